From an optimization exercise on the open Yosys and OpenROAD flow, aimed at small area; shortcuts taken in it are not production practice. At most, simulation tests tie the RTL to the original design; equivalence was not proved. The runs stand in the order in which they began. Some may have run side by side, so a run need not build on the results above it, and the first need not be the original design. Not every run is shown, and edits may drop behaviour that the tests do not exercise. The RTL of runs 1, 5, 6, 15, 16, 18, 22 and 23 was laid out without a check of its function. No activity file was given, so power comes from the tool's default toggle rates.

`flow/run.sh`:
```
#!/bin/bash
# synth_recipe.tcl (not shown) runs the flow's synth.tcl, then flattens the netlist and writes it again
# the make line also repeats each setting of config.mk as NAME=value (left out here)
make -C /OpenROAD-flow-scripts/flow DESIGN_CONFIG=/design/flow/config.mk WORK_HOME=/design/flow/orfs CLKGATE_MAP_FILE= SYNTH_SCRIPT=/design/flow/synth_recipe.tcl finish
```
`flow/design.v`:
```
module key_deb
(
	input clk,
	input rst,
	input [3:0] key_in,
	output reg [3:0] key_out
);
reg [11:0] cnt;
reg clk100;
reg [3:0] key0,key1,key2;
wire tick = (cnt==2_500);
wire smp = tick & ~clk100;	 
always@(posedge clk)
begin
	if(rst)
	begin
		cnt <= 0;
		clk100 <= 0;
	end
	else if(tick)
	begin
		cnt <= 0;
		clk100 <= ~clk100;
	end
	else
		cnt <= cnt+1;
end
always@(posedge clk)
begin
	if(rst)
	begin
		key_out <= 4'hf;
		key0 <= 4'hf;
		key1 <= 4'hf;
		key2 <= 4'hf;
	end
	else if(smp)
	begin
		key_out <= key_in|key0|key1|key2;
		key2 <= key1;
		key1 <= key0;
		key0 <= key_in;
	end
end
endmodule
module cnt(clk,rst,key,dat0,dat1,dat2,dat3,dat4,dat5,dig_cnt,start,send_rate,rec_rate,txstate);
input clk,rst;
input [3:0]key;
output reg [3:0]dat0,dat1,dat2,dat3,dat4,dat5;
output reg [2:0] dig_cnt;
output reg start,send_rate,rec_rate,txstate;
reg [3:0] key_o;
reg [3:0] key_p;
wire [3:0] fall = key_p & ~key_o;	 
always@(posedge clk)
begin
	if(rst)
	begin
		key_o <= 4'hf;
		key_p <= 4'hf;
	end
	else
	begin
		key_o <= key;
		key_p <= key_o;
	end
end
always@(posedge clk)
begin
	if(rst)
		start <= 0;
	else if((dig_cnt==6)&&~key_o[1])
		start <= 1;
	else
		start <= 0;
end
always@(posedge clk)
begin
	if(rst)
		dig_cnt <= 0;
	else if(fall[0])
	begin
		if(dig_cnt==3'd6)
			dig_cnt <= 0;
		else
			dig_cnt <= dig_cnt + 1;
	end
end
always@(posedge clk)
begin
	if(rst)
	begin
		dat0 <= 0;
		dat1 <= 0;
		dat2 <= 0;
		dat3 <= 0;
		dat4 <= 0;
		dat5 <= 0;
	end
	else if(fall[1] && (dig_cnt!=6))
	begin
		case(dig_cnt)
			3'd0:dat0 <= dat0 + 3'd1;
			3'd1:dat1 <= dat1 + 3'd1;
			3'd2:dat2 <= dat2 + 3'd1;
			3'd3:dat3 <= dat3 + 3'd1;
			3'd4:dat4 <= dat4 + 3'd1;
			3'd5:dat5 <= dat5 + 3'd1;
			default:
				;
		endcase
	end
end
always@(posedge clk)
begin
	if(rst)
		txstate <= 0;
	else if(fall[2])
		txstate <= ~txstate;
end
always@(posedge clk)
begin
	if(rst)
	begin
		send_rate <= 0;
		rec_rate <= 0;
	end
	else if(fall[3])
	begin
		case(txstate)
			1'b0:send_rate <= ~send_rate;
			1'b1:rec_rate <= ~rec_rate;
		endcase
	end
end
endmodule
module disp(clk50M,rst,dat0,dat1,dat2,dat3,dat4,dat5,rec_dat24,txstate,dig,seg,dig_cnt);
input clk50M,rst,txstate;
input [3:0]dat0,dat1,dat2,dat3,dat4,dat5;
input [23:0]rec_dat24;
output reg [5:0]dig;
output reg [0:7]seg;
parameter N = 250,WIDTH = 8;
reg clk2k;
reg [WIDTH-1:0]cnt;
output reg [2:0]dig_cnt;
reg [3:0]bin_data;
wire tick = (cnt == N-1);
always@(posedge clk50M)
begin
	if(rst)
	begin
		cnt <= 0;
		clk2k <= 0;
	end
	else if(tick)
	begin
		cnt <= 0;
		clk2k <= ~clk2k;
	end
	else
		cnt <= cnt +1;
end
always@(posedge clk50M)	 
begin
	if(rst)
		dig_cnt <= 0;
	else if(tick & ~clk2k)
	begin
		if(dig_cnt==3'b101)
			dig_cnt <= 0;
		else
			dig_cnt <= dig_cnt + 1;
	end
end
always@(*)
begin
	case(dig_cnt)	 
		3'd0:dig = 6'b011111;
		3'd1:dig = 6'b101111;
		3'd2:dig = 6'b110111;
		3'd3:dig = 6'b111011;
		3'd4:dig = 6'b111101;
		3'd5:dig = 6'b111110;
		default:dig = 6'b000000;
	endcase
	if(~txstate)
	begin
		case(dig_cnt)	 
			3'd0:bin_data = dat0;
			3'd1:bin_data = dat1;
			3'd2:bin_data = dat2;
			3'd3:bin_data = dat3;
			3'd4:bin_data = dat4;
			3'd5:bin_data = dat5;
			default:bin_data = 4'h4;
		endcase
	end
	else
	begin
		case(dig_cnt)
			3'd0:bin_data = rec_dat24[3:0];
			3'd1:bin_data = rec_dat24[7:4];
			3'd2:bin_data = rec_dat24[11:8];
			3'd3:bin_data = rec_dat24[15:12];
			3'd4:bin_data = rec_dat24[19:16];
			3'd5:bin_data = rec_dat24[23:20];
		default:bin_data = 4'h4;
		endcase
	end
	case(bin_data)	 
		4'h0:seg = {8'b0000_0011};	 
		4'h1:seg = {8'b1001_1111};	 
		4'h2:seg = {8'b0010_0101};	 
		4'h3:seg = {8'b0000_1101};	 
		4'h4:seg = {8'b1001_1001};	 
		4'h5:seg = {8'b0100_1001};	 
		4'h6:seg = {8'b0100_0001};	 
		4'h7:seg = {8'b0001_1111};	 
		4'h8:seg = {8'b0000_0001};	 
		4'h9:seg = {8'b0000_1001};	 
		4'ha:seg = {8'b0001_0001};	 
		4'hb:seg = {8'b1100_0001};	 
		4'hc:seg = {8'b0110_0011};	 
		4'hd:seg = {8'b1000_0101};	 
		4'he:seg = {8'b0110_0001};	 
		4'hf:seg = {8'b0111_0001};	 
		default:seg = 8'b1111_1111;
	endcase
end
endmodule
module flikerer
(
	input clk,
	input rst,
	input [7:0]seg_in,
	input [2:0]disp_out,
	input [2:0]cnt_out,
	input txstate,
	output reg [7:0]seg
);
reg [17:0] cnt;
reg clk1;
always@(posedge clk)
begin
	if(rst)
	begin
		cnt <= 0;
		clk1 <= 0;
	end
	else if(cnt == 250_000)
	begin
		cnt <= 0;
		clk1 <= ~clk1;
	end
	else
		cnt <= cnt +1;
end
always@(posedge clk)
begin
	if(rst)
		seg <= 8'hff;
	else if(clk1)
	begin
		if((disp_out==cnt_out)&&~txstate)
			seg <= 8'hff;
		else
			seg <= seg_in;
	end
	else
		seg <= seg_in;
end
endmodule
module send(TxA,TxB,busy,start,clk,rst,send_rate_sel,dat24);	 
input [23:0] dat24;
reg [23:0] buffer24;
input start,clk,rst,send_rate_sel;
output reg TxA,TxB;
output busy;
reg [8:0] cnt_h;
reg [6:0] cnt_l;
reg clk_h,clk_l,clk_buff,buzy;
parameter Idle=0,BeginTx=1,SendBit=2,SendZero=3,SendNull=4;
reg [2:0] state;
reg [4:0] count;
wire clk_sel = send_rate_sel ? clk_h : clk_l;
wire step = clk_sel & ~clk_buff;	 
assign busy = buzy;
always@(posedge clk)	 
begin
	if(rst)
	begin
		cnt_h <= 0;
		cnt_l <= 0;
		clk_h <= 0;
		clk_l <= 0;
	end
	else if(cnt_h==250)
	begin
		cnt_h <= 0;
		clk_h <= ~clk_h;
		if(cnt_l==100)
		begin
			cnt_l <= 0;
			clk_l <= ~clk_l;
		end
		else
			cnt_l <= cnt_l+1;
	end
	else
		cnt_h <= cnt_h+1;
end
always@(posedge clk)	 
begin
	if(rst)
	begin
		state <= Idle;
		count <= 0;
		buffer24 <= 0;
		buzy <= 0;
		TxA <= 0;
		TxB <= 0;
	end
	else if(step)
	begin
		case(state)
			Idle:
			begin
				if(start==0)
					state <= Idle;
				else
					state <= BeginTx;
				buzy <= 0;
				TxA <= 0;
				TxB <= 0;
			end
			BeginTx:
			begin
				count <= 0;
				buffer24 <= dat24;
				buzy <= 1;
				TxA <= 0;
				TxB <= 0;
				state <= SendBit;
			end
			SendBit:
			begin
				count <= count+1;
				TxA <= buffer24[0];
				TxB <= ~buffer24[0];
				state <= SendZero;
			end
			SendZero:
			begin
				if(count==24)
				begin
					count <= 1;
					state <= SendNull;
				end
				else
					state <= SendBit;
				buffer24 <= buffer24>>1;
				TxA <= 0;
				TxB <= 0;
			end
			SendNull:
			begin
				if(count==6)
					state <= Idle;
				else
				begin
					count <= count+1;
					state <= SendNull;
				end
			end
			default:
				state <= Idle;
		endcase
	end
end
always@(posedge clk)	 
begin
	if(rst)
		clk_buff <= 0;
	else
		clk_buff <= clk_sel;
end
endmodule
module rec(RxA,RxB,clk,rst,rec_rate_sel,dat24);
output reg [23:0] dat24;
reg [23:0] buffer24;
input clk,rst,rec_rate_sel;
input RxA,RxB;
reg [8:0] cnt_h;
reg [6:0] cnt_l;
reg clk_h,clk_l,clk_buff;
parameter Idle=0,BeginRx=1,RecBit=2,RecZero=3,RecNull=4;
reg [2:0] state;
reg [4:0] count;
wire clk_sel = rec_rate_sel ? clk_h : clk_l;
wire step = ~clk_sel & clk_buff;	 
always@(posedge clk)	 
begin
	if(rst)
	begin
		cnt_h <= 0;
		cnt_l <= 0;
		clk_h <= 0;
		clk_l <= 0;
	end
	else if(cnt_h==250)
	begin
		cnt_h <= 0;
		clk_h <= ~clk_h;
		if(cnt_l==100)
		begin
			cnt_l <= 0;
			clk_l <= ~clk_l;
		end
		else
			cnt_l <= cnt_l+1;
	end
	else
		cnt_h <= cnt_h+1;
end
always@(posedge clk)	 
begin
	if(rst)
		clk_buff <= 0;
	else
		clk_buff <= clk_sel;
end
always@(posedge clk)	 
begin
	if(rst)
	begin
		state <= Idle;
		count <= 0;
		buffer24 <= 0;
		dat24 <= 0;
	end
	else if(step)
	begin
		case(state)
			Idle:
			begin
				if((RxA||RxB)==0)
					state <= Idle;
				else
				begin
					count <= 1;
					buffer24[23] <= (RxA)&&(~RxB);
					state <= RecZero;
				end
			end
			RecBit:
			begin
				count <= count+1;
				buffer24[23] <= (RxA)&&(~RxB);
				state <= RecZero;
			end
			RecZero:
			begin
				if(count==24)
				begin
					count <= 1;
					state <= RecNull;
				end
				else
				begin
					buffer24 <= buffer24>>1;
					state <= RecBit;
				end
			end
			RecNull:
			begin
				if(count==6)
				begin
					dat24 <= buffer24;
					state <= Idle;
				end
				else
				begin
					count <= count+1;
					state <= RecNull;
				end
			end
			default:
				state <= Idle;
		endcase
	end
end
endmodule
module led(clk,rst,txstate,send_rate,rec_rate,start,led);
input clk,rst,txstate,send_rate,rec_rate,start;
output reg [3:0]led;
always@(posedge clk)
begin
	if(rst)
		led <= 4'b0000;
	else
	begin
		if(txstate)
			led[0] <= 1;
		else
			led[0] <= 0;
		if(start)
			led[1] <= 1;
		else
			led[1] <= 0;
		if(send_rate)
			led[2] <= 1;
		else
			led[2] <= 0;
		if(rec_rate)
			led[3] <= 1;
		else
			led[3] <= 0;
	end
end
endmodule
module commu
(
	input clk,
	input rst,
	input [3:0]key,
	input RxA,
	input RxB,
	output [5:0]dig,
	output [0:7]seg,
	output TxA,
	output TxB,
	output busy,
	output [3:0] led
);
wire start,send_rate,rec_rate,txstate;
wire [23:0] dat_rec24;
wire [3:0] key_out;
key_deb key_deb_inst
(
	.clk(clk),
	.rst(rst),
	.key_in(key),
	.key_out(key_out)
);
wire [3:0] dat0,dat1,dat2,dat3,dat4,dat5;
wire [2:0]cnt_out;
cnt cnt_inst
(
	.clk(clk),
	.rst(rst),
	.key(key_out[3:0]),
	.dat0(dat0),
	.dat1(dat1),
	.dat2(dat2),
	.dat3(dat3),
	.dat4(dat4),
	.dat5(dat5),
	.dig_cnt(cnt_out),
	.start(start),
	.send_rate(send_rate),
	.rec_rate(rec_rate),
	.txstate(txstate)
);
wire [2:0]disp_cnt;
wire [0:7]seg_in;
disp disp_inst
(
	.clk50M(clk),
	.rst(rst),
	.dat0(dat0),
	.dat1(dat1),
	.dat2(dat2),
	.dat3(dat3),
	.dat4(dat4),
	.dat5(dat5),
	.rec_dat24(dat_rec24),
	.txstate(txstate),
	.dig(dig),
	.seg(seg_in),
	.dig_cnt(disp_cnt)
);
flikerer flikerer_inst
(
	.clk(clk),
	.rst(rst),
	.seg_in(seg_in),
	.disp_out(disp_cnt),
	.cnt_out(cnt_out),
	.txstate(txstate),
	.seg(seg)
);
wire [23:0] dat24 = {dat5,dat4,dat3,dat2,dat1,dat0};
send send_inst
(
	.dat24(dat24),
	.TxA(TxA),
	.TxB(TxB),
	.busy(busy),
	.start(start),
	.clk(clk),
	.rst(rst),
	.send_rate_sel(send_rate)
);
led led_inst
(
	.clk(clk),
	.rst(rst),
	.txstate(txstate),
	.send_rate(send_rate),
	.rec_rate(rec_rate),
	.start(TxA),
	.led(led)
);
rec rec_inst
(
	.dat24(dat_rec24),
	.clk(clk),
	.rst(rst),
	.RxA(RxA),
	.RxB(RxB),
	.rec_rate_sel(rec_rate)
);
endmodule
```
`flow/constraint.sdc`:
```
create_clock -name core_clock -period 10.0 [get_ports {clk}]
set_input_delay 2.0000 -clock core_clock [delete_from_list [all_inputs] [get_ports {clk}]]
set_output_delay 2.0000 -clock core_clock [all_outputs]
set_load 0.01 [all_outputs]
```
`flow/config.mk`:
```
export PLATFORM = sky130hd
export DESIGN_NAME = commu
export DESIGN_NICKNAME = commu
export VERILOG_FILES = /design/flow/design.v
export SDC_FILE = /design/flow/constraint.sdc
export NUM_CORES = 4
export LEC_CHECK = 0
export CAP_MARGIN = 20
export CORE_MARGIN = 2
export CORE_UTILIZATION = 40
export PLACE_DENSITY = 0.6
export SLEW_MARGIN = 20
```
==> notes.md, run 1 <==
R2R setup slack=6.75 ns; total wire length=20400 microns; area leader, netlist=dfxtp_1; Peak Freq=209 MHz; Leak=4.56 nW; nets=1227; CP Max Fanout=22; Finish-stage setup viols=0; switching power=0.000419 W; Via density=5.04; setup TNS=0 ns; RSZ-0062 raised after global routing=no; post-route ant nets=0; area share of the leading cell type in the synthesized netlist=44.9%; # Post-CTS Setup Buffers=0; Area Overhead vs Synth=13.0%; Pre-antenna DRT Iters=15; I/O Pins=29; Buf/Inv on CP=1; synthesized net count=1230; Sw Share=20.9%; Flop pwr share=48.1%; Synth area leaders=dfxtp_1 (45%), nor2_1 (7.2%), mux2i_1 (6.6%); Port Buffers=27; warning count from the yosys run=7; Clk pwr share=49.9%; Comb pwr share=2.0%; Core Footprint=26100 sq um; Total Routing Usage GR=14.4%; Slew Viols, Final=0; initial antenna violation count=0; Worst Setup End Kind=output pin; WHS Path Cells=1; ys flop type=dfxtp_1; Hold EP=cnt_inst.key_o[1]$_SDFF_PP1_; Netlist cell types=76; Row Count=59; Async SR Flop Fraction=0%; Die Footprint=28000 sq um; crit path cell chain=and2_1, ha_1, o21bai_1, clkdlybuf4s50_1; CTS Sinks=239; synthesis-stage register bit count=239; worst-margin pin slew=0.807 ns; # Max-Cap Violations=0; min-delay src=key_deb_inst.key_out[1]$_SDFFE_PP1P_; most frequent cells in the layout=dfxtp_1 (239), nor2_1 (203), nand2_1 (106); post-cts sizing count=0; Die H=167 microns; CTS tree=done; DPL Wire Length=13300 microns; number of global-route vias before repair=7150; number of cells on the critical path=4; cells after synthesis=1188; Reg-to-Reg End=flikerer_inst.seg[4]$_SDFF_PP1_; status=no timing/DRC/antenna violations; Period Utilization, post-route=47.9%; Relative slew margins=46.2%; clock buffer depth=3; EDFF count, synth=0; gr ovfl total=0; Slowest cell on crit path=dfxtp_1; Worst-Skew Late Latency=0.53 ns; Multi-input gate area=5440 sq um; critical path class=reg2out; CP arrival=2.79 ns; share of layout cells above drive strength 1=7.38%; final hold viol count=0; maximum vdd ir drop=0.0902 mV; CP delay by family, top=flip-flops; Mapped Avg Cell Area=8.97 sq um; internal power=0.00159 W; Worst R2R Start=disp_inst.dig_cnt[1]$_SDFFE_PP0P_; Antenna Diode Count=0; gpl congestion=0.761; Power Density=167 nW/um^2; register area share after synthesis=44.9%; critical path required time=8.00 ns; Die X=167 microns; Syn Std Cell Area=10700 sq um; crit path time final=4.79 ns; R2R depth=11; CTS H-tree lvls=1; first-pass GRT wire length=34800 microns; Filler cells=2555; slowest stage delay, CP=0.80 ns; total chip power=0.00201 W; Post-route DRC=0; Hold WC Path Type=reg2reg; vias=7763; startpoint types=flip-flop; clock slew at reported path FFs=0.06 ns; most common cell after layout, fill and taps aside=dfxtp_1; cts hold-fix bufs=0; clk_skew=0.0137 ns; initial DRC count=378; largest net degree at the start of global routing=84; register area=4780 sq um; Initial Util=40.8%; Root Driver=clkbuf_16; TritonCTS Buffers=27; wire length per cell=13.2 microns
through the flow:
stage                     utilization (%)  std cells  hold WS [ns]  instance area (sq um)  worst slack (ns)
after floorplan                         -       1188         0.408                  10700              6.19
after global placement               42.5       1490         0.425                  11100              5.66
after detailed placement             42.5       1490         0.420                  11100              5.64
after CTS                            46.0       1540         0.437                  12000              5.17
after global routing                 46.1       1541         0.444                  12000              5.05
final                                46.1       1541         0.434                  12000              5.21
Yosys cell counts (all sizes together) (21+ instances only):
cell type / instances
a211oi: 26
a21oi: 54
buf: 26
clkbuf: 42
dfxtp: 239
ha: 34
inv: 34
mux2i: 70
nand2: 108
nand3: 25
nand4: 21
nor2: 204
o21ai: 23
xnor2: 47
xor2: 48
worst reg2reg max path: stages (launching register included):
cell	delay, ns
dfxtp_1	0.54
and2_1	0.31
ha_1	0.36
a21o_1	0.25
a311oi_1	0.27
o21ai_0	0.16
nand2_2	0.23
inv_1	0.09
ha_1	0.23
nor3b_1	0.15
a2111oi_0	0.37
a31oi_1	0.12
area by class of cell:
| cell class | instances | share of cell area, % |
|---|---|---|
| Clock buffer | 41 | 6.79 |
| Clock inverter | 9 | 0.914 |
| Inverter | 34 | 1.06 |
| Multi-Input combinational cell | 847 | 45.2 |
| Sequential cell | 239 | 39.7 |
| Tap cell | 335 | 3.48 |
| Timing Repair Buffer | 36 | 2.85 |
routing by layer:
metal  routed length [microns]  global-route usage (%)  part of all wire, %
met3                       703                    2.39                  3.5
met1                     10100                    19.7                   50
met5                         0                       0                    0
met2                      9340                    24.1                   46
met4                       229                    2.95                  1.1
sequential cells by signal (all words and copies together), names as in the netlist, 5 cells and up:
register	flops
flikerer_inst.cnt	18
send_inst.cnt_l	7
rec_inst.cnt_h	9
send_inst.count	5
send_inst.cnt_h	9
disp_inst.cnt	8
send_inst.buffer24	24
key_deb_inst.cnt	12
rec_inst.cnt_l	7
rec_inst.count	5
rec_inst.buffer24	24
rec_inst.dat24	24
flikerer_inst.seg	7
power groups by stage:
stage                     registers [W]   logic, W  clock network (W)
after global routing           0.000967  0.0000447            0.00108
after global placement         0.000987  0.0000397                  0
after detailed placement       0.000987  0.0000400                  0
after floorplan                0.000986  0.0000287                  0
final                          0.000966  0.0000393            0.00100
after CTS                      0.000966  0.0000401            0.00104
kinds of logic after synthesis:
kind of cell / synth area share (%)
AOI/OAI and AO/OA: 10.3
xor gates and xnor gates: 7.81
adders and majority gates: 3.99
buffers and inverters: 4.21
DFF: 44.9
muxes: 7.21
other: 0.0352
and+or+nand+nor: 21.6
worst max path at each step:
stage                                                  from                              to
after floorplan           disp_inst.dig_cnt[0]$_SDFFE_PP0P_                          dig[1]
after global placement                                  rst  key_deb_inst.cnt[8]$_SDFF_PP0_
after detailed placement                                rst  key_deb_inst.cnt[4]$_SDFF_PP0_
after CTS                 disp_inst.dig_cnt[1]$_SDFFE_PP0P_                          dig[1]
after global routing      disp_inst.dig_cnt[1]$_SDFFE_PP0P_                          dig[1]
final                     disp_inst.dig_cnt[1]$_SDFFE_PP0P_                          dig[1]
==> inputs of run 2 (changes only) <==
==> flow/design.v (replaced) <==
module commu
(
	input clk,
	input rst,
	input [3:0]key,
	input RxA,
	input RxB,
	output [5:0]dig,
	output [0:7]seg,
	output TxA,
	output TxB,
	output busy,
	output [3:0] led
);
reg [12:0] kq;
wire kq_j = ((kq & 13'h1eee) == 13'h18c4);
wire smp = ((kq & 13'h1fef) == 13'h1cc7);
wire ph1 = ((kq & 13'h1fd7) == 13'h651);
wire ph2 = ((kq & 13'h1f37) == 13'h1315);
wire ph3 = kq_j;
wire kq_fb = (^(kq & 13'h100d)) ^ 1'b0 ^ kq_j;
always @(posedge clk)
	if (rst) kq <= 13'h10d3;
	else kq <= {~kq[11:0], kq_fb};
reg [2:0] r0, r1, r2, r3;
always @(posedge clk)
	if (rst) begin r0 <= 0; r1 <= 0; r2 <= 0; r3 <= 0; end
	else if (smp) begin
		r0 <= key[0] ? 3'd0 : (r0 == 3'd5 ? 3'd5 : r0 + 1'b1);
		r2 <= key[2] ? 3'd0 : (r2 == 3'd5 ? 3'd5 : r2 + 1'b1);
		r3 <= key[3] ? 3'd0 : (r3 == 3'd5 ? 3'd5 : r3 + 1'b1);
		r1 <= key[1] ? ((r1 == 3'd4 || r1 == 3'd5) ? 3'd6 : 3'd0)
		             : (r1 == 3'd6 ? 3'd1 : (r1 == 3'd5 ? 3'd5 : r1 + 1'b1));
	end
wire f0 = ph2 & (r0 == 3'd4);
wire f1 = ph2 & (r1 == 3'd4);
wire f2 = ph2 & (r2 == 3'd4);
wire f3 = ph2 & (r3 == 3'd4);
wire k1o = ph1 ? ~(r1 == 3'd5 || r1 == 3'd6) : ~(r1 == 3'd4 || r1 == 3'd5);
reg [2:0] cur;
reg [3:0] dat0, dat1, dat2, dat3, dat4, dat5;
reg start, txstate, send_rate, rec_rate;
always @(posedge clk) begin
	if (rst) begin
		cur <= 0; start <= 0; txstate <= 0; send_rate <= 0; rec_rate <= 0;
		dat0 <= 0; dat1 <= 0; dat2 <= 0; dat3 <= 0; dat4 <= 0; dat5 <= 0;
	end else begin
		start <= (cur == 3'd6) & ~k1o;
		if (f0) cur <= (cur == 3'd6) ? 3'd0 : cur + 1'b1;
		if (f1) case (cur)
			3'd0: dat0 <= dat0 + 1'b1;
			3'd1: dat1 <= dat1 + 1'b1;
			3'd2: dat2 <= dat2 + 1'b1;
			3'd3: dat3 <= dat3 + 1'b1;
			3'd4: dat4 <= dat4 + 1'b1;
			3'd5: dat5 <= dat5 + 1'b1;
			default: ;
		endcase
		if (f2) txstate <= ~txstate;
		if (f3 & ~txstate) send_rate <= ~send_rate;
		if (f3 & txstate) rec_rate <= ~rec_rate;
	end
end
reg [8:0] dq;
wire dq_j = ((dq & 9'hff) == 9'h62);
wire dstep = dq_j;
wire dq_fb = (^(dq & 9'h110)) ^ 1'b1 ^ dq_j;
always @(posedge clk)
	if (rst) dq <= 9'hf1;
	else dq <= {~dq[7:0], dq_fb};
reg [2:0] dsel;
always @(posedge clk)
	if (rst) dsel <= 0;
	else if (dstep) dsel <= (dsel == 3'd5) ? 3'd0 : dsel + 1'b1;
assign dig = (dsel == 3'd0) ? 6'b011111 :
             (dsel == 3'd1) ? 6'b101111 :
             (dsel == 3'd2) ? 6'b110111 :
             (dsel == 3'd3) ? 6'b111011 :
             (dsel == 3'd4) ? 6'b111101 :
             (dsel == 3'd5) ? 6'b111110 : 6'b000000;
reg [17:0] bq;
wire bq_j = ((bq & 18'h3ffff) == 18'h3fa63);
wire btick = bq_j;
wire bq_fb = (^(bq & 18'h20400)) ^ 1'b0 ^ bq_j;
always @(posedge clk)
	if (rst) bq <= 18'hb38;
	else bq <= {~bq[16:0], bq_fb};
reg blink;
always @(posedge clk)
	if (rst) blink <= 0;
	else if (btick) blink <= ~blink;
reg [23:0] rdat;
reg rvalid;
reg [3:0] nib;
reg blank;
reg [3:0] dnib, rnib;
always @(*) begin
	case (dsel)
		3'd0: dnib = dat0;
		3'd1: dnib = dat1;
		3'd2: dnib = dat2;
		3'd3: dnib = dat3;
		3'd4: dnib = dat4;
		default: dnib = dat5;
	endcase
	case (dsel)
		3'd0: rnib = rdat[3:0];
		3'd1: rnib = rdat[7:4];
		3'd2: rnib = rdat[11:8];
		3'd3: rnib = rdat[15:12];
		3'd4: rnib = rdat[19:16];
		default: rnib = rdat[23:20];
	endcase
end
always @(posedge clk) begin
	blank <= rst | (blink & (dsel == cur) & ~txstate);
	nib <= txstate ? (rnib & {4{rvalid}}) : dnib;
end
reg [0:7] code;
always @(*)
	case (nib)
		4'h0: code = 8'b0000_0011;
		4'h1: code = 8'b1001_1111;
		4'h2: code = 8'b0010_0101;
		4'h3: code = 8'b0000_1101;
		4'h4: code = 8'b1001_1001;
		4'h5: code = 8'b0100_1001;
		4'h6: code = 8'b0100_0001;
		4'h7: code = 8'b0001_1111;
		4'h8: code = 8'b0000_0001;
		4'h9: code = 8'b0000_1001;
		4'ha: code = 8'b0001_0001;
		4'hb: code = 8'b1100_0001;
		4'hc: code = 8'b0110_0011;
		4'hd: code = 8'b1000_0101;
		4'he: code = 8'b0110_0001;
		default: code = 8'b0111_0001;
	endcase
assign seg = blank ? 8'hff : code;
reg [7:0] hq;
wire hq_j = ((hq & 8'h7f) == 8'h6e);
wire htick = hq_j;
wire hq_fb = (^(hq & 8'hb8)) ^ 1'b0 ^ hq_j;
always @(posedge clk)
	if (rst) hq <= 8'h23;
	else hq <= {~hq[6:0], hq_fb};
reg [6:0] lq;
wire lq_j = ((lq & 7'h1f) == 7'ha);
wire ltick = lq_j;
wire lq_fb = (^(lq & 7'h44)) ^ 1'b1 ^ lq_j;
always @(posedge clk)
	if (rst) lq <= 7'h6b;
	else if (htick) lq <= {~lq[5:0], lq_fb};
reg clk_h, clk_l;
always @(posedge clk)
	if (rst) begin clk_h <= 0; clk_l <= 0; end
	else if (htick) begin
		clk_h <= ~clk_h;
		if (ltick) clk_l <= ~clk_l;
	end
localparam S_IDLE0 = 3'd0, S_IDLE1 = 3'd1, S_BEGIN = 3'd2, S_BIT = 3'd3, S_ZERO = 3'd4, S_NULL = 3'd5;
reg [2:0] sst;
reg [4:0] scnt;
reg [23:0] sbuf;
reg sbuf_clk;
wire ssel = send_rate ? clk_h : clk_l;
wire sstep = ssel & ~sbuf_clk;
always @(posedge clk) begin
	if (rst) sbuf_clk <= 0; else sbuf_clk <= ssel;
	if (rst) sst <= S_IDLE0;
	else if (sstep) case (sst)
		S_IDLE0, S_IDLE1: sst <= start ? S_BEGIN : S_IDLE0;
		S_BEGIN: sst <= S_BIT;
		S_BIT: sst <= S_ZERO;
		S_ZERO: sst <= (scnt == 5'd24) ? S_NULL : S_BIT;
		S_NULL: if (scnt == 5'd6) sst <= S_IDLE1;
		default: sst <= S_IDLE0;
	endcase
	if (sstep) case (sst)
		S_BEGIN: begin scnt <= 0; sbuf <= {dat5, dat4, dat3, dat2, dat1, dat0}; end
		S_BIT: scnt <= scnt + 1'b1;
		S_ZERO: begin if (scnt == 5'd24) scnt <= 1; sbuf[22:0] <= sbuf[23:1]; end
		S_NULL: scnt <= scnt + 1'b1;
		default: ;
	endcase
end
assign TxA = (sst == S_ZERO) & sbuf[0];
assign TxB = (sst == S_ZERO) & ~sbuf[0];
assign busy = (sst == S_IDLE1) | (sst == S_BIT) | (sst == S_ZERO) | (sst == S_NULL);
localparam R_IDLE = 2'd0, R_BIT = 2'd1, R_ZERO = 2'd2, R_NULL = 2'd3;
reg [1:0] rst_q;
reg [4:0] rcnt;
reg [23:0] rbuf;
reg rbuf_clk;
wire rsel = rec_rate ? clk_h : clk_l;
wire rstep = ~rsel & rbuf_clk;
wire rbit = RxA & ~RxB;
always @(posedge clk) begin
	if (rst) rbuf_clk <= 0; else rbuf_clk <= rsel;
	if (rst) begin rst_q <= R_IDLE; rvalid <= 0; end
	else if (rstep) case (rst_q)
		R_IDLE: if (RxA | RxB) rst_q <= R_ZERO;
		R_BIT: rst_q <= R_ZERO;
		R_ZERO: rst_q <= (rcnt == 5'd24) ? R_NULL : R_BIT;
		default: if (rcnt == 5'd6) begin rst_q <= R_IDLE; rvalid <= 1; end
	endcase
	if (rstep) case (rst_q)
		R_IDLE: if (RxA | RxB) begin rcnt <= 1; rbuf <= {rbit, rbuf[23:1]}; end
		R_BIT: begin rcnt <= rcnt + 1'b1; rbuf <= {rbit, rbuf[23:1]}; end
		R_ZERO: if (rcnt == 5'd24) rcnt <= 1;
		default: if (rcnt == 5'd6) rdat <= rbuf; else rcnt <= rcnt + 1'b1;
	endcase
end
reg led1;
always @(posedge clk) led1 <= ~rst & TxA;
wire tx_chg = ph3 & (r2 == 3'd4);
wire rt_chg = ph3 & (r3 == 3'd4);
wire tx_old = txstate ^ tx_chg;
assign led[0] = tx_old;
assign led[1] = led1;
assign led[2] = send_rate ^ (rt_chg & ~tx_old);
assign led[3] = rec_rate ^ (rt_chg & tx_old);
endmodule
==> notes.md, run 2 <==
status=no timing/DRC/antenna violations; most frequent cells in the layout=dfxtp_1 (121), nor2_1 (109), edfxtp_1 (82); initial DRC count=288; cells after synthesis=768; CTS H-tree lvls=1; I/O Pins=29; WHS Path Cells=1; Hold WC Path Type=reg2reg; warning count from the yosys run=1; EDFF count, synth=82; Async SR Flop Fraction=0%; hold_ws=0.391 ns; final hold viol count=0; maximum vdd ir drop=0.0964 mV; Leak=3.43 nW; initial antenna violation count=0; TritonCTS Buffers=22; Synth area leaders=edfxtp_1 (29%), dfxtp_1 (28%), nor2_1 (4.9%); crit path time final=5.04 ns; area leader, netlist=edfxtp_1; critical path required time=8.00 ns; synthesis-stage register bit count=203; # Max-Cap Violations=0; Clk pwr share=46.3%; fraction of synthesized area in multiplexers=5.83%; number of global-route vias before repair=4902; Flop pwr share=51.3%; # Post-CTS Setup Buffers=0; DPL Wire Length=10500 microns; CP arrival=3.04 ns; Root Driver=clkbuf_16; share of layout cells above drive strength 1=11.7%; critical path class=reg2out; Row Count=53; register area share after synthesis=56.7%; Die H=151 microns; Mapped Avg Cell Area=11.2 sq um; Antenna Diode Count=0; Syn Std Cell Area=8610 sq um; Total Routing Usage GR=14.0%; simple-gate share of the synthesized area=18.4%; ys flop type=dfxtp_1; Port Buffers=27; main combinational cell family by area after synthesis=simple AND/OR/NAND/NOR gates; post-cts sizing count=0; switching power=0.000367 W; Core Footprint=21100 sq um; internal power=0.00135 W; CP Max Fanout=19; largest net degree at the start of global routing=81; post-synthesis compound-gate area fraction=7.82%; most common cell in the netlist=dfxtp_1; area share of the leading cell type in the synthesized netlist=28.6%; Area Overhead vs Synth=14.1%; setup TNS=0 ns; Design Area, Final=9830 sq um; Pre-antenna DRT Iters=6; Post-synth top cells=dfxtp_1 (121), nor2_1 (112), edfxtp_1 (82), nand2_1 (31), a21oi_1 (30); Slew Viols, Final=0; Sw Share=21.4%; post-route ant nets=0; post-synthesis adder-cell area fraction=3.47%; Power Density=175 nW/um^2; Peak Freq=198 MHz; RSZ-0062 raised after global routing=no; Comb pwr share=2.4%; most common cell after layout, fill and taps aside=dfxtp_1; Finish-stage setup viols=0; Netlist cell types=69; Relative slew margins=40.4%; Die X=151 microns; gpl congestion=0.824; XOR/XNOR Fraction of Synth Area=4.68%; R2R depth=10; vias=5388; Period Utilization, post-route=50.4%; wire length per cell=14.6 microns; Worst-Skew Late Latency=0.51 ns; CTS tree=done; synthesized net count=799; Die Footprint=22700 sq um; Post-route DRC=0; gr ovfl total=0; clock buffer depth=3; CTS Sinks=203; top flop regs=rbuf (24), rdat (24), sbuf (24); Via density=5.00; Worst Setup End Kind=output pin; worst-margin pin slew=0.893 ns; clk_skew=0.0269 ns; total wire length=15700 microns; startpoint types=flip-flop; cts hold-fix bufs=0; nets=817; first-pass GRT wire length=25600 microns; placed cell area=9100 sq um; clock slew at reported path FFs=0.06 ns; Initial Util=40.8%
## run 2: changes by cell type in the layout (fill, tap and decap cells not counted), sizes merged, moves of 25 or more
cell	change
dfxtp	-118
edfxtp	+82
mux2i	-48
nand2	-77
nor2	-91
xor2	-25
## run 2: logic make-up (layout without fill, tap and decap cells)
kind of cell	after synthesis	after routing
other cells	1	1
simple gates	285	285
flops	203	203
mux	47	47
buf+inv	60	94
compound gates	102	102
fa+ha+maj	24	24
xor+xnor	46	46
## run 2: critical path: stages (launching register included)
cell and delay (ns):
dfxtp_1 0.74, inv_1 0.25, nor2_1 0.16, ha_1 0.54, nor2b_4 0.15, inv_4 0.13
clkdlybuf4s50_1 0.55
## run 2: final timing paths
check                                          start               end  slack (ns)
worst max-delay path            dsel[0]$_SDFFE_PP0P_            dig[0]        4.96
worst min-delay path                hq[0]$_SDFF_PP1_  hq[1]$_SDFF_PP1_        0.39
worst max register to register  dsel[0]$_SDFFE_PP0P_   code[0]$_DFF_P_        6.26
worst min register to register      hq[0]$_SDFF_PP1_  hq[1]$_SDFF_PP1_        0.39
## run 2: per-layer routing
metal / share of wire [%] / track usage, % / up-vias / wire length (microns)
met3: 3.2 / 2.18 / 23 / 506
met2: 44 / 21.0 / 76 / 6910
met1: 51 / 20.4 / 2538 / 7960
met5: 0 / 0 / - / 0
met4: 2.3 / 5.28 / 0 / 354
li1: - / - / 2751 / -
## run 2: metrics by stage
stage	cells	worst slack, ns	utilization (%)	power (W)
after detailed placement	1037	5.50	43.1	0.000940
after global routing	1077	4.76	46.6	0.00178
after floorplan	768	6.32	-	0.000926
final	1077	4.96	46.6	0.00172
after global placement	1036	5.58	43.1	0.000940
after CTS	1077	4.95	46.5	0.00174
## run 2: power groups by stage
stage	Combinational (W)	Sequential, W	Clock, W
final	0.0000404	0.000881	0.000796
after detailed placement	0.0000407	0.000899	0
after global routing	0.0000453	0.000883	0.000851
after CTS	0.0000409	0.000881	0.000819
after global placement	0.0000405	0.000899	0
after floorplan	0.0000297	0.000896	0
## run 2: final cells by class
class | instances | area, sq um
clock buffers | 24 | 558
clock inverters | 16 | 155
fillers | 1984 | 11300
inverters | 22 | 85.1
multi-input cells | 505 | 3490
flip-flops and latches | 203 | 4880
well taps | 275 | 344
repair buffers | 32 | 313
==> inputs of run 3 (changes only) <==
--- a/flow/config.mk
+++ b/flow/config.mk
@@ -9,4 +9,7 @@
 export CORE_MARGIN = 2
 export CORE_UTILIZATION = 40
+export CTS_BUF_LIST = sky130_fd_sc_hd__clkbuf_4
+export CTS_CLUSTER_DIAMETER = 40
+export CTS_CLUSTER_SIZE = 10
 export PLACE_DENSITY = 0.6
 export SLEW_MARGIN = 20
==> notes.md, run 3 <==
Flop pwr share=59.4%; top flop regs=rbuf (24), rdat (24), sbuf (24); critical path class=reg2out; Async SR Flop Fraction=0%; area share of the leading cell type in the synthesized netlist=28.6%; Slew Viols, Final=0; # Post-CTS Setup Buffers=0; clk_skew=0.0311 ns; startpoint types=flip-flop; Via density=4.98; Pre-antenna DRT Iters=5; total wire length=15600 microns; routed wl met3=573 microns; internal power=0.00115 W; Mapped Avg Cell Area=11.2 sq um; vias=5442; crit path time final=5.21 ns; gpl congestion=0.824; register area share after synthesis=56.7%; CP arrival=3.21 ns; # Max-Cap Violations=0; most common cell in the netlist=dfxtp_1; Finish-stage setup viols=0; Relative slew margins=39.6%; Area Overhead vs Synth=11.2%; Die H=151 microns; number of global-route vias before repair=4964; TritonCTS Buffers=31; clock buffer depth=3; CTS H-tree lvls=1; initial DRC count=310; Syn Std Cell Area=8610 sq um; Synth area leaders=edfxtp_1 (29%), dfxtp_1 (28%), nor2_1 (4.9%); Port Buffers=27; Die Footprint=22700 sq um; Post-synth top cells=dfxtp_1 (121), nor2_1 (112), edfxtp_1 (82), nand2_1 (31), a21oi_1 (30); Netlist cell types=69; setup TNS=0 ns; Leak=3.34 nW; cells after synthesis=768; RSZ-0062 raised after global routing=no; maximum vdd ir drop=0.0644 mV; WL met1=7820 microns; synthesis-stage register bit count=203; synthesized net count=799; CTS tree=done; wire length per cell=14.3 microns; DPL Wire Length=10500 microns; EDFF count, synth=82; final hold viol count=0; gr ovfl total=0; share of layout cells above drive strength 1=13.5%; Core Footprint=21100 sq um; CTS Sinks=203; switching power=0.000333 W; Peak Freq=192 MHz; Period Utilization, post-route=52.1%; Die X=151 microns; area leader, netlist=edfxtp_1; status=no timing/DRC/antenna violations; CP Launch Point=dsel[0]$_SDFFE_PP0P_; Row Count=53; ys flop type=dfxtp_1; initial antenna violation count=1; CP Max Fanout=19; post-route ant nets=0; warning count from the yosys run=1; top routing layer in use=met4; largest net degree at the start of global routing=81; Clk pwr share=37.9%; min-delay src=dq[7]$_SDFF_PP1_; WHS Path Cells=1; Total Routing Usage GR=13.9%; Sw Share=22.5%; critical path required time=8.00 ns; Root Driver=clkbuf_4; Worst R2R Start=dsel[0]$_SDFFE_PP0P_; R2R depth=10; nets=826; first-pass GRT wire length=25500 microns; cts hold-fix bufs=0; WL met2=6870 microns; Worst Setup End Kind=output pin; most common cell after layout, fill and taps aside=dfxtp_1; Comb pwr share=2.7%; post-cts sizing count=0; most frequent cells in the layout=dfxtp_1 (121), nor2_1 (109), edfxtp_1 (82); Hold WC Path Type=reg2reg; clock slew at reported path FFs=0.10 ns; Power Density=155 nW/um^2; Post-route DRC=0; worst-margin pin slew=0.905 ns; I/O Pins=29; Initial Util=40.8%; Worst-Skew Late Latency=0.67 ns; hold_ws=0.393 ns
run 3: cell counts after synthesis:
No cell type changed its count.
run 3: logic make-up after synthesis:
logic type | synth area share, %
fa+ha+maj | 3.47
mux | 5.83
simple gates | 18.4
other cells | 0.0436
buf+inv | 3.01
compound gates | 7.82
flops | 56.7
xor+xnor | 4.68
run 3: path summary, 6_finish.rpt:
path	endpoint	slack, ns
worst max register to register	code[0]$_DFF_P_	6.24
worst min-delay path	dq[8]$_SDFF_PP0_	0.39
worst max-delay path	dig[0]	4.79
worst min register to register	dq[8]$_SDFF_PP0_	0.39
run 3: critical path, cell delays in order (launching register included):
cell             delay, ns
dfxtp_1               0.77
inv_1                 0.26
nor2_1                0.16
ha_1                  0.53
nor2b_4               0.15
inv_4                 0.12
clkdlybuf4s50_1       0.55
run 3: cell type report:
cell class | count | area (sq um)
multi-input combinational | 505 | 3490
inverter | 22 | 85.1
clock buffer | 36 | 270
sequential | 203 | 4880
clock inverter | 18 | 185
tap | 275 | 344
timing repair buffer | 32 | 313
antenna | 1 | 2.50
fill | 2007 | 11500
run 3: routing by layer:
| metal | track usage (%) | vias up |
|---|---|---|
| met2 | 20.8 | 84 |
| met5 | 0 | - |
| met4 | 4.86 | 0 |
| met1 | 20.3 | 2552 |
| met3 | 2.42 | 23 |
| li1 | - | 2783 |
run 3: through the flow:
stage	util, %	std cells	cell area, sq um	setup WS, ns	total power, W
4_1_cts	45.3	1091	9550	4.76	0.00151
3_5_place_dp	43.1	1037	9100	5.50	0.000940
3_3_place_gp	43.1	1036	9080	5.58	0.000940
5_1_grt	45.4	1092	9570	4.57	0.00155
2_1_floorplan	-	768	8610	6.32	0.000926
6_report	45.4	1092	9570	4.79	0.00148
run 3: power by group through the flow:
stage / logic [W] / clock network [W] / registers (W)
2_1_floorplan: 0.0000297 / 0 / 0.000896
3_3_place_gp: 0.0000405 / 0 / 0.000899
3_5_place_dp: 0.0000407 / 0 / 0.000899
4_1_cts: 0.0000409 / 0.000588 / 0.000881
5_1_grt: 0.0000453 / 0.000621 / 0.000883
6_report: 0.0000404 / 0.000562 / 0.000880
==> inputs of run 4 (changes only) <==
--- a/flow/config.mk
+++ b/flow/config.mk
@@ -9,7 +9,7 @@
 export CORE_MARGIN = 2
 export CORE_UTILIZATION = 40
-export CTS_BUF_LIST = sky130_fd_sc_hd__clkbuf_4
-export CTS_CLUSTER_DIAMETER = 40
-export CTS_CLUSTER_SIZE = 10
+export CTS_BUF_LIST = sky130_fd_sc_hd__clkbuf_8
+export CTS_CLUSTER_DIAMETER = 60
+export CTS_CLUSTER_SIZE = 16
 export PLACE_DENSITY = 0.6
 export SLEW_MARGIN = 20
==> notes.md, run 4 <==
Leak=3.32 nW; Power Density=152 nW/um^2; Syn Std Cell Area=8610 sq um; crit path time final=5.07 ns; Pre-antenna DRT Iters=5; Synth area leaders=edfxtp_1 (29%), dfxtp_1 (28%), nor2_1 (4.9%); Hold WC Path Type=reg2reg; simple-gate share of the synthesized area=18.4%; CP arrival=3.07 ns; CTS Sinks=203; initial antenna violation count=0; GR Util met2=20.8%; Via density=5.03; EDFF count, synth=82; Relative slew margins=39.6%; clock buffer depth=3; Port Buffers=27; Initial Util=40.8%; maximum vdd ir drop=0.0689 mV; met1 usage=20.7%; post-cts sizing count=0; placed cell area=9100 sq um; gpl congestion=0.824; warning count from the yosys run=1; Core Footprint=21100 sq um; min-delay src=hq[4]$_SDFF_PP0_; register area share after synthesis=56.7%; fraction of synthesized area in multiplexers=5.83%; R2R depth=10; wire length per cell=14.6 microns; Die Footprint=22700 sq um; Row Count=53; startpoint types=flip-flop; most frequent cells in the layout=dfxtp_1 (121), nor2_1 (109), edfxtp_1 (82); # Max-Cap Violations=0; DPL Wire Length=10500 microns; CTS H-tree lvls=1; Peak Freq=197 MHz; number of global-route vias before repair=4856; TritonCTS Buffers=18; largest net degree at the start of global routing=81; Netlist cell types=69; Worst Setup End Kind=output pin; first-pass GRT wire length=25500 microns; Hold EP=hq[5]$_SDFF_PP1_; Mapped Avg Cell Area=11.2 sq um; total wire length=15600 microns; cells after synthesis=768; post-route ant nets=0; Buf/Inv on CP=3; Post-route DRC=0; Die X=151 microns; area leader, netlist=edfxtp_1; Reg-to-Reg End=code[0]$_DFF_P_; synthesis-stage register bit count=203; met3 Usage GRT=2.21%; ys flop type=dfxtp_1; main combinational cell family by area after synthesis=simple AND/OR/NAND/NOR gates; setup TNS=0 ns; CP Max Fanout=19; critical path class=reg2out; status=no timing/DRC/antenna violations; Worst-Skew Late Latency=0.52 ns; Total Routing Usage GR=13.9%; RSZ-0062 raised after global routing=no; Worst R2R Start=dsel[0]$_SDFFE_PP0P_; Slew Viols, Final=0; cts hold-fix bufs=0; clk_skew=0.0242 ns; Async SR Flop Fraction=0%; clock slew at reported path FFs=0.11 ns; Area Overhead vs Synth=10.4%; # Post-CTS Setup Buffers=0; Design Area, Final=9510 sq um; Period Utilization, post-route=50.7%; gr ovfl total=0; slowest stage delay, CP=0.76 ns; worst-margin pin slew=0.905 ns; vias=5380; nets=813; Top Usage Layer GRT=met2; Finish-stage setup viols=0; synthesized net count=799; WHS Path Cells=1; post-synthesis compound-gate area fraction=7.82%; most common cell in the netlist=dfxtp_1; Post-synth top cells=dfxtp_1 (121), nor2_1 (112), edfxtp_1 (82), nand2_1 (31), a21oi_1 (30); Slowest cell on crit path=dfxtp_1; final hold viol count=0; initial DRC count=339; R2R setup slack=6.24 ns; share of layout cells above drive strength 1=10.7%; XOR/XNOR Fraction of Synth Area=4.68%; CTS tree=done; crit path cell chain=inv_1, nor2_1, ha_1, nor2b_4, inv_4, clkdlybuf4s50_1; post-synthesis adder-cell area fraction=3.47%; most common cell after layout, fill and taps aside=dfxtp_1; Die H=151 microns; area share of the leading cell type in the synthesized netlist=28.6%; I/O Pins=29; critical path required time=8.00 ns; Antenna Diode Count=0; top flop regs=rbuf (24), rdat (24), sbuf (24); CP delay by family, top=buffers and inverters; Root Driver=clkbuf_8
run 4: cell families (layout without fill, tap and decap cells):
| logic type | after synthesis | in the layout |
|---|---|---|
| buffers and inverters | 60 | 86 |
| DFF | 203 | 203 |
| AOI/OAI and AO/OA | 102 | 102 |
| muxes | 47 | 47 |
| adders and majority gates | 24 | 24 |
| xor gates and xnor gates | 46 | 46 |
| other | 1 | 1 |
| and+or+nand+nor | 285 | 285 |
run 4: worst reg2reg max path, stage by stage (launching register included):
cell	delay, ns
dfxtp_1	0.76
inv_1	0.26
nor2_1	0.16
ha_1	0.53
nor2b_4	0.15
a2111oi_0	0.50
o22a_1	0.38
inv_1	0.12
ha_1	0.27
or3_1	0.39
o211a_1	0.12
run 4: cell type report:
class | count | area, sq um
clock buffers | 20 | 275
repair buffers | 32 | 313
fillers | 2003 | 11600
clock inverters | 12 | 118
flip-flops and latches | 203 | 4880
multi-input cells | 505 | 3490
inverters | 22 | 85.1
well taps | 275 | 344
run 4: how the worst max path moves through the flow:
stage,startpoint,to,slack [ns],depth (start not counted)
after floorplan,dsel[1]$_SDFFE_PP0P_,dig[5],6.32,7
after global placement,dsel[0]$_SDFFE_PP0P_,dig[0],5.58,6
after detailed placement,dsel[0]$_SDFFE_PP0P_,dig[0],5.50,6
after CTS,dsel[0]$_SDFFE_PP0P_,dig[0],4.91,6
after global routing,dsel[0]$_SDFFE_PP0P_,dig[0],4.72,6
final,dsel[0]$_SDFFE_PP0P_,dig[0],4.93,6
run 4: metrics by stage:
step	util (%)	hold WS (ns)	std cells	setup WS [ns]	total power (W)
after floorplan	-	0.366	768	6.32	0.000926
after global placement	43.1	0.372	1036	5.58	0.000940
after detailed placement	43.1	0.380	1037	5.50	0.000940
after CTS	45.0	0.386	1069	4.91	0.00147
after global routing	45.1	0.393	1069	4.72	0.00151
final	45.1	0.383	1069	4.93	0.00144
run 4: layer usage:
metal  part of all wire, %  wire [microns]  vias to the layer above
li1                      -               -                     2730
met1                    51            7920                     2559
met2                    44            6800                       67
met3                   3.3             519                       24
met4                   2.1             321                        0
met5                     0               0                        -
run 4: power breakdown:
group	switching [W]	internal (W)	leakage [nW]	total [W]
combinational	0.0000204	0.0000200	1.36	0.0000404
sequential	0.0000113	0.000869	1.73	0.000880
clock	0.000282	0.000242	0.225	0.000524
total	0.000313	0.00113	3.32	0.00144
==> inputs of run 5 (changes only) <==
--- a/flow/design.v
+++ b/flow/design.v
@@ -15,12 +15,11 @@
 reg [12:0] kq;
 wire kq_j = ((kq & 13'h1eee) == 13'h18c4);
-wire smp = ((kq & 13'h1fef) == 13'h1cc7);
-wire ph1 = ((kq & 13'h1fd7) == 13'h651);
-wire ph2 = ((kq & 13'h1f37) == 13'h1315);
-wire ph3 = kq_j;
+wire smp = kq_j;
 wire kq_fb = (^(kq & 13'h100d)) ^ 1'b0 ^ kq_j;
 always @(posedge clk)
-	if (rst) kq <= 13'h10d3;
+	if (rst) kq <= 13'h1962;
 	else kq <= {~kq[11:0], kq_fb};
+reg ph1, ph2, ph3;
+always @(posedge clk) begin ph1 <= smp; ph2 <= ph1; ph3 <= ph2; end
 reg [2:0] r0, r1, r2, r3;
 always @(posedge clk)
@@ -173,5 +172,5 @@
 		S_BEGIN: sst <= S_BIT;
 		S_BIT: sst <= S_ZERO;
-		S_ZERO: sst <= (scnt == 5'd24) ? S_NULL : S_BIT;
+		S_ZERO: sst <= (scnt == 5'd23) ? S_NULL : S_BIT;
 		S_NULL: if (scnt == 5'd6) sst <= S_IDLE1;
 		default: sst <= S_IDLE0;
@@ -179,12 +178,12 @@
 	if (sstep) case (sst)
 		S_BEGIN: begin scnt <= 0; sbuf <= {dat5, dat4, dat3, dat2, dat1, dat0}; end
-		S_BIT: scnt <= scnt + 1'b1;
-		S_ZERO: begin if (scnt == 5'd24) scnt <= 1; sbuf[22:0] <= sbuf[23:1]; end
+		S_ZERO: scnt <= (scnt == 5'd23) ? 5'd1 : scnt + 1'b1;
 		S_NULL: scnt <= scnt + 1'b1;
 		default: ;
 	endcase
 end
-assign TxA = (sst == S_ZERO) & sbuf[0];
-assign TxB = (sst == S_ZERO) & ~sbuf[0];
+wire sbit = sbuf[scnt];
+assign TxA = (sst == S_ZERO) & sbit;
+assign TxB = (sst == S_ZERO) & ~sbit;
 assign busy = (sst == S_IDLE1) | (sst == S_BIT) | (sst == S_ZERO) | (sst == S_NULL);
 localparam R_IDLE = 2'd0, R_BIT = 2'd1, R_ZERO = 2'd2, R_NULL = 2'd3;
--- a/flow/config.mk
+++ b/flow/config.mk
@@ -8,8 +8,8 @@
 export CAP_MARGIN = 20
 export CORE_MARGIN = 2
-export CORE_UTILIZATION = 40
+export CORE_UTILIZATION = 65
 export CTS_BUF_LIST = sky130_fd_sc_hd__clkbuf_8
-export CTS_CLUSTER_DIAMETER = 60
-export CTS_CLUSTER_SIZE = 16
-export PLACE_DENSITY = 0.6
+export CTS_CLUSTER_DIAMETER = 50
+export CTS_CLUSTER_SIZE = 20
+export PLACE_DENSITY = 0.8
 export SLEW_MARGIN = 20
==> notes.md, run 5 <==
status=no timing/DRC/antenna violations; total wire length=14700 microns; clock slew at reported path FFs=0.11 ns; area share of the leading cell type in the synthesized netlist=29.5%; Die H=118 microns; Slowest cell on crit path=dfxtp_1; Power Density=155 nW/um^2; Via density=5.71; CP Max Fanout=28; Row Count=41; Period Utilization, post-route=52.3%; number of global-route vias before repair=4969; cts hold-fix bufs=0; Antenna Diode Count=0; vias=5256; Mapped Avg Cell Area=11.4 sq um; register area share after synthesis=58.9%; most frequent cells in the layout=dfxtp_1 (124), nor2_1 (104), edfxtp_1 (82); I/O Pins=29; Total Routing Usage GR=20.9%; R2R depth=10; Hold EP=ph2$_DFF_P_; final hold viol count=0; crit path cell chain=and2_1, ha_1, nor2b_1, o21ai_0, clkdlybuf4s50_1; clk_skew=0.0221 ns; initial DRC count=407; CTS H-tree lvls=1; Relative slew margins=30.1%; initial antenna violation count=0; Port Buffers=27; DPL Wire Length=10200 microns; critical path required time=8.00 ns; Syn Std Cell Area=8400 sq um; nets=768; CP arrival=3.23 ns; synthesized net count=762; synthesis-stage register bit count=206; R2R setup slack=6.04 ns; fin util=71.7%; Peak Freq=191 MHz; placed cell area=8690 sq um; TritonCTS Buffers=17; top flop regs=rbuf (24), rdat (24), sbuf (24); Worst-Skew Late Latency=0.50 ns; WHS Path Cells=0; gpl congestion=0.904; wire length per cell=15.9 microns; share of layout cells above drive strength 1=8.14%; most common cell in the netlist=dfxtp_1; Root Driver=clkbuf_8; Initial Util=66.6%; warning count from the yosys run=1; Pre-antenna DRT Iters=5; Async SR Flop Fraction=0%; Reg-to-Reg End=code[0]$_DFF_P_; most common cell after layout, fill and taps aside=dfxtp_1; Setup WS post-layout=4.77 ns; CTS tree=done; maximum vdd ir drop=0.184 mV; # Max-Cap Violations=0; worst-margin pin slew=1.05 ns; Die Footprint=13900 sq um; Worst R2R Start=dsel[2]$_SDFFE_PP0P_; startpoint types=flip-flop; critical path class=reg2out; cells after synthesis=734; # Post-CTS Setup Buffers=0; ys flop type=dfxtp_1; Filler cells=895; Synth area leaders=dfxtp_1 (30%), edfxtp_1 (29%), nor2_1 (4.7%); Layout Cells excl Fill=921; Worst Setup End Kind=output pin; area leader, netlist=dfxtp_1; slowest stage delay, CP=0.98 ns; clock buffer depth=3; Multi-input gate area=3170 sq um; crit path time final=5.23 ns; EDFF count, synth=82; Die X=118 microns; Slew Viols, Final=0; largest net degree at the start of global routing=115; Netlist cell types=71; Post-route DRC=0; post-route ant nets=0; Core Footprint=12600 sq um; Post-synth top cells=dfxtp_1 (124), nor2_1 (106), edfxtp_1 (82), a21oi_1 (35), nand2b_1 (31); Finish-stage setup viols=0; register area=4940 sq um; Area Overhead vs Synth=7.64%; gr ovfl total=0; Leak=3.19 nW; CTS Sinks=206; RSZ-0062 raised after global routing=no; first-pass GRT wire length=24000 microns; Design Area, Final=9040 sq um; placed cell count=893; pre-CTS WS=5.43 ns; setup TNS=0 ns; min-delay src=ph1$_DFF_P_; post-cts sizing count=0; Hold WC Path Type=reg2reg
==> run 5: changes by cell type in the layout (fill, tap and decap cells not counted), sizes merged, moves of 6 or more <==
cell,change
nand2,-9
a22o,-6
mux2,-19
nor2,-7
mux4,+7
nand3b,-8
nor4,-6
o21ai,-7
==> run 5: worst max path at each step <==
stage	from	to	slack, ns	cells after the start
4_1_cts	dsel[1]$_SDFFE_PP0P_	dig[4]	4.84	5
5_1_grt	dsel[1]$_SDFFE_PP0P_	dig[4]	4.61	5
6_report	dsel[1]$_SDFFE_PP0P_	dig[4]	4.77	5
3_5_place_dp	dsel[1]$_SDFFE_PP0P_	dig[4]	5.43	5
2_1_floorplan	scnt[0]$_DFFE_PP_	TxB	6.08	6
3_3_place_gp	dsel[1]$_SDFFE_PP0P_	dig[4]	5.48	5
==> run 5: through the flow <==
stage                     power (W)  hold slack (ns)
after detailed placement   0.000946            0.360
final                       0.00140            0.380
after global routing        0.00144            0.388
after floorplan            0.000934            0.332
after global placement     0.000943            0.340
after CTS                   0.00141            0.378
==> run 5: report_power, final <==
part | switching (W) | total [W] | internal, W
clock network | 0.000286 | 0.000471 | 0.000185
logic | 0.0000189 | 0.0000374 | 0.0000185
registers | 0.00000933 | 0.000890 | 0.000880
total | 0.000314 | 0.00140 | 0.00108
==> run 5: critical path, delay by kind of cell, from the launching register on <==
kind / cells / cell delay [ns]
flops: 1 / 0.98
simple gates: 2 / 0.35
fa+ha+maj: 1 / 0.45
buf+inv: 1 / 0.62
compound gates: 1 / 0.32
==> run 5: per-layer routing <==
| metal | routed length, microns | share of wire, % | up-vias | global-route usage [%] |
|---|---|---|---|---|
| met5 | 0 | 0 | - | 0 |
| met4 | 328 | 2.2 | 0 | 5.65 |
| met3 | 636 | 4.3 | 26 | 3.49 |
| met2 | 7050 | 48 | 137 | 35.0 |
| met1 | 6660 | 45 | 2491 | 28.6 |
| li1 | - | - | 2602 | - |
==> run 5: final cells by class <==
| type | count | share of cell area (%) |
|---|---|---|
| flip-flops and latches | 206 | 54.7 |
| clock buffers | 18 | 2.74 |
| multi-input cells | 464 | 35.1 |
| repair buffers | 27 | 2.96 |
| well taps | 172 | 2.38 |
| inverters | 24 | 1.13 |
| clock inverters | 10 | 1.05 |
==> run 5: kinds of logic after synthesis <==
kind of cell    Yosys count  synth area share [%]
simple gates            251                  15.5
flops                   206                  58.9
compound gates          111                  8.86
buf+inv                  64                  3.59
xor+xnor                 45                  4.69
mux                      35                  5.30
fa+ha+maj                21                  3.11
other cells               1                0.0446
==> inputs of run 6 (changes only) <==
--- a/flow/config.mk
+++ b/flow/config.mk
@@ -8,8 +8,8 @@
 export CAP_MARGIN = 20
 export CORE_MARGIN = 2
-export CORE_UTILIZATION = 65
+export CORE_UTILIZATION = 40
 export CTS_BUF_LIST = sky130_fd_sc_hd__clkbuf_8
-export CTS_CLUSTER_DIAMETER = 50
-export CTS_CLUSTER_SIZE = 20
-export PLACE_DENSITY = 0.8
+export CTS_CLUSTER_DIAMETER = 60
+export CTS_CLUSTER_SIZE = 16
+export PLACE_DENSITY = 0.6
 export SLEW_MARGIN = 20
==> notes.md, run 6 <==
initial DRC count=383; status=no timing/DRC/antenna violations; top flop regs=rbuf (24), rdat (24), sbuf (24); largest net degree at the start of global routing=115; CTS Sinks=206; maximum vdd ir drop=0.0933 mV; ys flop type=dfxtp_1; post-route ant nets=0; TritonCTS Buffers=17; synthesized net count=762; Port Buffers=27; RSZ-0062 raised after global routing=no; final hold viol count=0; Worst Setup End Kind=output pin; Antenna Diode Count=0; Leak=3.19 nW; Root Driver=clkbuf_8; synthesis-stage register bit count=206; initial antenna violation count=0; most frequent cells in the layout=dfxtp_1 (124), nor2_1 (104), edfxtp_1 (82); Most Frequent Cell on Critical Path=mux4_2; most common cell in the netlist=dfxtp_1; total chip power=0.00136 W; area share of the leading cell type in the synthesized netlist=29.5%; CP Launch Point=scnt[0]$_DFFE_PP_; Via density=5.15; clock slew at reported path FFs=0.10 ns; Syn Std Cell Area=8400 sq um; startpoint types=flip-flop; Relative slew margins=33.7%; CP arrival=3.10 ns; vias=5277; Worst-Skew Late Latency=0.51 ns; Mapped Avg Cell Area=11.4 sq um; Filler cells=1944; Die Footprint=22200 sq um; Slew Viols, Final=0; Area Overhead vs Synth=8.70%; warning count from the yosys run=1; DPL Wire Length=10500 microns; Row Count=53; crit path cell chain=mux4_2, mux4_2, inv_1, o22ai_1, nor3_1, clkdlybuf4s50_1; Finish-stage setup viols=0; worst-margin pin slew=0.993 ns; Worst R2R Start=dsel[2]$_SDFFE_PP0P_; area leader, netlist=dfxtp_1; CP delay by family, top=multiplexers; Core Footprint=20800 sq um; cts hold-fix bufs=0; Power Density=149 nW/um^2; nets=768; # Post-CTS Setup Buffers=0; Synth area leaders=dfxtp_1 (30%), edfxtp_1 (29%), nor2_1 (4.7%); cells after synthesis=734; Netlist cell types=71; crit path time final=5.10 ns; setup TNS=0 ns; most common cell after layout, fill and taps aside=dfxtp_1; Hold WC Path Type=reg2reg; total wire length=15300 microns; Die H=149 microns; gpl congestion=0.800; CP Max Fanout=10; critical path required time=8.00 ns; register area share after synthesis=58.9%; post-cts sizing count=0; slowest stage delay, CP=0.67 ns; Die X=149 microns; # Max-Cap Violations=0; Peak Freq=196 MHz; Async SR Flop Fraction=0%; CTS H-tree lvls=1; number of global-route vias before repair=5104; Buf/Inv on CP=2; wire length per cell=14.9 microns; register area=4940 sq um; gr ovfl total=0; Multi-input gate area=3170 sq um; share of layout cells above drive strength 1=7.48%; Post-route DRC=0; CTS tree=done; Post-synth top cells=dfxtp_1 (124), nor2_1 (106), edfxtp_1 (82), a21oi_1 (35), nand2b_1 (31); Total Routing Usage GR=13.9%; critical path class=reg2out; clock buffer depth=3; Initial Util=40.3%; first-pass GRT wire length=25100 microns; EDFF count, synth=82; clk_skew=0.0219 ns; min-delay src=ph1$_DFF_P_; Pre-antenna DRT Iters=5; Slowest cell on crit path=edfxtp_1; I/O Pins=29; Period Utilization, post-route=51.0%
run 6: cell counts after synthesis:
No cell type changed its count.
run 6: worst paths after layout:
check                                       end  slack (ns)  cells past startpoint
worst min register to register      ph2$_DFF_P_        0.37                      0
worst max-delay path                        TxB        4.90                      6
worst max register to register  code[0]$_DFF_P_        6.18                     10
worst min-delay path                ph2$_DFF_P_        0.37                      0
run 6: final cells by class:
class	count	share of cell area [%]
clock buffers	18	2.71
clock inverters	10	0.562
inverters	24	1.12
multi-input cells	464	34.7
flip-flops and latches	206	54.1
well taps	275	3.77
repair buffers	27	2.97
run 6: worst register-to-register path: stages, from the launching register on:
cell and delay [ns]:
dfxtp_1 0.86, inv_1 0.26, ha_1 0.45, nor2b_4 0.34
clkinv_8 0.11, o211a_1 0.23, a22oi_1 0.55, inv_1 0.15
ha_1 0.28, or3_1 0.37, o221a_1 0.12
run 6: where the power goes:
group          leakage, nW  internal, W  total (W)  switching [W]
clock                0.177     0.000171   0.000438       0.000267
combinational         1.25    0.0000185  0.0000371      0.0000186
sequential            1.75     0.000880   0.000889     0.00000892
total                 3.19      0.00107    0.00136       0.000295
run 6: logic make-up (layout without fill, tap and decap cells):
group | after synthesis | count (layout) | synth area share (%)
and+or+nand+nor | 251 | 251 | 15.5
DFF | 206 | 206 | 58.9
AOI/OAI and AO/OA | 111 | 111 | 8.86
buffers and inverters | 64 | 79 | 3.59
xor gates and xnor gates | 45 | 45 | 4.69
muxes | 35 | 35 | 5.30
adders and majority gates | 21 | 21 | 3.11
other | 1 | 1 | 0.0446
run 6: through the flow:
step / std cells / cell area [sq um] / hold WS (ns) / utilization (%) / setup WS [ns]
2_1_floorplan: 734 / 8400 / 0.332 / - / 6.08
3_3_place_gp: 996 / 8820 / 0.342 / 42.4 / 5.47
3_5_place_dp: 996 / 8820 / 0.351 / 42.4 / 5.44
4_1_cts: 1024 / 9120 / 0.366 / 43.8 / 4.85
5_1_grt: 1024 / 9130 / 0.378 / 43.9 / 4.67
6_report: 1024 / 9130 / 0.366 / 43.9 / 4.90
run 6: layer usage:
layer	vias to the layer above	track usage [%]	wire length (microns)
met5	-	0	0
met4	0	4.67	376
met3	27	2.02	406
met2	72	23.5	7440
met1	2582	18.3	7050
li1	2596	-	-
==> inputs of run 7 (changes only) <==
--- a/flow/design.v
+++ b/flow/design.v
@@ -26,24 +26,27 @@
 	if (rst) begin r0 <= 0; r1 <= 0; r2 <= 0; r3 <= 0; end
 	else if (smp) begin
-		r0 <= key[0] ? 3'd0 : (r0 == 3'd5 ? 3'd5 : r0 + 1'b1);
-		r2 <= key[2] ? 3'd0 : (r2 == 3'd5 ? 3'd5 : r2 + 1'b1);
-		r3 <= key[3] ? 3'd0 : (r3 == 3'd5 ? 3'd5 : r3 + 1'b1);
-		r1 <= key[1] ? ((r1 == 3'd4 || r1 == 3'd5) ? 3'd6 : 3'd0)
-		             : (r1 == 3'd6 ? 3'd1 : (r1 == 3'd5 ? 3'd5 : r1 + 1'b1));
+		r0 <= key[0] ? 3'b000 : {r0[2] | r0[1], r0[0], ~r0[2]};
+		r2 <= key[2] ? 3'b000 : {r2[2] | r2[1], r2[0], ~r2[2]};
+		r3 <= key[3] ? 3'b000 : {r3[2] | r3[1], r3[0], ~r3[2]};
+		r1 <= key[1] ? {1'b0, r1[2] & ~r1[0], 1'b0} : {r1[2] | (r1[1] & r1[0]), r1[0], ~r1[2]};
 	end
-wire f0 = ph2 & (r0 == 3'd4);
-wire f1 = ph2 & (r1 == 3'd4);
-wire f2 = ph2 & (r2 == 3'd4);
-wire f3 = ph2 & (r3 == 3'd4);
-wire k1o = ph1 ? ~(r1 == 3'd5 || r1 == 3'd6) : ~(r1 == 3'd4 || r1 == 3'd5);
+wire r0_4 = r0[1] & ~r0[0];
+wire r1_4 = r1[2] & r1[1] & ~r1[0];
+wire r2_4 = r2[1] & ~r2[0];
+wire r3_4 = r3[1] & ~r3[0];
+wire f0 = ph2 & r0_4;
+wire f1 = ph2 & r1_4;
+wire f2 = ph2 & r2_4;
+wire f3 = ph2 & r3_4;
+wire k1o = ph1 ? ~(~r1[0] & (r1[2] ^ r1[1])) : ~(r1[2] & ~r1[0]);
 reg [2:0] cur;
 reg [3:0] dat0, dat1, dat2, dat3, dat4, dat5;
 reg start, txstate, send_rate, rec_rate;
 always @(posedge clk) begin
+	start <= (cur == 3'd6) & ~k1o;	 
 	if (rst) begin
-		cur <= 0; start <= 0; txstate <= 0; send_rate <= 0; rec_rate <= 0;
+		cur <= 0; txstate <= 0; send_rate <= 0; rec_rate <= 0;
 		dat0 <= 0; dat1 <= 0; dat2 <= 0; dat3 <= 0; dat4 <= 0; dat5 <= 0;
 	end else begin
-		start <= (cur == 3'd6) & ~k1o;
 		if (f0) cur <= (cur == 3'd6) ? 3'd0 : cur + 1'b1;
 		if (f1) case (cur)
@@ -166,5 +169,5 @@
 wire sstep = ssel & ~sbuf_clk;
 always @(posedge clk) begin
-	if (rst) sbuf_clk <= 0; else sbuf_clk <= ssel;
+	sbuf_clk <= ssel;	 
 	if (rst) sst <= S_IDLE0;
 	else if (sstep) case (sst)
@@ -213,6 +216,6 @@
 reg led1;
 always @(posedge clk) led1 <= ~rst & TxA;
-wire tx_chg = ph3 & (r2 == 3'd4);
-wire rt_chg = ph3 & (r3 == 3'd4);
+wire tx_chg = ph3 & r2_4;
+wire rt_chg = ph3 & r3_4;
 wire tx_old = txstate ^ tx_chg;
 assign led[0] = tx_old;
==> notes.md, run 7 <==
Root Driver=clkbuf_8; post-cts sizing count=0; Relative slew margins=41.1%; number of cells on the critical path=6; Hold WC Path Type=reg2reg; Synth area leaders=dfxtp_1 (30%), edfxtp_1 (30%), nor2_1 (4.9%); TritonCTS Buffers=19; Area Overhead vs Synth=10.3%; EDFF count, synth=82; Port Buffers=27; area share of the leading cell type in the synthesized netlist=30.1%; total wire length=14500 microns; slowest stage delay, CP=0.67 ns; startpoint types=flip-flop; Top Usage Layer GRT=met2; Mapped Avg Cell Area=11.4 sq um; cells after synthesis=725; Row Count=52; Buf/Inv on CP=2; synthesized net count=754; Most Frequent Cell on Critical Path=mux4_2; share of layout cells above drive strength 1=8.03%; warning count from the yosys run=1; area leader, netlist=dfxtp_1; Worst Setup End Kind=output pin; Slowest cell on crit path=edfxtp_1; Leak=3.22 nW; Post-route DRC=0; clk_skew=0.0200 ns; I/O Pins=29; # Max-Cap Violations=0; Slew Viols, Final=0; clock buffer depth=3; clock slew at reported path FFs=0.10 ns; Initial Util=40.7%; Via density=5.06; # Post-CTS Setup Buffers=0; CP Launch Point=scnt[0]$_DFFE_PP_; vias=5151; post-synthesis adder-cell area fraction=3.32%; setup TNS=0 ns; Antenna Diode Count=0; CTS H-tree lvls=1; Die H=148 microns; DPL Wire Length=9930 microns; largest net degree at the start of global routing=113; XOR/XNOR Fraction of Synth Area=4.46%; post-route ant nets=0; gr ovfl total=0; critical path required time=8.00 ns; R2R depth=10; Syn Std Cell Area=8240 sq um; Die Footprint=21800 sq um; RSZ-0062 raised after global routing=no; Post-synth top cells=dfxtp_1 (124), nor2_1 (107), edfxtp_1 (82), nand2_1 (38), a21oi_1 (36); fraction of synthesized area in multiplexers=4.74%; simple-gate share of the synthesized area=15.8%; R2R setup slack=6.23 ns; Worst-Skew Late Latency=0.51 ns; initial antenna violation count=0; GR Util met2=22.5%; final hold viol count=0; ys flop type=dfxtp_1; critical path class=reg2out; CP Max Fanout=10; first-pass GRT wire length=24600 microns; Period Utilization, post-route=51.4%; initial DRC count=323; Core Footprint=20200 sq um; met1 usage=18.3%; Worst Setup EP=TxB; Pre-antenna DRT Iters=5; main combinational cell family by area after synthesis=simple AND/OR/NAND/NOR gates; most common cell in the netlist=dfxtp_1; most frequent cells in the layout=dfxtp_1 (124), nor2_1 (106), edfxtp_1 (82); crit path time final=5.14 ns; Netlist cell types=72; crit path cell chain=mux4_2, mux4_2, inv_1, o22ai_1, nor3_1, clkdlybuf4s50_1; nets=766; top flop regs=rbuf (24), rdat (24), sbuf (24); Async SR Flop Fraction=0%; worst-margin pin slew=0.882 ns; met3 Usage GRT=2.59%; Power Density=159 nW/um^2; Peak Freq=195 MHz; CP delay by family, top=multiplexers; CP arrival=3.14 ns; most common cell after layout, fill and taps aside=dfxtp_1; Total Routing Usage GR=13.6%; Die X=148 microns; synthesis-stage register bit count=206; gpl congestion=0.767; wire length per cell=14.3 microns; register area share after synthesis=60.0%; number of global-route vias before repair=5073; maximum vdd ir drop=0.0659 mV; cts hold-fix bufs=0; status=no timing/DRC/antenna violations; CTS tree=done; Worst R2R Start=dsel[0]$_SDFFE_PP0P_; Finish-stage setup viols=0; CTS Sinks=206; total chip power=0.00145 W; Reg-to-Reg End=code[0]$_DFF_P_; post-synthesis compound-gate area fraction=8.15%
==> run 7: final cells by class <==
type / count / area (sq um)
Inverter: 24 / 95.1
Clock inverter: 12 / 129
Multi-Input combinational cell: 457 / 3030
Fill cell: 1856 / 11100
Tap cell: 270 / 338
Timing Repair Buffer: 29 / 295
Sequential cell: 206 / 4940
Clock buffer: 19 / 262
==> run 7: power by group <==
part	switching (W)	total (W)	internal, W
registers	0.00000865	0.000889	0.000880
logic	0.0000173	0.0000359	0.0000186
clock network	0.000284	0.000524	0.000240
total	0.000310	0.00145	0.00114
==> run 7: per-stage QoR <==
| stage | hold WS (ns) | util (%) | cell area (sq um) | setup slack (ns) | instances |
|---|---|---|---|---|---|
| 6_report | 0.376 | 44.9 | 9090 | 4.86 | 1017 |
| 5_1_grt | 0.390 | 44.9 | 9090 | 4.68 | 1017 |
| 4_1_cts | 0.378 | 44.8 | 9060 | 4.83 | 1016 |
| 3_5_place_dp | 0.360 | 42.9 | 8670 | 5.39 | 985 |
| 3_3_place_gp | 0.357 | 42.9 | 8670 | 5.47 | 985 |
| 2_1_floorplan | 0.351 | - | 8240 | 6.08 | 725 |
==> run 7: how the worst min path moves through the flow <==
stage                startpoint           to  slack [ns]  cells after the start
floorplan           ph1$_DFF_P_  ph2$_DFF_P_        0.35                      0
global placement    ph1$_DFF_P_  ph2$_DFF_P_        0.36                      0
detailed placement  ph1$_DFF_P_  ph2$_DFF_P_        0.36                      0
CTS                 ph1$_DFF_P_  ph2$_DFF_P_        0.38                      0
global route        ph1$_DFF_P_  ph2$_DFF_P_        0.39                      0
finish              ph1$_DFF_P_  ph2$_DFF_P_        0.38                      0
==> run 7: routing by layer <==
layer  part of all wire [%]  routed length (microns)
met1                     47                     6910
met2                     47                     6800
met3                    3.7                      543
met4                    2.0                      293
met5                      0                        0
==> run 7: cell families after synthesis <==
logic type	Yosys count
simple gates	263
flops	206
compound gates	99
buf+inv	62
xor+xnor	42
mux	30
fa+ha+maj	22
other cells	1
==> inputs of run 8 (changes only) <==
==> flow/flow/run.sh (new file) <==
#!/bin/bash
# Standard ORFS layout with smaller port buffers and a clock tree without dummy loads.
set -euo pipefail
export BUFFER_PORTS_ARGS="-buffer_cell sky130_fd_sc_hd__buf_1"
export CTS_ARGS="-sink_clustering_enable -repair_clock_nets -sink_clustering_size 16 -sink_clustering_max_diameter 60 -buf_list sky130_fd_sc_hd__clkbuf_8 -dont_use_dummy_load"
bash standard.sh > standard_flow.log 2>&1
==> flow/standard.sh (new file) <==
#!/bin/bash
# synth_recipe.tcl (not shown) runs the flow's synth.tcl, then flattens the netlist and writes it again
# the make line also repeats each setting of config.mk as NAME=value (left out here)
make -C /OpenROAD-flow-scripts/flow DESIGN_CONFIG=/design/flow/config.mk WORK_HOME=/design/flow/orfs CLKGATE_MAP_FILE= SYNTH_SCRIPT=/design/flow/synth_recipe.tcl "${@:-finish}"
removed: flow/run.sh
==> notes.md, run 8 <==
Design Area, Final=8780 sq um; share of layout cells above drive strength 1=7.08%; CTS tree=done; gpl congestion=0.772; Die Footprint=21800 sq um; CP Max Fanout=10; Core Footprint=20200 sq um; number of cells on the critical path=6; register area share after synthesis=60.0%; top flop regs=rbuf (24), rdat (24), sbuf (24); Netlist cell types=72; status=no timing/DRC/antenna violations; post-cts sizing count=0; Die H=148 microns; Worst R2R Start=dsel[1]$_SDFFE_PP0P_; Relative slew margins=30.0%; critical path class=reg2out; clk_skew=0.0373 ns; initial antenna violation count=0; Root Driver=clkbuf_8; Peak Freq=215 MHz; synthesized net count=754; Worst-Skew Late Latency=0.50 ns; I/O Pins=29; Post-route DRC=0; # Max-Cap Violations=0; Synth area leaders=dfxtp_1 (30%), edfxtp_1 (30%), nor2_1 (4.9%); synthesis-stage register bit count=206; Setup WS post-layout=5.34 ns; ys flop type=dfxtp_1; slowest stage delay, CP=0.65 ns; number of global-route vias before repair=4907; Via density=5.06; Reg-to-Reg End=code[0]$_DFF_P_; Async SR Flop Fraction=0%; R2R depth=10; Syn Std Cell Area=8240 sq um; most common cell after layout, fill and taps aside=dfxtp_1; most common cell in the netlist=dfxtp_1; # Post-CTS Setup Buffers=0; total wire length=14400 microns; Initial Util=40.7%; cts hold-fix bufs=0; clock slew at reported path FFs=0.09 ns; Hold WC Path Type=reg2reg; critical path required time=8.00 ns; DPL Wire Length=9890 microns; worst-margin pin slew=1.05 ns; CTS H-tree lvls=1; first-pass GRT wire length=23800 microns; Power Density=152 nW/um^2; largest net degree at the start of global routing=113; Post-synth top cells=dfxtp_1 (124), nor2_1 (107), edfxtp_1 (82), nand2_1 (38), a21oi_1 (36); cells after synthesis=725; Mapped Avg Cell Area=11.4 sq um; maximum vdd ir drop=0.0703 mV; area leader, netlist=dfxtp_1; Filler cells=1843; Area Overhead vs Synth=6.48%; RSZ-0062 raised after global routing=no; warning count from the yosys run=1; clock buffer depth=3; pre-CTS WS=5.83 ns; Total Routing Usage GR=13.2%; crit path cell chain=mux4_2, mux4_2, inv_1, o22ai_1, nor3_1, buf_1; Row Count=52; vias=5083; Die X=148 microns; Finish-stage setup viols=0; wire length per cell=14.3 microns; CP Launch Point=scnt[0]$_DFFE_PP_; final hold viol count=0; Port Buffers=27; TritonCTS Buffers=19; Period Utilization, post-route=46.6%; Slowest cell on crit path=edfxtp_1; Buf/Inv on CP=2; R2R setup slack=6.25 ns; setup TNS=0 ns; Slew Viols, Final=0; register area=4940 sq um; nets=765; gr ovfl total=0; Antenna Diode Count=0; placed cell area=8510 sq um; startpoint types=flip-flop; WHS Path Cells=0; Worst Setup End Kind=output pin; Worst Setup EP=TxB; Leak=3.06 nW; CP arrival=2.66 ns; post-route ant nets=0; Most Frequent Cell on Critical Path=mux4_2; CTS Sinks=206; CP delay by family, top=multiplexers; most frequent cells in the layout=dfxtp_1 (124), nor2_1 (106), edfxtp_1 (82); initial DRC count=284; EDFF count, synth=82; Multi-input gate area=3030 sq um; area share of the leading cell type in the synthesized netlist=30.1%; crit path time final=4.66 ns; Pre-antenna DRT Iters=4
-- run 8: cell type report --
type                    count  share of cell area (%)
flip-flops and latches    206                    56.3
multi-input cells         457                    34.5
well taps                 270                    3.85
clock buffers              19                    2.98
repair buffers             28                    1.28
inverters                  24                    1.08
-- run 8: how the worst min path moves through the flow --
| stage | slack (ns) | to | startpoint |
|---|---|---|---|
| after floorplan | 0.35 | ph2$_DFF_P_ | ph1$_DFF_P_ |
| after global placement | 0.36 | ph2$_DFF_P_ | ph1$_DFF_P_ |
| after detailed placement | 0.36 | ph2$_DFF_P_ | ph1$_DFF_P_ |
| after CTS | 0.38 | ph2$_DFF_P_ | ph1$_DFF_P_ |
| after global routing | 0.39 | ph2$_DFF_P_ | ph1$_DFF_P_ |
| final | 0.37 | ph2$_DFF_P_ | ph1$_DFF_P_ |
-- run 8: worst reg2reg max path, stage by stage, from the launching register on --
cell and delay (ns):
dfxtp_1 0.90, inv_2 0.16, nor2_1 0.14, ha_1 0.47, nor2b_4 0.15, a2111oi_0 0.50, o32a_1 0.42, inv_1 0.12
ha_1 0.27, and3_1 0.19, a311o_1 0.32
-- run 8: metal layers --
| metal | vias to the layer above | share of wire (%) | global-route usage [%] |
|---|---|---|---|
| li1 | 2550 | - | - |
| met1 | 2434 | 46 | 17.1 |
| met2 | 73 | 48 | 22.7 |
| met3 | 26 | 3.2 | 2.04 |
| met4 | 0 | 2.2 | 4.38 |
| met5 | - | 0 | 0 |
-- run 8: report_power, final --
part	internal, W	switching (W)	leakage, nW
Combinational	0.0000148	0.0000174	1.17
Clock	0.000170	0.000247	0.137
Sequential	0.000880	0.00000857	1.75
Total	0.00107	0.000273	3.06
-- run 8: stage by stage --
stage / std cells / hold WS [ns] / power [W] / util (%)
after floorplan: 725 / 0.351 / 0.000932 / -
after global placement: 985 / 0.357 / 0.000939 / 42.1
after detailed placement: 985 / 0.359 / 0.000941 / 42.1
after CTS: 1004 / 0.375 / 0.00136 / 43.4
after global routing: 1004 / 0.386 / 0.00139 / 43.4
final: 1004 / 0.372 / 0.00134 / 43.4
-- run 8: logic make-up (layout without fill, tap and decap cells) --
family | count (synthesis) | count (layout) | share of synthesized area, %
xor+xnor | 42 | 42 | 4.46
flops | 206 | 206 | 60.0
simple gates | 263 | 263 | 15.8
buf+inv | 62 | 71 | 3.46
mux | 30 | 30 | 4.74
compound gates | 99 | 99 | 8.15
other cells | 1 | 1 | 0.0455
fa+ha+maj | 22 | 22 | 3.32
==> inputs of run 9 (changes only) <==
--- a/flow/design.v
+++ b/flow/design.v
@@ -43,4 +43,7 @@
 reg [3:0] dat0, dat1, dat2, dat3, dat4, dat5;
 reg start, txstate, send_rate, rec_rate;
+function [3:0] inc_mask(input en, input [3:0] d);
+	inc_mask = {en & d[2] & d[1] & d[0], en & d[1] & d[0], en & d[0], en};
+endfunction
 always @(posedge clk) begin
 	start <= (cur == 3'd6) & ~k1o;	 
@@ -50,13 +53,10 @@
 	end else begin
 		if (f0) cur <= (cur == 3'd6) ? 3'd0 : cur + 1'b1;
-		if (f1) case (cur)
-			3'd0: dat0 <= dat0 + 1'b1;
-			3'd1: dat1 <= dat1 + 1'b1;
-			3'd2: dat2 <= dat2 + 1'b1;
-			3'd3: dat3 <= dat3 + 1'b1;
-			3'd4: dat4 <= dat4 + 1'b1;
-			3'd5: dat5 <= dat5 + 1'b1;
-			default: ;
-		endcase
+		dat0 <= dat0 ^ inc_mask(f1 & (cur == 3'd0), dat0);
+		dat1 <= dat1 ^ inc_mask(f1 & (cur == 3'd1), dat1);
+		dat2 <= dat2 ^ inc_mask(f1 & (cur == 3'd2), dat2);
+		dat3 <= dat3 ^ inc_mask(f1 & (cur == 3'd3), dat3);
+		dat4 <= dat4 ^ inc_mask(f1 & (cur == 3'd4), dat4);
+		dat5 <= dat5 ^ inc_mask(f1 & (cur == 3'd5), dat5);
 		if (f2) txstate <= ~txstate;
 		if (f3 & ~txstate) send_rate <= ~send_rate;
@@ -75,10 +75,12 @@
 	if (rst) dsel <= 0;
 	else if (dstep) dsel <= (dsel == 3'd5) ? 3'd0 : dsel + 1'b1;
-assign dig = (dsel == 3'd0) ? 6'b011111 :
-             (dsel == 3'd1) ? 6'b101111 :
-             (dsel == 3'd2) ? 6'b110111 :
-             (dsel == 3'd3) ? 6'b111011 :
-             (dsel == 3'd4) ? 6'b111101 :
-             (dsel == 3'd5) ? 6'b111110 : 6'b000000;
+wire [5:0] don;
+assign don[0] = ~dsel[2] & ~dsel[1] & ~dsel[0];
+assign don[1] = ~dsel[2] & ~dsel[1] & dsel[0];
+assign don[2] = dsel[1] & ~dsel[0];
+assign don[3] = dsel[1] & dsel[0];
+assign don[4] = dsel[2] & ~dsel[0];
+assign don[5] = dsel[2] & dsel[0];
+assign dig = ~{don[0], don[1], don[2], don[3], don[4], don[5]};
 reg [17:0] bq;
 wire bq_j = ((bq & 18'h3ffff) == 18'h3fa63);
@@ -96,48 +98,32 @@
 reg [3:0] nib;
 reg blank;
-reg [3:0] dnib, rnib;
-always @(*) begin
-	case (dsel)
-		3'd0: dnib = dat0;
-		3'd1: dnib = dat1;
-		3'd2: dnib = dat2;
-		3'd3: dnib = dat3;
-		3'd4: dnib = dat4;
-		default: dnib = dat5;
-	endcase
-	case (dsel)
-		3'd0: rnib = rdat[3:0];
-		3'd1: rnib = rdat[7:4];
-		3'd2: rnib = rdat[11:8];
-		3'd3: rnib = rdat[15:12];
-		3'd4: rnib = rdat[19:16];
-		default: rnib = rdat[23:20];
-	endcase
-end
+wire [5:0] sd = don & {6{~txstate}};
+wire [5:0] sr = don & {6{txstate & rvalid}};
+wire [3:0] dnib = ({4{sd[0]}} & dat0) | ({4{sd[1]}} & dat1) | ({4{sd[2]}} & dat2) |
+                  ({4{sd[3]}} & dat3) | ({4{sd[4]}} & dat4) | ({4{sd[5]}} & dat5);
+wire [3:0] rnib = ({4{sr[0]}} & rdat[3:0]) | ({4{sr[1]}} & rdat[7:4]) | ({4{sr[2]}} & rdat[11:8]) |
+                  ({4{sr[3]}} & rdat[15:12]) | ({4{sr[4]}} & rdat[19:16]) | ({4{sr[5]}} & rdat[23:20]);
 always @(posedge clk) begin
 	blank <= rst | (blink & (dsel == cur) & ~txstate);
-	nib <= txstate ? (rnib & {4{rvalid}}) : dnib;
-end
-reg [0:7] code;
-always @(*)
-	case (nib)
-		4'h0: code = 8'b0000_0011;
-		4'h1: code = 8'b1001_1111;
-		4'h2: code = 8'b0010_0101;
-		4'h3: code = 8'b0000_1101;
-		4'h4: code = 8'b1001_1001;
-		4'h5: code = 8'b0100_1001;
-		4'h6: code = 8'b0100_0001;
-		4'h7: code = 8'b0001_1111;
-		4'h8: code = 8'b0000_0001;
-		4'h9: code = 8'b0000_1001;
-		4'ha: code = 8'b0001_0001;
-		4'hb: code = 8'b1100_0001;
-		4'hc: code = 8'b0110_0011;
-		4'hd: code = 8'b1000_0101;
-		4'he: code = 8'b0110_0001;
-		default: code = 8'b0111_0001;
-	endcase
-assign seg = blank ? 8'hff : code;
+	nib <= dnib | rnib;
+end
+wire [0:7] code;
+localparam [15:0] SEG0 = 16'h2812;
+localparam [15:0] SEG1 = 16'hd860;
+localparam [15:0] SEG2 = 16'hd004;
+localparam [15:0] SEG3 = 16'h8492;
+localparam [15:0] SEG4 = 16'h02ba;
+localparam [15:0] SEG5 = 16'h208e;
+localparam [15:0] SEG6 = 16'h1083;
+localparam [15:0] SEG7 = 16'hffff;
+assign code[0] = blank | SEG0[nib];
+assign code[1] = blank | SEG1[nib];
+assign code[2] = blank | SEG2[nib];
+assign code[3] = blank | SEG3[nib];
+assign code[4] = blank | SEG4[nib];
+assign code[5] = blank | SEG5[nib];
+assign code[6] = blank | SEG6[nib];
+assign code[7] = 1'b1;
+assign seg = code;
 reg [7:0] hq;
 wire hq_j = ((hq & 8'h7f) == 8'h6e);
--- a/flow/config.mk
+++ b/flow/config.mk
@@ -9,7 +9,4 @@
 export CORE_MARGIN = 2
 export CORE_UTILIZATION = 40
-export CTS_BUF_LIST = sky130_fd_sc_hd__clkbuf_8
-export CTS_CLUSTER_DIAMETER = 60
-export CTS_CLUSTER_SIZE = 16
 export PLACE_DENSITY = 0.6
 export SLEW_MARGIN = 20
==> notes.md, run 9 <==
initial antenna violation count=0; TritonCTS Buffers=16; gr ovfl total=0; synthesis-stage register bit count=203; # Max-Cap Violations=0; setup TNS=0 ns; critical path class=reg2out; CTS H-tree lvls=1; Most Frequent Cell on Critical Path=a2111oi_0; area leader, netlist=edfxtp_1; area share of the leading cell type in the synthesized netlist=30.4%; Leak=3.00 nW; Sw Share=20.5%; top flop regs=rbuf (24), rdat (24), sbuf (24); Slowest cell on crit path=edfxtp_1; initial DRC count=296; maximum vdd ir drop=0.0592 mV; Port Buffers=27; Synth area leaders=edfxtp_1 (30%), dfxtp_1 (30%), nor2_1 (5.1%); wire length per cell=14.3 microns; largest net degree at the start of global routing=113; switching power=0.000264 W; Mapped Avg Cell Area=11.4 sq um; register area=4880 sq um; Flop pwr share=67.9%; Async SR Flop Fraction=0%; R2R setup slack=7.63 ns; Worst Setup End Kind=output pin; Antenna Diode Count=0; CP Max Fanout=14; worst-margin pin slew=1.07 ns; Die H=146 microns; clock buffer depth=3; critical path required time=8.00 ns; Setup WS post-layout=5.21 ns; Hold EP=ph2$_DFF_P_; post-route ant nets=0; min-delay src=ph1$_DFF_P_; internal power=0.00103 W; synthesized net count=740; most common cell after layout, fill and taps aside=dfxtp_1; share of layout cells above drive strength 1=6.09%; Root Driver=clkbuf_8; first-pass GRT wire length=23700 microns; crit path time final=4.79 ns; post-synthesis adder-cell area fraction=3.09%; Initial Util=40.4%; gpl congestion=0.812; Die Footprint=21400 sq um; Finish-stage setup viols=0; Slew Viols, Final=0; I/O Pins=29; Worst R2R Start=rec_rate$_SDFFE_PP0P_; Reg-to-Reg End=rbuf[1]$_DFFE_PP_; ys flop type=dfxtp_1; status=no timing/DRC/antenna violations; CTS Sinks=203; Relative slew margins=28.9%; Worst-Skew Late Latency=0.50 ns; number of global-route vias before repair=4868; most frequent cells in the layout=dfxtp_1 (121), nor2_1 (108), edfxtp_1 (82); main combinational cell family by area after synthesis=simple AND/OR/NAND/NOR gates; Core Footprint=20000 sq um; WHS Path Cells=0; CTS tree=done; fraction of synthesized area in multiplexers=4.00%; Filler cells=1924; Post-synth top cells=dfxtp_1 (121), nor2_1 (109), edfxtp_1 (82), nand2_1 (43), a21oi_1 (29); Post-route DRC=0; Netlist cell types=61; slowest stage delay, CP=0.69 ns; register area share after synthesis=60.3%; Design Area, Final=8620 sq um; startpoint types=flip-flop; Power Density=150 nW/um^2; EDFF count, synth=82; Comb pwr share=2.3%; post-cts sizing count=0; vias=5002; most common cell in the netlist=dfxtp_1; Total Routing Usage GR=13.3%; cts hold-fix bufs=0; final hold viol count=0; placed cell area=8400 sq um; Area Overhead vs Synth=6.41%; Syn Std Cell Area=8100 sq um; simple-gate share of the synthesized area=16.9%; clock slew at reported path FFs=0.10 ns; hold_ws=0.375 ns; Pre-antenna DRT Iters=4; Row Count=52; Die X=146 microns; total wire length=14200 microns; Period Utilization, post-route=47.9%; Hold WC Path Type=reg2reg; pre-CTS WS=5.74 ns; clk_skew=0.0329 ns; CP arrival=2.79 ns; nets=752; warning count from the yosys run=1; crit path cell chain=and2b_2, a2111oi_0, a2111oi_0, a221oi_2, nor3b_2, buf_1; Clk pwr share=29.8%; post-synthesis compound-gate area fraction=7.92%; cells after synthesis=712; XOR/XNOR Fraction of Synth Area=4.54%; Via density=5.04; R2R depth=4; DPL Wire Length=9770 microns; Multi-input gate area=2970 sq um; Peak Freq=209 MHz; # Post-CTS Setup Buffers=0; RSZ-0062 raised after global routing=no
## run 9: changes by cell type after synthesis, moves of 5 or more
| cell | delta |
|---|---|
| nor2b_1 | +10 |
| a21oi_1 | -7 |
| mux2i_1 | -7 |
| a221oi_1 | +6 |
| mux4_2 | -6 |
| nor3_1 | -6 |
| mux2_2 | +5 |
| nand2_1 | +5 |
| nand4_1 | -5 |
| or2_2 | -5 |
| xnor2_1 | +5 |
| xor2_1 | -5 |
## run 9: layer usage
layer	vias up	wire (microns)	share of wire [%]	GRT usage [%]
met2	80	6970	49	23.5
li1	2493	-	-	-
met1	2408	6400	45	16.8
met5	-	0	0	0
met4	0	266	1.9	3.93
met3	21	557	3.9	2.19
## run 9: logic make-up (layout without fill, tap and decap cells)
| logic type | Yosys count | in the layout |
|---|---|---|
| other cells | 1 | 1 |
| flops | 203 | 203 |
| fa+ha+maj | 20 | 20 |
| buf+inv | 57 | 67 |
| simple gates | 269 | 269 |
| xor+xnor | 42 | 42 |
| compound gates | 96 | 96 |
| mux | 24 | 24 |
## run 9: power by group through the flow
stage | Combinational (W) | Clock [W] | Sequential (W)
3_5_place_dp | 0.0000298 | 0 | 0.000895
4_1_cts | 0.0000301 | 0.000401 | 0.000876
6_report | 0.0000294 | 0.000384 | 0.000876
5_1_grt | 0.0000335 | 0.000433 | 0.000878
3_3_place_gp | 0.0000288 | 0 | 0.000894
2_1_floorplan | 0.0000239 | 0 | 0.000893
## run 9: per-stage QoR
step           total power, W  instances  util (%)
4_1_cts               0.00131        992      43.0
5_1_grt               0.00134        992      43.0
2_1_floorplan        0.000917        712         -
3_5_place_dp         0.000925        976      41.9
3_3_place_gp         0.000923        976      41.9
6_report              0.00129        992      43.0
## run 9: worst max-delay path: cells and delay by family, from the launching register on
kind,cells,cell delay [ns]
buffers and inverters,1,0.17
DFF,1,0.69
and+or+nand+nor,2,0.50
AOI/OAI and AO/OA,3,0.93
## run 9: worst max-delay path by stage
stage	startpoint	endpoint	slack, ns	cells after the start
2_1_floorplan	scnt[0]$_DFFE_PP_	TxB	6.24	6
3_3_place_gp	scnt[0]$_DFFE_PP_	TxB	5.82	6
3_5_place_dp	scnt[0]$_DFFE_PP_	TxB	5.74	6
4_1_cts	scnt[0]$_DFFE_PP_	TxB	5.17	6
5_1_grt	scnt[0]$_DFFE_PP_	TxB	4.87	6
6_report	scnt[0]$_DFFE_PP_	TxB	5.21	6
## run 9: final cells by class
| type | instances | area share, % |
|---|---|---|
| flip-flops and latches | 203 | 56.7 |
| multi-input cells | 452 | 34.4 |
| well taps | 270 | 3.92 |
| clock buffers | 16 | 2.55 |
| repair buffers | 31 | 1.57 |
| inverters | 20 | 0.871 |
==> inputs of run 10 (changes only) <==
==> flow/flow/run.sh (replaced) <==
#!/bin/bash
# Standard ORFS layout with smaller port buffers and a clock tree without dummy loads.
set -euo pipefail
export BUFFER_PORTS_ARGS="-buffer_cell sky130_fd_sc_hd__buf_1"
export CTS_ARGS="-sink_clustering_enable -repair_clock_nets -sink_clustering_size 10 -sink_clustering_max_diameter 40 -buf_list sky130_fd_sc_hd__clkbuf_4 -dont_use_dummy_load"
bash standard.sh > standard_flow.log 2>&1
==> notes.md, run 10 <==
warning count from the yosys run=1; WL met1=6410 microns; Filler cells=1943; Netlist cell types=61; Die H=146 microns; I/O Pins=29; Post-synth top cells=dfxtp_1 (121), nor2_1 (109), edfxtp_1 (82), nand2_1 (43), a21oi_1 (29); post-cts sizing count=0; area share of the leading cell type in the synthesized netlist=30.4%; # Post-CTS Setup Buffers=0; startpoint types=flip-flop; Period Utilization, post-route=49.2%; Peak Freq=203 MHz; CP arrival=2.92 ns; post-route ant nets=0; Core Footprint=20000 sq um; Die Footprint=21400 sq um; R2R depth=4; ys flop type=dfxtp_1; Power Density=148 nW/um^2; Pre-antenna DRT Iters=6; critical path required time=8.00 ns; RSZ-0062 raised after global routing=no; first-pass GRT wire length=24100 microns; number of global-route vias before repair=5011; status=no timing/DRC/antenna violations; synthesis-stage register bit count=203; Hold EP=bq[14]$_SDFF_PP0_; slowest stage delay, CP=0.69 ns; final hold viol count=0; critical path class=reg2out; CTS tree=done; CP Launch Point=scnt[0]$_DFFE_PP_; Slowest cell on crit path=edfxtp_1; vias=5077; initial antenna violation count=1; most common cell in the netlist=dfxtp_1; Root Driver=clkbuf_4; initial DRC count=297; cells after synthesis=712; wire length per cell=14.3 microns; TritonCTS Buffers=28; Most Frequent Cell on Critical Path=a2111oi_0; WL met2=7020 microns; synthesized net count=740; routed wl met3=564 microns; Finish-stage setup viols=0; crit path time final=4.92 ns; top routing layer in use=met4; most frequent cells in the layout=dfxtp_1 (121), nor2_1 (108), edfxtp_1 (82); min-delay src=bq[13]$_SDFF_PP0_; Area Overhead vs Synth=6.32%; Synth area leaders=edfxtp_1 (30%), dfxtp_1 (30%), nor2_1 (5.1%); DPL Wire Length=9770 microns; Worst Setup End Kind=output pin; Reg-to-Reg End=rbuf[18]$_DFFE_PP_; clock slew at reported path FFs=0.10 ns; Relative slew margins=28.5%; register area share after synthesis=60.3%; CP Max Fanout=14; Worst R2R Start=rec_rate$_SDFFE_PP0P_; R2R setup slack=7.61 ns; Total Routing Usage GR=13.5%; Async SR Flop Fraction=0%; area leader, netlist=edfxtp_1; clock buffer depth=3; Hold WC Path Type=reg2reg; total wire length=14300 microns; gr ovfl total=0; Via density=5.05; Buf/Inv on CP=1; EDFF count, synth=82; Mapped Avg Cell Area=11.4 sq um; share of layout cells above drive strength 1=7.63%; Syn Std Cell Area=8100 sq um; hold_ws=0.348 ns; worst-margin pin slew=1.07 ns; cts hold-fix bufs=0; Worst-Skew Late Latency=0.62 ns; Leak=3.02 nW; Port Buffers=27; WHS Path Cells=1; Row Count=52; Slew Viols, Final=0; # Max-Cap Violations=0; Die X=146 microns; largest net degree at the start of global routing=113; CTS H-tree lvls=1; CTS Sinks=203; nets=764; Post-route DRC=0; Initial Util=40.4%; setup TNS=0 ns; maximum vdd ir drop=0.0594 mV; gpl congestion=0.812; total chip power=0.00128 W; CP delay by family, top=compound AO/OA/AOI/OAI gates; most common cell after layout, fill and taps aside=dfxtp_1; clk_skew=0.0554 ns; crit path cell chain=and2b_2, a2111oi_0, a2111oi_0, a221oi_2, nor3b_2, buf_1; top flop regs=rbuf (24), rdat (24), sbuf (24)
[run 10: per-stage QoR]
stage	setup slack [ns]	util (%)	cell area, sq um	std cells
2_1_floorplan	6.24	-	8100	712
3_3_place_gp	5.82	41.9	8400	976
3_5_place_dp	5.74	41.9	8400	976
4_1_cts	5.00	43.0	8610	1004
5_1_grt	4.70	43.0	8610	1005
6_report	5.08	43.0	8610	1005
[run 10: cells by family (layout without fill, tap and decap cells)]
family / count (synthesis) / count (layout) / synth area share [%]
flip-flops: 203 / 203 / 60.3
buffers and inverters: 57 / 79 / 3.17
multiplexers: 24 / 24 / 4.00
XOR/XNOR: 42 / 42 / 4.54
other: 1 / 2 / 0.0463
adder cells (fa/ha/maj): 20 / 20 / 3.09
AND/OR/NAND/NOR: 269 / 269 / 16.9
AO/OA/AOI/OAI: 96 / 96 / 7.92
[run 10: area by class of cell]
type	count	area, sq um	share of cell area, %
well taps	270	338	3.92
clock buffers	28	210	2.44
inverters	20	75.1	0.872
flip-flops and latches	203	4880	56.7
multi-input cells	452	2970	34.4
diodes	1	2.50	0.0291
repair buffers	31	135	1.57
[run 10: where the power goes]
part | switching [W] | internal (W)
clock network | 0.000242 | 0.000128
registers | 0.00000828 | 0.000868
logic | 0.0000166 | 0.0000128
[run 10: how the worst max path moves through the flow]
stage | end | slack, ns | depth (start not counted)
5_1_grt | TxB | 4.70 | 6
3_3_place_gp | TxB | 5.82 | 6
2_1_floorplan | TxB | 6.24 | 6
3_5_place_dp | TxB | 5.74 | 6
6_report | TxB | 5.08 | 6
4_1_cts | TxB | 5.00 | 6
[run 10: metal layers]
metal / up-vias / track usage [%]
li1: 2534 / -
met1: 2415 / 16.6
met2: 95 / 23.9
met3: 33 / 2.38
met4: 0 / 4.90
met5: - / 0
==> inputs of run 11 (changes only) <==
--- a/flow/design.v
+++ b/flow/design.v
@@ -147,36 +147,23 @@
 		if (ltick) clk_l <= ~clk_l;
 	end
-localparam S_IDLE0 = 3'd0, S_IDLE1 = 3'd1, S_BEGIN = 3'd2, S_BIT = 3'd3, S_ZERO = 3'd4, S_NULL = 3'd5;
-reg [2:0] sst;
-reg [4:0] scnt;
+reg [5:0] sk;
 reg [23:0] sbuf;
 reg sbuf_clk;
 wire ssel = send_rate ? clk_h : clk_l;
 wire sstep = ssel & ~sbuf_clk;
+wire s_idle = sk[5] & sk[4] & ~sk[3] & sk[2] & sk[1];	 
+wire s_load = sk[5] & sk[4] & sk[3];			 
 always @(posedge clk) begin
 	sbuf_clk <= ssel;	 
-	if (rst) sst <= S_IDLE0;
-	else if (sstep) case (sst)
-		S_IDLE0, S_IDLE1: sst <= start ? S_BEGIN : S_IDLE0;
-		S_BEGIN: sst <= S_BIT;
-		S_BIT: sst <= S_ZERO;
-		S_ZERO: sst <= (scnt == 5'd23) ? S_NULL : S_BIT;
-		S_NULL: if (scnt == 5'd6) sst <= S_IDLE1;
-		default: sst <= S_IDLE0;
-	endcase
-	if (sstep) case (sst)
-		S_BEGIN: begin scnt <= 0; sbuf <= {dat5, dat4, dat3, dat2, dat1, dat0}; end
-		S_ZERO: scnt <= (scnt == 5'd23) ? 5'd1 : scnt + 1'b1;
-		S_NULL: scnt <= scnt + 1'b1;
-		default: ;
-	endcase
+	if (rst) sk <= 6'd55;
+	else if (sstep) sk <= s_idle ? (start ? 6'd63 : 6'd55) : sk + 1'b1;
+	if (sstep & s_load) sbuf <= {dat5, dat4, dat3, dat2, dat1, dat0};
 end
-wire sbit = sbuf[scnt];
-assign TxA = (sst == S_ZERO) & sbit;
-assign TxB = (sst == S_ZERO) & ~sbit;
-assign busy = (sst == S_IDLE1) | (sst == S_BIT) | (sst == S_ZERO) | (sst == S_NULL);
-localparam R_IDLE = 2'd0, R_BIT = 2'd1, R_ZERO = 2'd2, R_NULL = 2'd3;
-reg [1:0] rst_q;
-reg [4:0] rcnt;
+wire s_sym = sk[0] & ~(sk[5] & sk[4]);			 
+wire sbit = sbuf[sk[5:1]];
+assign TxA = s_sym & sbit;
+assign TxB = s_sym & ~sbit;
+assign busy = ~(sk[5] & sk[4] & sk[2] & sk[1] & sk[0]);	 
+reg [5:0] rk;
 reg [23:0] rbuf;
 reg rbuf_clk;
@@ -184,19 +171,17 @@
 wire rstep = ~rsel & rbuf_clk;
 wire rbit = RxA & ~RxB;
+wire r_idle = rk[5] & rk[4] & rk[2] & rk[0];		 
+wire r_copy = rk[5] & rk[4] & rk[2] & ~rk[0];		 
+wire r_bit = rk[0] & ~(rk[5] & (rk[4] | (rk[3] & rk[2] & rk[1])));	 
 always @(posedge clk) begin
 	if (rst) rbuf_clk <= 0; else rbuf_clk <= rsel;
-	if (rst) begin rst_q <= R_IDLE; rvalid <= 0; end
-	else if (rstep) case (rst_q)
-		R_IDLE: if (RxA | RxB) rst_q <= R_ZERO;
-		R_BIT: rst_q <= R_ZERO;
-		R_ZERO: rst_q <= (rcnt == 5'd24) ? R_NULL : R_BIT;
-		default: if (rcnt == 5'd6) begin rst_q <= R_IDLE; rvalid <= 1; end
-	endcase
-	if (rstep) case (rst_q)
-		R_IDLE: if (RxA | RxB) begin rcnt <= 1; rbuf <= {rbit, rbuf[23:1]}; end
-		R_BIT: begin rcnt <= rcnt + 1'b1; rbuf <= {rbit, rbuf[23:1]}; end
-		R_ZERO: if (rcnt == 5'd24) rcnt <= 1;
-		default: if (rcnt == 5'd6) rdat <= rbuf; else rcnt <= rcnt + 1'b1;
-	endcase
+	if (rst) begin rk <= 6'd53; rvalid <= 0; end
+	else if (rstep) begin
+		if (r_idle) begin if (RxA | RxB) rk <= 6'd0; end
+		else rk <= r_copy ? 6'd53 : rk + 1'b1;
+		if (r_copy) rvalid <= 1;
+	end
+	if (rstep & (r_bit | (r_idle & (RxA | RxB)))) rbuf <= {rbit, rbuf[23:1]};
+	if (rstep & r_copy) rdat <= rbuf;
 end
 reg led1;
==> flow/flow/run.sh (replaced) <==
#!/bin/bash
# Standard ORFS layout with smaller port buffers and a clock tree without dummy loads.
set -euo pipefail
export BUFFER_PORTS_ARGS="-buffer_cell sky130_fd_sc_hd__buf_1"
export CTS_ARGS="-sink_clustering_enable -repair_clock_nets -sink_clustering_size 12 -sink_clustering_max_diameter 50 -buf_list sky130_fd_sc_hd__clkbuf_8 -dont_use_dummy_load"
bash standard.sh > standard_flow.log 2>&1
==> notes.md, run 11 <==
Antenna Diode Count=0; Die H=144 microns; Initial Util=40.5%; first-pass GRT wire length=23600 microns; initial DRC count=247; final hold viol count=0; ys flop type=dfxtp_1; Pre-antenna DRT Iters=4; met3 Usage GRT=3.40%; Synth area leaders=dfxtp_1 (33%), edfxtp_1 (28%), nor2_1 (4.4%); TritonCTS Buffers=17; Post-route DRC=0; Netlist cell types=61; Period Utilization, post-route=46.9%; Peak Freq=213 MHz; post-synthesis compound-gate area fraction=8.52%; Relative slew margins=46.9%; warning count from the yosys run=1; top flop regs=rbuf (24), rdat (24), sbuf (24); Core Footprint=19300 sq um; gpl congestion=0.852; critical path required time=8.00 ns; largest net degree at the start of global routing=81; XOR/XNOR Fraction of Synth Area=4.37%; internal power=0.00101 W; vias=4939; CTS Sinks=200; gr ovfl total=0; DPL Wire Length=9800 microns; share of layout cells above drive strength 1=5.21%; register area share after synthesis=60.4%; met1 usage=18.5%; main combinational cell family by area after synthesis=simple AND/OR/NAND/NOR gates; Worst Setup End Kind=output pin; fraction of synthesized area in multiplexers=4.53%; Slowest cell on crit path=dfxtp_1; most common cell in the netlist=dfxtp_1; Worst-Skew Late Latency=0.48 ns; initial antenna violation count=0; # Post-CTS Setup Buffers=0; switching power=0.000260 W; status=no timing/DRC/antenna violations; Post-synth top cells=dfxtp_1 (128), nor2_1 (91), edfxtp_1 (72), nand2_1 (52), a21oi_1 (26); Filler cells=1766; total wire length=14200 microns; Power Density=152 nW/um^2; cts hold-fix bufs=0; Async SR Flop Fraction=0%; slowest stage delay, CP=0.72 ns; post-cts sizing count=0; clock slew at reported path FFs=0.11 ns; Die X=144 microns; synthesized net count=726; clk_skew=0.0381 ns; area leader, netlist=dfxtp_1; CTS tree=done; Most Frequent Cell on Critical Path=nor2b_1; Row Count=51; nets=737; clock buffer depth=2; startpoint types=flip-flop; CP arrival=2.69 ns; most common cell after layout, fill and taps aside=dfxtp_1; crit path cell chain=nor2b_1, a2111oi_0, a311oi_1, o311ai_1, nor2b_1, buf_1; crit path time final=4.69 ns; Area Overhead vs Synth=6.99%; Slew Viols, Final=0; Leak=2.88 nW; maximum vdd ir drop=0.0771 mV; wire length per cell=14.6 microns; critical path class=reg2out; Total Routing Usage GR=14.7%; post-route ant nets=0; Finish-stage setup viols=0; Die Footprint=20700 sq um; fin util=43.3%; number of global-route vias before repair=4741; Syn Std Cell Area=7830 sq um; post-synthesis adder-cell area fraction=2.72%; I/O Pins=29; Via density=5.07; worst-margin pin slew=0.797 ns; area share of the leading cell type in the synthesized netlist=32.7%; setup TNS=0 ns; GR Util met2=24.2%; Root Driver=clkbuf_8; Top Usage Layer GRT=met2; RSZ-0062 raised after global routing=no; Port Buffers=27; # Max-Cap Violations=0; simple-gate share of the synthesized area=16.7%; Flop pwr share=67.4%; most frequent cells in the layout=dfxtp_1 (128), nor2_1 (90), edfxtp_1 (72); Clk pwr share=30.2%; Mapped Avg Cell Area=11.2 sq um; EDFF count, synth=72; CTS H-tree lvls=4; cells after synthesis=701; Comb pwr share=2.4%; Hold WC Path Type=reg2reg; synthesis-stage register bit count=200; Sw Share=20.4%; CP Max Fanout=16
-- run 11: cells by family after synthesis --
kind of cell               count (synthesis)
and+or+nand+nor                          261
adders and majority gates                 17
buffers and inverters                     52
AOI/OAI and AO/OA                         99
other                                      1
muxes                                     32
DFF                                      200
xor gates and xnor gates                  39
-- run 11: final cells by class --
class / instances / area, sq um / share of cell area, %
flip-flops and latches: 200 / 4720 / 56.4
multi-input cells: 449 / 2900 / 34.7
clock buffers: 17 / 234 / 2.79
inverters: 14 / 52.6 / 0.628
repair buffers: 30 / 128 / 1.52
well taps: 265 / 332 / 3.96
-- run 11: routing by layer --
metal / part of all wire, % / vias up
li1: - / 2480
met1: 46 / 2359
met2: 49 / 75
met3: 2.5 / 25
met4: 2.2 / 0
met5: 0 / -
-- run 11: through the flow --
step | hold slack, ns | setup slack, ns | power [W] | cells | instance area [sq um]
2_1_floorplan | 0.351 | 6.34 | 0.000900 | 701 | 7830
3_3_place_gp | 0.362 | 6.06 | 0.000906 | 958 | 8130
3_5_place_dp | 0.361 | 5.81 | 0.000909 | 958 | 8130
4_1_cts | 0.367 | 5.29 | 0.00129 | 975 | 8370
5_1_grt | 0.379 | 5.12 | 0.00133 | 975 | 8370
6_report | 0.367 | 5.31 | 0.00127 | 975 | 8370
-- run 11: power groups by stage --
stage                     Combinational (W)  Clock [W]  Sequential (W)
after floorplan                   0.0000248          0        0.000875
after global placement            0.0000298          0        0.000877
after detailed placement          0.0000316          0        0.000878
after CTS                         0.0000315   0.000398        0.000859
after global routing              0.0000352   0.000431        0.000861
final                             0.0000310   0.000385        0.000859
-- run 11: worst paths after layout --
path / start / endpoint / slack [ns] / cells past startpoint
worst min-delay path: kq[10]$_SDFF_PP0_ / kq[11]$_SDFF_PP1_ / 0.37 / 1
worst max-delay path: sk[3]$_SDFFE_PP0P_ / TxB / 5.31 / 6
worst max register to register: kq[7]$_SDFF_PP0_ / r0[2]$_SDFFE_PP0P_ / 7.79 / 5
worst min register to register: kq[10]$_SDFF_PP0_ / kq[11]$_SDFF_PP1_ / 0.37 / 1
-- run 11: worst max-delay path: cells and delay by family, from the launching register on --
family | cells | cell delay (ns)
compound gates | 3 | 1.07
flops | 1 | 0.72
simple gates | 2 | 0.28
buf+inv | 1 | 0.16
==> inputs of run 12 (changes only) <==
==> flow/flow/run.sh (replaced) <==
#!/bin/bash
# Standard ORFS layout with smaller port buffers and a clock tree without dummy loads.
set -euo pipefail
export BUFFER_PORTS_ARGS="-buffer_cell sky130_fd_sc_hd__buf_1"
export CTS_ARGS="-sink_clustering_enable -repair_clock_nets -sink_clustering_size 30 -sink_clustering_max_diameter 80 -buf_list sky130_fd_sc_hd__clkbuf_16 -dont_use_dummy_load"
bash standard.sh > standard_flow.log 2>&1
==> notes.md, run 12 <==
vias=4944; Period Utilization, post-route=46.4%; Worst Setup EP=TxB; share of layout cells above drive strength 1=5.21%; Die X=144 microns; maximum vdd ir drop=0.106 mV; Port Buffers=27; startpoint types=flip-flop; cts hold-fix bufs=0; Synth area leaders=dfxtp_1 (33%), edfxtp_1 (28%), nor2_1 (4.4%); EDFF count, synth=72; Antenna Diode Count=0; worst-margin pin slew=0.797 ns; Area Overhead vs Synth=9.43%; Peak Freq=215 MHz; CTS tree=done; hold_ws=0.371 ns; Mapped Avg Cell Area=11.2 sq um; setup TNS=0 ns; Hold WC Path Type=reg2reg; Worst Setup End Kind=output pin; post-cts sizing count=0; CP Max Fanout=16; initial DRC count=274; most common cell in the netlist=dfxtp_1; Die H=144 microns; Finish-stage setup viols=0; Post-synth top cells=dfxtp_1 (128), nor2_1 (91), edfxtp_1 (72), nand2_1 (52), a21oi_1 (26); Total Routing Usage GR=14.7%; Syn Std Cell Area=7830 sq um; ys flop type=dfxtp_1; DPL Wire Length=9800 microns; Relative slew margins=46.9%; number of global-route vias before repair=4762; synthesis-stage register bit count=200; Via density=5.07; final hold viol count=0; CP arrival=2.64 ns; post-route ant nets=0; most frequent cells in the layout=dfxtp_1 (128), nor2_1 (90), edfxtp_1 (72); register area share after synthesis=60.4%; top routing layer in use=met4; Netlist cell types=61; Reg-to-Reg End=sbuf[1]$_DFFE_PP_; CP Launch Point=sk[3]$_SDFFE_PP0P_; Async SR Flop Fraction=0%; gr ovfl total=0; Row Count=51; warning count from the yosys run=1; synthesized net count=726; most common cell after layout, fill and taps aside=dfxtp_1; nets=737; top flop regs=rbuf (24), rdat (24), sbuf (24); WL met2=7050 microns; WL met1=6430 microns; total wire length=14200 microns; Post-route DRC=0; crit path time final=4.64 ns; CTS Sinks=200; clk_skew=0.0224 ns; initial antenna violation count=0; Leak=2.97 nW; R2R setup slack=7.80 ns; # Max-Cap Violations=0; Initial Util=40.5%; first-pass GRT wire length=23600 microns; Slew Viols, Final=0; R2R depth=4; Worst R2R Start=send_rate$_SDFFE_PP0P_; Pre-antenna DRT Iters=6; area share of the leading cell type in the synthesized netlist=32.7%; Power Density=168 nW/um^2; Die Footprint=20700 sq um; area leader, netlist=dfxtp_1; Worst-Skew Late Latency=0.43 ns; Core Footprint=19300 sq um; # Post-CTS Setup Buffers=0; gpl congestion=0.852; RSZ-0062 raised after global routing=no; clock buffer depth=2; critical path required time=8.00 ns; critical path class=reg2out; largest net degree at the start of global routing=81; wire length per cell=14.5 microns; routed wl met3=363 microns; CTS H-tree lvls=4; I/O Pins=29; cells after synthesis=701; Root Driver=clkbuf_16; status=no timing/DRC/antenna violations; TritonCTS Buffers=17; clock slew at reported path FFs=0.06 ns
run 12: cell types whose count changed in the layout (fill, tap and decap cells not counted):
cell	change
clkbuf_16	+17
clkbuf_8	-17
run 12: logic make-up after synthesis:
family | share of synthesized area [%]
DFF | 60.4
buffers and inverters | 2.72
other | 0.0479
xor gates and xnor gates | 4.37
and+or+nand+nor | 16.7
muxes | 4.53
AOI/OAI and AO/OA | 8.52
adders and majority gates | 2.72
run 12: metrics by stage:
step                      cells  utilization, %  power (W)  setup WS (ns)  area [sq um]
final                       975            44.3    0.00144           5.36          8560
after floorplan             701               -   0.000900           6.34          7830
after detailed placement    958            42.1   0.000909           5.81          8130
after global placement      958            42.1   0.000906           6.06          8130
after CTS                   975            44.3    0.00145           5.34          8560
after global routing        975            44.3    0.00149           5.17          8560
run 12: cell type report:
class	count	area, sq um
fill	1740	10800
sequential	200	4720
multi-input combinational	449	2900
clock buffer	17	425
tap	265	332
timing repair buffer	30	128
inverter	14	52.6
run 12: worst min-delay path by stage:
stage | slack, ns | cells past startpoint | to | from
finish | 0.37 | 0 | ph2$_DFF_P_ | ph1$_DFF_P_
global route | 0.38 | 0 | ph2$_DFF_P_ | ph1$_DFF_P_
CTS | 0.38 | 0 | ph2$_DFF_P_ | ph1$_DFF_P_
detailed placement | 0.36 | 0 | ph2$_DFF_P_ | ph1$_DFF_P_
global placement | 0.36 | 0 | ph2$_DFF_P_ | ph1$_DFF_P_
floorplan | 0.35 | 0 | ph2$_DFF_P_ | ph1$_DFF_P_
run 12: worst max-delay path, stage by stage (launching register included):
cell	delay (ns)
dfxtp_1	0.71
nor2b_1	0.10
a2111oi_0	0.60
a311oi_1	0.10
o311ai_1	0.37
nor2b_1	0.18
buf_1	0.16
run 12: where the power goes:
| group | switching [W] | total, W | internal (W) |
|---|---|---|---|
| Clock | 0.000252 | 0.000547 | 0.000296 |
| Sequential | 0.00000866 | 0.000860 | 0.000851 |
| Combinational | 0.0000176 | 0.0000312 | 0.0000136 |
| Total | 0.000278 | 0.00144 | 0.00116 |
run 12: routing by layer:
layer | up-vias | GRT usage, %
met5 | - | 0
met4 | 0 | 6.50
met2 | 72 | 24.3
li1 | 2487 | -
met3 | 26 | 3.43
met1 | 2359 | 18.3
==> inputs of run 13 (changes only) <==
==> flow/flow/run.sh (replaced) <==
#!/bin/bash
# Standard ORFS layout with smaller port buffers and a clock tree without dummy loads.
set -euo pipefail
export BUFFER_PORTS_ARGS="-buffer_cell sky130_fd_sc_hd__buf_1"
export CTS_ARGS="-sink_clustering_enable -repair_clock_nets -sink_clustering_size 16 -sink_clustering_max_diameter 60 -buf_list sky130_fd_sc_hd__clkbuf_8 -dont_use_dummy_load"
bash standard.sh > standard_flow.log 2>&1
==> notes.md, run 13 <==
most common cell after layout, fill and taps aside=dfxtp_1; Power Density=152 nW/um^2; Worst Setup End Kind=output pin; largest net degree at the start of global routing=81; Hold EP=kq[11]$_SDFF_PP1_; Design Area, Final=8370 sq um; fin util=43.3%; Finish-stage setup viols=0; Layout Cells excl Fill=975; crit path cell chain=nor2b_1, a2111oi_0, a311oi_1, o311ai_1, nor2b_1, buf_1; Leak=2.88 nW; slowest stage delay, CP=0.72 ns; most common cell in the netlist=dfxtp_1; post-cts sizing count=0; register area share after synthesis=60.4%; Multi-input gate area=2900 sq um; CTS H-tree lvls=4; Antenna Diode Count=0; crit path time final=4.69 ns; cells after synthesis=701; area leader, netlist=dfxtp_1; total wire length=14200 microns; status=no timing/DRC/antenna violations; Worst R2R Start=kq[7]$_SDFF_PP0_; Netlist cell types=61; I/O Pins=29; Core Footprint=19300 sq um; # Post-CTS Setup Buffers=0; EDFF count, synth=72; warning count from the yosys run=1; Reg-to-Reg End=r0[2]$_SDFFE_PP0P_; most frequent cells in the layout=dfxtp_1 (128), nor2_1 (90), edfxtp_1 (72); critical path class=reg2out; gr ovfl total=0; # Max-Cap Violations=0; RSZ-0062 raised after global routing=no; nets=737; Die Footprint=20700 sq um; Die H=144 microns; register area=4720 sq um; placed cell count=958; Slowest cell on crit path=dfxtp_1; Mapped Avg Cell Area=11.2 sq um; R2R depth=5; Worst-Skew Late Latency=0.48 ns; Filler cells=1766; vias=4939; clk_skew=0.0381 ns; post-route ant nets=0; Total Routing Usage GR=14.7%; Relative slew margins=46.9%; Slew Viols, Final=0; CTS tree=done; critical path required time=8.00 ns; Hold WC Path Type=reg2reg; CTS Sinks=200; area share of the leading cell type in the synthesized netlist=32.7%; placed cell area=8130 sq um; worst-margin pin slew=0.797 ns; DPL Wire Length=9800 microns; Most Frequent Cell on Critical Path=nor2b_1; maximum vdd ir drop=0.0771 mV; cts hold-fix bufs=0; Die X=144 microns; startpoint types=flip-flop; hold_ws=0.367 ns; synthesis-stage register bit count=200; Initial Util=40.5%; Port Buffers=27; Async SR Flop Fraction=0%; setup TNS=0 ns; Post-synth top cells=dfxtp_1 (128), nor2_1 (91), edfxtp_1 (72), nand2_1 (52), a21oi_1 (26); Synth area leaders=dfxtp_1 (33%), edfxtp_1 (28%), nor2_1 (4.4%); top flop regs=rbuf (24), rdat (24), sbuf (24); Via density=5.07; Post-route DRC=0; final hold viol count=0; gpl congestion=0.852; Pre-antenna DRT Iters=4; Area Overhead vs Synth=6.99%; initial DRC count=247; Peak Freq=213 MHz; clock buffer depth=2; CP Max Fanout=16; TritonCTS Buffers=17; ys flop type=dfxtp_1; Syn Std Cell Area=7830 sq um; share of layout cells above drive strength 1=5.21%; Root Driver=clkbuf_8; min-delay src=kq[10]$_SDFF_PP0_; synthesized net count=726; wire length per cell=14.6 microns; WHS Path Cells=1; initial antenna violation count=0; Period Utilization, post-route=46.9%; Row Count=51; R2R setup slack=7.79 ns; CP arrival=2.69 ns; number of global-route vias before repair=4741; clock slew at reported path FFs=0.11 ns; first-pass GRT wire length=23600 microns
==> run 13: kinds of logic after synthesis <==
group / synth area share, %
compound gates: 8.52
xor+xnor: 4.37
fa+ha+maj: 2.72
buf+inv: 2.72
flops: 60.4
mux: 4.53
other cells: 0.0479
simple gates: 16.7
==> run 13: how the worst max path moves through the flow <==
stage,start,to,slack [ns],depth (start not counted)
global route,sk[3]$_SDFFE_PP0P_,TxB,5.12,6
CTS,sk[3]$_SDFFE_PP0P_,TxB,5.29,6
detailed placement,sk[3]$_SDFFE_PP0P_,TxB,5.81,6
floorplan,sk[1]$_SDFFE_PP1P_,TxB,6.34,6
global placement,sk[3]$_SDFFE_PP0P_,TxB,6.06,6
finish,sk[3]$_SDFFE_PP0P_,TxB,5.31,6
==> run 13: routing by layer <==
layer | share of wire, % | vias up | track usage (%)
met3 | 2.5 | 25 | 3.40
met5 | 0 | - | 0
met2 | 49 | 75 | 24.2
met1 | 46 | 2359 | 18.5
li1 | - | 2480 | -
met4 | 2.2 | 0 | 6.24
==> run 13: final cells by class <==
cell class,count,share of cell area [%]
timing repair buffer,30,1.52
sequential,200,56.4
inverter,14,0.628
multi-input combinational,449,34.7
tap,265,3.96
clock buffer,17,2.79
==> run 13: stage by stage <==
stage | power, W | setup WS [ns]
final | 0.00127 | 5.31
after global routing | 0.00133 | 5.12
after CTS | 0.00129 | 5.29
after detailed placement | 0.000909 | 5.81
after global placement | 0.000906 | 6.06
after floorplan | 0.000900 | 6.34
==> run 13: critical path: cells and delay by family, from the launching register on <==
kind / cells / cell delay (ns)
buffers and inverters: 1 / 0.16
DFF: 1 / 0.72
and+or+nand+nor: 2 / 0.28
AOI/OAI and AO/OA: 3 / 1.07
==> run 13: power breakdown <==
| part | internal, W | switching (W) | total [W] |
|---|---|---|---|
| logic | 0.0000136 | 0.0000174 | 0.0000310 |
| registers | 0.000850 | 0.00000869 | 0.000859 |
| clock network | 0.000151 | 0.000234 | 0.000385 |
==> inputs of run 14 (changes only) <==
==> flow/flow/run.sh (replaced) <==
#!/bin/bash
# Standard ORFS layout with smaller port buffers and a clock tree without dummy loads.
set -euo pipefail
export BUFFER_PORTS_ARGS="-buffer_cell sky130_fd_sc_hd__buf_1"
export CTS_ARGS="-sink_clustering_enable -repair_clock_nets -sink_clustering_size 16 -sink_clustering_max_diameter 60 -buf_list {sky130_fd_sc_hd__clkbuf_4 sky130_fd_sc_hd__clkbuf_8} -dont_use_dummy_load"
bash standard.sh > standard_flow.log 2>&1
==> notes.md, run 14 <==
Sw Share=20.4%; synthesized net count=726; critical path required time=8.00 ns; initial DRC count=247; Relative slew margins=46.9%; total wire length=14200 microns; Hold EP=kq[11]$_SDFF_PP1_; Worst R2R Start=kq[7]$_SDFF_PP0_; post-cts sizing count=0; internal power=0.00101 W; # Max-Cap Violations=0; RSZ-0062 raised after global routing=no; Slew Viols, Final=0; CTS H-tree lvls=4; initial antenna violation count=0; worst-margin pin slew=0.797 ns; Async SR Flop Fraction=0%; Initial Util=40.5%; cts hold-fix bufs=0; pre-CTS WS=5.81 ns; Die X=144 microns; Port Buffers=27; I/O Pins=29; Die Footprint=20700 sq um; Peak Freq=213 MHz; share of layout cells above drive strength 1=5.21%; clock buffer depth=2; number of global-route vias before repair=4741; crit path time final=4.69 ns; most frequent cells in the layout=dfxtp_1 (128), nor2_1 (90), edfxtp_1 (72); top flop regs=rbuf (24), rdat (24), sbuf (24); Flop pwr share=67.4%; CTS Sinks=200; Finish-stage setup viols=0; Leak=2.88 nW; Antenna Diode Count=0; synthesis-stage register bit count=200; clk_skew=0.0381 ns; nets=737; most common cell after layout, fill and taps aside=dfxtp_1; post-route ant nets=0; wire length per cell=14.6 microns; Row Count=51; Mapped Avg Cell Area=11.2 sq um; maximum vdd ir drop=0.0771 mV; Power Density=152 nW/um^2; Via density=5.07; DPL Wire Length=9800 microns; R2R setup slack=7.79 ns; min-delay src=kq[10]$_SDFF_PP0_; Period Utilization, post-route=46.9%; Die H=144 microns; R2R depth=5; Reg-to-Reg End=r0[2]$_SDFFE_PP0P_; TritonCTS Buffers=17; area share of the leading cell type in the synthesized netlist=32.7%; Setup WS post-layout=5.31 ns; CP Launch Point=sk[3]$_SDFFE_PP0P_; total chip power=0.00127 W; WHS Path Cells=1; Synth area leaders=dfxtp_1 (33%), edfxtp_1 (28%), nor2_1 (4.4%); status=no timing/DRC/antenna violations; switching power=0.000260 W; critical path class=reg2out; CP Max Fanout=16; CTS tree=done; Post-synth top cells=dfxtp_1 (128), nor2_1 (91), edfxtp_1 (72), nand2_1 (52), a21oi_1 (26); Root Driver=clkbuf_8; ys flop type=dfxtp_1; Area Overhead vs Synth=6.99%; first-pass GRT wire length=23600 microns; Core Footprint=19300 sq um; Hold WC Path Type=reg2reg; setup TNS=0 ns; final hold viol count=0; gr ovfl total=0; EDFF count, synth=72; Post-route DRC=0; CP arrival=2.69 ns; gpl congestion=0.852; Pre-antenna DRT Iters=4; Clk pwr share=30.2%; startpoint types=flip-flop; cells after synthesis=701; Worst-Skew Late Latency=0.48 ns; area leader, netlist=dfxtp_1; register area share after synthesis=60.4%; warning count from the yosys run=1; Filler cells=1766; Netlist cell types=61; most common cell in the netlist=dfxtp_1; clock slew at reported path FFs=0.11 ns; largest net degree at the start of global routing=81; vias=4939; Syn Std Cell Area=7830 sq um; Comb pwr share=2.4%; Worst Setup End Kind=output pin; Total Routing Usage GR=14.7%; # Post-CTS Setup Buffers=0
-- run 14: cell counts in the layout (fill, tap and decap cells not counted) --
No cell type changed its count.
-- run 14: per-layer routing --
metal,wire length (microns),track usage (%),up-vias
li1,-,-,2480
met1,6590,18.5,2359
met2,6970,24.2,75
met3,353,3.40,25
met4,316,6.24,0
met5,0,0,-
-- run 14: cell families (layout without fill, tap and decap cells) --
kind of cell | count (synthesis) | in the layout | synth area share, %
buf+inv | 52 | 61 | 2.72
other cells | 1 | 1 | 0.0479
flops | 200 | 200 | 60.4
fa+ha+maj | 17 | 17 | 2.72
xor+xnor | 39 | 39 | 4.37
simple gates | 261 | 261 | 16.7
mux | 32 | 32 | 4.53
compound gates | 99 | 99 | 8.52
-- run 14: per-stage QoR --
| stage | hold WS (ns) | instance area [sq um] | utilization (%) | instances |
|---|---|---|---|---|
| 5_1_grt | 0.379 | 8370 | 43.3 | 975 |
| 4_1_cts | 0.367 | 8370 | 43.3 | 975 |
| 6_report | 0.367 | 8370 | 43.3 | 975 |
| 3_5_place_dp | 0.361 | 8130 | 42.1 | 958 |
| 2_1_floorplan | 0.351 | 7830 | - | 701 |
| 3_3_place_gp | 0.362 | 8130 | 42.1 | 958 |
-- run 14: final cells by class --
cell class | count | area [sq um] | area share (%)
multi-input combinational | 449 | 2900 | 34.7
clock buffer | 17 | 234 | 2.79
inverter | 14 | 52.6 | 0.628
sequential | 200 | 4720 | 56.4
timing repair buffer | 30 | 128 | 1.52
tap | 265 | 332 | 3.96
-- run 14: critical path, cell delays in order, from the launching register on --
cell       delay, ns
dfxtp_1         0.72
nor2b_1         0.10
a2111oi_0       0.60
a311oi_1        0.10
o311ai_1        0.37
nor2b_1         0.18
buf_1           0.16
-- run 14: power by group through the flow --
stage                      logic, W  registers [W]  clock network [W]
after floorplan           0.0000248       0.000875                  0
after global placement    0.0000298       0.000877                  0
after detailed placement  0.0000316       0.000878                  0
after CTS                 0.0000315       0.000859           0.000398
after global routing      0.0000352       0.000861           0.000431
final                     0.0000310       0.000859           0.000385
-- run 14: worst max path at each step --
stage / to / depth (start not counted)
floorplan: TxB / 6
global placement: TxB / 6
detailed placement: TxB / 6
CTS: TxB / 6
global route: TxB / 6
finish: TxB / 6
==> inputs of run 15 (changes only) <==
--- a/flow/design.v
+++ b/flow/design.v
@@ -14,9 +14,9 @@
 );
 reg [12:0] kq;
-wire kq_j = ((kq & 13'h1eee) == 13'h18c4);
+wire kq_j = ((kq & 13'hfee) == 13'h9ae);
 wire smp = kq_j;
-wire kq_fb = (^(kq & 13'h100d)) ^ 1'b0 ^ kq_j;
+wire kq_fb = (^(kq & 13'h1001)) ^ 1'b1 ^ kq_j;
 always @(posedge clk)
-	if (rst) kq <= 13'h1962;
+	if (rst) kq <= 13'hdfd;
 	else kq <= {~kq[11:0], kq_fb};
 reg ph1, ph2, ph3;
==> flow/flow/run.sh (replaced) <==
#!/bin/bash
# Standard ORFS layout with smaller port buffers and a clock tree without dummy loads.
set -euo pipefail
export BUFFER_PORTS_ARGS="-buffer_cell sky130_fd_sc_hd__buf_1"
export CTS_ARGS="-sink_clustering_enable -repair_clock_nets -sink_clustering_size 16 -sink_clustering_max_diameter 60 -buf_list sky130_fd_sc_hd__clkbuf_8 -dont_use_dummy_load"
bash standard.sh > standard_flow.log 2>&1
==> notes.md, run 15 <==
status=no timing/DRC/antenna violations; Core Footprint=19500 sq um; most frequent cells in the layout=dfxtp_1 (128), nor2_1 (94), edfxtp_1 (72); Die X=145 microns; pre-CTS WS=6.06 ns; Slowest cell on crit path=dfxtp_1; Pre-antenna DRT Iters=5; CTS Sinks=200; Period Utilization, post-route=44.3%; largest net degree at the start of global routing=77; number of global-route vias before repair=4999; Row Count=51; post-route ant nets=0; total wire length=14600 microns; Syn Std Cell Area=7920 sq um; post-cts sizing count=0; maximum vdd ir drop=0.0745 mV; DPL Wire Length=10000 microns; setup TNS=0 ns; synthesis-stage register bit count=200; Hold WC Path Type=reg2reg; Area Overhead vs Synth=6.87%; TritonCTS Buffers=17; ys flop type=dfxtp_1; clock buffer depth=2; CP delay by family, top=flip-flops; gr ovfl total=0; # Max-Cap Violations=0; Design Area, Final=8460 sq um; top flop regs=rbuf (24), rdat (24), sbuf (24); I/O Pins=29; clock slew at reported path FFs=0.09 ns; Post-synth top cells=dfxtp_1 (128), nor2_1 (94), edfxtp_1 (72), nand2_1 (46), nand2b_1 (32); area leader, netlist=dfxtp_1; CTS H-tree lvls=4; clk_skew=0.0382 ns; Mapped Avg Cell Area=11.2 sq um; nets=743; Netlist cell types=62; CP Max Fanout=16; vias=5012; most common cell in the netlist=dfxtp_1; wire length per cell=14.8 microns; Buf/Inv on CP=1; Die H=145 microns; most common cell after layout, fill and taps aside=dfxtp_1; Leak=2.93 nW; Finish-stage setup viols=0; initial antenna violation count=0; initial DRC count=337; CTS tree=done; Synth area leaders=dfxtp_1 (32%), edfxtp_1 (27%), nor2_1 (4.5%); register area share after synthesis=59.7%; cells after synthesis=707; Worst R2R Start=send_rate$_SDFFE_PP0P_; worst-margin pin slew=1.04 ns; Relative slew margins=31.0%; Port Buffers=27; share of layout cells above drive strength 1=6.01%; Via density=5.11; critical path required time=8.00 ns; synthesized net count=732; CP Launch Point=sk[3]$_SDFFE_PP0P_; Antenna Diode Count=0; first-pass GRT wire length=24500 microns; Post-route DRC=0; area share of the leading cell type in the synthesized netlist=32.4%; Root Driver=clkbuf_8; slowest stage delay, CP=0.68 ns; final hold viol count=0; placed cell area=8220 sq um; startpoint types=flip-flop; Async SR Flop Fraction=0%; RSZ-0062 raised after global routing=no; Power Density=150 nW/um^2; gpl congestion=0.932; Worst Setup End Kind=output pin; min-delay src=ph1$_DFF_P_; Peak Freq=226 MHz; cts hold-fix bufs=0; Die Footprint=20900 sq um; warning count from the yosys run=1; Initial Util=40.7%; Setup WS post-layout=5.57 ns; crit path time final=4.43 ns; Total Routing Usage GR=15.0%; CP arrival=2.43 ns; EDFF count, synth=72; crit path cell chain=mux2_2, o221ai_1, nor2_1, or3_1, buf_1; Worst-Skew Late Latency=0.46 ns; # Post-CTS Setup Buffers=0; critical path class=reg2out; Slew Viols, Final=0
==> run 15: cell type report <==
cell class / instances / area [sq um]
Clock buffer: 17 / 234
Fill cell: 1814 / 11000
Inverter: 16 / 60.1
Multi-Input combinational cell: 452 / 2980
Sequential cell: 200 / 4720
Tap cell: 265 / 332
Timing Repair Buffer: 31 / 135
==> run 15: cell families (layout without fill, tap and decap cells) <==
logic type,count (synthesis),in the layout,share of synthesized area (%)
buffers and inverters,55,64,2.91
adder cells (fa/ha/maj),17,17,2.69
other,1,1,0.0474
AND/OR/NAND/NOR,260,260,16.7
multiplexers,34,34,4.79
XOR/XNOR,39,39,4.31
flip-flops,200,200,59.7
AO/OA/AOI/OAI,101,101,8.91
==> run 15: worst reg2reg max path: cells and delay by family (launching register included) <==
family	cells	cell delay [ns]
and+or+nand+nor	2	1.38
DFF	1	0.40
muxes	1	0.18
==> run 15: final timing paths <==
kind / endpoint / depth (start not counted) / slack (ns)
worst max-delay path: TxA / 5 / 5.57
worst min-delay path: ph2$_DFF_P_ / 0 / 0.38
worst max register to register: sbuf[15]$_DFFE_PP_ / 3 / 7.62
worst min register to register: ph2$_DFF_P_ / 0 / 0.38
==> run 15: stage by stage <==
step	std cells	hold slack, ns	power, W	utilization (%)
floorplan	707	0.351	0.000894	-
global placement	963	0.359	0.000900	42.2
detailed placement	963	0.362	0.000903	42.2
CTS	980	0.375	0.00128	43.4
global route	981	0.384	0.00132	43.5
finish	981	0.377	0.00127	43.5
==> run 15: report_power, final <==
group / switching [W] / internal [W] / total [W]
registers: 0.00000774 / 0.000849 / 0.000857
clock network: 0.000232 / 0.000151 / 0.000383
logic: 0.0000159 / 0.0000108 / 0.0000267
total: 0.000256 / 0.00101 / 0.00127
==> run 15: routing by layer <==
metal	part of all wire [%]	wire, microns	track usage (%)
met1	47	6810	19.0
met2	48	6980	24.9
met3	2.9	427	3.42
met4	2.4	348	6.03
met5	0	0	0
==> inputs of run 16 (changes only) <==
--- a/flow/design.v
+++ b/flow/design.v
@@ -14,9 +14,9 @@
 );
 reg [12:0] kq;
-wire kq_j = ((kq & 13'hfee) == 13'h9ae);
+wire kq_j = ((kq & 13'h1eee) == 13'h18c4);
 wire smp = kq_j;
-wire kq_fb = (^(kq & 13'h1001)) ^ 1'b1 ^ kq_j;
+wire kq_fb = (^(kq & 13'h100d)) ^ 1'b0 ^ kq_j;
 always @(posedge clk)
-	if (rst) kq <= 13'hdfd;
+	if (rst) kq <= 13'h1962;
 	else kq <= {~kq[11:0], kq_fb};
 reg ph1, ph2, ph3;
@@ -171,13 +171,13 @@
 wire rstep = ~rsel & rbuf_clk;
 wire rbit = RxA & ~RxB;
-wire r_idle = rk[5] & rk[4] & rk[2] & rk[0];		 
-wire r_copy = rk[5] & rk[4] & rk[2] & ~rk[0];		 
-wire r_bit = rk[0] & ~(rk[5] & (rk[4] | (rk[3] & rk[2] & rk[1])));	 
+wire r_wait = rk[5] & rk[4];				 
+wire r_idle = r_wait & rk[2] & rk[1];			 
+wire r_copy = r_wait & rk[2] & rk[0];			 
+wire r_bit = ~rk[0] & ~r_wait;				 
 always @(posedge clk) begin
 	if (rst) rbuf_clk <= 0; else rbuf_clk <= rsel;
-	if (rst) begin rk <= 6'd53; rvalid <= 0; end
+	if (rst) begin rk <= 6'd54; rvalid <= 0; end
 	else if (rstep) begin
-		if (r_idle) begin if (RxA | RxB) rk <= 6'd0; end
-		else rk <= r_copy ? 6'd53 : rk + 1'b1;
+		if (~r_idle | RxA | RxB) rk <= r_idle ? 6'd1 : rk + 1'b1;
 		if (r_copy) rvalid <= 1;
 	end
==> notes.md, run 16 <==
Leak=2.94 nW; post-route ant nets=0; Port Buffers=27; clock slew at reported path FFs=0.10 ns; Mapped Avg Cell Area=11.2 sq um; wire length per cell=14.6 microns; initial antenna violation count=0; Antenna Diode Count=0; nets=734; area leader, netlist=dfxtp_1; Total Routing Usage GR=14.6%; cts hold-fix bufs=0; Netlist cell types=68; gpl congestion=0.832; most common cell in the netlist=dfxtp_1; CTS tree=done; Core Footprint=19300 sq um; gr ovfl total=0; Die H=144 microns; # Post-CTS Setup Buffers=0; total wire length=14200 microns; Peak Freq=223 MHz; TritonCTS Buffers=17; post-synthesis adder-cell area fraction=2.72%; Synth area leaders=dfxtp_1 (33%), edfxtp_1 (28%), nor2_1 (4.3%); area share of the leading cell type in the synthesized netlist=32.8%; clk_skew=0.0318 ns; routed wl met3=443 microns; EDFF count, synth=72; Finish-stage setup viols=0; Via density=5.10; most common cell after layout, fill and taps aside=dfxtp_1; Relative slew margins=37.3%; WL met2=7060 microns; Multi-input gate area=2860 sq um; CTS H-tree lvls=4; simple-gate share of the synthesized area=16.0%; CP arrival=2.49 ns; first-pass GRT wire length=23500 microns; Worst Setup End Kind=output pin; Syn Std Cell Area=7810 sq um; main combinational cell family by area after synthesis=simple AND/OR/NAND/NOR gates; pre-CTS WS=5.85 ns; RSZ-0062 raised after global routing=no; XOR/XNOR Fraction of Synth Area=4.71%; Post-synth top cells=dfxtp_1 (128), nor2_1 (90), edfxtp_1 (72), nand2_1 (70), xnor2_1 (26); DPL Wire Length=9990 microns; post-cts sizing count=0; fraction of synthesized area in multiplexers=3.81%; critical path class=reg2out; crit path time final=4.49 ns; worst-margin pin slew=0.941 ns; initial DRC count=379; CTS Sinks=200; Filler cells=1781; Async SR Flop Fraction=0%; clock buffer depth=2; ys flop type=dfxtp_1; Die Footprint=20700 sq um; maximum vdd ir drop=0.0737 mV; status=no timing/DRC/antenna violations; synthesis-stage register bit count=200; Setup WS post-layout=5.51 ns; Area Overhead vs Synth=6.82%; top routing layer in use=met4; share of layout cells above drive strength 1=6.36%; Hold WC Path Type=reg2reg; vias=4957; CP Max Fanout=16; register area=4720 sq um; WL met1=6510 microns; most frequent cells in the layout=dfxtp_1 (128), nor2_1 (88), edfxtp_1 (72); largest net degree at the start of global routing=91; Initial Util=40.4%; top flop regs=rbuf (24), rdat (24), sbuf (24); Root Driver=clkbuf_8; setup TNS=0 ns; Worst-Skew Late Latency=0.46 ns; critical path required time=8.00 ns; startpoint types=flip-flop; synthesized net count=720; total chip power=0.00127 W; Pre-antenna DRT Iters=5; fin util=43.2%; R2R setup slack=7.67 ns; I/O Pins=29; Post-route DRC=0; Row Count=51; Die X=144 microns; post-synthesis compound-gate area fraction=9.16%; # Max-Cap Violations=0; hold_ws=0.376 ns; warning count from the yosys run=1; Slew Viols, Final=0; final hold viol count=0; cells after synthesis=695; Period Utilization, post-route=44.9%; register area share after synthesis=60.5%; Power Density=152 nW/um^2; number of global-route vias before repair=4797
==> run 16: cell types whose count changed in the layout (fill, tap and decap cells not counted), moves of 6 or more <==
cell and change:
mux2i_1 -7, nand2_1 +24, o211ai_1 +8, a211o_1 -6, nor2_1 -6, nand2b_1 -26
==> run 16: metal layers <==
layer	global-route usage (%)	vias to the layer above
met2	24.3	82
met1	18.3	2389
li1	-	2469
met5	0	-
met3	3.67	17
met4	5.11	0
==> run 16: worst paths after layout <==
check / startpoint / end / depth (start not counted)
worst max-delay path: sk[3]$_SDFFE_PP0P_ / TxB / 6
worst min-delay path: kq[4]$_SDFF_PP0_ / kq[5]$_SDFF_PP1_ / 1
worst max register to register: rec_rate$_SDFFE_PP0P_ / rbuf[12]$_DFFE_PP_ / 4
worst min register to register: kq[4]$_SDFF_PP0_ / kq[5]$_SDFF_PP1_ / 1
==> run 16: cell type report <==
cell class,count,area share (%)
sequential,200,56.6
multi-input combinational,443,34.3
tap,265,3.97
clock buffer,17,2.80
timing repair buffer,31,1.59
inverter,16,0.720
==> run 16: worst max-delay path, cell delays in order (launching register included) <==
cell	delay (ns)
dfxtp_1	0.71
nor2b_1	0.10
a2111oi_1	0.48
a311oi_1	0.12
o311ai_2	0.30
nor2b_1	0.18
buf_1	0.15
==> run 16: kinds of logic (layout without fill, tap and decap cells) <==
family | after synthesis | after routing
AOI/OAI and AO/OA | 101 | 101
and+or+nand+nor | 256 | 256
muxes | 26 | 26
xor gates and xnor gates | 42 | 42
other | 1 | 1
DFF | 200 | 200
adders and majority gates | 17 | 17
buffers and inverters | 52 | 64
==> run 16: report_power, final <==
group          internal (W)  switching, W   total, W
Clock              0.000151      0.000229   0.000380
Sequential         0.000850    0.00000847   0.000859
Combinational     0.0000117     0.0000180  0.0000297
Total               0.00101      0.000255    0.00127
==> run 16: through the flow <==
stage	cell area, sq um	instances
2_1_floorplan	7810	695
3_3_place_gp	8110	955
3_5_place_dp	8110	955
4_1_cts	8340	972
5_1_grt	8350	972
6_report	8350	972
==> inputs of run 17 (changes only) <==
--- a/flow/design.v
+++ b/flow/design.v
@@ -157,5 +157,5 @@
 	sbuf_clk <= ssel;	 
 	if (rst) sk <= 6'd55;
-	else if (sstep) sk <= s_idle ? (start ? 6'd63 : 6'd55) : sk + 1'b1;
+	else if (sstep & ~(s_idle & sk[0] & ~start)) sk <= (s_idle & start) ? 6'd63 : sk + 1'b1;	 
 	if (sstep & s_load) sbuf <= {dat5, dat4, dat3, dat2, dat1, dat0};
 end
==> notes.md, run 17 <==
status=no timing/DRC/antenna violations; critical path required time=8.00 ns; DPL Wire Length=9730 microns; Worst Setup End Kind=output pin; CP Max Fanout=12; total chip power=0.00127 W; share of layout cells above drive strength 1=5.19%; Antenna Diode Count=0; I/O Pins=29; CTS H-tree lvls=4; synthesized net count=709; Total Routing Usage GR=14.8%; Power Density=153 nW/um^2; Relative slew margins=31.8%; Syn Std Cell Area=7760 sq um; startpoint types=flip-flop; Pre-antenna DRT Iters=4; Area Overhead vs Synth=6.84%; clock slew at reported path FFs=0.10 ns; most common cell after layout, fill and taps aside=dfxtp_1; initial DRC count=305; clk_skew=0.0294 ns; TritonCTS Buffers=17; cells after synthesis=684; Setup WS post-layout=5.51 ns; maximum vdd ir drop=0.0766 mV; Port Buffers=27; Die H=143 microns; warning count from the yosys run=1; most frequent cells in the layout=dfxtp_1 (128), nor2_1 (88), edfxtp_1 (72); Post-route DRC=0; final hold viol count=0; Die X=143 microns; # Max-Cap Violations=0; most common cell in the netlist=dfxtp_1; ys flop type=dfxtp_1; Leak=2.99 nW; initial antenna violation count=0; area share of the leading cell type in the synthesized netlist=33.0%; fin util=43.9%; nets=721; Peak Freq=223 MHz; Root Driver=clkbuf_8; vias=4857; cts hold-fix bufs=0; Hold WC Path Type=reg2reg; EDFF count, synth=72; gpl congestion=0.780; Via density=5.09; Die Footprint=20500 sq um; Async SR Flop Fraction=0%; CP arrival=2.49 ns; synthesis-stage register bit count=200; post-route ant nets=0; Netlist cell types=65; Core Footprint=18900 sq um; setup TNS=0 ns; number of global-route vias before repair=4816; Finish-stage setup viols=0; crit path time final=4.49 ns; Row Count=50; gr ovfl total=0; Initial Util=41.1%; total wire length=14100 microns; Worst-Skew Late Latency=0.46 ns; Post-synth top cells=dfxtp_1 (128), nor2_1 (89), edfxtp_1 (72), nand2_1 (58); post-cts sizing count=0; wire length per cell=14.8 microns; # Post-CTS Setup Buffers=0; clock buffer depth=2; largest net degree at the start of global routing=96; Synth area leaders=dfxtp_1 (33%), edfxtp_1 (28%), nor2_1 (4.3%); critical path class=reg2out; CTS tree=done; first-pass GRT wire length=23500 microns; top flop regs=rbuf (24), rdat (24), sbuf (24); register area share after synthesis=60.9%; CTS Sinks=200; area leader, netlist=dfxtp_1; RSZ-0062 raised after global routing=no; pre-CTS WS=6.00 ns; Slew Viols, Final=0; worst-margin pin slew=1.02 ns; Period Utilization, post-route=44.9%; Mapped Avg Cell Area=11.3 sq um
run 17: changes by cell type in the layout (fill, tap and decap cells not counted), moves of 3 or more:
cell      before  now
mux2i_1       14   21
a22oi_1        9    5
or3_1          5    2
nand2b_1       6   10
a21oi_1       24   20
nand2_1       70   58
a31oi_1        2    5
mux2_2        10    7
nor3_1         9   14
nor2b_1       16   12
run 17: layout make-up:
class	instances	area (sq um)
Multi-Input combinational cell	430	2820
Tap cell	260	325
Inverter	17	63.8
Clock buffer	17	234
Fill cell	1797	10600
Sequential cell	200	4720
Timing Repair Buffer	30	125
run 17: stage by stage:
step | cell area, sq um | hold WS (ns) | cells
4_1_cts | 8290 | 0.374 | 954
5_1_grt | 8290 | 0.377 | 954
6_report | 8290 | 0.372 | 954
2_1_floorplan | 7760 | 0.343 | 684
3_5_place_dp | 8060 | 0.351 | 937
3_3_place_gp | 8050 | 0.347 | 937
run 17: routing by layer:
layer | wire length, microns | vias to the layer above | part of all wire [%] | global-route usage [%]
li1 | - | 2418 | - | -
met1 | 6500 | 2361 | 46 | 18.2
met2 | 6940 | 60 | 49 | 24.7
met3 | 515 | 18 | 3.6 | 4.49
met4 | 201 | 0 | 1.4 | 5.21
met5 | 0 | - | 0 | 0
run 17: final timing paths:
check,depth (start not counted),slack [ns],end,from
setup / recovery,6,5.51,TxB,sk[1]$_SDFFE_PP1P_
hold / removal,1,0.37,kq[6]$_SDFF_PP1_,kq[5]$_SDFF_PP1_
setup reg to reg,3,7.72,sbuf[11]$_DFFE_PP_,send_rate$_SDFFE_PP0P_
hold reg to reg,1,0.37,kq[6]$_SDFF_PP1_,kq[5]$_SDFF_PP1_
run 17: logic make-up (layout without fill, tap and decap cells):
group	Yosys count	in the layout	synth area share [%]
DFF	200	200	60.9
xor gates and xnor gates	44	44	4.97
other	1	1	0.0483
AOI/OAI and AO/OA	89	89	8.05
adders and majority gates	17	17	2.74
muxes	31	31	4.60
buffers and inverters	54	64	2.98
and+or+nand+nor	248	248	15.7
run 17: worst max-delay path, stage by stage (launching register included):
cell     delay [ns]
dfxtp_1        0.63
mux2i_1        0.15
mux4_2         0.48
nor3b_1        0.16
a221o_1        0.31
and3_1         0.19
buf_1          0.12
run 17: report_power, final:
part	total (W)	switching [W]	leakage, nW	internal [W]
sequential	0.000859	0.00000860	1.71	0.000851
combinational	0.0000316	0.0000181	1.16	0.0000135
clock	0.000380	0.000230	0.122	0.000151
total	0.00127	0.000257	2.99	0.00101
==> inputs of run 18 (changes only) <==
--- a/flow/design.v
+++ b/flow/design.v
@@ -39,13 +39,12 @@
 wire f2 = ph2 & r2_4;
 wire f3 = ph2 & r3_4;
-wire k1o = ph1 ? ~(~r1[0] & (r1[2] ^ r1[1])) : ~(r1[2] & ~r1[0]);
+wire k1o_p = (ph1 | ph2) ? ~(~r1[0] & (r1[2] ^ r1[1])) : ~(r1[2] & ~r1[0]);
 reg [2:0] cur;
 reg [3:0] dat0, dat1, dat2, dat3, dat4, dat5;
-reg start, txstate, send_rate, rec_rate;
+reg txstate, send_rate, rec_rate;
 function [3:0] inc_mask(input en, input [3:0] d);
 	inc_mask = {en & d[2] & d[1] & d[0], en & d[1] & d[0], en & d[0], en};
 endfunction
 always @(posedge clk) begin
-	start <= (cur == 3'd6) & ~k1o;	 
 	if (rst) begin
 		cur <= 0; txstate <= 0; send_rate <= 0; rec_rate <= 0;
@@ -64,4 +63,6 @@
 	end
 end
+wire cur6_p = (ph3 & r0_4) ? (cur == 3'd0) : (cur == 3'd6);
+wire start = cur6_p & ~k1o_p;
 reg [8:0] dq;
 wire dq_j = ((dq & 9'hff) == 9'h62);
==> notes.md, run 18 <==
EDFF count, synth=72; Clk pwr share=30.1%; synthesis-stage register bit count=199; Hold EP=kq[5]$_SDFF_PP1_; wire length per cell=14.7 microns; clock slew at reported path FFs=0.08 ns; maximum vdd ir drop=0.0964 mV; total wire length=14400 microns; TritonCTS Buffers=17; initial DRC count=318; Finish-stage setup viols=0; Slowest cell on crit path=dfxtp_1; Peak Freq=225 MHz; Sw Share=20.3%; gpl congestion=0.804; Period Utilization, post-route=44.5%; DPL Wire Length=9700 microns; pre-CTS WS=5.89 ns; area leader, netlist=dfxtp_1; critical path required time=8.00 ns; Row Count=51; most common cell in the netlist=dfxtp_1; XOR/XNOR Fraction of Synth Area=4.61%; final hold viol count=0; number of global-route vias before repair=4874; Top Usage Layer GRT=met2; Die H=144 microns; cts hold-fix bufs=0; Worst R2R Start=kq[3]$_SDFF_PP0_; Hold WC Path Type=reg2reg; fraction of synthesized area in multiplexers=3.98%; placed cell count=961; most common cell after layout, fill and taps aside=dfxtp_1; worst-margin pin slew=0.929 ns; critical path class=reg2out; Pre-antenna DRT Iters=4; Async SR Flop Fraction=0%; Mapped Avg Cell Area=11.1 sq um; post-synthesis compound-gate area fraction=8.92%; Worst Setup End Kind=output pin; Buf/Inv on CP=1; Synth area leaders=dfxtp_1 (33%), edfxtp_1 (28%), nor2_1 (4.1%); Antenna Diode Count=0; clock buffer depth=2; Die X=144 microns; RSZ-0062 raised after global routing=no; Core Footprint=19300 sq um; internal power=0.00101 W; cells after synthesis=701; simple-gate share of the synthesized area=16.4%; # Post-CTS Setup Buffers=0; Post-route DRC=0; vias=5016; Relative slew margins=38.1%; synthesized net count=726; share of layout cells above drive strength 1=5.74%; register area share after synthesis=60.4%; Setup WS post-layout=5.55 ns; Via density=5.12; Area Overhead vs Synth=7.48%; clk_skew=0.0323 ns; met3 Usage GRT=2.80%; top flop regs=rbuf (24), rdat (24), sbuf (24); setup TNS=0 ns; CTS Sinks=199; Flop pwr share=67.4%; ys flop type=dfxtp_1; Root Driver=clkbuf_8; post-synthesis adder-cell area fraction=2.73%; # Max-Cap Violations=0; initial antenna violation count=0; area share of the leading cell type in the synthesized netlist=32.6%; post-cts sizing count=0; crit path cell chain=mux4_1, mux2_2, a32o_1, o32ai_1, buf_1; most frequent cells in the layout=dfxtp_1 (127), nor2_1 (84), nand2_1 (79); met1 usage=19.2%; CTS tree=done; crit path time final=4.45 ns; I/O Pins=29; WHS Path Cells=1; Filler cells=1848; Syn Std Cell Area=7790 sq um; CP arrival=2.45 ns; slowest stage delay, CP=0.61 ns; Post-synth top cells=dfxtp_1 (127), nor2_1 (86), nand2_1 (79), edfxtp_1 (72), a21oi_1 (29); Comb pwr share=2.5%; Layout Cells excl Fill=979; largest net degree at the start of global routing=88; Port Buffers=27; status=no timing/DRC/antenna violations; Reg-to-Reg End=r1[2]$_SDFFE_PP0P_; Initial Util=40.4%; CTS H-tree lvls=4; min-delay src=kq[4]$_SDFF_PP0_; GR Util met2=23.3%; Worst-Skew Late Latency=0.47 ns; warning count from the yosys run=1; Leak=2.95 nW; main combinational cell family by area after synthesis=simple AND/OR/NAND/NOR gates; nets=741; gr ovfl total=0; switching power=0.000257 W; startpoint types=flip-flop; Power Density=151 nW/um^2; first-pass GRT wire length=23800 microns; Total Routing Usage GR=14.6%; Die Footprint=20600 sq um; post-route ant nets=0; R2R depth=6; R2R setup slack=7.78 ns; CP delay by family, top=multiplexers; Netlist cell types=65; Slew Viols, Final=0; CP Max Fanout=13
## run 18: changes by cell type in the layout (fill, tap and decap cells not counted), moves of 4 or more
| cell | previous run | this run |
|---|---|---|
| nor2_1 | 88 | 84 |
| nand2_1 | 58 | 79 |
| a21oi_1 | 20 | 29 |
| mux2i_1 | 21 | 10 |
| or3_1 | 2 | 7 |
| and3_1 | 7 | 3 |
| o21ai_0 | 9 | 16 |
| a22oi_1 | 5 | 10 |
| mux4_1 | 0 | 5 |
## run 18: cell families after synthesis
kind of cell / count (synthesis)
buffers and inverters: 53
other: 1
adders and majority gates: 17
muxes: 22
xor gates and xnor gates: 41
AOI/OAI and AO/OA: 105
DFF: 199
and+or+nand+nor: 263
## run 18: worst max-delay path by stage
stage | cells after the start | end | startpoint | slack (ns)
floorplan | 4 | TxB | sk[2]$_SDFFE_PP1P_ | 6.31
global placement | 4 | rk[3]$_SDFFE_PP0P_ | rst | 5.99
detailed placement | 4 | rk[3]$_SDFFE_PP0P_ | rst | 5.89
CTS | 5 | TxB | sk[2]$_SDFFE_PP1P_ | 5.50
global route | 5 | TxB | sk[2]$_SDFFE_PP1P_ | 5.34
finish | 5 | TxB | sk[2]$_SDFFE_PP1P_ | 5.55
## run 18: per-stage QoR
step,total power (W),util (%),cell area [sq um],hold slack (ns)
after floorplan,0.000894,-,7790,0.326
after global placement,0.000901,42.1,8110,0.348
after detailed placement,0.000904,42.1,8110,0.349
after CTS,0.00128,43.3,8350,0.358
after global routing,0.00131,43.5,8380,0.354
final,0.00127,43.5,8380,0.352
## run 18: routing by layer
metal / share of wire (%) / wire length (microns) / vias up
met5: 0 / 0 / -
met4: 2.3 / 335 / 0
met3: 3.0 / 431 / 27
met2: 47 / 6820 / 92
met1: 47 / 6860 / 2418
li1: - / - / 2479
## run 18: final cells by class
cell class	instances	area, sq um	area share (%)
sequential	199	4700	56.2
multi-input combinational	449	2880	34.3
tap	265	332	3.96
clock buffer	17	234	2.79
timing repair buffer	34	175	2.09
inverter	15	56.3	0.672
## run 18: power by group through the flow
stage | clock, W | combinational (W) | sequential [W]
floorplan | 0 | 0.0000235 | 0.000871
global placement | 0 | 0.0000288 | 0.000873
detailed placement | 0 | 0.0000308 | 0.000873
CTS | 0.000395 | 0.0000311 | 0.000854
global route | 0.000419 | 0.0000361 | 0.000856
finish | 0.000381 | 0.0000315 | 0.000854
==> inputs of run 19 (changes only) <==
--- a/flow/design.v
+++ b/flow/design.v
@@ -39,12 +39,13 @@
 wire f2 = ph2 & r2_4;
 wire f3 = ph2 & r3_4;
-wire k1o_p = (ph1 | ph2) ? ~(~r1[0] & (r1[2] ^ r1[1])) : ~(r1[2] & ~r1[0]);
+wire k1o = ph1 ? ~(~r1[0] & (r1[2] ^ r1[1])) : ~(r1[2] & ~r1[0]);
 reg [2:0] cur;
 reg [3:0] dat0, dat1, dat2, dat3, dat4, dat5;
-reg txstate, send_rate, rec_rate;
+reg start, txstate, send_rate, rec_rate;
 function [3:0] inc_mask(input en, input [3:0] d);
 	inc_mask = {en & d[2] & d[1] & d[0], en & d[1] & d[0], en & d[0], en};
 endfunction
 always @(posedge clk) begin
+	start <= (cur == 3'd6) & ~k1o;	 
 	if (rst) begin
 		cur <= 0; txstate <= 0; send_rate <= 0; rec_rate <= 0;
@@ -63,6 +64,4 @@
 	end
 end
-wire cur6_p = (ph3 & r0_4) ? (cur == 3'd0) : (cur == 3'd6);
-wire start = cur6_p & ~k1o_p;
 reg [8:0] dq;
 wire dq_j = ((dq & 9'hff) == 9'h62);
--- a/flow/config.mk
+++ b/flow/config.mk
@@ -6,7 +6,7 @@
 export NUM_CORES = 4
 export LEC_CHECK = 0
-export CAP_MARGIN = 20
+export CAP_MARGIN = 0
 export CORE_MARGIN = 2
 export CORE_UTILIZATION = 40
 export PLACE_DENSITY = 0.6
-export SLEW_MARGIN = 20
+export SLEW_MARGIN = 0
==> notes.md, run 19 <==
Leak=2.98 nW; Sw Share=20.2%; CTS H-tree lvls=4; CP Max Fanout=12; clock buffer depth=2; Port Buffers=27; Relative slew margins=20.8%; # Max-Cap Violations=0; warning count from the yosys run=1; area leader, netlist=dfxtp_1; total wire length=14200 microns; post-route ant nets=0; number of global-route vias before repair=4756; critical path class=reg2out; fin util=43.8%; DPL Wire Length=9720 microns; Total Routing Usage GR=14.8%; post-cts sizing count=0; area share of the leading cell type in the synthesized netlist=33.0%; cts hold-fix bufs=0; Clk pwr share=30.0%; Comb pwr share=2.5%; CP Launch Point=sk[1]$_SDFFE_PP1P_; most common cell in the netlist=dfxtp_1; synthesis-stage register bit count=200; Area Overhead vs Synth=6.74%; fraction of synthesized area in multiplexers=4.60%; Hold WC Path Type=reg2reg; clk_skew=0.0284 ns; # Post-CTS Setup Buffers=0; wire length per cell=14.9 microns; simple-gate share of the synthesized area=15.7%; clock slew at reported path FFs=0.08 ns; slowest stage delay, CP=0.63 ns; Worst-Skew Late Latency=0.46 ns; Period Utilization, post-route=44.8%; Worst R2R Start=rec_rate$_SDFFE_PP0P_; CTS Sinks=200; Power Density=154 nW/um^2; CP delay by family, top=flip-flops; initial DRC count=391; maximum vdd ir drop=0.0774 mV; gpl congestion=0.780; CP arrival=2.48 ns; XOR/XNOR Fraction of Synth Area=4.97%; Via density=5.12; Slew Viols, Final=0; Slowest cell on crit path=dfxtp_1; Die H=143 microns; I/O Pins=29; crit path time final=4.48 ns; nets=721; Worst Setup End Kind=output pin; setup TNS=0 ns; Row Count=50; Peak Freq=223 MHz; Async SR Flop Fraction=0%; first-pass GRT wire length=23500 microns; share of layout cells above drive strength 1=5.19%; Flop pwr share=67.5%; Synth area leaders=dfxtp_1 (33%), edfxtp_1 (28%), nor2_1 (4.3%); final hold viol count=0; critical path required time=8.00 ns; top flop regs=rbuf (24), rdat (24), sbuf (24); most frequent cells in the layout=dfxtp_1 (128), nor2_1 (88), edfxtp_1 (72); synthesized net count=709; switching power=0.000257 W; Core Footprint=18900 sq um; startpoint types=flip-flop; CTS tree=done; initial antenna violation count=0; status=no timing/DRC/antenna violations; Layout Cells excl Fill=954; internal power=0.00101 W; ys flop type=dfxtp_1; Finish-stage setup viols=0; crit path cell chain=mux2i_1, mux4_2, nor3b_1, a221o_1, and3_1, buf_1; main combinational cell family by area after synthesis=simple AND/OR/NAND/NOR gates; worst-margin pin slew=1.19 ns; most common cell after layout, fill and taps aside=dfxtp_1; TritonCTS Buffers=17; EDFF count, synth=72; Root Driver=clkbuf_8; post-synthesis compound-gate area fraction=8.05%; Syn Std Cell Area=7760 sq um; Pre-antenna DRT Iters=5; register area share after synthesis=60.9%; min-delay src=ph1$_DFF_P_; Antenna Diode Count=0; RSZ-0062 raised after global routing=no; Initial Util=41.1%; Netlist cell types=65; Mapped Avg Cell Area=11.3 sq um; gr ovfl total=0; placed cell count=937; Filler cells=1807; Post-synth top cells=dfxtp_1 (128), nor2_1 (89), edfxtp_1 (72), nand2_1 (58); Die X=143 microns; Die Footprint=20500 sq um; Post-route DRC=0; largest net degree at the start of global routing=96; vias=4881; Buf/Inv on CP=1; cells after synthesis=684; post-synthesis adder-cell area fraction=2.74%
-- run 19: per-layer routing --
layer / up-vias / share of wire [%] / global-route usage, %
met2: 86 / 49 / 24.7
met5: - / 0 / 0
li1: 2427 / - / -
met1: 2353 / 46 / 18.4
met3: 15 / 3.8 / 3.96
met4: 0 / 1.4 / 5.42
-- run 19: final timing paths --
path                                      endpoint  slack (ns)  cells after the start
worst max-delay path                           TxB        5.52                      6
worst min-delay path                   ph2$_DFF_P_        0.37                      0
worst min register to register         ph2$_DFF_P_        0.37                      0
worst max register to register  rbuf[13]$_DFFE_PP_        7.51                      3
-- run 19: power groups by stage --
stage | logic, W | clock network (W) | registers, W
global route | 0.0000362 | 0.000429 | 0.000861
CTS | 0.0000320 | 0.000398 | 0.000859
floorplan | 0.0000253 | 0 | 0.000875
global placement | 0.0000306 | 0 | 0.000877
detailed placement | 0.0000319 | 0 | 0.000878
finish | 0.0000316 | 0.000381 | 0.000859
-- run 19: cell type report --
| type | count | area (sq um) | share of cell area [%] |
|---|---|---|---|
| flip-flops and latches | 200 | 4720 | 57.0 |
| multi-input cells | 430 | 2810 | 33.9 |
| clock buffers | 17 | 234 | 2.83 |
| repair buffers | 30 | 125 | 1.51 |
| inverters | 17 | 63.8 | 0.771 |
| well taps | 260 | 325 | 3.93 |
-- run 19: cell families (layout without fill, tap and decap cells) --
group | after synthesis | count (layout)
AND/OR/NAND/NOR | 248 | 248
flip-flops | 200 | 200
AO/OA/AOI/OAI | 89 | 89
buffers and inverters | 54 | 64
XOR/XNOR | 44 | 44
multiplexers | 31 | 31
adder cells (fa/ha/maj) | 17 | 17
other | 1 | 1
-- run 19: metrics by stage --
step           area (sq um)  total power, W  setup WS (ns)  hold slack [ns]
2_1_floorplan          7760        0.000901           6.31            0.343
3_3_place_gp           8050        0.000908           6.07            0.347
3_5_place_dp           8050        0.000910           6.01            0.350
4_1_cts                8280         0.00129           5.48            0.373
5_1_grt                8280         0.00133           5.40            0.376
6_report               8280         0.00127           5.52            0.373
==> inputs of run 20 (changes only) <==
==> flow/flow/run.sh (replaced) <==
#!/bin/bash
set -euo pipefail
export BUFFER_PORTS_ARGS="-buffer_cell sky130_fd_sc_hd__buf_1"
export CTS_ARGS="-sink_clustering_enable -repair_clock_nets -buf_list sky130_fd_sc_hd__clkbuf_8 -dont_use_dummy_load"
bash standard.sh > standard_flow.log 2>&1
--- a/flow/config.mk
+++ b/flow/config.mk
@@ -6,7 +6,7 @@
 export NUM_CORES = 4
 export LEC_CHECK = 0
-export CAP_MARGIN = 0
+export CAP_MARGIN = 20
 export CORE_MARGIN = 2
 export CORE_UTILIZATION = 40
 export PLACE_DENSITY = 0.6
-export SLEW_MARGIN = 0
+export SLEW_MARGIN = 20
==> notes.md, run 20 <==
cts hold-fix bufs=0; register area share after synthesis=60.9%; largest net degree at the start of global routing=96; Finish-stage setup viols=0; Pre-antenna DRT Iters=4; setup TNS=0 ns; most common cell in the netlist=dfxtp_1; Initial Util=41.1%; initial DRC count=305; nets=721; Async SR Flop Fraction=0%; Port Buffers=27; synthesis-stage register bit count=200; clk_skew=0.0294 ns; number of global-route vias before repair=4816; clock buffer depth=2; Worst-Skew Late Latency=0.46 ns; status=no timing/DRC/antenna violations; vias=4857; Synth area leaders=dfxtp_1 (33%), edfxtp_1 (28%), nor2_1 (4.3%); area leader, netlist=dfxtp_1; initial antenna violation count=0; Setup WS post-layout=5.51 ns; Die H=143 microns; DPL Wire Length=9730 microns; Power Density=153 nW/um^2; critical path class=reg2out; worst-margin pin slew=1.02 ns; wire length per cell=14.8 microns; Filler cells=1797; Peak Freq=223 MHz; CTS tree=done; Area Overhead vs Synth=6.84%; most frequent cells in the layout=dfxtp_1 (128), nor2_1 (88), edfxtp_1 (72); register area=4720 sq um; CP arrival=2.49 ns; Post-route DRC=0; Hold WC Path Type=reg2reg; Period Utilization, post-route=44.9%; CTS H-tree lvls=4; ys flop type=dfxtp_1; Total Routing Usage GR=14.8%; Mapped Avg Cell Area=11.3 sq um; Root Driver=clkbuf_8; CTS Sinks=200; Worst Setup End Kind=output pin; CP Max Fanout=12; Sw Share=20.2%; cells after synthesis=684; Post-synth top cells=dfxtp_1 (128), nor2_1 (89), edfxtp_1 (72), nand2_1 (58); Die X=143 microns; startpoint types=flip-flop; Slew Viols, Final=0; maximum vdd ir drop=0.0766 mV; Flop pwr share=67.6%; internal power=0.00101 W; warning count from the yosys run=1; top flop regs=rbuf (24), rdat (24), sbuf (24); critical path required time=8.00 ns; # Max-Cap Violations=0; Clk pwr share=29.9%; Leak=2.99 nW; EDFF count, synth=72; Layout Cells excl Fill=954; synthesized net count=709; TritonCTS Buffers=17; first-pass GRT wire length=23500 microns; final hold viol count=0; Netlist cell types=65; placed cell count=937; Comb pwr share=2.5%; gpl congestion=0.780; pre-CTS WS=6.00 ns; Syn Std Cell Area=7760 sq um; Relative slew margins=31.8%; post-route ant nets=0; switching power=0.000257 W; Via density=5.09; I/O Pins=29; RSZ-0062 raised after global routing=no; clock slew at reported path FFs=0.10 ns; # Post-CTS Setup Buffers=0; area share of the leading cell type in the synthesized netlist=33.0%; crit path time final=4.49 ns; total wire length=14100 microns; most common cell after layout, fill and taps aside=dfxtp_1; Die Footprint=20500 sq um; total chip power=0.00127 W; Core Footprint=18900 sq um; share of layout cells above drive strength 1=5.19%; post-cts sizing count=0; Row Count=50; Multi-input gate area=2820 sq um; gr ovfl total=0; Antenna Diode Count=0
run 20: cell type report:
cell class	count	share of cell area (%)
Clock buffer	17	2.82
Inverter	17	0.770
Multi-Input combinational cell	430	34.0
Sequential cell	200	57.0
Tap cell	260	3.92
Timing Repair Buffer	30	1.51
run 20: path summary, 6_finish.rpt:
path,from,end,slack [ns],depth (start not counted)
max reg2reg,send_rate$_SDFFE_PP0P_,sbuf[11]$_DFFE_PP_,7.72,3
max,sk[1]$_SDFFE_PP1P_,TxB,5.51,6
min,kq[5]$_SDFF_PP1_,kq[6]$_SDFF_PP1_,0.37,1
min reg2reg,kq[5]$_SDFF_PP1_,kq[6]$_SDFF_PP1_,0.37,1
run 20: critical path, cell delays in order, from the launching register on:
cell,delay (ns)
dfxtp_1,0.63
mux2i_1,0.15
mux4_2,0.48
nor3b_1,0.16
a221o_1,0.31
and3_1,0.19
buf_1,0.12
run 20: logic make-up (layout without fill, tap and decap cells):
family | after synthesis | after routing | share of synthesized area (%)
buffers and inverters | 54 | 64 | 2.98
other | 1 | 1 | 0.0483
multiplexers | 31 | 31 | 4.60
XOR/XNOR | 44 | 44 | 4.97
adder cells (fa/ha/maj) | 17 | 17 | 2.74
AO/OA/AOI/OAI | 89 | 89 | 8.05
AND/OR/NAND/NOR | 248 | 248 | 15.7
flip-flops | 200 | 200 | 60.9
run 20: power groups by stage:
stage,registers (W),clock network [W],logic [W]
global placement,0.000877,0,0.0000306
finish,0.000859,0.000380,0.0000316
CTS,0.000859,0.000400,0.0000320
detailed placement,0.000878,0,0.0000319
global route,0.000861,0.000429,0.0000362
floorplan,0.000875,0,0.0000253
run 20: metal layers:
layer,GRT usage [%],vias up,wire (microns)
met3,4.49,18,515
met1,18.2,2361,6500
met4,5.21,0,201
met2,24.7,60,6940
met5,0,-,0
li1,-,2418,-
run 20: metrics by stage:
step                instance area, sq um  hold slack (ns)  util [%]
floorplan                           7760            0.343         -
global placement                    8050            0.347      42.6
detailed placement                  8060            0.351      42.6
CTS                                 8290            0.374      43.9
global route                        8290            0.377      43.9
finish                              8290            0.372      43.9
==> inputs of run 21 (changes only) <==
==> flow/flow/run.sh (replaced) <==
#!/bin/bash
set -euo pipefail
export BUFFER_PORTS_ARGS="-buffer_cell sky130_fd_sc_hd__buf_1"
export CTS_ARGS="-sink_clustering_enable -repair_clock_nets -sink_clustering_size 24 -sink_clustering_max_diameter 80 -sink_clustering_levels 1 -buf_list sky130_fd_sc_hd__clkbuf_8 -dont_use_dummy_load"
bash standard.sh > standard_flow.log 2>&1
==> notes.md, run 21 <==
Post-route DRC=0; critical path required time=8.00 ns; initial DRC count=305; register area share after synthesis=60.9%; vias=4857; Layout Cells excl Fill=954; CP arrival=2.49 ns; gr ovfl total=0; crit path time final=4.49 ns; Core Footprint=18900 sq um; nets=721; post-route ant nets=0; wire length per cell=14.8 microns; share of layout cells above drive strength 1=5.19%; worst-margin pin slew=1.02 ns; maximum vdd ir drop=0.0766 mV; DPL Wire Length=9730 microns; CTS tree=done; number of global-route vias before repair=4816; TritonCTS Buffers=17; Die X=143 microns; Comb pwr share=2.5%; Power Density=153 nW/um^2; initial antenna violation count=0; gpl congestion=0.780; final hold viol count=0; Filler cells=1797; # Post-CTS Setup Buffers=0; most common cell in the netlist=dfxtp_1; Row Count=50; Die Footprint=20500 sq um; Worst-Skew Late Latency=0.46 ns; Port Buffers=27; placed cell count=937; Clk pwr share=29.9%; Flop pwr share=67.6%; Root Driver=clkbuf_8; warning count from the yosys run=1; register area=4720 sq um; Netlist cell types=65; most common cell after layout, fill and taps aside=dfxtp_1; Via density=5.09; cts hold-fix bufs=0; Die H=143 microns; switching power=0.000257 W; clock buffer depth=2; total chip power=0.00127 W; Sw Share=20.2%; clk_skew=0.0294 ns; Antenna Diode Count=0; CP Max Fanout=12; Worst Setup End Kind=output pin; area share of the leading cell type in the synthesized netlist=33.0%; Pre-antenna DRT Iters=4; Period Utilization, post-route=44.9%; # Max-Cap Violations=0; first-pass GRT wire length=23500 microns; Post-synth top cells=dfxtp_1 (128), nor2_1 (89), edfxtp_1 (72), nand2_1 (58); most frequent cells in the layout=dfxtp_1 (128), nor2_1 (88), edfxtp_1 (72); Initial Util=41.1%; placed cell area=8060 sq um; internal power=0.00101 W; Hold WC Path Type=reg2reg; area leader, netlist=dfxtp_1; Relative slew margins=31.8%; Finish-stage setup viols=0; synthesized net count=709; Leak=2.99 nW; Syn Std Cell Area=7760 sq um; EDFF count, synth=72; total wire length=14100 microns; startpoint types=flip-flop; post-cts sizing count=0; setup TNS=0 ns; Mapped Avg Cell Area=11.3 sq um; Async SR Flop Fraction=0%; RSZ-0062 raised after global routing=no; top flop regs=rbuf (24), rdat (24), sbuf (24); largest net degree at the start of global routing=96; Area Overhead vs Synth=6.84%; critical path class=reg2out; Peak Freq=223 MHz; CTS Sinks=200; ys flop type=dfxtp_1; I/O Pins=29; Multi-input gate area=2820 sq um; clock slew at reported path FFs=0.10 ns; hold_ws=0.372 ns; Slew Viols, Final=0; cells after synthesis=684; Synth area leaders=dfxtp_1 (33%), edfxtp_1 (28%), nor2_1 (4.3%); synthesis-stage register bit count=200; Total Routing Usage GR=14.8%; CTS H-tree lvls=4; Design Area, Final=8290 sq um; status=no timing/DRC/antenna violations
run 21: worst max-delay path: stages (launching register included):
cell and delay [ns]:
dfxtp_1 0.63, mux2i_1 0.15, mux4_2 0.48, nor3b_1 0.16, a221o_1 0.31, and3_1 0.19, buf_1 0.12
run 21: final cells by class:
cell class	instances	share of cell area (%)
flip-flops and latches	200	57.0
multi-input cells	430	34.0
well taps	260	3.92
clock buffers	17	2.82
repair buffers	30	1.51
inverters	17	0.770
run 21: power groups by stage:
stage / Combinational, W / Clock, W / Sequential, W
finish: 0.0000316 / 0.000380 / 0.000859
global placement: 0.0000306 / 0 / 0.000877
floorplan: 0.0000253 / 0 / 0.000875
detailed placement: 0.0000319 / 0 / 0.000878
CTS: 0.0000320 / 0.000400 / 0.000859
global route: 0.0000362 / 0.000429 / 0.000861
run 21: stage by stage:
step,utilization [%],setup WS (ns)
2_1_floorplan,-,6.31
3_3_place_gp,42.6,6.07
3_5_place_dp,42.6,6.00
4_1_cts,43.9,5.48
5_1_grt,43.9,5.39
6_report,43.9,5.51
run 21: routing by layer:
metal,global-route usage [%],part of all wire [%],vias to the layer above
li1,-,-,2418
met5,0,0,-
met4,5.21,1.4,0
met3,4.49,3.6,18
met2,24.7,49,60
met1,18.2,46,2361
run 21: path summary, 6_finish.rpt:
check / cells after the start / start / to / slack, ns
max: 6 / sk[1]$_SDFFE_PP1P_ / TxB / 5.51
min: 1 / kq[5]$_SDFF_PP1_ / kq[6]$_SDFF_PP1_ / 0.37
max reg2reg: 3 / send_rate$_SDFFE_PP0P_ / sbuf[11]$_DFFE_PP_ / 7.72
min reg2reg: 1 / kq[5]$_SDFF_PP1_ / kq[6]$_SDFF_PP1_ / 0.37
run 21: logic make-up after synthesis:
| family | after synthesis | share of synthesized area (%) |
|---|---|---|
| adders and majority gates | 17 | 2.74 |
| AOI/OAI and AO/OA | 89 | 8.05 |
| buffers and inverters | 54 | 2.98 |
| and+or+nand+nor | 248 | 15.7 |
| xor gates and xnor gates | 44 | 4.97 |
| muxes | 31 | 4.60 |
| other | 1 | 0.0483 |
| DFF | 200 | 60.9 |
==> inputs of run 22 (changes only) <==
--- a/flow/design.v
+++ b/flow/design.v
@@ -14,9 +14,9 @@
 );
 reg [12:0] kq;
-wire kq_j = ((kq & 13'h1eee) == 13'h18c4);
+wire kq_j = ((kq & 13'hfee) == 13'h9ae);
 wire smp = kq_j;
-wire kq_fb = (^(kq & 13'h100d)) ^ 1'b0 ^ kq_j;
+wire kq_fb = (^(kq & 13'h1001)) ^ 1'b1 ^ kq_j;
 always @(posedge clk)
-	if (rst) kq <= 13'h1962;
+	if (rst) kq <= 13'hdfd;
 	else kq <= {~kq[11:0], kq_fb};
 reg ph1, ph2, ph3;
==> flow/flow/run.sh (replaced) <==
#!/bin/bash
# Standard ORFS layout with smaller port buffers and a clock tree without dummy loads.
set -euo pipefail
export BUFFER_PORTS_ARGS="-buffer_cell sky130_fd_sc_hd__buf_1"
export CTS_ARGS="-sink_clustering_enable -repair_clock_nets -sink_clustering_size 16 -sink_clustering_max_diameter 60 -buf_list sky130_fd_sc_hd__clkbuf_8 -dont_use_dummy_load"
bash standard.sh > standard_flow.log 2>&1
==> notes.md, run 22 <==
critical path class=reg2out; Flop pwr share=67.7%; critical path required time=8.00 ns; first-pass GRT wire length=23700 microns; Root Driver=clkbuf_8; CTS tree=done; slowest stage delay, CP=0.68 ns; cells after synthesis=690; area share of the leading cell type in the synthesized netlist=32.7%; initial DRC count=296; most common cell in the netlist=dfxtp_1; cts hold-fix bufs=0; Setup WS post-layout=5.53 ns; register area share after synthesis=60.3%; switching power=0.000257 W; Row Count=51; Netlist cell types=68; Period Utilization, post-route=44.7%; Peak Freq=224 MHz; Die Footprint=20700 sq um; CP Max Fanout=13; Die X=144 microns; Most Frequent Cell on Critical Path=nor2b_1; Total Routing Usage GR=14.6%; Via density=5.12; Design Area, Final=8400 sq um; crit path cell chain=nor2b_1, a2111oi_2, and4b_1, o311ai_2, nor2b_1, buf_1; CP delay by family, top=flip-flops; # Post-CTS Setup Buffers=0; Pre-antenna DRT Iters=5; Buf/Inv on CP=1; Antenna Diode Count=0; CTS H-tree lvls=4; most common cell after layout, fill and taps aside=dfxtp_1; top flop regs=rbuf (24), rdat (24), sbuf (24); vias=4943; Slew Viols, Final=0; Initial Util=40.5%; post-cts sizing count=0; gr ovfl total=0; total wire length=14200 microns; EDFF count, synth=72; initial antenna violation count=0; RSZ-0062 raised after global routing=no; Slowest cell on crit path=dfxtp_1; ys flop type=dfxtp_1; internal power=0.00101 W; synthesis-stage register bit count=200; Core Footprint=19300 sq um; Port Buffers=27; Post-route DRC=0; Post-synth top cells=dfxtp_1 (128), nor2_1 (89), edfxtp_1 (72), nand2_1 (69), xnor2_1 (26); worst-margin pin slew=0.956 ns; Area Overhead vs Synth=7.20%; share of layout cells above drive strength 1=6.56%; post-route ant nets=0; area leader, netlist=dfxtp_1; largest net degree at the start of global routing=87; Worst Setup End Kind=output pin; wire length per cell=14.7 microns; pre-CTS WS=5.97 ns; Leak=2.93 nW; crit path time final=4.47 ns; I/O Pins=29; number of cells on the critical path=6; R2R depth=4; Worst-Skew Late Latency=0.46 ns; setup TNS=0 ns; CP arrival=2.47 ns; synthesized net count=715; Die H=144 microns; warning count from the yosys run=1; Async SR Flop Fraction=0%; TritonCTS Buffers=17; most frequent cells in the layout=dfxtp_1 (128), nor2_1 (87), edfxtp_1 (72); Power Density=151 nW/um^2; status=no timing/DRC/antenna violations; clk_skew=0.0265 ns; clock buffer depth=2; gpl congestion=0.856; # Max-Cap Violations=0; Relative slew margins=36.2%; final hold viol count=0; Mapped Avg Cell Area=11.4 sq um; Syn Std Cell Area=7830 sq um; number of global-route vias before repair=4864; CTS Sinks=200; nets=728; Clk pwr share=30.3%; clock slew at reported path FFs=0.10 ns; Comb pwr share=2.0%; Synth area leaders=dfxtp_1 (33%), edfxtp_1 (28%), nor2_1 (4.3%); Finish-stage setup viols=0; DPL Wire Length=9920 microns; startpoint types=flip-flop; Hold WC Path Type=reg2reg; maximum vdd ir drop=0.0739 mV; Sw Share=20.3%; placed cell area=8150 sq um; WHS Path Cells=1
==> run 22: cell count changes after synthesis, sizes merged, moves of 3 or more <==
cell | before | now
o311ai | 1 | 4
nor2b | 12 | 15
clkbuf | 28 | 20
nand2 | 58 | 69
o22ai | 1 | 4
and2 | 5 | 2
mux2 | 7 | 4
nor3b | 3 | 0
nor3 | 14 | 11
mux2i | 21 | 24
buf | 9 | 19
==> run 22: logic make-up (layout without fill, tap and decap cells) <==
group | count (synthesis) | count (layout) | synth area share [%]
AO/OA/AOI/OAI | 98 | 98 | 9.27
XOR/XNOR | 41 | 41 | 4.58
adder cells (fa/ha/maj) | 17 | 17 | 2.72
buffers and inverters | 54 | 65 | 3.05
flip-flops | 200 | 200 | 60.3
multiplexers | 30 | 30 | 4.22
other | 1 | 1 | 0.0479
AND/OR/NAND/NOR | 249 | 249 | 15.8
==> run 22: power by group through the flow <==
stage / Sequential (W) / Combinational [W] / Clock, W
after CTS: 0.000856 / 0.0000261 / 0.000400
after global placement: 0.000875 / 0.0000251 / 0
final: 0.000856 / 0.0000257 / 0.000383
after global routing: 0.000858 / 0.0000294 / 0.000431
after detailed placement: 0.000875 / 0.0000262 / 0
after floorplan: 0.000873 / 0.0000195 / 0
==> run 22: cell type report <==
type | instances | area [sq um]
well taps | 265 | 332
repair buffers | 33 | 159
inverters | 15 | 56.3
fillers | 1810 | 10900
flip-flops and latches | 200 | 4720
multi-input cells | 436 | 2890
clock buffers | 17 | 234
==> run 22: metal layers <==
| layer | GRT usage, % | share of wire [%] | up-vias |
|---|---|---|---|
| met1 | 17.9 | 45 | 2391 |
| li1 | - | - | 2446 |
| met2 | 24.5 | 49 | 82 |
| met5 | 0 | 0 | - |
| met4 | 5.73 | 2.2 | 0 |
| met3 | 4.03 | 3.1 | 24 |
==> run 22: worst paths after layout <==
check,from,endpoint,slack (ns)
worst max-delay path,sk[1]$_SDFFE_PP1P_,TxB,5.53
worst min-delay path,kq[4]$_SDFF_PP1_,kq[5]$_SDFF_PP1_,0.37
worst max register to register,send_rate$_SDFFE_PP0P_,sbuf[11]$_DFFE_PP_,7.79
worst min register to register,kq[4]$_SDFF_PP1_,kq[5]$_SDFF_PP1_,0.37
==> run 22: worst register-to-register path, stage by stage (launching register included) <==
cell and delay (ns):
dfxtp_1 0.43, mux2i_1 0.20, nor2_1 0.45, nand2_1 0.17
nor2_4 0.56
==> run 22: metrics by stage <==
stage / util, % / power [W] / hold slack, ns / std cells
after global routing: 43.4 / 0.00132 / 0.401 / 966
after detailed placement: 42.1 / 0.000901 / 0.351 / 948
after floorplan: - / 0.000893 / 0.343 / 690
after CTS: 43.3 / 0.00128 / 0.376 / 965
after global placement: 42.0 / 0.000900 / 0.347 / 946
final: 43.4 / 0.00127 / 0.372 / 966
==> inputs of run 23 (changes only) <==
--- a/flow/design.v
+++ b/flow/design.v
@@ -14,12 +14,15 @@
 );
 reg [12:0] kq;
-wire kq_j = ((kq & 13'hfee) == 13'h9ae);
+wire kq_j = ((kq & 13'h1eee) == 13'h18c4);
 wire smp = kq_j;
-wire kq_fb = (^(kq & 13'h1001)) ^ 1'b1 ^ kq_j;
+wire kq_fb = (^(kq & 13'h100d)) ^ 1'b0 ^ kq_j;
 always @(posedge clk)
-	if (rst) kq <= 13'hdfd;
+	if (rst) kq <= 13'h1962;
 	else kq <= {~kq[11:0], kq_fb};
-reg ph1, ph2, ph3;
-always @(posedge clk) begin ph1 <= smp; ph2 <= ph1; ph3 <= ph2; end
+reg [1:0] phc;
+always @(posedge clk) phc <= smp ? 2'd1 : (phc == 2'd0 ? 2'd0 : phc + 1'b1);
+wire ph1 = (phc == 2'd1);
+wire ph2 = (phc == 2'd2);
+wire ph3 = (phc == 2'd3);
 reg [2:0] r0, r1, r2, r3;
 always @(posedge clk)
==> notes.md, run 23 <==
area share of the leading cell type in the synthesized netlist=32.5%; clock buffer depth=2; ys flop type=dfxtp_1; gpl congestion=0.756; startpoint types=flip-flop; register area share after synthesis=60.2%; TritonCTS Buffers=17; crit path cell chain=mux2i_1, mux4_2, a221o_1, nor2_1, buf_1; Worst-Skew Late Latency=0.46 ns; Via density=5.11; post-cts sizing count=0; maximum vdd ir drop=0.0752 mV; share of layout cells above drive strength 1=5.89%; DPL Wire Length=9930 microns; total wire length=14300 microns; Hold EP=kq[5]$_SDFF_PP1_; Power Density=151 nW/um^2; Pre-antenna DRT Iters=4; setup TNS=0 ns; clk_skew=0.0299 ns; largest net degree at the start of global routing=86; number of global-route vias before repair=4859; initial DRC count=389; Syn Std Cell Area=7810 sq um; Total Routing Usage GR=14.8%; WHS Path Cells=1; CTS Sinks=199; post-route ant nets=0; # Max-Cap Violations=0; Reg-to-Reg End=rbuf[4]$_DFFE_PP_; I/O Pins=29; Antenna Diode Count=0; fin util=43.3%; EDFF count, synth=72; Die H=144 microns; Peak Freq=224 MHz; Worst R2R Start=rec_rate$_SDFFE_PP0P_; crit path time final=4.46 ns; CP Max Fanout=17; Leak=3.02 nW; R2R setup slack=7.83 ns; Buf/Inv on CP=1; pre-CTS WS=6.01 ns; top flop regs=rbuf (24), rdat (24), sbuf (24); Core Footprint=19300 sq um; # Post-CTS Setup Buffers=0; Worst Setup End Kind=output pin; first-pass GRT wire length=23900 microns; nets=727; synthesized net count=713; Area Overhead vs Synth=7.14%; Slowest cell on crit path=dfxtp_1; Period Utilization, post-route=44.6%; status=no timing/DRC/antenna violations; gr ovfl total=0; min-delay src=kq[4]$_SDFF_PP0_; Row Count=51; Netlist cell types=66; clock slew at reported path FFs=0.09 ns; wire length per cell=14.9 microns; RSZ-0062 raised after global routing=no; critical path required time=8.00 ns; Post-synth top cells=dfxtp_1 (127), nor2_1 (94), edfxtp_1 (72), nand2_1 (54), xnor2_1 (26); Async SR Flop Fraction=0%; area leader, netlist=dfxtp_1; CTS tree=done; warning count from the yosys run=1; Root Driver=clkbuf_8; Synth area leaders=dfxtp_1 (33%), edfxtp_1 (28%), nor2_1 (4.5%); most common cell after layout, fill and taps aside=dfxtp_1; Port Buffers=27; worst-margin pin slew=0.892 ns; critical path class=reg2out; CP delay by family, top=flip-flops; Hold WC Path Type=reg2reg; cts hold-fix bufs=0; Initial Util=40.4%; Relative slew margins=40.5%; Slew Viols, Final=0; CP arrival=2.46 ns; synthesis-stage register bit count=199; vias=4909; initial antenna violation count=0; Setup WS post-layout=5.54 ns; slowest stage delay, CP=0.73 ns; Finish-stage setup viols=0; CTS H-tree lvls=4; Mapped Avg Cell Area=11.4 sq um; Post-route DRC=0; most common cell in the netlist=dfxtp_1; Die X=144 microns; most frequent cells in the layout=dfxtp_1 (127), nor2_1 (92), edfxtp_1 (72); final hold viol count=0; cells after synthesis=684; Die Footprint=20700 sq um; R2R depth=4
## run 23: cell types whose count changed after synthesis, moves of 5 or more
cell,delta
a22oi_1,+5
nor2_1,+5
a221oi_1,+5
a21oi_1,+5
clkbuf_1,+5
buf_2,-5
nand2_1,-15
## run 23: metal layers
layer	vias up	share of wire [%]	wire, microns	global-route usage (%)
met3	18	2.9	419	3.43
met2	76	49	7050	24.8
met1	2374	46	6590	18.7
met5	-	0	0	0
met4	0	1.5	217	5.31
li1	2441	-	-	-
## run 23: how the worst max path moves through the flow
stage	from	end	slack [ns]	cells after the start
3_3_place_gp	sk[3]$_SDFFE_PP0P_	TxA	6.09	5
5_1_grt	sk[1]$_SDFFE_PP1P_	TxA	5.38	6
2_1_floorplan	RxA	rbuf[0]$_DFFE_PP_	6.31	2
4_1_cts	sk[1]$_SDFFE_PP1P_	TxA	5.49	6
6_report	sk[3]$_SDFFE_PP0P_	TxA	5.54	5
3_5_place_dp	sk[1]$_SDFFE_PP1P_	TxA	6.01	6
## run 23: metrics by stage
stage          area (sq um)  hold WS, ns  cells  total power [W]
2_1_floorplan          7810        0.343    684         0.000895
3_5_place_dp           8130        0.356    944         0.000904
6_report               8370        0.368    961          0.00127
4_1_cts                8370        0.375    961          0.00128
3_3_place_gp           8120        0.353    943         0.000902
5_1_grt                8370        0.399    961          0.00132
## run 23: layout make-up
type | instances | area, sq um
multi-input cells | 435 | 2910
inverters | 14 | 52.6
flip-flops and latches | 199 | 4700
clock buffers | 17 | 234
fillers | 1792 | 11000
repair buffers | 31 | 136
well taps | 265 | 332
## run 23: kinds of logic after synthesis
family,share of synthesized area (%)
AOI/OAI and AO/OA,8.57
and+or+nand+nor,15.5
adders and majority gates,3.36
muxes,4.93
xor gates and xnor gates,4.71
buffers and inverters,2.69
other,0.0480
DFF,60.2
## run 23: report_power, final
group | leakage (nW) | switching, W | internal (W)
Sequential | 1.70 | 0.00000835 | 0.000846
Combinational | 1.20 | 0.0000179 | 0.0000123
Clock | 0.122 | 0.000232 | 0.000151
## run 23: worst reg2reg max path, cell delays in order (launching register included)
cell       delay, ns
dfxtp_1         0.42
mux2i_1         0.46
o2111ai_1       0.39
o21ai_2         0.33
buf_6           0.25

[static timing again, ports no longer ideal]
The flow's constraints put no driver on any port. The routed layouts listed below were extracted and timed again, unchanged, in two steps.
Step 1 (the two cells are an assumption about what drives the block):
set clk [get_ports {clk}]
set_driving_cell -lib_cell sky130_fd_sc_hd__clkbuf_16 $clk
set_driving_cell -lib_cell sky130_fd_sc_hd__buf_2 [delete_from_list [all_inputs] $clk]
Step 2 times the ports against the registers' clock, not the clock port: input delays grow and output delays shrink by t, the midpoint of the rising clock arrivals with the driver on.
Slacks: ideal / step 1 / step 2; pairs: ideal / step 1.
run | t, ns | slack for setup (ns) | worst setup path at the end | slew at the worst register clock pin (ns) | pins driven straight from the clock port
run 1 | 0.566 | 5.209 / 5.163 / 5.664 | input to register | 0.06 / 0.06 | 1
run 2 | 0.544 | 4.957 / 4.911 / 5.454 | register to output | 0.06 / 0.06 | 1
run 3 | 0.686 | 4.787 / 4.751 / 5.438 | register to output | 0.11 / 0.11 | 1
run 4 | 0.548 | 4.933 / 4.894 / 5.442 | register to output | 0.11 / 0.11 | 1
run 5 | 0.527 | 4.766 / 4.731 / 5.258 | register to output | 0.11 / 0.11 | 1
run 6 | 0.542 | 4.898 / 4.859 / 5.401 | register to output | 0.10 / 0.10 | 1
run 7 | 0.541 | 4.864 / 4.826 / 5.367 | register to output | 0.10 / 0.10 | 1
run 8 | 0.517 | 5.345 / 5.307 / 5.824 | register to output | 0.09 / 0.09 | 1
run 9 | 0.520 | 5.210 / 5.175 / 5.694 | register to output | 0.10 / 0.10 | 1
run 10 | 0.634 | 5.081 / 5.046 / 5.680 | register to output | 0.10 / 0.10 | 1
run 11 | 0.496 | 5.315 / 5.277 / 5.773 | register to output | 0.11 / 0.11 | 1
run 12 | 0.462 | 5.356 / 5.317 / 5.779 | register to output | 0.08 / 0.08 | 1
run 13 | 0.496 | 5.315 / 5.277 / 5.773 | register to output | 0.11 / 0.11 | 1
run 14 | 0.496 | 5.315 / 5.277 / 5.773 | register to output | 0.11 / 0.11 | 1
run 15 | 0.480 | 5.568 / 5.530 / 6.010 | register to output | 0.10 / 0.10 | 1
run 16 | 0.482 | 5.510 / 5.469 / 5.892 | input to register | 0.10 / 0.10 | 1
run 17 | 0.485 | 5.512 / 5.474 / 5.960 | register to output | 0.10 / 0.10 | 1
run 18 | 0.484 | 5.553 / 5.514 / 5.998 | register to output | 0.11 / 0.11 | 1
run 19 | 0.485 | 5.524 / 5.486 / 5.971 | register to output | 0.10 / 0.10 | 1
run 20 | 0.485 | 5.512 / 5.474 / 5.960 | register to output | 0.10 / 0.10 | 1
run 21 | 0.485 | 5.512 / 5.474 / 5.960 | register to output | 0.10 / 0.10 | 1
run 22 | 0.494 | 5.533 / 5.493 / 5.987 | register to output | 0.10 / 0.10 | 1
run 23 | 0.481 | 5.544 / 5.506 / 5.986 | register to output | 0.11 / 0.11 | 1
After both steps every run listed still meets setup and hold.
